Source: an optimization exercise on an open RTL-to-GDS flow (aim: small area). Production flows keep margins and buffers that such runs may drop.
At most, simulation tests tie the RTL to the original design; equivalence was not proved.
Runs are listed by start time; runs that overlapped did not see each other's results, and the first one shown may already differ from the original design.
The series may have gaps, and a smaller design here may also do less where the tests do not look.
No functional check of the RTL was part of runs 14 to 18, 28 and 31.
Power is estimated from default activity; no workload was simulated.

### flow/design.v
module stage23_encode_module (
    clk , rst_n ,
    original_data_1 , original_data_2 , original_data_3 ,
    message_en_in ,
    message_en_out ,
    packet_head_data_out ,
    length_fast_1_out , length_fast_2_out , length_fast_3_out ,
    message_fast_1_out , message_fast_2_out , message_fast_3_out ,
    packet_ETX_data_out
    );
    input          clk , rst_n , message_en_in ;
    input  [263:0] original_data_1 , original_data_2 , original_data_3 ;
    output         message_en_out ;
    output [119:0] packet_head_data_out ;
    output [7:0]   length_fast_1_out , length_fast_2_out , length_fast_3_out ;
    output [343:0] message_fast_1_out , message_fast_2_out , message_fast_3_out ;
    output [7:0]   packet_ETX_data_out ;
    reg         en1 ;
    reg [263:0] s1_d1 , s1_d2 , s1_d3 ;
    always @( posedge clk ) begin
        en1   <= rst_n & message_en_in ;
        s1_d1 <= original_data_1 ;
        s1_d2 <= original_data_2 ;
        s1_d3 <= original_data_3 ;
    end
    reg  [7:0]  dict_pid , dict_mc , dict_mt ;
    wire [23:0] eh1 , eh2 , eh3 ;
    wire        v1 , v2 , v3 ;
    hdr_eff #( .SLOT3 ( 0 ) ) he1 ( .d ( s1_d1 ) , .d2 ( s1_d2 ) , .eh ( eh1 ) , .valid ( v1 ) );
    hdr_eff #( .SLOT3 ( 0 ) ) he2 ( .d ( s1_d2 ) , .d2 ( s1_d2 ) , .eh ( eh2 ) , .valid ( v2 ) );
    hdr_eff #( .SLOT3 ( 1 ) ) he3 ( .d ( s1_d3 ) , .d2 ( s1_d2 ) , .eh ( eh3 ) , .valid ( v3 ) );
    wire [2:0] ne1 = { eh1[23:16] != dict_pid , eh1[15:8] != dict_mc , eh1[7:0] != dict_mt } ;
    wire [2:0] ne2 = { eh2[23:16] != dict_pid , eh2[15:8] != dict_mc , eh2[7:0] != dict_mt } ;
    wire [2:0] ne3 = { eh3[23:16] != dict_pid , eh3[15:8] != dict_mc , eh3[7:0] != dict_mt } ;
    always @( posedge clk ) begin
        if ( !rst_n )
            { dict_pid , dict_mc , dict_mt } <= 24'd0 ;
        else if ( en1 ) begin
            if ( v3 )
                { dict_pid , dict_mc , dict_mt } <= eh3 ;
            else if ( v2 )
                { dict_pid , dict_mc , dict_mt } <= eh2 ;
            else if ( v1 )
                { dict_pid , dict_mc , dict_mt } <= eh1 ;
        end
    end
    reg [79:0] seq ;
    always @( posedge clk ) begin
        if ( !rst_n )
            seq <= { 80 { 1'b1 } } ;
        else if ( en1 )
            seq <= seq + 80'd1 ;
    end
    reg         en2 ;
    reg [263:0] s2_d1 , s2_d2 , s2_d3 ;
    reg [2:0]   s2_ne1 , s2_ne2 , s2_ne3 ;
    always @( posedge clk ) begin
        en2    <= rst_n & en1 ;
        s2_d1  <= s1_d1 ;
        s2_d2  <= s1_d2 ;
        s2_d3  <= s1_d3 ;
        s2_ne1 <= ne1 ;
        s2_ne2 <= ne2 ;
        s2_ne3 <= ne3 ;
    end
    fast_slot #( .QUIRK ( 1 ) ) fs1 ( .d ( s2_d1 ) , .qd ( s2_d1 ) , .ne ( s2_ne1 ) ,
                                      .msg ( message_fast_1_out ) , .len ( length_fast_1_out ) );
    fast_slot #( .QUIRK ( 0 ) ) fs2 ( .d ( s2_d2 ) , .qd ( s2_d2 ) , .ne ( s2_ne2 ) ,
                                      .msg ( message_fast_2_out ) , .len ( length_fast_2_out ) );
    fast_slot #( .QUIRK ( 0 ) ) fs3 ( .d ( s2_d3 ) , .qd ( s2_d2 ) , .ne ( s2_ne3 ) ,
                                      .msg ( message_fast_3_out ) , .len ( length_fast_3_out ) );
    wire [1:0] msg_count = { 1'b0 , s2_d1[255:248] != 8'd0 } +
                           { 1'b0 , s2_d2[255:248] != 8'd0 } +
                           { 1'b0 , s2_d3[255:248] != 8'd0 } ;
    assign message_en_out       = en2 ;
    assign packet_head_data_out = { 8'hAA , 8'h0F , seq , 16'h0000 , 6'b000000 , msg_count } ;
    assign packet_ETX_data_out  = 8'h55 ;
endmodule
module hdr_eff #( parameter SLOT3 = 0 ) ( d , d2 , eh , valid );
    input  [263:0] d , d2 ;
    output [23:0]  eh ;
    output         valid ;
    wire [7:0] c = d[255:248] ;
    wire [7:0] t = d[247:240] ;
    wire is_d = ( c == 8'h64 ) ;
    wire is_q = ( c == 8'h71 ) ;
    wire is_n = ( c == 8'h4e ) ;
    wire n_ok = ( t == 8'h4c ) | ( t == 8'h4d ) | ( t == 8'h4e ) | ( t == 8'h52 ) | ( t == 8'h53 ) ;
    assign valid = ( c == 8'h61 ) | is_d | ( c == 8'h6b ) | is_q | is_n ;
    wire zero = is_d | ( is_n & !n_ok ) ;
    wire [23:0] h = ( SLOT3 && is_q ) ? d2[263:240] : d[263:240] ;
    assign eh = zero ? 24'd0 : h ;
endmodule
module fast_slot #( parameter QUIRK = 0 ) ( d , qd , ne , msg , len );
    input  [263:0] d , qd ;
    input  [2:0]   ne ;
    output [343:0] msg ;
    output [7:0]   len ;
    wire [7:0] P = d[263:256] ;
    wire [7:0] C = d[255:248] ;
    wire [7:0] T = d[247:240] ;
    wire is_a = ( C == 8'h61 ) ;
    wire is_d = ( C == 8'h64 ) ;
    wire is_k = ( C == 8'h6b ) ;
    wire is_q = ( C == 8'h71 ) ;
    wire is_n = ( C == 8'h4e ) ;
    wire n_lr = is_n & ( ( T == 8'h4c ) | ( T == 8'h52 ) ) ;
    wire n_m  = is_n & ( T == 8'h4d ) ;
    wire n_ns = is_n & ( ( T == 8'h4e ) | ( T == 8'h53 ) ) ;
    wire fam  = is_a | is_k | n_lr | n_m | n_ns ;    
    wire nonq = fam | is_d ;
    wire [1:0] k = { 1'b0 , ne[2] } + { 1'b0 , ne[1] } + { 1'b0 , ne[0] } ;
    wire [5:0] base = is_a ? 6'd28 : is_k ? 6'd32 : ( is_d | is_q ) ? 6'd19 :
                      n_lr ? 6'd2 : n_m ? 6'd6 : n_ns ? 6'd10 : 6'd0 ;
    assign len = { 2'b00 , base } + { 6'd0 , ( nonq | is_q ) ? k : 2'd0 } ;
    wire [7:0] g2 = ne[0] ? T : ne[1] ? C : P ;
    wire [7:0] g1 = ( ne[0] & ne[1] ) ? C : P ;
    wire [7:0] g0 = P ;
    wire [135:0] dbody = { d[262:240] , 8'h00 , d[239:231] , d[222:200] , 8'h00 , d[199:135] } ;
    wire [7:0] y [0:37] ;
    genvar mi ;
    generate
        for ( mi = 0 ; mi <= 34 ; mi = mi + 1 ) begin : gy
            localparam integer m = mi - 2 ;
            wire [7:0] fv , dv , qv ;
            wire       fs , ds , qs ;
            if ( m < 0 ) begin : neg
                assign fv = 8'h00 ; assign fs = 1'b0 ;
            end else if ( m < 3 ) begin : hdr
                assign fv = ( m == 0 ) ? g0 : ( m == 1 ) ? g1 : g2 ;
                assign fs = fam ;
            end else begin : body
                assign fv = d[239 - 8 * ( m - 3 ) -: 8] ;
                assign fs = fam & ( base >= m ) ;
            end
            if ( m >= 3 && m <= 19 ) begin : dd
                assign dv = dbody[135 - 8 * ( m - 3 ) -: 8] ;
                assign ds = is_d ;
            end else begin : nd
                assign dv = 8'h00 ; assign ds = 1'b0 ;
            end
            if ( m <= 8 ) begin : qq
                assign qv = qd[239 - 8 * ( m + 8 ) -: 8] ;
                assign qs = ( m < 0 ) ? 1'b1 : is_q ;
            end else begin : nq
                assign qv = 8'h00 ; assign qs = 1'b0 ;
            end
            assign y[mi] = ( { 8 { fs } } & fv ) | ( { 8 { ds } } & dv ) | ( { 8 { qs } } & qv ) ;
        end
    endgenerate
    assign y[35] = 8'h00 ;
    assign y[36] = 8'h00 ;
    assign y[37] = 8'h00 ;
    wire [7:0] z [0:37] ;    
    genvar j ;
    generate
        for ( j = 0 ; j <= 37 ; j = j + 1 ) begin : gz
            if ( j == 0 ) begin : z0
                assign z[j] = k[0] ? 8'h00 : y[j] ;
            end else begin : zn
                assign z[j] = k[0] ? y[j - 1] : y[j] ;
            end
        end
    endgenerate
    wire [7:0] o [0:34] ;
    generate
        for ( j = 0 ; j <= 34 ; j = j + 1 ) begin : go
            wire [7:0] sh = k[1] ? z[j + 1] : z[j + 3] ;
            if ( j == 0 ) begin : pm0
                assign o[j] = is_q ? sh : { nonq , ~ne[2] & nonq , ~ne[1] & nonq , ~ne[0] & nonq , 4'b0000 } ;
            end else if ( j == 1 ) begin : pm1
                assign o[j] = is_q ? sh : 8'h00 ;
            end else begin : rest
                assign o[j] = sh ;
            end
        end
    endgenerate
    wire [343:0] norm ;
    generate
        for ( j = 0 ; j <= 34 ; j = j + 1 ) begin : gm
            assign norm[343 - 8 * j -: 8] = o[j] ;
        end
    endgenerate
    assign norm[63:0] = 64'd0 ;
    wire quirk = ( QUIRK != 0 ) & n_lr & ( ne == 3'b011 ) ;
    assign msg = quirk ? { 7'b0 , C , T , 321'b0 } : norm ;
endmodule
### flow/constraint.sdc
create_clock -name core_clock -period 7.0 [get_ports {clk}]
set_input_delay 1.4000 -clock core_clock [delete_from_list [all_inputs] [get_ports {clk}]]
set_output_delay 1.4000 -clock core_clock [all_outputs]
set_load 0.01 [all_outputs]
### flow/config.mk
export PLATFORM = sky130hd
export DESIGN_NAME = stage23_encode_module
export DESIGN_NICKNAME = stage23_encode_module
export VERILOG_FILES = /design/flow/design.v
export SDC_FILE = /design/flow/constraint.sdc
export NUM_CORES = 8
export LEC_CHECK = 0
export CAP_MARGIN = 20
export CORE_AREA = 5 5 715 715
export DIE_AREA = 0 0 720 720
export SLEW_MARGIN = 20
### flow/run.sh
#!/bin/bash
# synth_recipe.tcl (not shown) runs the flow's synth.tcl, then flattens the netlist and writes it again
# the make line also repeats each setting of config.mk as NAME=value (left out here)
make -C /OpenROAD-flow-scripts/flow DESIGN_CONFIG=/design/flow/config.mk WORK_HOME=/design/flow/orfs CLKGATE_MAP_FILE= SYNTH_SCRIPT=/design/flow/synth_recipe.tcl finish
==> impl_metrics.yaml, run 1 <==
synthesis:
  ys_ff_latch: 1699
  ys_seq_area_share_pct: 49.9
  synth_flop_cell: "dfxtp_1"
  async_flop_share_pct: 0
  netlist_area_mm2: 0.0682
  ys_types: 88
  syn_inst: 6442
  syn_avg_cell_area_um2: 10.6
  synth_edf_count: 0
  yosysWarnings: 3
power_and_ir_drop:
  powerDensity_mw_per_mm2: 244
  irDropWorstVdd_mv: 0.235
  seq_power_share_pct: 45.6
  p_clk_share_pct: 46.7
  p_comb_share_pct: 7.8
  intPower_mw: 17.8
  switchingPower_mw: 6.59
  swShare_pct: 27.1
  p_leak_nw: 37.6
global_route:
  grt_pass1_vias: 60157
  grt.total_usage_pct: 19.0
  antenna_found_initial: 229
  grt_max_degree: 110
  overflow: 0
  grt_pass1_wl_um: 654000
worst_setup_path:
  rrSetupSlack_ns: 3.24
  crit_required_ns: 5.60
  cp-end-kind: "output pin"
  path_class: "flop to output pin"
  critPathArrivalTime_ns: 5.40
  rr_endpoint: "seq[79]"
  path_buf_inv: 3
  worstSetupStartpointType: "flop"
  slowest_delay_ns: 1.18
  crit_path_top_delay_cell: "fa_4"
  r2r_start: "en1"
  path_cells: "fa_4, buf_12, buf_4, a221o_1, nand2_1, o21ai_0, clkdlybuf4s50_1"
  critPathTopFamily: "buffers and inverters"
  crit_fanout: 107
  ff2ff_path_depth: 8
die:
  initial_core_util_pct: 13.6
  die_area_mm2: 0.518
  chipHeight_um: 720
  row_count: 260
  ios: 1980
  coreArea_mm2: 0.502
  dieWidth_um: 720
routing:
  vias_per_cell: 4.32
  drt_first_pass_iters: 9
  drt_iter0_drc: 8656
  wl_per_cell_um: 34.9
  wl_um: 522000
  ant_nets: 0
  drcViolationCount: 0
  dr_total_vias: 64696
status:
  status: "no timing/DRC/antenna violations"
place:
  place.detailed.hpwl_um: 435000
  portBuffers: 1735
  place_congestion: 1.03
layout:
  drive_gt1_share_pct: 11.2
  nNetsFinal: 8813
  fill_cells: 54942
  layout_commonest_cell: "clkdlybuf4s50_1"
  final_util_pct: 19.9
  multi_input_area_mm2: 0.0312
  syn_to_final_growth_pct: 46.3
  ff_latch_area_mm2: 0.0340
  final_cell_mix: "1706 x clkdlybuf4s50_1, 1699 x dfxtp_1, 568 x mux2i_1, 402 x nand2_1, 331 x o21ai_0"
clock_network:
  clk_path_buf_depth: 4
  cts-resized-gates: 0
  clock_sinks: 1699
  cts_buffers: 198
  cts_tree: "built"
  holdBufCountCts: 0
  cts-root-buf: "clkbuf_16"
  path_clk_slew_ns: 0.07
  worst_skew_pair.late_latency_ns: 0.98
  post_cts_buffers: 0
  cts-htree-levels: 4
worst_hold_path:
  min_to: "s2_d3[136]"
  hp-class: "flop to flop"
  hold_depth: 0
  min-delay-start: "s1_d3[136]"
timing:
  finClkSkew_ns: 0.128
  slew_viol_final: 0
  worstMarginPinSlew_ns: 1.09
  fin_crit_ns: 6.80
  finalHoldViolCount: 0
  tns_ns: 0
  timing.fmax_mhz: 147
  whs_ns: 0.257
  rsz0062_at_grt: "no"
  slew_headroom_pct: 26.7
  period_share_pct: 97.1
  finalSetupViolations: 0
job:
  maxCapViolations: 0
[state kept, by name, indices dropped and copies added (netlist names)]
register	cells
dict_mc	8
dict_mt	8
dict_pid	8
en1	1
en2	1
s1_d1	264
s1_d2	264
s1_d3	264
s2_d1	264
s2_d2	264
s2_d3	264
s2_ne1	3
s2_ne2	3
s2_ne3	3
seq	80
[how the worst max path moves through the flow]
| stage | slack (ns) | cells after the start | from | to |
|---|---|---|---|---|
| finish | 0.20 | 7 | s2_ne3[1] | message_fast_3_out[237] |
| floorplan | 2.55 | 11 | s2_ne3[0] | length_fast_3_out[4] |
| global route | 0.0005 | 7 | s2_ne3[0] | message_fast_3_out[237] |
| detailed placement | 1.10 | 7 | s2_ne3[1] | message_fast_3_out[237] |
| CTS | 0.07 | 7 | s2_ne3[0] | message_fast_3_out[237] |
| global placement | 0.86 | 6 | s2_ne2[0] | message_fast_2_out[342] |
[metal layers]
| layer | GRT usage, % | part of all wire [%] |
|---|---|---|
| met1 | 23.4 | 40 |
| met3 | 6.49 | 11 |
| met2 | 29.2 | 44 |
| met4 | 9.81 | 5.4 |
| met5 | 0 | 0.12 |
[metrics by stage]
| stage | instances | cell area (um^2) | setup slack [ns] | power [mW] |
|---|---|---|---|---|
| 2_1_floorplan | 6684 | 69100 | 2.55 | 11.6 |
| 3_3_place_gp | 14482 | 92300 | 0.863 | 13.1 |
| 3_5_place_dp | 14485 | 92300 | 1.10 | 13.1 |
| 4_1_cts | 14850 | 99400 | 0.0745 | 24.7 |
| 5_1_grt | 14950 | 99700 | 0.000468 | 25.1 |
| 6_report | 14983 | 99700 | 0.205 | 24.4 |
[logic make-up after synthesis]
family | Yosys count | share of synthesized area (%)
flip-flops | 1699 | 49.9
multiplexers | 917 | 16.5
AND/OR/NAND/NOR | 1302 | 9.71
buffers and inverters | 801 | 5.85
adder cells (fa/ha/maj) | 14 | 0.334
XOR/XNOR | 106 | 1.36
AO/OA/AOI/OAI | 1601 | 16.4
other | 2 | 0.0110
[cell usage after synthesis, drive strengths merged, types with 39 or more instances]
cell    count  share of area [%]
dfxtp    1699                 50
mux2i     568                8.3
nand2     402                2.2
buf       374                3.5
clkbuf    372                2.0
o21ai     339                2.5
nor2      259                1.4
mux2      206                3.4
a21oi     205                1.5
a22oi     199                2.2
and2      186                1.7
a22o      172                2.2
mux4      143                4.7
nand3      99               0.73
a221oi     88                1.1
and3       88               0.81
o22ai      88               0.81
a211oi     83               0.91
a31oi      82               0.76
a21o       81               0.89
xnor2      67               0.86
a221o      57               0.84
inv        52               0.29
nor3       39               0.30
xor2       39               0.50
[power groups by stage]
stage,sequential (mW),combinational (mW),clock [mW]
2_1_floorplan,10.7,0.944,0
3_3_place_gp,11.3,1.87,0
3_5_place_dp,11.3,1.87,0
4_1_cts,11.1,1.88,11.7
5_1_grt,11.1,2.00,12.0
6_report,11.1,1.89,11.4
[cell type report]
| type | count | area share (%) |
|---|---|---|
| flip-flops and latches | 1699 | 34.1 |
| multi-input cells | 4184 | 31.3 |
| clock buffers | 249 | 5.45 |
| repair buffers | 1866 | 18.5 |
| inverters | 55 | 0.237 |
| clock inverters | 116 | 1.68 |
| diodes | 133 | 0.334 |
| well taps | 6681 | 8.38 |
==> run 2: changes to the inputs <==
==> flow/flow/run.sh (new file) <==
#!/bin/bash
# Own layout flow: the standard flow, except that
#  - synthesis maps with an area-oriented ABC script (same Yosys passes and registers otherwise),
#  - the port buffers are the smallest buffer cell.
set -euo pipefail
W=$(pwd)
F=$W/flow

# ORFS's synth.tcl with the ABC call replaced
sed -e 's|log_cmd abc {\*}\$abc_args|log_cmd abc -script $::env(OWN_ABC_SCRIPT) {*}$lib_args {*}$lib_dont_use_args|' \
    "$FLOW_HOME/scripts/synth.tcl" > "$W/own_synth.tcl"
grep -q 'OWN_ABC_SCRIPT' "$W/own_synth.tcl"
export OWN_SYNTH_TCL=$W/own_synth.tcl
export OWN_ABC_SCRIPT=$F/abc_area.script

bash standard.sh SYNTH_SCRIPT="$F/synth_wrap.tcl" synth > "$W/own_synth.log" 2>&1
bash standard.sh BUFFER_PORTS_ARGS="-buffer_cell sky130_fd_sc_hd__buf_1" finish > "$W/own_layout.log" 2>&1
test -s out/final.def
==> flow/flow/abc_area.script (new file) <==
strash
dc2
dch -f
amap
==> flow/flow/synth_wrap.tcl (new file) <==
proc synth {args} { yosys synth -nofsm -noshare {*}$args }
source $::env(OWN_SYNTH_TCL)
# left out here: clear keep_hierarchy, flatten, clean up, hide names made inside functions, write 1_2_yosys.v
==> flow/standard.sh (new file) <==
#!/bin/bash
# synth_recipe.tcl (not shown) runs the flow's synth.tcl, then flattens the netlist and writes it again
# the make line also repeats each setting of config.mk as NAME=value (left out here)
make -C /OpenROAD-flow-scripts/flow DESIGN_CONFIG=/design/flow/config.mk WORK_HOME=/design/flow/orfs CLKGATE_MAP_FILE= SYNTH_SCRIPT=/design/flow/synth_recipe.tcl "${@:-finish}"
removed: flow/run.sh
==> impl_metrics.yaml, run 2 <==
routing:
  drt_first_pass_iters: 7
  wl_per_cell_um: 35.1
  dr_total_vias: 63231
  vias_per_cell: 4.19
  drt_iter0_drc: 7003
  drcViolationCount: 0
  wl_um: 530000
  ant_nets: 0
worst_setup_path:
  worstSetupStartpointType: "flop"
  path_cells: "nand2b_1, or3_1, nor3_2, clkinv_1, nand2_4, or2_4, a222oi_1, buf_2, buf_6, o22a_1, o22ai_1, buf_1"
  crit_path_top_delay_cell: "o22a_1"
  cp-end-kind: "output pin"
  crit_required_ns: 5.60
  path_class: "flop to output pin"
  crit_fanout: 15
  slowest_delay_ns: 0.84
  critPathArrivalTime_ns: 5.33
global_route:
  grt_busiest_layer: "met2"
  overflow: 0
  antenna_found_initial: 262
  grt.total_usage_pct: 19.3
  grt_util_met1_pct: 19.9
  grt_max_degree: 203
  use_met3_pct: 3.52
  grt_pass1_wl_um: 656000
  grtUsageMet2_pct: 36.5
  grt_pass1_vias: 59123
worst_hold_path:
  hp-class: "flop to flop"
synthesis:
  syn_avg_cell_area_um2: 10.0
  yosysWarnings: 3
  ys_ff_latch: 1699
  yosys-top-cells-count: "1699 x dfxtp_1, 1174 x o22ai_1, 446 x o22a_1"
  async_flop_share_pct: 0
  synth_top_area_share_pct: 56.7
  ys_seq_area_share_pct: 56.7
  synth_edf_count: 0
  synth_area_leader_cell: "dfxtp_1"
  yosys.cell_count.top_type: "dfxtp_1"
  synth.area.top_cells: "dfxtp_1 57%, o22ai_1 12%, o22a_1 6.5%, buf_4 3.1%, a22oi_1 3.0%"
  ys_types: 52
  netlist_area_mm2: 0.0600
  synth_flop_cell: "dfxtp_1"
  syn_inst: 5974
layout:
  nNetsFinal: 8882
  drive_gt1_share_pct: 7.71
  syn_to_final_growth_pct: 39.7
  layout_commonest_cell: "buf_1"
  fill_cells: 56735
  final_cell_mix: "1708 x buf_1, 1692 x dfxtp_1, 1171 x o22ai_1, 446 x o22a_1, 399 x nand2_1"
  fin_area_mm2: 0.0838
  final_util_pct: 16.7
clock_network:
  cts_tree: "built"
  cts-resized-gates: 3
  cts_buffers: 208
  clk_path_buf_depth: 4
  cts-root-buf: "clkbuf_16"
  worst_skew_pair.late_latency_ns: 0.93
  clock_sinks: 1699
  holdBufCountCts: 0
  post_cts_buffers: 0
  cts-htree-levels: 4
  path_clk_slew_ns: 0.07
status:
  status: "no timing/DRC/antenna violations"
timing:
  fin_crit_ns: 6.73
  worstMarginPinSlew_ns: 1.36
  finalSetupViolations: 0
  slew_viol_final: 0
  fin_ws_ns: 0.265
  whs_ns: 0.286
  finalHoldViolCount: 0
  slew_headroom_pct: 9.10
  rsz0062_at_grt: "no"
  finClkSkew_ns: 0.0445
  timing.fmax_mhz: 148
  period_share_pct: 96.2
power_and_ir_drop:
  p_total_mw: 23.9
  irDropWorstVdd_mv: 0.228
  p_leak_nw: 27.6
  powerDensity_mw_per_mm2: 285
die:
  die_area_mm2: 0.518
  initial_core_util_pct: 11.9
  dieWidth_um: 720
  chipHeight_um: 720
  row_count: 260
  ios: 1980
  coreArea_mm2: 0.502
place:
  place_area_mm2: 0.0760
  place.detailed.hpwl_um: 449000
  portBuffers: 1735
  place_congestion: 0.959
  place_ws_ns: 0.733
job:
  maxCapViolations: 0
## run 2: area by class of cell
type	count	area (um^2)	share of cell area [%]
sequential	1699	34000	40.6
clock buffer	255	5660	6.75
antenna	152	380	0.454
timing repair buffer	1891	8200	9.78
inverter	337	1320	1.57
clock inverter	133	1780	2.12
tap	6681	8360	9.97
multi-input combinational	3936	24100	28.7
## run 2: worst paths after layout
path | start | to | slack (ns) | depth (start not counted)
setup reg to reg | en1 | seq[58] | 2.59 | 12
hold reg to reg | s1_d1[150] | s2_d1[150] | 0.29 | 0
setup / recovery | s2_d3[255] | message_fast_3_out[269] | 0.27 | 12
hold / removal | s1_d1[150] | s2_d1[150] | 0.29 | 0
## run 2: through the flow
stage	std cells	setup TNS (ns)
after CTS	14930	0
after global routing	15050	0
after floorplan	6216	-2445.62
after global placement	14529	0
after detailed placement	14542	0
final	15084	0
## run 2: where the power goes
part / total, mW / internal [mW] / switching, mW
Combinational: 1.42 / 0.434 / 0.988
Sequential: 10.7 / 10.2 / 0.538
Clock: 11.7 / 6.83 / 4.91
## run 2: cells by family (layout without fill, tap and decap cells)
group,Yosys count,after routing,share of synthesized area (%)
XOR/XNOR,1,1,0.0146
adder cells (fa/ha/maj),14,14,0.380
flip-flops,1699,1699,56.7
buffers and inverters,581,2616,5.16
other,2,396,0.0125
AND/OR/NAND/NOR,1223,1223,9.49
AO/OA/AOI/OAI,2454,2454,28.2
## run 2: critical path, delay by kind of cell, from the launching register on
family | cells | cell delay (ns)
AOI/OAI and AO/OA | 3 | 2.00
buffers and inverters | 4 | 0.98
DFF | 1 | 0.40
and+or+nand+nor | 5 | 1.01
## run 2: metal layers
metal | share of wire, % | up-vias
li1 | - | 27242
met1 | 34 | 30998
met2 | 53 | 4004
met3 | 6.3 | 979
met4 | 6.3 | 8
met5 | 0.012 | -
==> run 3: changes to the inputs <==
--- a/flow/design.v
+++ b/flow/design.v
@@ -56,2 +56,3 @@
     reg [2:0]   s2_ne1 , s2_ne2 , s2_ne3 ;
+    reg [1:0]   s2_k1 , s2_k2 , s2_k3 ;       
     always @( posedge clk ) begin
@@ -64,8 +65,11 @@
         s2_ne3 <= ne3 ;
+        s2_k1  <= { 1'b0 , ne1[2] } + { 1'b0 , ne1[1] } + { 1'b0 , ne1[0] } ;
+        s2_k2  <= { 1'b0 , ne2[2] } + { 1'b0 , ne2[1] } + { 1'b0 , ne2[0] } ;
+        s2_k3  <= { 1'b0 , ne3[2] } + { 1'b0 , ne3[1] } + { 1'b0 , ne3[0] } ;
     end
-    fast_slot #( .QUIRK ( 1 ) ) fs1 ( .d ( s2_d1 ) , .qd ( s2_d1 ) , .ne ( s2_ne1 ) ,
+    fast_slot #( .QUIRK ( 1 ) ) fs1 ( .d ( s2_d1 ) , .qd ( s2_d1 ) , .ne ( s2_ne1 ) , .k ( s2_k1 ) ,
                                       .msg ( message_fast_1_out ) , .len ( length_fast_1_out ) );
-    fast_slot #( .QUIRK ( 0 ) ) fs2 ( .d ( s2_d2 ) , .qd ( s2_d2 ) , .ne ( s2_ne2 ) ,
+    fast_slot #( .QUIRK ( 0 ) ) fs2 ( .d ( s2_d2 ) , .qd ( s2_d2 ) , .ne ( s2_ne2 ) , .k ( s2_k2 ) ,
                                       .msg ( message_fast_2_out ) , .len ( length_fast_2_out ) );
-    fast_slot #( .QUIRK ( 0 ) ) fs3 ( .d ( s2_d3 ) , .qd ( s2_d2 ) , .ne ( s2_ne3 ) ,
+    fast_slot #( .QUIRK ( 0 ) ) fs3 ( .d ( s2_d3 ) , .qd ( s2_d2 ) , .ne ( s2_ne3 ) , .k ( s2_k3 ) ,
                                       .msg ( message_fast_3_out ) , .len ( length_fast_3_out ) );
@@ -93,5 +97,6 @@
 endmodule
-module fast_slot #( parameter QUIRK = 0 ) ( d , qd , ne , msg , len );
+module fast_slot #( parameter QUIRK = 0 ) ( d , qd , ne , k , msg , len );
     input  [263:0] d , qd ;
     input  [2:0]   ne ;
+    input  [1:0]   k ;
     output [343:0] msg ;
@@ -111,3 +116,2 @@
     wire nonq = fam | is_d ;
-    wire [1:0] k = { 1'b0 , ne[2] } + { 1'b0 , ne[1] } + { 1'b0 , ne[0] } ;
     wire [5:0] base = is_a ? 6'd28 : is_k ? 6'd32 : ( is_d | is_q ) ? 6'd19 :
==> flow/run.sh (new file) <==
#!/bin/bash
# synth_recipe.tcl (not shown) runs the flow's synth.tcl, then flattens the netlist and writes it again
# the make line also repeats each setting of config.mk as NAME=value (left out here)
make -C /OpenROAD-flow-scripts/flow DESIGN_CONFIG=/design/flow/config.mk WORK_HOME=/design/flow/orfs CLKGATE_MAP_FILE= SYNTH_SCRIPT=/design/flow/synth_recipe.tcl finish
--- a/flow/config.mk
+++ b/flow/config.mk
@@ -9,2 +9,3 @@
 export CORE_AREA = 5 5 715 715
+export CTS_BUF_LIST = sky130_fd_sc_hd__clkbuf_4 sky130_fd_sc_hd__clkbuf_8
 export DIE_AREA = 0 0 720 720
removed: flow/flow/run.sh
removed: flow/flow/abc_area.script
removed: flow/flow/synth_wrap.tcl
removed: flow/standard.sh
==> impl_metrics.yaml, run 3 <==
routing:
  drcViolationCount: 0
  wl_um: 596000
  highest_layer: "met5"
  dr_wl_met3_um: 77100
  drt_first_pass_iters: 8
  wl_per_cell_um: 38.7
  drt_iter0_drc: 9319
  vias_per_cell: 4.49
  wl_met1_um: 236000
  met2WireLength_um: 253000
  dr_total_vias: 69146
  ant_nets: 0
clock_network:
  cts-htree-levels: 5
  path_clk_slew_ns: 0.06
  holdBufCountCts: 0
  cts_buffers: 331
  cts-root-buf: "clkbuf_8"
  clock_sinks: 1705
  worst_skew_pair.late_latency_ns: 1.23
  clk_path_buf_depth: 4
  cts_tree: "built"
power_and_ir_drop:
  powerDensity_mw_per_mm2: 249
  p_leak_nw: 38.4
  irDropWorstVdd_mv: 0.190
die:
  die_area_mm2: 0.518
  ios: 1980
  coreArea_mm2: 0.502
  initial_core_util_pct: 13.7
  chipHeight_um: 720
  row_count: 260
  dieWidth_um: 720
synthesis:
  synth.area.top_cells: "dfxtp_1 50%, mux2i_1 7.5%, a211oi_1 3.0%, a22o_1 3.0%, buf_4 2.9%"
  syn_inst: 6648
  ys_types: 105
  synth_flop_cell: "dfxtp_1"
  ys_seq_area_share_pct: 49.5
  async_flop_share_pct: 0
  ys_ff_latch: 1705
  syn_avg_cell_area_um2: 10.4
  yosys.cell_count.top_type: "dfxtp_1"
  synth_area_leader_cell: "dfxtp_1"
  netlist_area_mm2: 0.0690
  yosysWarnings: 3
  synth_edf_count: 0
  synth_top_area_share_pct: 49.5
  yosys-top-cells-count: "1705 x dfxtp_1, 518 x mux2i_1, 369 x clkbuf_1"
layout:
  fin_area_mm2: 0.101
  drive_gt1_share_pct: 13.0
  multi_input_area_mm2: 0.0315
  final_cell_mix: "1725 x clkdlybuf4s50_1, 1690 x dfxtp_1, 514 x mux2i_1, 414 x clkbuf_8, 357 x nand2_1"
  syn_to_final_growth_pct: 47.1
  layout_commonest_cell: "clkdlybuf4s50_1"
  ff_latch_area_mm2: 0.0342
  fill_cells: 54868
  final_util_pct: 20.2
  nNetsFinal: 9163
job:
  maxCapViolations: 0
timing:
  fin_crit_ns: 6.79
  worstMarginPinSlew_ns: 1.37
  slew_headroom_pct: 8.41
  period_share_pct: 97.0
  finalHoldViolCount: 0
  rsz0062_at_grt: "no"
  tns_ns: 0
  finClkSkew_ns: 0.188
  timing.fmax_mhz: 147
  whs_ns: 0.179
  fin_ws_ns: 0.210
  finalSetupViolations: 0
  slew_viol_final: 0
worst_hold_path:
  hp-class: "flop to flop"
global_route:
  antenna_found_initial: 402
  grt.total_usage_pct: 21.7
  grt_max_degree: 137
  grt_pass1_vias: 64418
  grt_pass1_wl_um: 739000
  overflow: 0
worst_setup_path:
  crit_path_top_delay_cell: "o22ai_1"
  rrSetupSlack_ns: 3.34
  path_cells: "nor3b_1, and3_4, buf_12, nand2_1, o22ai_1, clkdlybuf4s50_1"
  critPathTopFamily: "simple AND/OR/NAND/NOR gates"
  critPathArrivalTime_ns: 5.39
  crit_fanout: 51
  cp-end-kind: "output pin"
  crit_required_ns: 5.60
  slowest_delay_ns: 0.85
  path_class: "flop to output pin"
  worstSetupStartpointType: "flop"
  path_buf_inv: 2
place:
  place_area_mm2: 0.0932
  place_congestion: 1.02
  portBuffers: 1735
  place_ws_ns: 1.16
  place.detailed.hpwl_um: 502000
status:
  status: "no timing/DRC/antenna violations"
## run 3: cell types whose count changed after synthesis, moves of 149 or more
cell / before / now
o22ai_1: 1174 / 127
mux2i_1: 0 / 518
o22a_1: 446 / 7
clkbuf_1: 0 / 369
clkinv_1: 337 / 0
a211oi_1: 8 / 280
a22o_1: 7 / 240
nor2_1: 349 / 200
## run 3: stage by stage
step                      cells  total power, mW
final                     15393             25.2
after global routing      15322             26.1
after CTS                 15300             25.6
after floorplan            6890             11.7
after global placement    14701             13.3
after detailed placement  14702             13.3
## run 3: final timing paths
kind | from | to | cells past startpoint
max | s2_d3[248] | message_fast_3_out[106] | 6
min reg2reg | s1_d2[171] | s2_d2[171] | 0
min | s1_d2[171] | s2_d2[171] | 0
max reg2reg | s1_d3[246] | s2_k3[0] | 7
## run 3: logic make-up (layout without fill, tap and decap cells)
logic type | after synthesis | in the layout | synth area share, %
AO/OA/AOI/OAI | 1961 | 1961 | 20.8
XOR/XNOR | 100 | 100 | 1.27
AND/OR/NAND/NOR | 1294 | 1294 | 9.98
other | 2 | 337 | 0.0109
flip-flops | 1705 | 1705 | 49.5
adder cells (fa/ha/maj) | 14 | 14 | 0.330
multiplexers | 715 | 715 | 11.8
buffers and inverters | 857 | 2586 | 6.36
## run 3: what timing repair did
item	in CTS	in global routing
pin swaps	0	1
hold endpoints to repair	0	0
setup buffers	0	0
endpoints found under the setup margin	1	4
gates resized for setup	1	4
## run 3: power breakdown
group	leakage (nW)	switching (mW)	internal (mW)	total, mW
Sequential	14.3	0.824	10.3	11.1
Clock	4.14	5.09	7.01	12.1
Combinational	19.9	1.09	0.942	2.03
## run 3: layout make-up
class / count / area share (%)
diodes: 93 / 0.229
flip-flops and latches: 1705 / 33.7
repair buffers: 1931 / 18.7
multi-input cells: 4328 / 31.1
well taps: 6681 / 8.24
clock inverters: 117 / 1.71
clock buffers: 481 / 6.11
inverters: 57 / 0.241
## run 3: per-layer routing
| metal | vias up | GRT usage [%] |
|---|---|---|
| li1 | 27952 | - |
| met1 | 34116 | 26.8 |
| met2 | 5368 | 32.8 |
| met3 | 1460 | 10.0 |
| met4 | 250 | 8.47 |
| met5 | - | 0 |
==> run 4: changes to the inputs <==
==> flow/flow/run.sh (new file) <==
#!/bin/bash
# Own layout flow: the standard flow, except that
#  - synthesis maps with an area-oriented ABC script (same Yosys passes and registers otherwise),
#  - the port buffers are the smallest buffer cell.
set -euo pipefail
W=$(pwd)
F=$W/flow

# ORFS's synth.tcl with the ABC call replaced
sed -e 's|log_cmd abc {\*}\$abc_args|log_cmd abc -script $::env(OWN_ABC_SCRIPT) {*}$lib_args {*}$lib_dont_use_args|' \
    "$FLOW_HOME/scripts/synth.tcl" > "$W/own_synth.tcl"
grep -q 'OWN_ABC_SCRIPT' "$W/own_synth.tcl"
export OWN_SYNTH_TCL=$W/own_synth.tcl
export OWN_ABC_SCRIPT=$F/abc_area.script

bash standard.sh SYNTH_SCRIPT="$F/synth_wrap.tcl" synth > "$W/own_synth.log" 2>&1
bash standard.sh BUFFER_PORTS_ARGS="-buffer_cell sky130_fd_sc_hd__buf_1" finish > "$W/own_layout.log" 2>&1
test -s out/final.def
==> flow/flow/abc_area.script (new file) <==
strash
dc2
dch -f
amap
==> flow/flow/synth_wrap.tcl (new file) <==
proc synth {args} { yosys synth -nofsm -noshare {*}$args }
source $::env(OWN_SYNTH_TCL)
# left out here: clear keep_hierarchy, flatten, clean up, hide names made inside functions, write 1_2_yosys.v
==> flow/standard.sh (new file) <==
#!/bin/bash
# synth_recipe.tcl (not shown) runs the flow's synth.tcl, then flattens the netlist and writes it again
# the make line also repeats each setting of config.mk as NAME=value (left out here)
make -C /OpenROAD-flow-scripts/flow DESIGN_CONFIG=/design/flow/config.mk WORK_HOME=/design/flow/orfs CLKGATE_MAP_FILE= SYNTH_SCRIPT=/design/flow/synth_recipe.tcl "${@:-finish}"
--- a/flow/config.mk
+++ b/flow/config.mk
@@ -9,4 +9,7 @@
 export CORE_AREA = 5 5 715 715
-export CTS_BUF_LIST = sky130_fd_sc_hd__clkbuf_4 sky130_fd_sc_hd__clkbuf_8
+export CTS_BUF_LIST = sky130_fd_sc_hd__clkbuf_16
+export CTS_CLUSTER_DIAMETER = 100
+export CTS_CLUSTER_SIZE = 20
 export DIE_AREA = 0 0 720 720
+export PLACE_DENSITY = 0.85
 export SLEW_MARGIN = 20
removed: flow/run.sh
==> impl_metrics.yaml, run 4 <==
synthesis:
  syn_avg_cell_area_um2: 10.0
  ys_types: 54
  yosysWarnings: 3
  synth_compound_area_share_pct: 28.1
  synth_top_family_by_area: "compound AO/OA/AOI/OAI gates"
  yosys-top-cells-count: "1705 x dfxtp_1, 1180 x o22ai_1, 420 x nand2_1"
  synth_mux_area_share_pct: 0
  netlist_area_mm2: 0.0602
  synthAdderAreaFrac_pct: 0.378
  ys_ff_latch: 1705
  yosys.cell_count.top_type: "dfxtp_1"
  synth_top_area_share_pct: 56.7
  syn_inst: 6008
  synth_edf_count: 0
  synth_flop_cell: "dfxtp_1"
  ys_seq_area_share_pct: 56.7
  yosys.area_share.simple_pct: 9.66
  synth_area_leader_cell: "dfxtp_1"
  synth_xor_area_share_pct: 0.0146
  synth.area.top_cells: "dfxtp_1 57%, o22ai_1 12%, o22a_1 5.7%, buf_4 3.0%, a22oi_1 2.9%"
  async_flop_share_pct: 0
die:
  coreArea_mm2: 0.502
  chipHeight_um: 720
  die_area_mm2: 0.518
  row_count: 260
  ios: 1980
  dieWidth_um: 720
  initial_core_util_pct: 12.0
place:
  place_congestion: 1.01
  place.detailed.hpwl_um: 431000
  portBuffers: 1735
worst_setup_path:
  crit_cells: 18
  cp-end-kind: "output pin"
  path_buf_inv: 6
  crit_path_top_delay_cell: "dfxtp_1"
  rrSetupSlack_ns: 2.14
  worstSetupStartpointType: "flop"
  path_common_cell: "nor2_1"
  slowest_delay_ns: 0.44
  crit_required_ns: 5.60
  path_cells: "clkinv_1, nand2_1, or3_1, nor2_4, nor2_2, buf_4, inv_6, nor2_1, buf_4, clkinv_2, nor2_1, nor2_1, ha_1, a21oi_2, o21bai_4, nor2_1, a21oi_4, buf_12"
  path_class: "flop to output pin"
  critPathArrivalTime_ns: 5.35
  rr_endpoint: "s2_k3[0]"
  r2r_start: "s1_d3[241]"
  critPathTopFamily: "simple AND/OR/NAND/NOR gates"
  ff2ff_path_depth: 13
  crit_fanout: 21
layout:
  syn_to_final_growth_pct: 33.4
  ff_latch_area_mm2: 0.0342
  drive_gt1_share_pct: 5.23
  nNetsFinal: 8792
  multi_input_area_mm2: 0.0242
  fill_cells: 56879
  layout_commonest_cell: "dfxtp_1"
  final_util_pct: 16.0
  final_cell_mix: "1698 x dfxtp_1, 1672 x buf_1, 1174 x o22ai_1, 418 x nand2_1, 393 x o22a_1"
power_and_ir_drop:
  irDropWorstVdd_mv: 0.218
  powerDensity_mw_per_mm2: 243
  p_total_mw: 19.5
  p_leak_nw: 26.0
clock_network:
  path_clk_slew_ns: 0.09
  cts_buffers: 119
  cts_tree: "built"
  cts-htree-levels: 3
  clk_path_buf_depth: 4
  clock_sinks: 1705
  worst_skew_pair.late_latency_ns: 0.91
  cts-root-buf: "clkbuf_16"
job:
  maxCapViolations: 0
timing:
  slew_viol_final: 0
  slew_headroom_pct: 13.0
  timing.fmax_mhz: 148
  rsz0062_at_grt: "no"
  worstMarginPinSlew_ns: 1.31
  fin_crit_ns: 6.75
  finalHoldViolCount: 0
  finalSetupViolations: 0
  period_share_pct: 96.4
  finClkSkew_ns: 0.0826
routing:
  drt_iter0_drc: 9935
  drt_first_pass_iters: 10
  wl_um: 507000
  drcViolationCount: 0
  dr_total_vias: 65021
  ant_nets: 0
  wl_per_cell_um: 34.1
  vias_per_cell: 4.37
worst_hold_path:
  hold_depth: 0
  min_to: "s2_d1[38]"
  min-delay-start: "s1_d1[38]"
  hp-class: "flop to flop"
global_route:
  antenna_found_initial: 246
  grt.total_usage_pct: 18.3
  grt_pass1_wl_um: 629000
  grt_max_degree: 173
  overflow: 0
  grt_pass1_vias: 59095
status:
  status: "no timing/DRC/antenna violations"
[run 4: worst max path at each step]
stage	start	endpoint	slack [ns]
after floorplan	s2_k3[1]	length_fast_3_out[2]	-2.49
after global placement	s2_d3[249]	length_fast_3_out[2]	0.11
after detailed placement	s2_d3[249]	length_fast_3_out[2]	0.22
after CTS	s2_d3[249]	length_fast_3_out[2]	0.03
after global routing	s2_d3[250]	message_fast_3_out[340]	0.006
final	s2_d3[250]	length_fast_3_out[3]	0.25
[run 4: cell type report]
class	instances	share of cell area, %
flip-flops and latches	1705	42.5
multi-input cells	3976	30.2
well taps	6681	10.4
repair buffers	1856	10.2
clock buffers	120	3.74
inverters	325	1.60
clock inverters	50	0.870
diodes	151	0.471
[run 4: through the flow]
stage	cells	hold WS [ns]	setup TNS [ns]	setup slack, ns	cell area [um^2]
after global placement	14541	0.310	0	0.112	76100
final	14864	0.319	0	0.253	80300
after global routing	14793	0.305	0	0.00598	80100
after floorplan	6250	0.310	-1729.43	-2.49	61200
after detailed placement	14543	0.312	0	0.217	76200
after CTS	14713	0.314	0	0.0299	79900
[run 4: what timing repair did]
action	in CTS	in global routing
setup buffers	0	0
gates resized for setup	8	3
hold buffers	0	0
endpoints found under the setup margin	21	80
[run 4: cell families (layout without fill, tap and decap cells)]
group / Yosys count / in the layout
flops: 1705 / 1705
simple gates: 1256 / 1256
fa+ha+maj: 14 / 14
compound gates: 2461 / 2461
other cells: 2 / 395
buf+inv: 569 / 2351
xor+xnor: 1 / 1
[run 4: worst register-to-register path, stage by stage (launching register included)]
cell,delay (ns)
dfxtp_1,0.86
clkinv_1,0.18
o31a_1,0.33
or3_1,0.38
a21oi_1,0.23
clkinv_1,0.56
nor2_1,0.39
a21oi_1,0.10
a2111oi_0,0.53
o2111ai_1,0.40
buf_4,0.29
clkinv_1,0.07
fa_1,0.42
clkinv_1,0.08
[run 4: power breakdown]
part           internal (mW)  switching (mW)  total (mW)
logic                  0.458           0.971        1.43
registers               10.2           0.583        10.8
clock network           3.36            3.91        7.26
[run 4: routing by layer]
metal	track usage (%)	routed length, um	vias up
li1	-	-	26920
met5	0	799	-
met3	8.84	68500	978
met1	22.3	198000	32131
met4	7.43	25700	109
met2	27.4	214000	4883
==> run 5: changes to the inputs <==
--- a/flow/config.mk
+++ b/flow/config.mk
@@ -13,3 +13,2 @@
 export DIE_AREA = 0 0 720 720
-export PLACE_DENSITY = 0.85
 export SLEW_MARGIN = 20
==> impl_metrics.yaml, run 5 <==
worst_setup_path:
  slowest_delay_ns: 0.76
  critPathArrivalTime_ns: 5.40
  rr_endpoint: "s2_k3[0]"
  r2r_start: "s1_d3[241]"
  cp-endpoint: "message_fast_3_out[324]"
  worstSetupStartpointType: "flop"
  crit_fanout: 22
  crit_required_ns: 5.60
  path_class: "flop to output pin"
  ff2ff_path_depth: 13
  path_cells: "nand2b_1, nand2b_1, or2_0, nor2_1, clkinv_1, o21ai_0, or3_2, buf_4, a222oi_1, nor2_1, a21oi_1, o22ai_2, buf_1"
  crit_path_top_delay_cell: "or3_2"
  path_buf_inv: 3
  rrSetupSlack_ns: 2.15
  critPathTopFamily: "simple AND/OR/NAND/NOR gates"
  crit_cells: 13
  cp-end-kind: "output pin"
  crit_start: "s2_d3[255]"
synthesis:
  synth_area_leader_cell: "dfxtp_1"
  syn_inst: 6008
  synth_top_area_share_pct: 56.7
  ys_seq_area_share_pct: 56.7
  async_flop_share_pct: 0
  yosys.cell_count.top_type: "dfxtp_1"
  synth.area.top_cells: "dfxtp_1 57%, o22ai_1 12%, o22a_1 5.7%, buf_4 3.0%, a22oi_1 2.9%"
  synth_edf_count: 0
  yosys-top-cells-count: "1705 x dfxtp_1, 1180 x o22ai_1, 420 x nand2_1"
  ys_types: 54
  yosysWarnings: 3
  ys_ff_latch: 1705
  synth_flop_cell: "dfxtp_1"
  syn_avg_cell_area_um2: 10.0
  netlist_area_mm2: 0.0602
die:
  dieWidth_um: 720
  coreArea_mm2: 0.502
  initial_core_util_pct: 12.0
  chipHeight_um: 720
  die_area_mm2: 0.518
  row_count: 260
  ios: 1980
timing:
  period_share_pct: 97.1
  rsz0062_at_grt: "no"
  slew_headroom_pct: 20.6
  finalHoldViolCount: 0
  timing.fmax_mhz: 147
  fin_ws_ns: 0.204
  fin_crit_ns: 6.80
  slew_viol_final: 0
  tns_ns: 0
  finalSetupViolations: 0
  worstMarginPinSlew_ns: 1.19
  finClkSkew_ns: 0.169
global_route:
  grt_pass1_vias: 59026
  grt.total_usage_pct: 18.1
  grt_max_degree: 186
  overflow: 0
  antenna_found_initial: 268
  grt_pass1_wl_um: 625000
place:
  place_area_mm2: 0.0758
  place_ws_ns: 0.848
  place.detailed.hpwl_um: 420000
  portBuffers: 1735
  place_congestion: 1.05
power_and_ir_drop:
  p_leak_nw: 25.9
  irDropWorstVdd_mv: 0.211
  p_total_mw: 19.8
  powerDensity_mw_per_mm2: 247
layout:
  final_cell_mix: "1697 x dfxtp_1, 1695 x buf_1, 1175 x o22ai_1, 417 x nand2_1, 393 x o22a_1"
  syn_to_final_growth_pct: 32.8
  drive_gt1_share_pct: 4.79
  fin_area_mm2: 0.0799
  layout_commonest_cell: "dfxtp_1"
  nNetsFinal: 8777
clock_network:
  path_clk_slew_ns: 0.10
  cts-htree-levels: 3
  clk_path_buf_depth: 4
  cts_buffers: 122
  cts_tree: "built"
  clock_sinks: 1705
  cts-root-buf: "clkbuf_16"
  worst_skew_pair.late_latency_ns: 0.95
routing:
  dr_total_vias: 64621
  wl_um: 499000
  drcViolationCount: 0
  ant_nets: 0
  drt_first_pass_iters: 14
  drt_iter0_drc: 9303
  wl_per_cell_um: 33.7
  vias_per_cell: 4.36
status:
  status: "no timing/DRC/antenna violations"
job:
  maxCapViolations: 0
worst_hold_path:
  hp-class: "flop to flop"
## run 5: worst min path at each step
stage,cells past startpoint,to,slack [ns],start
final,0,s2_d2[186],0.29,s1_d2[186]
after global routing,0,s2_d2[186],0.29,s1_d2[186]
after CTS,0,s2_d3[105],0.30,s1_d3[105]
after detailed placement,0,s2_d1[100],0.31,s1_d1[100]
after global placement,0,s2_d1[80],0.31,s1_d1[80]
after floorplan,0,s2_d1[0],0.31,s1_d1[0]
## run 5: logic make-up (layout without fill, tap and decap cells)
logic type	after synthesis	count (layout)	synth area share, %
AOI/OAI and AO/OA	2461	2461	28.1
xor gates and xnor gates	1	1	0.0146
adders and majority gates	14	14	0.378
buffers and inverters	569	2341	5.07
DFF	1705	1705	56.7
other	2	354	0.0125
and+or+nand+nor	1256	1256	9.66
## run 5: what timing repair did
| action | in CTS | in global routing |
|---|---|---|
| gates cloned | 0 | 0 |
| hold buffers | 0 | 0 |
| endpoints found under the setup margin | 4 | 8 |
| resized for setup | 3 | 3 |
| buffers inserted | 0 | 0 |
## run 5: worst reg2reg max path, cell delays in order, from the launching register on
cell       delay (ns)
dfxtp_1          0.77
clkinv_1         0.16
o31a_1           0.31
or3_1            0.37
a21oi_1          0.25
clkinv_1         0.63
nor2_1           0.40
a21oi_1          0.12
a2111oi_0        0.56
o2111ai_1        0.46
buf_4            0.31
clkinv_1         0.07
fa_1             0.41
clkinv_1         0.05
## run 5: area by class of cell
class                           instances  area [um^2]
Clock inverter                         56          769
Fill cell                           57236       422000
Clock buffer                          122         3050
Inverter                              325         1290
Multi-Input combinational cell       3976        24200
Tap cell                             6681         8360
Antenna cell                          110          275
Sequential cell                      1705        34200
Timing Repair Buffer                 1838         7820
## run 5: per-layer routing
metal  up-vias  track usage (%)  share of wire [%]
met5         -                0               0.14
met4       114             7.01                4.4
met3       962             7.84                 12
met2      4660             27.5                 43
met1     31977             22.4                 40
li1      26908                -                  -
## run 5: power breakdown
group          switching, mW  internal (mW)
logic                   1.00          0.456
registers              0.599           10.2
clock network           4.08           3.41
total                   5.67           14.1
## run 5: per-stage QoR
step	utilization, %	hold slack (ns)	instances
final	15.9	0.289	14813
after detailed placement	15.1	0.312	14525
after global routing	15.9	0.290	14751
after global placement	15.1	0.310	14522
after CTS	15.9	0.300	14703
after floorplan	-	0.310	6250
==> run 6: changes to the inputs <==
--- a/flow/config.mk
+++ b/flow/config.mk
@@ -8,3 +8,3 @@
 export CAP_MARGIN = 20
-export CORE_AREA = 5 5 715 715
+export CORE_AREA = 5 5 445 445
 export CTS_BUF_LIST = sky130_fd_sc_hd__clkbuf_16
@@ -12,3 +12,3 @@
 export CTS_CLUSTER_SIZE = 20
-export DIE_AREA = 0 0 720 720
+export DIE_AREA = 0 0 450 450
 export SLEW_MARGIN = 20
==> impl_metrics.yaml, run 6 <==
status:
  status: "stopped before the end"
  failed_stage: "I/O pin placement (3_2_place_iop)"
  firstError: "[ERROR PPL-0024] Number of IO pins (1980) exceeds maximum number of available positions (1628). Increase the die perimeter from 1800.00um to 2692.80um."
synthesis:
  syn_inst: 6008
  synth_edf_count: 0
  ys_ff_latch: 1705
  synth_area_leader_cell: "dfxtp_1"
  netlist_area_mm2: 0.0602
  synth.area.top_cells: "dfxtp_1 57%, o22ai_1 12%, o22a_1 5.7%, buf_4 3.0%, a22oi_1 2.9%"
  synth_flop_cell: "dfxtp_1"
  syn_avg_cell_area_um2: 10.0
  ys_types: 54
  async_flop_share_pct: 0
  yosysWarnings: 3
  synth_top_area_share_pct: 56.7
  yosys-top-cells-count: "1705 x dfxtp_1, 1180 x o22ai_1, 420 x nand2_1"
  ys_seq_area_share_pct: 56.7
  yosys.cell_count.top_type: "dfxtp_1"
die:
  initial_core_util_pct: 31.3
  dieWidth_um: 450
  chipHeight_um: 450
  row_count: 161
[run 6: cell counts after synthesis]
No cell type changed its count.
[run 6: cells by family after synthesis]
logic type	share of synthesized area [%]
flops	56.7
compound gates	28.1
fa+ha+maj	0.378
simple gates	9.66
other cells	0.0125
xor+xnor	0.0146
buf+inv	5.07
==> run 7: changes to the inputs <==
--- a/flow/design.v
+++ b/flow/design.v
@@ -46,3 +46,18 @@
     end
-    reg [79:0] seq ;
+    reg  [79:0] seq ;
+    wire [9:0]  seq_all ;
+    wire [10:0] seq_tg ;
+    wire [79:0] seq_t ;
+    assign seq_tg[0] = en1 ;
+    genvar sg , si ;
+    generate
+        for ( sg = 0 ; sg < 10 ; sg = sg + 1 ) begin : gsq
+            assign seq_all[sg]    = &seq[8 * sg + 7 : 8 * sg] ;
+            assign seq_tg[sg + 1] = seq_tg[sg] & seq_all[sg] ;
+            assign seq_t[8 * sg]  = seq_tg[sg] ;
+            for ( si = 1 ; si < 8 ; si = si + 1 ) begin : gsb
+                assign seq_t[8 * sg + si] = seq_t[8 * sg + si - 1] & seq[8 * sg + si - 1] ;
+            end
+        end
+    endgenerate
     always @( posedge clk ) begin
@@ -50,4 +65,4 @@
             seq <= { 80 { 1'b1 } } ;
-        else if ( en1 )
-            seq <= seq + 80'd1 ;
+        else
+            seq <= seq ^ seq_t ;
     end
--- a/flow/config.mk
+++ b/flow/config.mk
@@ -8,3 +8,3 @@
 export CAP_MARGIN = 20
-export CORE_AREA = 5 5 445 445
+export CORE_AREA = 5 5 715 715
 export CTS_BUF_LIST = sky130_fd_sc_hd__clkbuf_16
@@ -12,3 +12,3 @@
 export CTS_CLUSTER_SIZE = 20
-export DIE_AREA = 0 0 450 450
+export DIE_AREA = 0 0 720 720
 export SLEW_MARGIN = 20
==> impl_metrics.yaml, run 7 <==
status:
  status: "no timing/DRC/antenna violations"
global_route:
  grt_pass1_vias: 56810
  grt.total_usage_pct: 19.9
  grt_pass1_wl_um: 667000
  grt_max_degree: 233
  overflow: 0
  antenna_found_initial: 398
place:
  place_congestion: 1.05
  place.detailed.hpwl_um: 464000
  place_ws_ns: 0.921
  placed_cells: 14284
  portBuffers: 1735
  place_area_mm2: 0.0782
worst_setup_path:
  rrSetupSlack_ns: 2.38
  path_class: "flop to output pin"
  crit_fanout: 147
  worstSetupStartpointType: "flop"
  crit_required_ns: 5.60
  cp-end-kind: "output pin"
  critPathArrivalTime_ns: 5.25
power_and_ir_drop:
  irDropWorstVdd_mv: 0.210
  p_leak_nw: 27.2
  powerDensity_mw_per_mm2: 245
  p_total_mw: 20.3
routing:
  wl_um: 546000
  drcViolationCount: 0
  ant_nets: 0
  drt_iter0_drc: 7578
  dr_total_vias: 61476
  drt_first_pass_iters: 8
  vias_per_cell: 4.20
  wl_per_cell_um: 37.3
die:
  ios: 1980
  chipHeight_um: 720
  coreArea_mm2: 0.502
  die_area_mm2: 0.518
  initial_core_util_pct: 11.8
  dieWidth_um: 720
  row_count: 260
synthesis:
  ys_ff_latch: 1705
  yosysWarnings: 3
  synth.area.top_cells: "dfxtp_1 57%, o22ai_1 13%, o22a_1 5.7%, buf_4 3.1%, a22oi_1 2.8%"
  syn_avg_cell_area_um2: 10.4
  synth_edf_count: 0
  netlist_area_mm2: 0.0594
  synth_area_leader_cell: "dfxtp_1"
  synth_top_area_share_pct: 57.5
  yosys-top-cells-count: "1705 x dfxtp_1, 1250 x o22ai_1, 385 x o22a_1"
  async_flop_share_pct: 0
  ys_seq_area_share_pct: 57.5
  syn_inst: 5723
  synth_flop_cell: "dfxtp_1"
  yosys.cell_count.top_type: "dfxtp_1"
  ys_types: 50
layout:
  layout_commonest_cell: "dfxtp_1"
  fin_area_mm2: 0.0829
  fill_cells: 56713
  stdcell_count: 14630
  syn_to_final_growth_pct: 39.7
  drive_gt1_share_pct: 8.63
  final_cell_mix: "1689 x dfxtp_1, 1485 x buf_1, 1241 x o22ai_1, 384 x o22a_1, 322 x nand2_1"
  final_util_pct: 16.5
  nNetsFinal: 8620
timing:
  timing.fmax_mhz: 150
  finalSetupViolations: 0
  slew_headroom_pct: 20.4
  finClkSkew_ns: 0.0966
  period_share_pct: 95.0
  fin_crit_ns: 6.65
  whs_ns: 0.299
  finalHoldViolCount: 0
  fin_ws_ns: 0.353
  tns_ns: 0
  rsz0062_at_grt: "no"
  worstMarginPinSlew_ns: 1.19
  slew_viol_final: 0
clock_network:
  clk_path_buf_depth: 4
  worst_skew_pair.late_latency_ns: 0.86
  cts-resized-gates: 1
  holdBufCountCts: 0
  cts-root-buf: "clkbuf_16"
  cts_tree: "built"
  clock_sinks: 1705
  post_cts_buffers: 0
  cts_buffers: 136
  path_clk_slew_ns: 0.08
  cts-htree-levels: 4
job:
  maxCapViolations: 0
worst_hold_path:
  hp-class: "flop to flop"
run 7: cell count changes after synthesis, moves of 41 or more:
cell | previous run | this run
or3_1 | 50 | 9
nor2_1 | 380 | 270
or2_0 | 39 | 88
o22ai_1 | 1180 | 1250
ha_1 | 7 | 76
nand2_1 | 420 | 324
a21oi_1 | 223 | 134
run 7: critical path: stages, from the launching register on:
cell and delay [ns]:
dfxtp_1 0.48, nand3_1 0.16, or2_0 0.39, nor4_4 0.31
clkinv_1 0.17, o21ai_4 0.11, buf_12 0.42, a22oi_1 0.50
o22a_1 0.49, o22ai_1 0.63, buf_4 0.24
run 7: worst paths after layout:
kind         startpoint                 endpoint  cells past startpoint
max          s2_d3[253]  message_fast_3_out[195]                     10
min          s1_d2[166]               s2_d2[166]                      0
max reg2reg         en1                  seq[78]                     19
min reg2reg  s1_d2[166]               s2_d2[166]                      0
run 7: cell families after synthesis:
kind of cell | after synthesis | share of synthesized area [%]
AOI/OAI and AO/OA | 2374 | 27.8
DFF | 1705 | 57.5
and+or+nand+nor | 979 | 7.70
buffers and inverters | 580 | 5.21
adders and majority gates | 83 | 1.84
other | 2 | 0.0126
run 7: where the power goes:
| part | internal [mW] | switching, mW |
|---|---|---|
| Clock | 3.93 | 4.39 |
| Combinational | 0.395 | 0.780 |
| Sequential | 10.2 | 0.573 |
| Total | 14.6 | 5.74 |
run 7: layer usage:
layer | vias to the layer above | part of all wire, % | track usage (%)
li1 | 25991 | - | -
met5 | - | 0.12 | 0
met1 | 30020 | 35 | 21.1
met4 | 96 | 6.3 | 9.37
met3 | 1149 | 8.8 | 5.79
met2 | 4220 | 50 | 36.0
run 7: cell type report:
cell class                      instances  area, um^2  share of cell area (%)
Tap cell                             6681        8360                    10.1
Antenna cell                          137         343                   0.413
Sequential cell                      1705       34200                    41.2
Multi-Input combinational cell       3680       23300                    28.1
Clock inverter                         69         946                    1.14
Timing Repair Buffer                 1883       11000                    13.3
Inverter                              336        1310                    1.58
Clock buffer                          139        3480                    4.19
==> run 8: changes to the inputs <==
--- a/flow/config.mk
+++ b/flow/config.mk
@@ -13,2 +13,3 @@
 export DIE_AREA = 0 0 720 720
+export GPL_TIMING_DRIVEN = 0
 export SLEW_MARGIN = 20
==> impl_metrics.yaml, run 8 <==
worst_setup_path:
  critPathArrivalTime_ns: 5.42
  ff2ff_path_depth: 11
  crit_required_ns: 5.60
  cp-end-kind: "output pin"
  crit_fanout: 19
  worstSetupStartpointType: "flop"
  path_class: "flop to output pin"
timing:
  tns_ns: 0
  fin_crit_ns: 6.82
  whs_ns: 0.303
  timing.fmax_mhz: 147
  slew_headroom_pct: 14.6
  rsz0062_at_grt: "no"
  finalHoldViolCount: 0
  finalSetupViolations: 0
  worstMarginPinSlew_ns: 1.27
  slew_viol_final: 0
  finClkSkew_ns: 0.103
  period_share_pct: 97.5
global_route:
  grt.total_usage_pct: 19.5
  antenna_found_initial: 405
  overflow: 0
  grt_pass1_vias: 56053
  grt_pass1_wl_um: 650000
  grt_max_degree: 126
layout:
  layout_commonest_cell: "buf_1"
  fill_cells: 56727
  nNetsFinal: 8872
  final_util_pct: 16.5
  syn_to_final_growth_pct: 39.1
  fin_area_mm2: 0.0826
  drive_gt1_share_pct: 8.93
  final_cell_mix: "1718 x buf_1, 1686 x dfxtp_1, 1241 x o22ai_1, 380 x o22a_1, 320 x nand2_1"
synthesis:
  synth_area_leader_cell: "dfxtp_1"
  syn_inst: 5723
  yosys.cell_count.top_type: "dfxtp_1"
  async_flop_share_pct: 0
  synth_top_area_share_pct: 57.5
  synth.area.top_cells: "dfxtp_1 57%, o22ai_1 13%, o22a_1 5.7%, buf_4 3.1%, a22oi_1 2.8%"
  yosysWarnings: 3
  ys_ff_latch: 1705
  syn_avg_cell_area_um2: 10.4
  ys_seq_area_share_pct: 57.5
  synth_flop_cell: "dfxtp_1"
  ys_types: 50
  netlist_area_mm2: 0.0594
  yosys-top-cells-count: "1705 x dfxtp_1, 1250 x o22ai_1, 385 x o22a_1"
  synth_edf_count: 0
power_and_ir_drop:
  p_total_mw: 19.2
  p_leak_nw: 27.3
  irDropWorstVdd_mv: 0.214
  powerDensity_mw_per_mm2: 232
routing:
  drt_iter0_drc: 7518
  drt_first_pass_iters: 10
  wl_um: 533000
  drcViolationCount: 0
  dr_total_vias: 62344
  wl_per_cell_um: 35.8
  ant_nets: 0
  vias_per_cell: 4.19
die:
  dieWidth_um: 720
  ios: 1980
  die_area_mm2: 0.518
  chipHeight_um: 720
  row_count: 260
  initial_core_util_pct: 11.8
  coreArea_mm2: 0.502
clock_network:
  clock_sinks: 1705
  cts-root-buf: "clkbuf_16"
  cts_buffers: 119
  clk_path_buf_depth: 4
  cts_tree: "built"
  holdBufCountCts: 0
  worst_skew_pair.late_latency_ns: 0.94
  cts-htree-levels: 3
  path_clk_slew_ns: 0.08
job:
  maxCapViolations: 0
place:
  place_area_mm2: 0.0781
  portBuffers: 1735
  place_congestion: 1.08
  place.detailed.hpwl_um: 459000
worst_hold_path:
  hp-class: "flop to flop"
  hold_depth: 0
status:
  status: "no timing/DRC/antenna violations"
==> run 8: cell counts after synthesis <==
No cell type changed its count.
==> run 8: cells by family (layout without fill, tap and decap cells) <==
group	after synthesis	after routing	share of synthesized area, %
AOI/OAI and AO/OA	2374	2374	27.8
DFF	1705	1705	57.5
and+or+nand+nor	979	979	7.70
buffers and inverters	580	2657	5.21
adders and majority gates	83	83	1.84
other	2	391	0.0126
==> run 8: final timing paths <==
check	from	end	slack, ns
setup / recovery	s2_d3[248]	message_fast_3_out[324]	0.18
hold / removal	s1_d1[23]	s2_d1[23]	0.30
setup reg to reg	s1_d3[250]	dict_mc[7]	1.37
hold reg to reg	s1_d1[23]	s2_d1[23]	0.30
==> run 8: critical path, cell delays in order, from the launching register on <==
cell and delay [ns]:
dfxtp_1 0.44, clkinv_1 0.24, or3_1 0.52, nor2_2 0.76, nor2_4 0.20, clkinv_1 0.14, or3_4 0.43, buf_12 0.27
a222oi_1 0.17, nor2_1 0.16, a21oi_1 0.10, o22ai_1 0.21, buf_1 0.76
==> run 8: cell type report <==
cell class	instances	area, um^2	share of cell area (%)
sequential	1705	34200	41.4
multi-input combinational	3680	23500	28.5
timing repair buffer	1907	9330	11.3
tap	6681	8360	10.1
clock buffer	119	2980	3.60
buffer	244	1830	2.22
inverter	336	1400	1.69
clock inverter	50	659	0.798
antenna	147	368	0.445
timing repair inverter	1	8.76	0.0106
==> run 8: routing by layer <==
metal	GRT usage [%]	share of wire [%]	vias to the layer above
met5	0	0.15	-
met4	11.5	7.5	120
met3	6.91	10	1206
met2	33.8	49	4556
met1	20.1	34	29943
li1	-	-	26519
==> run 8: timing repair <==
action	CTS	global route
buffers inserted	12	7
gates resized for setup	72	12
hold endpoints to repair	0	0
pin swaps	10	4
gates cloned	0	1
setup endpoints to repair	432	28
==> run 8: where the power goes <==
group / switching [mW] / internal (mW) / total, mW
combinational: 0.702 / 0.446 / 1.15
clock: 3.96 / 3.30 / 7.25
sequential: 0.561 / 10.2 / 10.8
==> run 8: stage by stage <==
stage	setup WS (ns)	std cells
after floorplan	-2.60	5965
after global placement	-16.00	14381
after detailed placement	-2.20	14533
after CTS	-0.0178	14714
after global routing	0.0291	14788
final	0.178	14870
==> run 9: changes to the inputs <==
--- a/flow/config.mk
+++ b/flow/config.mk
@@ -13,3 +13,3 @@
 export DIE_AREA = 0 0 720 720
-export GPL_TIMING_DRIVEN = 0
+export PLACE_DENSITY = 0.3
 export SLEW_MARGIN = 20
==> impl_metrics.yaml, run 9 <==
layout:
  layout_commonest_cell: "dfxtp_1"
  final_cell_mix: "1700 x dfxtp_1, 1632 x buf_1, 1243 x o22ai_1, 385 x o22a_1, 329 x clkinv_1"
  syn_to_final_growth_pct: 35.6
  fin_area_mm2: 0.0805
  nNetsFinal: 8616
  drive_gt1_share_pct: 6.53
  final_util_pct: 16.0
  stdcell_count: 14578
routing:
  ant_nets: 0
  drcViolationCount: 0
  vias_per_cell: 4.11
  wl_um: 494000
  drt_iter0_drc: 5670
  drt_first_pass_iters: 7
  wl_per_cell_um: 33.9
  dr_total_vias: 59946
place:
  portBuffers: 1735
  placed_cells: 14272
  place_area_mm2: 0.0757
  place_congestion: 0.928
  place_ws_ns: 0.885
  place.detailed.hpwl_um: 412000
synthesis:
  synth_area_leader_cell: "dfxtp_1"
  syn_inst: 5723
  synth_top_area_share_pct: 57.5
  yosys.cell_count.top_type: "dfxtp_1"
  synth_flop_cell: "dfxtp_1"
  yosysWarnings: 3
  synth.area.top_cells: "dfxtp_1 57%, o22ai_1 13%, o22a_1 5.7%, buf_4 3.1%, a22oi_1 2.8%"
  yosys-top-cells-count: "1705 x dfxtp_1, 1250 x o22ai_1, 385 x o22a_1"
  async_flop_share_pct: 0
  netlist_area_mm2: 0.0594
  syn_avg_cell_area_um2: 10.4
  synth_edf_count: 0
  ys_ff_latch: 1705
  ys_seq_area_share_pct: 57.5
  ys_types: 50
power_and_ir_drop:
  p_total_mw: 20.5
  p_clk_share_pct: 42.0
  swShare_pct: 27.9
  p_leak_nw: 26.2
  switchingPower_mw: 5.71
  seq_power_share_pct: 52.8
  intPower_mw: 14.8
  p_comb_share_pct: 5.2
  powerDensity_mw_per_mm2: 254
  irDropWorstVdd_mv: 0.155
global_route:
  grt_max_degree: 149
  grt_pass1_wl_um: 624000
  antenna_found_initial: 278
  overflow: 0
  grt_pass1_vias: 59364
  grt.total_usage_pct: 18.0
clock_network:
  clock_sinks: 1705
  cts-root-buf: "clkbuf_16"
  cts-htree-levels: 4
  cts_tree: "built"
  clk_path_buf_depth: 4
  path_clk_slew_ns: 0.08
  worst_skew_pair.late_latency_ns: 0.89
  holdBufCountCts: 0
  cts_buffers: 144
timing:
  period_share_pct: 97.8
  rsz0062_at_grt: "no"
  slew_viol_final: 0
  finalHoldViolCount: 0
  fin_ws_ns: 0.154
  finalSetupViolations: 0
  finClkSkew_ns: 0.0749
  whs_ns: 0.285
  timing.fmax_mhz: 146
  slew_headroom_pct: 20.5
  fin_crit_ns: 6.85
  worstMarginPinSlew_ns: 1.18
  tns_ns: 0
worst_setup_path:
  slowest_delay_ns: 1.18
  critPathTopFamily: "compound AO/OA/AOI/OAI gates"
  crit_cells: 13
  worstSetupStartpointType: "flop"
  crit_path_top_delay_cell: "a222oi_1"
  crit_required_ns: 5.60
  rrSetupSlack_ns: 2.34
  crit_start: "s2_d2[247]"
  cp-endpoint: "message_fast_2_out[312]"
  rr_endpoint: "seq[78]"
  crit_fanout: 22
  r2r_start: "en1"
  critPathArrivalTime_ns: 5.45
  path_cells: "nand2b_1, or3_1, nor3_1, a31oi_1, a31oi_1, nor2_2, clkinv_1, a21oi_1, nand2_2, a222oi_1, o22a_1, o22ai_1, buf_1"
  path_common_cell: "a31oi_1"
  path_buf_inv: 2
  cp-end-kind: "output pin"
  path_class: "flop to output pin"
  ff2ff_path_depth: 19
worst_hold_path:
  min-delay-start: "s1_d2[182]"
  hp-class: "flop to flop"
job:
  maxCapViolations: 0
status:
  status: "no timing/DRC/antenna violations"
die:
  row_count: 260
  die_area_mm2: 0.518
  coreArea_mm2: 0.502
  chipHeight_um: 720
  dieWidth_um: 720
  ios: 1980
  initial_core_util_pct: 11.8
==> run 9: cell counts after synthesis <==
No cell type changed its count.
==> run 9: how the worst min path moves through the flow <==
stage	end	slack, ns	cells after the start
final	s2_d2[182]	0.29	0
after global routing	s2_d2[182]	0.29	0
after CTS	s2_d3[113]	0.29	0
after detailed placement	s2_d2[217]	0.31	0
after global placement	s2_d3[19]	0.31	0
after floorplan	s2_d1[0]	0.31	0
==> run 9: kinds of logic (layout without fill, tap and decap cells) <==
kind of cell / count (synthesis) / after routing / synth area share (%)
flops: 1705 / 1705 / 57.5
other cells: 2 / 328 / 0.0126
buf+inv: 580 / 2428 / 5.21
simple gates: 979 / 979 / 7.70
compound gates: 2374 / 2374 / 27.8
fa+ha+maj: 83 / 83 / 1.84
==> run 9: final cells by class <==
class	instances	area [um^2]
fill	57073	421000
sequential	1705	34200
multi-input combinational	3680	23300
timing repair buffer	1871	8600
tap	6681	8360
clock buffer	147	3680
inverter	336	1310
clock inverter	74	913
antenna	84	210
==> run 9: worst register-to-register path, stage by stage, from the launching register on <==
cell      delay (ns)
dfxtp_1         0.49
clkinv_1        0.15
nor3_1          0.22
nand3_1         0.15
nor3_1          0.35
nand2_1         0.15
nor3_1          0.48
nand4_1         0.34
nor3_1          0.31
nand2_1         0.14
nor3_1          0.26
nor3b_1         0.23
ha_1            0.18
ha_1            0.14
ha_1            0.14
ha_1            0.18
ha_1            0.16
ha_1            0.13
ha_1            0.21
or2_0           0.19
==> run 9: power by group through the flow <==
stage          clock network, mW  registers, mW  logic (mW)
5_1_grt                     9.26           10.9        1.16
2_1_floorplan                  0           10.7       0.560
4_1_cts                     9.01           10.8        1.08
6_report                    8.59           10.8        1.07
3_5_place_dp                   0           11.0        1.07
3_3_place_gp                   0           11.1        1.07
==> run 9: what timing repair did <==
action                                  CTS  global route
setup buffers                             0             1
gates resized for setup                   3             2
cloned                                    0             0
pin swaps                                 0             1
endpoints found under the setup margin    3             6
==> run 9: layer usage <==
metal | global-route usage [%] | routed length (um) | vias up | share of wire [%]
li1 | - | - | 25890 | -
met1 | 18.8 | 175000 | 29907 | 35
met2 | 35.2 | 267000 | 3237 | 54
met3 | 3.05 | 27100 | 882 | 5.5
met4 | 7.22 | 24900 | 30 | 5.0
met5 | 0 | 191 | - | 0.039
==> run 10: changes to the inputs <==
--- a/flow/config.mk
+++ b/flow/config.mk
@@ -8,3 +8,3 @@
 export CAP_MARGIN = 20
-export CORE_AREA = 5 5 715 715
+export CORE_AREA = 5 5 1095 255
 export CTS_BUF_LIST = sky130_fd_sc_hd__clkbuf_16
@@ -12,4 +12,3 @@
 export CTS_CLUSTER_SIZE = 20
-export DIE_AREA = 0 0 720 720
-export PLACE_DENSITY = 0.3
+export DIE_AREA = 0 0 1100 260
 export SLEW_MARGIN = 20
==> impl_metrics.yaml, run 10 <==
clock_network:
  cts-htree-levels: 3
  clk_path_buf_depth: 3
  worst_skew_pair.late_latency_ns: 0.80
  path_clk_slew_ns: 0.10
  holdBufCountCts: 0
  cts-root-buf: "clkbuf_16"
  post_cts_buffers: 0
  clock_sinks: 1705
  cts-resized-gates: 0
  cts_buffers: 95
  cts_tree: "built"
die:
  chipHeight_um: 260
  ios: 1980
  die_area_mm2: 0.286
  dieWidth_um: 1100
  row_count: 91
  coreArea_mm2: 0.270
  initial_core_util_pct: 22.0
power_and_ir_drop:
  p_comb_share_pct: 5.5
  irDropWorstVdd_mv: 0.194
  swShare_pct: 26.6
  switchingPower_mw: 4.76
  p_leak_nw: 24.4
  seq_power_share_pct: 60.5
  intPower_mw: 13.1
  powerDensity_mw_per_mm2: 244
  p_clk_share_pct: 34.0
global_route:
  grt.total_usage_pct: 26.1
  antenna_found_initial: 184
  overflow: 0
  grt_pass1_wl_um: 509000
  grt_pass1_vias: 53820
  grt_max_degree: 240
timing:
  finClkSkew_ns: 0.0533
  rsz0062_at_grt: "no"
  worstMarginPinSlew_ns: 1.17
  slew_viol_final: 0
  period_share_pct: 95.9
  slew_headroom_pct: 21.9
  fin_ws_ns: 0.288
  finalHoldViolCount: 0
  fin_crit_ns: 6.71
  timing.fmax_mhz: 149
  finalSetupViolations: 0
synthesis:
  ys_ff_latch: 1705
  yosys.cell_count.top_type: "dfxtp_1"
  netlist_area_mm2: 0.0594
  synth_edf_count: 0
  synth_top_area_share_pct: 57.5
  ys_types: 50
  synth.area.top_cells: "dfxtp_1 57%, o22ai_1 13%, o22a_1 5.7%, buf_4 3.1%, a22oi_1 2.8%"
  synth_flop_cell: "dfxtp_1"
  ys_seq_area_share_pct: 57.5
  synth_top_family_by_area: "compound AO/OA/AOI/OAI gates"
  async_flop_share_pct: 0
  syn_inst: 5723
  yosys-top-cells-count: "1705 x dfxtp_1, 1250 x o22ai_1, 385 x o22a_1"
  syn_avg_cell_area_um2: 10.4
  synthAdderAreaFrac_pct: 1.84
  synth_mux_area_share_pct: 0
  synth_xor_area_share_pct: 0
  yosysWarnings: 3
  synth_compound_area_share_pct: 27.8
  synth_area_leader_cell: "dfxtp_1"
  yosys.area_share.simple_pct: 7.70
routing:
  ant_nets: 0
  drt_iter0_drc: 10847
  drcViolationCount: 0
  vias_per_cell: 5.38
  dr_total_vias: 61201
  wl_per_cell_um: 35.4
  wl_um: 402000
  drt_first_pass_iters: 10
worst_setup_path:
  path_class: "flop to output pin"
  cp-end-kind: "output pin"
  path_cells: "clkinv_1, nand3_1, or2_0, nor4_4, clkinv_1, o21ai_4, buf_12, nand2_1, o22a_1, o22ai_1, buf_1"
  worstSetupStartpointType: "flop"
  crit_path_top_delay_cell: "clkinv_1"
  critPathArrivalTime_ns: 5.31
  crit_required_ns: 5.60
  crit_fanout: 145
  slowest_delay_ns: 0.75
  path_common_cell: "clkinv_1"
job:
  maxCapViolations: 0
layout:
  drive_gt1_share_pct: 2.99
  nNetsFinal: 8505
  syn_to_final_growth_pct: 23.4
  layout_commonest_cell: "buf_1"
  final_cell_mix: "1733 x buf_1, 1700 x dfxtp_1, 1250 x o22ai_1, 385 x o22a_1, 322 x nand2_1"
  fin_area_mm2: 0.0733
  fill_cells: 29251
place:
  place_congestion: 1.10
  place_area_mm2: 0.0704
  place.detailed.hpwl_um: 330000
  place_ws_ns: 1.32
  portBuffers: 1735
status:
  status: "no timing/DRC/antenna violations"
worst_hold_path:
  hp-class: "flop to flop"
==> run 10: routing by layer <==
metal  track usage [%]  routed length [um]
met2              37.1              164000
met3              12.2               51900
met1              34.9              169000
met4              8.37               16400
met5             0.700                 833
==> run 10: cells by family after synthesis <==
family          Yosys count
compound gates         2374
fa+ha+maj                83
buf+inv                 580
flops                  1705
other cells               2
simple gates            979
==> run 10: path summary, 6_finish.rpt <==
kind / cells past startpoint / to / slack [ns] / start
setup / recovery: 11 / message_fast_3_out[116] / 0.29 / s2_d3[255]
hold / removal: 0 / s2_d2[168] / 0.29 / s1_d2[168]
setup reg to reg: 19 / seq[78] / 1.72 / en1
hold reg to reg: 0 / s2_d2[168] / 0.29 / s1_d2[168]
==> run 10: worst max-delay path, delay by kind of cell (launching register included) <==
family	cells	cell delay, ns
flip-flops	1	0.36
AO/OA/AOI/OAI	3	0.91
AND/OR/NAND/NOR	4	1.16
buffers and inverters	4	1.78
==> run 10: layout make-up <==
| class | instances | area (um^2) | share of cell area (%) |
|---|---|---|---|
| Antenna cell | 102 | 255 | 0.348 |
| Clock buffer | 95 | 2380 | 3.24 |
| Clock inverter | 12 | 248 | 0.338 |
| Inverter | 336 | 1310 | 1.79 |
| Multi-Input combinational cell | 3680 | 23200 | 31.7 |
| Sequential cell | 1705 | 34200 | 46.6 |
| Tap cell | 3627 | 4540 | 6.19 |
| Timing Repair Buffer | 1809 | 7200 | 9.82 |
==> run 10: power groups by stage <==
stage	clock network (mW)	logic [mW]	registers [mW]
after floorplan	0	0.560	10.7
after global placement	0	0.951	11.0
after detailed placement	0	0.956	11.0
after CTS	6.18	0.963	10.8
after global routing	6.53	1.07	10.8
final	6.07	0.985	10.8
==> run 10: per-stage QoR <==
step,std cells,power (mW),hold WS (ns),TNS (ns),utilization [%]
floorplan,5965,11.2,0.310,-1699.64,-
global placement,11157,11.9,0.310,0,26.1
detailed placement,11157,11.9,0.312,0,26.1
CTS,11264,17.9,0.295,0,27.1
global route,11293,18.4,0.300,0,27.1
finish,11366,17.9,0.291,0,27.2
==> run 11: changes to the inputs <==
--- a/flow/config.mk
+++ b/flow/config.mk
@@ -8,3 +8,3 @@
 export CAP_MARGIN = 20
-export CORE_AREA = 5 5 1095 255
+export CORE_AREA = 5 5 1395 195
 export CTS_BUF_LIST = sky130_fd_sc_hd__clkbuf_16
@@ -12,3 +12,3 @@
 export CTS_CLUSTER_SIZE = 20
-export DIE_AREA = 0 0 1100 260
+export DIE_AREA = 0 0 1400 200
 export SLEW_MARGIN = 20
==> impl_metrics.yaml, run 11 <==
status:
  status: "no timing/DRC/antenna violations"
global_route:
  antenna_found_initial: 85
  overflow: 0
  grt_max_degree: 215
  grt.total_usage_pct: 22.8
  grt_pass1_wl_um: 448000
  grt_pass1_vias: 52307
synthesis:
  synth_flop_cell: "dfxtp_1"
  yosys.cell_count.top_type: "dfxtp_1"
  synth.area.top_cells: "dfxtp_1 57%, o22ai_1 13%, o22a_1 5.7%, buf_4 3.1%, a22oi_1 2.8%"
  synth_edf_count: 0
  yosys-top-cells-count: "1705 x dfxtp_1, 1250 x o22ai_1, 385 x o22a_1"
  syn_avg_cell_area_um2: 10.4
  yosysWarnings: 3
  synth_area_leader_cell: "dfxtp_1"
  syn_inst: 5723
  netlist_area_mm2: 0.0594
  ys_seq_area_share_pct: 57.5
  ys_ff_latch: 1705
  async_flop_share_pct: 0
  ys_types: 50
  synth_top_area_share_pct: 57.5
worst_setup_path:
  slowest_delay_ns: 0.60
  crit_path_top_delay_cell: "clkinvlp_4"
  crit_required_ns: 5.60
  path_cells: "clkinv_1, nor2_2, clkinv_1, nor3_1, clkinvlp_4, nand2_4, buf_12, o22ai_1, buf_1"
  worstSetupStartpointType: "flop"
  critPathArrivalTime_ns: 5.42
  cp-end-kind: "output pin"
  crit_fanout: 130
  path_buf_inv: 5
  r2r_start: "en1"
  critPathTopFamily: "buffers and inverters"
  crit_start: "s2_ne1[0]"
  path_common_cell: "clkinv_1"
  path_class: "flop to output pin"
die:
  initial_core_util_pct: 22.8
  die_area_mm2: 0.280
  row_count: 69
  ios: 1980
  chipHeight_um: 200
  dieWidth_um: 1400
  coreArea_mm2: 0.261
timing:
  period_share_pct: 97.4
  timing.fmax_mhz: 147
  finalHoldViolCount: 0
  tns_ns: 0
  finalSetupViolations: 0
  slew_headroom_pct: 18.1
  finClkSkew_ns: 0.111
  slew_viol_final: 0
  fin_ws_ns: 0.182
  rsz0062_at_grt: "no"
  fin_crit_ns: 6.82
  worstMarginPinSlew_ns: 1.23
layout:
  ff_latch_area_mm2: 0.0342
  final_util_pct: 28.1
  syn_to_final_growth_pct: 23.5
  layout_commonest_cell: "buf_1"
  fill_cells: 28066
  nNetsFinal: 8519
  drive_gt1_share_pct: 3.33
  final_cell_mix: "1722 x buf_1, 1700 x dfxtp_1, 1250 x o22ai_1, 385 x o22a_1, 322 x nand2_1"
  multi_input_area_mm2: 0.0233
routing:
  drcViolationCount: 0
  drt_first_pass_iters: 10
  ant_nets: 0
  vias_per_cell: 5.29
  dr_total_vias: 59689
  drt_iter0_drc: 9519
  wl_per_cell_um: 30.6
  wl_um: 345000
power_and_ir_drop:
  irDropWorstVdd_mv: 0.227
  p_leak_nw: 24.5
  powerDensity_mw_per_mm2: 243
  p_total_mw: 17.8
clock_network:
  cts-root-buf: "clkbuf_16"
  cts_tree: "built"
  cts-htree-levels: 3
  clock_sinks: 1705
  post_cts_buffers: 0
  cts_buffers: 99
  clk_path_buf_depth: 4
  path_clk_slew_ns: 0.10
  worst_skew_pair.late_latency_ns: 0.90
  holdBufCountCts: 0
place:
  place.detailed.hpwl_um: 276000
  portBuffers: 1735
  place_congestion: 1.04
  place_ws_ns: 0.805
job:
  maxCapViolations: 0
worst_hold_path:
  hp-class: "flop to flop"
  min-delay-start: "s1_d1[135]"
[run 11: cell counts after synthesis]
No cell type changed its count.
[run 11: path summary, 6_finish.rpt]
| kind | slack, ns | cells past startpoint | end |
|---|---|---|---|
| setup / recovery | 0.18 | 9 | message_fast_1_out[242] |
| hold / removal | 0.25 | 0 | s2_d1[135] |
| setup reg to reg | 1.61 | 19 | seq[78] |
| hold reg to reg | 0.25 | 0 | s2_d1[135] |
[run 11: metal layers]
metal | vias up | wire (um) | GRT usage, % | part of all wire, %
met2 | 4109 | 140000 | 32.0 | 40
met1 | 29195 | 146000 | 31.0 | 42
met3 | 690 | 46600 | 10.4 | 13
li1 | 25661 | - | - | -
met5 | - | 535 | 1.44 | 0.15
met4 | 34 | 12900 | 6.94 | 3.7
[run 11: cell families after synthesis]
family	synth area share (%)
compound gates	27.8
other cells	0.0126
buf+inv	5.21
fa+ha+maj	1.84
flops	57.5
simple gates	7.70
[run 11: layout make-up]
cell class              instances  share of cell area, %
inverters                     336                   1.80
well taps                    3550                   6.06
multi-input cells            3681                   31.7
repair buffers               1818                   10.1
clock buffers                 100                   3.41
clock inverters                 7                  0.118
flip-flops and latches       1705                   46.6
diodes                         85                  0.290
[run 11: through the flow]
step	instance area (um^2)	instances	hold slack (ns)
after global placement	70500	11089	0.309
after floorplan	60400	5965	0.310
final	73300	11282	0.252
after detailed placement	70500	11089	0.312
after global routing	73200	11241	0.274
after CTS	73100	11196	0.272
[run 11: repair_timing]
item / 4_1_cts / 5_1_grt
pin swaps: 0 / 1
gates resized for setup: 1 / 3
endpoints found under the setup margin: 163 / 232
gates cloned: 0 / 1
[run 11: power breakdown]
| group | switching [mW] | internal, mW |
|---|---|---|
| combinational | 0.643 | 0.345 |
| clock | 3.54 | 2.57 |
| sequential | 0.497 | 10.2 |
==> run 12: changes to the inputs <==
--- a/flow/config.mk
+++ b/flow/config.mk
@@ -8,3 +8,3 @@
 export CAP_MARGIN = 20
-export CORE_AREA = 5 5 1395 195
+export CORE_AREA = 5 5 1095 255
 export CTS_BUF_LIST = sky130_fd_sc_hd__clkbuf_16
@@ -12,3 +12,4 @@
 export CTS_CLUSTER_SIZE = 20
-export DIE_AREA = 0 0 1400 200
+export DIE_AREA = 0 0 1100 260
+export PLACE_DENSITY = 0.35
 export SLEW_MARGIN = 20
==> impl_metrics.yaml, run 12 <==
routing:
  wl_per_cell_um: 30.7
  vias_per_cell: 5.06
  dr_total_vias: 57280
  drcViolationCount: 0
  drt_first_pass_iters: 8
  drt_iter0_drc: 6320
  ant_nets: 0
  wl_um: 348000
job:
  maxCapViolations: 0
worst_hold_path:
  hp-class: "flop to flop"
  min-delay-start: "s1_d3[163]"
  min_to: "s2_d3[163]"
  hold_depth: 0
layout:
  syn_to_final_growth_pct: 23.4
  nNetsFinal: 8517
  fin_area_mm2: 0.0733
  final_cell_mix: "1733 x buf_1, 1700 x dfxtp_1, 1250 x o22ai_1, 385 x o22a_1, 321 x nand2_1"
  layout_commonest_cell: "buf_1"
  fill_cells: 29360
  drive_gt1_share_pct: 3.23
global_route:
  grt_pass1_wl_um: 461000
  overflow: 0
  use_met3_pct: 3.44
  grt_max_degree: 230
  grtUsageMet2_pct: 39.9
  grt.total_usage_pct: 22.6
  grt_pass1_vias: 54292
  grt_busiest_layer: "met2"
  antenna_found_initial: 99
  grt_util_met1_pct: 29.0
worst_setup_path:
  ff2ff_path_depth: 12
  critPathTopFamily: "buffers and inverters"
  path_cells: "nand2b_1, nand2b_1, or2_0, nor3_2, buf_4, nor2_4, buf_4, buf_4, nor2b_1, o22ai_1, o22ai_1, buf_1"
  path_common_cell: "buf_4"
  worstSetupStartpointType: "flop"
  critPathArrivalTime_ns: 5.36
  crit_path_top_delay_cell: "buf_4"
  slowest_delay_ns: 0.78
  path_buf_inv: 4
  cp-end-kind: "output pin"
  rrSetupSlack_ns: 1.87
  path_class: "flop to output pin"
  r2r_start: "s1_d3[248]"
  crit_fanout: 77
  crit_required_ns: 5.60
  rr_endpoint: "dict_mc[6]"
synthesis:
  synth.area.top_cells: "dfxtp_1 57%, o22ai_1 13%, o22a_1 5.7%, buf_4 3.1%, a22oi_1 2.8%"
  synth_edf_count: 0
  yosys.cell_count.top_type: "dfxtp_1"
  netlist_area_mm2: 0.0594
  synth_top_area_share_pct: 57.5
  synth_flop_cell: "dfxtp_1"
  yosysWarnings: 3
  async_flop_share_pct: 0
  ys_seq_area_share_pct: 57.5
  synth_area_leader_cell: "dfxtp_1"
  ys_ff_latch: 1705
  syn_inst: 5723
  yosys-top-cells-count: "1705 x dfxtp_1, 1250 x o22ai_1, 385 x o22a_1"
  syn_avg_cell_area_um2: 10.4
  ys_types: 50
timing:
  fin_crit_ns: 6.76
  period_share_pct: 96.5
  rsz0062_at_grt: "no"
  finalHoldViolCount: 0
  timing.fmax_mhz: 148
  finalSetupViolations: 0
  finClkSkew_ns: 0.0449
  slew_headroom_pct: 18.6
  slew_viol_final: 0
  worstMarginPinSlew_ns: 1.22
  tns_ns: 0
status:
  status: "no timing/DRC/antenna violations"
die:
  initial_core_util_pct: 22.0
  coreArea_mm2: 0.270
  die_area_mm2: 0.286
  chipHeight_um: 260
  dieWidth_um: 1100
  row_count: 91
  ios: 1980
clock_network:
  cts_buffers: 95
  post_cts_buffers: 0
  clk_path_buf_depth: 3
  clock_sinks: 1705
  cts-htree-levels: 3
  worst_skew_pair.late_latency_ns: 0.79
  holdBufCountCts: 0
  path_clk_slew_ns: 0.10
  cts-root-buf: "clkbuf_16"
  cts_tree: "built"
power_and_ir_drop:
  p_leak_nw: 24.4
  powerDensity_mw_per_mm2: 242
  irDropWorstVdd_mv: 0.164
place:
  place_area_mm2: 0.0706
  portBuffers: 1735
  place.detailed.hpwl_um: 272000
  place_congestion: 0.920
run 12: changes by cell type in the layout (fill, tap and decap cells not counted), sizes merged, moves of 2 or more:
cell and change:
buf +3, clkbuf -3, diode -43, inv +2
run 12: worst reg2reg max path: stages (launching register included):
cell      delay [ns]
dfxtp_1         0.45
clkinv_1        0.15
or2_0           0.15
nor2_1          0.08
nand3_1         0.62
clkinv_1        0.79
nor3_2          0.32
buf_4           0.47
nand2_1         0.43
o21ai_1         0.28
clkinv_1        0.72
o21ai_0         0.44
a31oi_1         0.08
run 12: what timing repair did:
item,4_1_cts,5_1_grt
setup endpoints to repair,0,1
resized for setup,0,1
endpoints found under the hold margin,0,0
run 12: power breakdown:
group	switching (mW)	total, mW	internal (mW)
Sequential	0.383	10.6	10.2
Clock	3.63	6.17	2.54
Combinational	0.615	0.957	0.342
run 12: how the worst max path moves through the flow:
stage	from	endpoint	slack, ns	depth (start not counted)
CTS	s2_d2[255]	message_fast_2_out[266]	0.27	16
floorplan	s2_k2[0]	length_fast_2_out[4]	-2.60	6
global route	s2_d1[255]	message_fast_1_out[136]	0.07	11
detailed placement	s2_d2[255]	message_fast_2_out[266]	1.15	16
global placement	s2_d2[255]	message_fast_2_out[266]	1.21	16
finish	s2_d1[255]	message_fast_1_out[136]	0.24	12
run 12: cells by family after synthesis:
logic type               Yosys count  synth area share, %
other                              2               0.0126
flip-flops                      1705                 57.5
AO/OA/AOI/OAI                   2374                 27.8
buffers and inverters            580                 5.21
AND/OR/NAND/NOR                  979                 7.70
adder cells (fa/ha/maj)           83                 1.84
run 12: cell type report:
class,instances,area [um^2],share of cell area (%)
Multi-Input combinational cell,3680,23200,31.7
Antenna cell,42,105,0.143
Tap cell,3627,4540,6.19
Inverter,336,1310,1.79
Clock buffer,97,2430,3.31
Clock inverter,10,139,0.190
Timing Repair Buffer,1821,7360,10.1
Sequential cell,1705,34200,46.6
run 12: layer usage:
layer | wire, um | part of all wire [%] | vias up
met5 | 77 | 0.022 | -
met2 | 173000 | 50 | 2487
li1 | - | - | 25608
met1 | 144000 | 42 | 28713
met4 | 9590 | 2.8 | 12
met3 | 20300 | 5.8 | 460
run 12: per-stage QoR:
stage	utilization [%]	total power [mW]	hold WS [ns]	worst slack, ns	std cells
floorplan	-	11.2	0.310	-2.60	5965
global placement	26.2	11.8	0.310	1.21	11168
detailed placement	26.2	11.8	0.312	1.15	11169
CTS	27.1	17.9	0.288	0.271	11276
global route	27.1	18.5	0.311	0.0728	11305
finish	27.2	17.7	0.296	0.244	11318
==> run 13: changes to the inputs <==
--- a/flow/config.mk
+++ b/flow/config.mk
@@ -10,6 +10,5 @@
 export CTS_BUF_LIST = sky130_fd_sc_hd__clkbuf_16
-export CTS_CLUSTER_DIAMETER = 100
+export CTS_CLUSTER_DIAMETER = 60
 export CTS_CLUSTER_SIZE = 20
 export DIE_AREA = 0 0 1100 260
-export PLACE_DENSITY = 0.35
 export SLEW_MARGIN = 20
==> impl_metrics.yaml, run 13 <==
synthesis:
  synth.area.top_cells: "dfxtp_1 57%, o22ai_1 13%, o22a_1 5.7%, buf_4 3.1%, a22oi_1 2.8%"
  synthAdderAreaFrac_pct: 1.84
  netlist_area_mm2: 0.0594
  synth_area_leader_cell: "dfxtp_1"
  ys_ff_latch: 1705
  yosys.area_share.simple_pct: 7.70
  syn_inst: 5723
  synth_compound_area_share_pct: 27.8
  ys_seq_area_share_pct: 57.5
  yosysWarnings: 3
  syn_avg_cell_area_um2: 10.4
  synth_top_family_by_area: "compound AO/OA/AOI/OAI gates"
  ys_types: 50
  synth_mux_area_share_pct: 0
  yosys.cell_count.top_type: "dfxtp_1"
  yosys-top-cells-count: "1705 x dfxtp_1, 1250 x o22ai_1, 385 x o22a_1"
  synth_xor_area_share_pct: 0
  synth_top_area_share_pct: 57.5
  synth_flop_cell: "dfxtp_1"
  synth_edf_count: 0
  async_flop_share_pct: 0
worst_setup_path:
  r2r_start: "en1"
  critPathArrivalTime_ns: 5.34
  rrSetupSlack_ns: 1.76
  slowest_delay_ns: 0.75
  path_class: "flop to output pin"
  crit_required_ns: 5.60
  ff2ff_path_depth: 19
  rr_endpoint: "seq[78]"
  path_buf_inv: 4
  path_common_cell: "clkinv_1"
  crit_path_top_delay_cell: "clkinv_1"
  path_cells: "clkinv_1, nand3_1, or2_0, nor4_4, clkinv_1, o21ai_4, buf_12, nand2_1, o22a_1, o22ai_1, buf_1"
  cp-end-kind: "output pin"
  worstSetupStartpointType: "flop"
  crit_fanout: 145
  critPathTopFamily: "buffers and inverters"
routing:
  wl_per_cell_um: 35.3
  dr_total_vias: 61050
  drcViolationCount: 0
  vias_per_cell: 5.36
  drt_first_pass_iters: 13
  wl_um: 402000
  ant_nets: 0
  drt_iter0_drc: 10626
clock_network:
  cts_buffers: 98
  path_clk_slew_ns: 0.10
  cts-resized-gates: 0
  post_cts_buffers: 0
  worst_skew_pair.late_latency_ns: 0.79
  cts_tree: "built"
  cts-root-buf: "clkbuf_16"
  cts-htree-levels: 3
  clk_path_buf_depth: 3
  holdBufCountCts: 0
  clock_sinks: 1705
timing:
  tns_ns: 0
  timing.fmax_mhz: 148
  period_share_pct: 96.2
  rsz0062_at_grt: "no"
  slew_headroom_pct: 23.8
  whs_ns: 0.292
  slew_viol_final: 0
  finalSetupViolations: 0
  finalHoldViolCount: 0
  worstMarginPinSlew_ns: 1.14
  finClkSkew_ns: 0.0507
  fin_crit_ns: 6.74
global_route:
  grt.total_usage_pct: 26.1
  grt_pass1_vias: 53846
  grt_pass1_wl_um: 509000
  grt_max_degree: 240
  overflow: 0
  antenna_found_initial: 182
layout:
  final_cell_mix: "1733 x buf_1, 1700 x dfxtp_1, 1250 x o22ai_1, 385 x o22a_1"
  final_util_pct: 27.2
  layout_commonest_cell: "buf_1"
  nNetsFinal: 8508
  drive_gt1_share_pct: 3.09
  stdcell_count: 11382
  fin_area_mm2: 0.0734
  syn_to_final_growth_pct: 23.7
place:
  portBuffers: 1735
  place.detailed.hpwl_um: 330000
  placed_cells: 11157
  place_area_mm2: 0.0704
  place_congestion: 1.10
job:
  maxCapViolations: 0
die:
  chipHeight_um: 260
  coreArea_mm2: 0.270
  initial_core_util_pct: 22.0
  ios: 1980
  die_area_mm2: 0.286
  dieWidth_um: 1100
  row_count: 91
power_and_ir_drop:
  irDropWorstVdd_mv: 0.223
  p_leak_nw: 24.4
  powerDensity_mw_per_mm2: 245
worst_hold_path:
  hold_depth: 0
  min_to: "s2_d2[134]"
  hp-class: "flop to flop"
  min-delay-start: "s1_d2[134]"
status:
  status: "no timing/DRC/antenna violations"
[run 13: cell families after synthesis]
kind of cell,after synthesis
AO/OA/AOI/OAI,2374
flip-flops,1705
AND/OR/NAND/NOR,979
buffers and inverters,580
adder cells (fa/ha/maj),83
other,2
[run 13: how the worst max path moves through the flow]
| stage | cells past startpoint | slack (ns) | from | to |
|---|---|---|---|---|
| 2_1_floorplan | 6 | -2.60 | s2_k2[0] | length_fast_2_out[4] |
| 3_3_place_gp | 14 | 1.42 | s2_d3[255] | length_fast_3_out[2] |
| 3_5_place_dp | 18 | 1.32 | s2_d1[255] | message_fast_1_out[324] |
| 4_1_cts | 18 | 0.43 | s2_d1[255] | message_fast_1_out[324] |
| 5_1_grt | 14 | 0.19 | s2_d3[255] | message_fast_3_out[337] |
| 6_report | 11 | 0.26 | s2_d3[255] | message_fast_3_out[116] |
[run 13: final cells by class]
type	count	area, um^2
diodes	107	268
clock buffers	98	2450
clock inverters	20	312
fillers	29240	196000
inverters	336	1310
multi-input cells	3680	23200
flip-flops and latches	1705	34200
well taps	3627	4540
repair buffers	1809	7200
[run 13: layer usage]
| metal | GRT usage (%) | share of wire, % |
|---|---|---|
| met1 | 34.5 | 42 |
| met2 | 37.2 | 41 |
| met3 | 12.6 | 13 |
| met4 | 8.16 | 4.0 |
| met5 | 1.42 | 0.17 |
[run 13: report_power, final]
group / internal [mW] / switching [mW] / total [mW]
Combinational: 0.340 / 0.647 / 0.987
Sequential: 10.2 / 0.556 / 10.8
Clock: 2.61 / 3.60 / 6.20
Total: 13.2 / 4.80 / 18.0
[run 13: stage by stage]
stage | setup WS [ns] | power (mW)
floorplan | -2.60 | 11.2
global placement | 1.42 | 11.9
detailed placement | 1.32 | 11.9
CTS | 0.430 | 18.0
global route | 0.189 | 18.5
finish | 0.263 | 18.0
==> run 14: changes to the inputs <==
--- a/flow/design.v
+++ b/flow/design.v
@@ -143,26 +143,16 @@
             localparam integer m = mi - 2 ;
-            wire [7:0] fv , dv , qv ;
-            wire       fs , ds , qs ;
-            if ( m < 0 ) begin : neg
-                assign fv = 8'h00 ; assign fs = 1'b0 ;
-            end else if ( m < 3 ) begin : hdr
-                assign fv = ( m == 0 ) ? g0 : ( m == 1 ) ? g1 : g2 ;
-                assign fs = fam ;
-            end else begin : body
-                assign fv = d[239 - 8 * ( m - 3 ) -: 8] ;
-                assign fs = fam & ( base >= m ) ;
-            end
-            if ( m >= 3 && m <= 19 ) begin : dd
-                assign dv = dbody[135 - 8 * ( m - 3 ) -: 8] ;
-                assign ds = is_d ;
-            end else begin : nd
-                assign dv = 8'h00 ; assign ds = 1'b0 ;
-            end
-            if ( m <= 8 ) begin : qq
-                assign qv = qd[239 - 8 * ( m + 8 ) -: 8] ;
-                assign qs = ( m < 0 ) ? 1'b1 : is_q ;
-            end else begin : nq
-                assign qv = 8'h00 ; assign qs = 1'b0 ;
-            end
-            assign y[mi] = ( { 8 { fs } } & fv ) | ( { 8 { ds } } & dv ) | ( { 8 { qs } } & qv ) ;
+            wire [7:0] fv = ( m == 0 ) ? g0 : ( m == 1 ) ? g1 : ( m == 2 ) ? g2 :
+                            ( m >= 3 ) ? d[239 - 8 * ( m - 3 ) -: 8] : 8'h00 ;
+            wire [7:0] dv = ( m >= 3 && m <= 19 ) ? dbody[135 - 8 * ( m - 3 ) -: 8] : 8'h00 ;
+            wire [7:0] qv = ( m <= 8 ) ? qd[239 - 8 * ( m + 8 ) -: 8] : 8'h00 ;
+            if ( m < 0 ) begin : yq
+                assign y[mi] = qv ;
+            end else if ( m <= 8 ) begin : yqdf
+                wire fsel = ~is_q & ~is_d ;
+                assign y[mi] = ( { 8 { is_q } } & qv ) | ( { 8 { is_d } } & dv ) | ( { 8 { fsel } } & fv ) ;
+            end else if ( m <= 19 ) begin : ydf
+                assign y[mi] = is_d ? dv : fv ;
+            end else begin : yf
+                assign y[mi] = fv ;
+            end
         end
@@ -172,3 +162,3 @@
     assign y[37] = 8'h00 ;
-    wire [7:0] z [0:37] ;    
+    wire [7:0] z [0:37] ;
     genvar j ;
@@ -183,2 +173,5 @@
     endgenerate
+    wire quirk = ( QUIRK != 0 ) & n_lr & ( ne == 3'b011 ) ;
+    wire pm    = nonq & ~quirk ;
+    wire [5:0] lim = quirk ? 6'd0 : is_q ? { 4'd0 , k } + 6'd8 : len[5:0] ;
     wire [7:0] o [0:34] ;
@@ -186,5 +179,7 @@
         for ( j = 0 ; j <= 34 ; j = j + 1 ) begin : go
-            wire [7:0] sh = k[1] ? z[j + 1] : z[j + 3] ;
+            wire       gj = ( lim > j ) ;
+            wire       sa = gj & k[1] , sb = gj & ~k[1] ;
+            wire [7:0] sh = ( { 8 { sa } } & z[j + 1] ) | ( { 8 { sb } } & z[j + 3] ) ;
             if ( j == 0 ) begin : pm0
-                assign o[j] = is_q ? sh : { nonq , ~ne[2] & nonq , ~ne[1] & nonq , ~ne[0] & nonq , 4'b0000 } ;
+                assign o[j] = is_q ? sh : { pm , ~ne[2] & pm , ~ne[1] & pm , ~ne[0] & pm , 4'b0000 } ;
             end else if ( j == 1 ) begin : pm1
@@ -203,4 +198,3 @@
     assign norm[63:0] = 64'd0 ;
-    wire quirk = ( QUIRK != 0 ) & n_lr & ( ne == 3'b011 ) ;
-    assign msg = quirk ? { 7'b0 , C , T , 321'b0 } : norm ;
+    assign msg = norm | { 7'b0 , { 16 { quirk } } & { C , T } , 321'b0 } ;
 endmodule
==> flow/flow/run.sh (replaced) <==
#!/bin/bash
# Own layout flow: the standard flow (standard.sh), except that
#  - synthesis maps with an area-oriented ABC script and without ORFS's adder
#    extraction (same Yosys passes, registers and names otherwise),
#  - the port buffers are the smallest buffer cell,
#  - clock tree synthesis uses no dummy loads.
set -euo pipefail
W=$(pwd)
F=$W/flow

# ORFS's synth.tcl with the ABC call replaced
sed -e 's|log_cmd abc {\*}\$abc_args|log_cmd abc -script $::env(OWN_ABC_SCRIPT) {*}$lib_args {*}$lib_dont_use_args|' \
    "$FLOW_HOME/scripts/synth.tcl" > "$W/own_synth.tcl"
grep -q 'OWN_ABC_SCRIPT' "$W/own_synth.tcl"
export OWN_SYNTH_TCL=$W/own_synth.tcl
export OWN_ABC_SCRIPT=$F/abc_area.script

bash standard.sh SYNTH_SCRIPT="$F/synth_wrap.tcl" ADDER_MAP_FILE= SYNTH_INSBUF=0 synth > "$W/own_synth.log" 2>&1

CTS="-sink_clustering_enable -repair_clock_nets -sink_clustering_size 20 -sink_clustering_max_diameter 60"
CTS="$CTS -buf_list sky130_fd_sc_hd__clkbuf_16 -dont_use_dummy_load"
bash standard.sh BUFFER_PORTS_ARGS="-buffer_cell sky130_fd_sc_hd__buf_1" CTS_ARGS="$CTS" finish > "$W/own_layout.log" 2>&1
test -s out/final.def
--- a/flow/config.mk
+++ b/flow/config.mk
@@ -7,8 +7,5 @@
 export LEC_CHECK = 0
-export CAP_MARGIN = 20
+export CAP_MARGIN = 30
 export CORE_AREA = 5 5 1095 255
-export CTS_BUF_LIST = sky130_fd_sc_hd__clkbuf_16
-export CTS_CLUSTER_DIAMETER = 60
-export CTS_CLUSTER_SIZE = 20
 export DIE_AREA = 0 0 1100 260
-export SLEW_MARGIN = 20
+export SLEW_MARGIN = 30
==> impl_metrics.yaml, run 14 <==
status:
  status: "failed layout checks"
  so_faults: "setup timing"
layout:
  ff_latch_area_mm2: 0.0341
  layout_commonest_cell: "buf_1"
  nNetsFinal: 8638
  syn_to_final_growth_pct: 32.4
  multi_input_area_mm2: 0.0229
  drive_gt1_share_pct: 7.46
  stdcell_count: 11551
  final_util_pct: 27.4
  final_cell_mix: "1728 x buf_1, 1701 x dfxtp_1, 1613 x o22ai_1, 389 x clkinv_1, 381 x nor2_1"
  fin_area_mm2: 0.0740
  fill_cells: 29261
die:
  chipHeight_um: 260
  row_count: 91
  coreArea_mm2: 0.270
  dieWidth_um: 1100
  initial_core_util_pct: 20.7
  ios: 1980
  die_area_mm2: 0.286
clock_network:
  cts_tree: "built"
  holdBufCountCts: 0
  cts-root-buf: "clkbuf_16"
  cts-htree-levels: 3
  clk_path_buf_depth: 3
  worst_skew_pair.late_latency_ns: 0.78
  clock_sinks: 1705
  path_clk_slew_ns: 0.09
  cts_buffers: 101
global_route:
  overflow: 0
  grt_pass1_vias: 55193
  grt.total_usage_pct: 26.2
  grt_max_degree: 177
  antenna_found_initial: 155
  grt_pass1_wl_um: 513000
worst_setup_path:
  slowest_delay_ns: 0.36
  rr_endpoint: "seq[79]"
  cp-end-kind: "flop"
  ff2ff_path_depth: 38
  cp-endpoint: "seq[79]"
  crit_required_ns: 7.66
  path_common_cell: "and3_4"
  crit_path_top_delay_cell: "dfxtp_2"
  crit_fanout: 4
  r2r_start: "en1"
  worstSetupStartpointType: "flop"
  crit_start: "en1"
  path_class: "flop to flop"
  critPathArrivalTime_ns: 7.69
  rrSetupSlack_ns: -0.03
routing:
  drt_iter0_drc: 10208
  wl_um: 402000
  wl_per_cell_um: 34.8
  drcViolationCount: 0
  drt_first_pass_iters: 14
  vias_per_cell: 5.36
  dr_total_vias: 61947
  ant_nets: 0
synthesis:
  ys_ff_latch: 1705
  synth.area.top_cells: "dfxtp_1 61%, o22ai_1 19%, clkinv_1 2.7%, nor2_1 2.7%, o21ai_0 2.5%"
  synth_area_leader_cell: "dfxtp_1"
  synth_top_area_share_pct: 61.1
  netlist_area_mm2: 0.0559
  synth_flop_cell: "dfxtp_1"
  yosys.cell_count.top_type: "o22ai_1"
  ys_seq_area_share_pct: 61.1
  yosysWarnings: 3
  syn_avg_cell_area_um2: 10.0
  syn_inst: 5564
  ys_types: 50
  async_flop_share_pct: 0
  synth_edf_count: 0
  yosys-top-cells-count: "1725 x o22ai_1, 1705 x dfxtp_1, 407 x clkinv_1"
timing:
  slew_viol_final: 0
  finClkSkew_ns: 0.0707
  fin_ws_ns: -0.0346
  timing.fmax_mhz: 142
  tns_ns: -0.0717
  finalHoldViolCount: 0
  worstMarginPinSlew_ns: 1.12
  fin_crit_ns: 7.03
  period_share_pct: 100
  finalSetupViolations: 3
  rsz0062_at_grt: "yes"
  slew_headroom_pct: 25.1
power_and_ir_drop:
  powerDensity_mw_per_mm2: 248
  irDropWorstVdd_mv: 0.222
  p_leak_nw: 26.3
  p_total_mw: 18.3
place:
  portBuffers: 1735
  placed_cells: 11341
  place_area_mm2: 0.0709
  place.detailed.hpwl_um: 331000
  place_congestion: 1.04
worst_hold_path:
  hp-class: "flop to flop"
job:
  maxCapViolations: 0
## run 14: cell count changes after synthesis, moves of 71 or more
cell	previous run	this run
o22ai_1	1250	1725
o22a_1	385	99
buf_4	244	0
a22oi_1	225	58
o21ai_0	115	277
nor2_1	270	406
nor2b_1	159	31
nand2_1	324	220
ha_1	76	0
clkinv_1	336	407
## run 14: kinds of logic (layout without fill, tap and decap cells)
logic type / count (synthesis) / in the layout / share of synthesized area (%)
compound gates: 2515 / 2515 / 28.6
flops: 1705 / 1705 / 61.1
simple gates: 932 / 933 / 7.50
buf+inv: 407 / 2441 / 2.73
xor+xnor: 3 / 3 / 0.0470
other cells: 2 / 327 / 0.0134
## run 14: layer usage
layer  track usage (%)  routed length, um  vias to the layer above
met4              10.5              19500                       54
met3              8.64              44300                      922
met5                 0                364                        -
li1                  -                  -                    26082
met1              34.5             165000                    30605
met2              39.4             173000                     4284
## run 14: area by class of cell
class	instances	area share, %
multi-input combinational	3695	30.9
tap	3627	6.13
sequential	1705	46.1
inverter	407	2.14
antenna	83	0.281
clock buffer	101	3.41
timing repair buffer	1933	11.0
## run 14: worst min path at each step
stage | start | to | slack (ns) | depth (start not counted)
6_report | s1_d1[166] | s2_d1[166] | 0.30 | 0
2_1_floorplan | s1_d1[0] | s2_d1[0] | 0.31 | 0
5_1_grt | s1_d1[166] | s2_d1[166] | 0.28 | 0
4_1_cts | s1_d1[166] | s2_d1[166] | 0.28 | 0
3_3_place_gp | s1_d1[87] | s2_d1[87] | 0.31 | 0
3_5_place_dp | s1_d2[31] | s2_d2[31] | 0.31 | 0
## run 14: worst max-delay path, delay by kind of cell (launching register included)
kind	cells	cell delay, ns
buffers and inverters	2	0.24
flip-flops	1	0.36
AND/OR/NAND/NOR	35	6.28
AO/OA/AOI/OAI	1	0.07
## run 14: timing repair
item,4_1_cts,5_1_grt
setup endpoints to repair,11,51
gates cloned,0,1
resized for setup,33,22
buffers inserted,10,14
pin swaps,5,5
## run 14: stage by stage
stage,setup slack [ns],hold slack (ns)
floorplan,-5.04,0.310
CTS,-0.00247,0.279
global route,-0.354,0.281
detailed placement,-0.425,0.312
finish,-0.0346,0.299
global placement,-0.334,0.310
## run 14: power breakdown
group | switching (mW) | internal (mW)
Sequential | 0.535 | 10.2
Combinational | 1.11 | 0.506
Clock | 3.40 | 2.56
Total | 5.04 | 13.3
==> run 15: changes to the inputs <==
--- a/flow/config.mk
+++ b/flow/config.mk
@@ -7,5 +7,5 @@
 export LEC_CHECK = 0
-export CAP_MARGIN = 30
-export CORE_AREA = 5 5 1095 255
-export DIE_AREA = 0 0 1100 260
-export SLEW_MARGIN = 30
+export CAP_MARGIN = 20
+export CORE_AREA = 5 5 945 415
+export DIE_AREA = 0 0 950 420
+export SLEW_MARGIN = 20
==> impl_metrics.yaml, run 15 <==
worst_setup_path:
  crit_required_ns: 7.71
  crit_fanout: 4
  worstSetupStartpointType: "flop"
  cp-end-kind: "flop"
  path_common_cell: "and3_4"
  path_class: "flop to flop"
  slowest_delay_ns: 0.36
  crit_path_top_delay_cell: "dfxtp_2"
  critPathArrivalTime_ns: 7.78
global_route:
  grt_pass1_vias: 59070
  overflow: 0
  antenna_found_initial: 215
  grt.total_usage_pct: 25.6
  grt_pass1_wl_um: 664000
  grt_max_degree: 168
status:
  status: "failed layout checks"
  so_faults: "setup timing"
die:
  ios: 1980
  initial_core_util_pct: 14.6
  die_area_mm2: 0.399
  chipHeight_um: 420
  row_count: 150
  dieWidth_um: 950
  coreArea_mm2: 0.383
timing:
  slew_headroom_pct: 10.2
  rsz0062_at_grt: "yes"
  finClkSkew_ns: 0.109
  finalHoldViolCount: 0
  slew_viol_final: 0
  fin_ws_ns: -0.0713
  timing.fmax_mhz: 141
  finalSetupViolations: 4
  fin_crit_ns: 7.07
  period_share_pct: 101
  worstMarginPinSlew_ns: 1.35
  tns_ns: -0.213
clock_network:
  cts-root-buf: "clkbuf_16"
  cts_buffers: 144
  path_clk_slew_ns: 0.09
  clock_sinks: 1705
  clk_path_buf_depth: 4
  cts-htree-levels: 4
  holdBufCountCts: 0
  cts_tree: "built"
  worst_skew_pair.late_latency_ns: 0.92
routing:
  ant_nets: 0
  vias_per_cell: 4.92
  drt_iter0_drc: 9915
  drcViolationCount: 0
  highest_layer: "met5"
  met2WireLength_um: 229000
  drt_first_pass_iters: 9
  dr_wl_met3_um: 53200
  wl_per_cell_um: 41.3
  dr_total_vias: 64597
  wl_um: 542000
  wl_met1_um: 228000
synthesis:
  syn_avg_cell_area_um2: 10.0
  synth_flop_cell: "dfxtp_1"
  syn_inst: 5564
  ys_types: 50
  synth_area_leader_cell: "dfxtp_1"
  yosys.cell_count.top_type: "o22ai_1"
  synth.area.top_cells: "dfxtp_1 61%, o22ai_1 19%, clkinv_1 2.7%, nor2_1 2.7%, o21ai_0 2.5%"
  synth_top_area_share_pct: 61.1
  async_flop_share_pct: 0
  synth_edf_count: 0
  ys_seq_area_share_pct: 61.1
  ys_ff_latch: 1705
  yosysWarnings: 3
  netlist_area_mm2: 0.0559
  yosys-top-cells-count: "1725 x o22ai_1, 1705 x dfxtp_1, 407 x clkinv_1"
place:
  portBuffers: 1735
  place.detailed.hpwl_um: 458000
  place_congestion: 1.05
power_and_ir_drop:
  irDropWorstVdd_mv: 0.181
  powerDensity_mw_per_mm2: 261
  p_leak_nw: 27.1
  p_total_mw: 20.2
layout:
  final_cell_mix: "1705 x buf_1, 1699 x dfxtp_1, 1606 x o22ai_1, 384 x clkinv_1, 380 x nor2_1"
  syn_to_final_growth_pct: 38.9
  nNetsFinal: 8699
  drive_gt1_share_pct: 8.83
  layout_commonest_cell: "buf_1"
  fill_cells: 42807
worst_hold_path:
  hp-class: "flop to flop"
job:
  maxCapViolations: 0
-- run 15: cell counts after synthesis --
Identical to the previous run, type by type.
-- run 15: worst paths after layout --
check / startpoint / to / slack (ns) / depth (start not counted)
min reg2reg: s1_d2[113] / s2_d2[113] / 0.26 / 0
min: s1_d2[113] / s2_d2[113] / 0.26 / 0
max: en1 / seq[79] / -0.07 / 38
max reg2reg: en1 / seq[79] / -0.07 / 38
-- run 15: worst max-delay path, delay by kind of cell, from the launching register on --
kind | cells | cell delay (ns)
AOI/OAI and AO/OA | 1 | 0.07
DFF | 1 | 0.36
and+or+nand+nor | 35 | 6.23
buffers and inverters | 2 | 0.23
-- run 15: metal layers --
metal / GRT usage, % / vias up
li1: - / 26169
met1: 33.8 / 32758
met2: 37.7 / 4415
met3: 8.00 / 1207
met4: 12.2 / 48
met5: 0 / -
-- run 15: repair_timing --
item / 4_1_cts / 5_1_grt
pin swaps: 11 / 6
buffers inserted: 14 / 11
resized for setup: 59 / 35
endpoints found under the setup margin: 80 / 131
-- run 15: final cells by class --
| type | count | area, um^2 | share of cell area, % |
|---|---|---|---|
| flip-flops and latches | 1705 | 34100 | 44.0 |
| repair buffers | 1952 | 8630 | 11.1 |
| diodes | 65 | 163 | 0.209 |
| clock buffers | 144 | 3600 | 4.64 |
| multi-input cells | 3694 | 23000 | 29.7 |
| well taps | 5168 | 6470 | 8.33 |
| inverters | 407 | 1610 | 2.07 |
-- run 15: report_power, final --
| group | switching [mW] | internal, mW |
|---|---|---|
| logic | 1.36 | 0.511 |
| registers | 0.680 | 10.2 |
| clock network | 3.82 | 3.63 |
| total | 5.87 | 14.4 |
-- run 15: per-stage QoR --
step	setup WS (ns)	cell area [um^2]	hold slack [ns]	cells	utilization [%]
global route	-0.324	77500	0.284	13093	20.2
finish	-0.0713	77600	0.261	13135	20.2
CTS	0.00220	77300	0.288	13059	20.2
floorplan	-5.04	58200	0.310	5806	-
detailed placement	-0.652	73300	0.312	12901	19.1
global placement	-0.766	73300	0.310	12900	19.1
-- run 15: cell families (layout without fill, tap and decap cells) --
logic type | count (synthesis) | after routing | synth area share [%]
AO/OA/AOI/OAI | 2515 | 2515 | 28.6
buffers and inverters | 407 | 2503 | 2.73
other | 2 | 309 | 0.0134
flip-flops | 1705 | 1705 | 61.1
AND/OR/NAND/NOR | 932 | 932 | 7.50
XOR/XNOR | 3 | 3 | 0.0470
==> run 16: changes to the inputs <==
--- a/flow/design.v
+++ b/flow/design.v
@@ -47,5 +47,6 @@
     reg  [79:0] seq ;
-    wire [9:0]  seq_all ;
-    wire [10:0] seq_tg ;
+    reg  [4:0]  seq_all ;
+    wire [5:0]  seq_tg ;
     wire [79:0] seq_t ;
+    wire [79:0] seq_n = seq ^ seq_t ;
     assign seq_tg[0] = en1 ;
@@ -53,16 +54,18 @@
     generate
-        for ( sg = 0 ; sg < 10 ; sg = sg + 1 ) begin : gsq
-            assign seq_all[sg]    = &seq[8 * sg + 7 : 8 * sg] ;
+        for ( sg = 0 ; sg < 5 ; sg = sg + 1 ) begin : gsq
             assign seq_tg[sg + 1] = seq_tg[sg] & seq_all[sg] ;
-            assign seq_t[8 * sg]  = seq_tg[sg] ;
-            for ( si = 1 ; si < 8 ; si = si + 1 ) begin : gsb
-                assign seq_t[8 * sg + si] = seq_t[8 * sg + si - 1] & seq[8 * sg + si - 1] ;
-            end
-        end
-    endgenerate
-    always @( posedge clk ) begin
-        if ( !rst_n )
-            seq <= { 80 { 1'b1 } } ;
-        else
-            seq <= seq ^ seq_t ;
+            assign seq_t[16 * sg]  = seq_tg[sg] ;
+            for ( si = 1 ; si < 16 ; si = si + 1 ) begin : gsb
+                assign seq_t[16 * sg + si] = seq_t[16 * sg + si - 1] & seq[16 * sg + si - 1] ;
+            end
+        end
+    endgenerate
+    always @( posedge clk ) begin
+        if ( !rst_n ) begin
+            seq     <= { 80 { 1'b1 } } ;
+            seq_all <= 5'b11111 ;
+        end else begin
+            seq     <= seq_n ;
+            seq_all <= { &seq_n[79:64] , &seq_n[63:48] , &seq_n[47:32] , &seq_n[31:16] , &seq_n[15:0] } ;
+        end
     end
--- a/flow/config.mk
+++ b/flow/config.mk
@@ -7,5 +7,5 @@
 export LEC_CHECK = 0
-export CAP_MARGIN = 20
-export CORE_AREA = 5 5 945 415
-export DIE_AREA = 0 0 950 420
-export SLEW_MARGIN = 20
+export CAP_MARGIN = 30
+export CORE_AREA = 5 5 1095 255
+export DIE_AREA = 0 0 1100 260
+export SLEW_MARGIN = 30
==> impl_metrics.yaml, run 16 <==
clock_network:
  worst_skew_pair.late_latency_ns: 0.85
  clk_path_buf_depth: 4
  clock_sinks: 1709
  cts-root-buf: "clkbuf_16"
  cts-htree-levels: 3
  path_clk_slew_ns: 0.10
  cts_buffers: 103
  cts_tree: "built"
routing:
  drcViolationCount: 0
  ant_nets: 0
  dr_total_vias: 63856
  vias_per_cell: 5.52
  drt_first_pass_iters: 10
  wl_um: 448000
  wl_per_cell_um: 38.7
  drt_iter0_drc: 11697
worst_setup_path:
  cp-end-kind: "output pin"
  path_class: "flop to output pin"
  crit_path_top_delay_cell: "or4_1"
  crit_fanout: 8
  rrSetupSlack_ns: 1.72
  critPathArrivalTime_ns: 5.37
  worstSetupStartpointType: "flop"
  path_cells: "nand4_1, or4_1, a2111oi_4, or3_1, or3_1, nor2_1, a21oi_1, a32oi_1, nor2_1, a21oi_1, nand2_1, clkinv_2, o31ai_2, o31ai_2, or2_0, buf_4, o22ai_1, buf_1"
  critPathTopFamily: "compound AO/OA/AOI/OAI gates"
  crit_required_ns: 5.60
  path_buf_inv: 3
  slowest_delay_ns: 0.56
place:
  place_congestion: 1.12
  place_ws_ns: 0.864
  place.detailed.hpwl_um: 374000
  portBuffers: 1735
job:
  maxCapViolations: 0
synthesis:
  ys_seq_area_share_pct: 61.0
  synth_mux_area_share_pct: 0
  ys_ff_latch: 1709
  synth_xor_area_share_pct: 0.0312
  syn_avg_cell_area_um2: 10.0
  syn_inst: 5598
  ys_types: 52
  yosysWarnings: 3
  yosys-top-cells-count: "1755 x o22ai_1, 1709 x dfxtp_1, 456 x clkinv_1"
  netlist_area_mm2: 0.0561
  yosys.cell_count.top_type: "o22ai_1"
  synthAdderAreaFrac_pct: 0
  async_flop_share_pct: 0
  synth.area.top_cells: "dfxtp_1 61%, o22ai_1 20%, clkinv_1 3.1%, nor2_1 2.5%, o21ai_0 2.2%"
  yosys.area_share.simple_pct: 7.19
  synth_top_family_by_area: "compound AO/OA/AOI/OAI gates"
  synth_flop_cell: "dfxtp_1"
  synth_edf_count: 0
  synth_top_area_share_pct: 61.0
  synth_compound_area_share_pct: 28.7
  synth_area_leader_cell: "dfxtp_1"
layout:
  ff_latch_area_mm2: 0.0342
  layout_commonest_cell: "buf_1"
  final_cell_mix: "1732 x buf_1, 1703 x dfxtp_1, 1682 x o22ai_1, 437 x clkinv_1, 368 x nor2_1"
  syn_to_final_growth_pct: 30.5
  fill_cells: 29345
  nNetsFinal: 8618
  multi_input_area_mm2: 0.0221
  drive_gt1_share_pct: 5.34
global_route:
  use_met3_pct: 16.6
  grt_pass1_wl_um: 557000
  grt.total_usage_pct: 29.1
  antenna_found_initial: 203
  overflow: 0
  grt_util_met1_pct: 39.6
  grtUsageMet2_pct: 38.3
  grt_max_degree: 180
  grt_pass1_vias: 54781
  grt_busiest_layer: "met1"
power_and_ir_drop:
  p_total_mw: 18.8
  seq_power_share_pct: 57.7
  switchingPower_mw: 5.47
  irDropWorstVdd_mv: 0.226
  swShare_pct: 29.0
  p_clk_share_pct: 33.0
  intPower_mw: 13.4
  p_comb_share_pct: 9.4
  p_leak_nw: 25.9
  powerDensity_mw_per_mm2: 257
timing:
  fin_crit_ns: 6.77
  slew_headroom_pct: 20.9
  finalHoldViolCount: 0
  period_share_pct: 96.8
  rsz0062_at_grt: "no"
  slew_viol_final: 0
  worstMarginPinSlew_ns: 1.17
  fin_ws_ns: 0.226
  timing.fmax_mhz: 148
  finClkSkew_ns: 0.0956
  finalSetupViolations: 0
die:
  die_area_mm2: 0.286
  dieWidth_um: 1100
  initial_core_util_pct: 20.8
  row_count: 91
  coreArea_mm2: 0.270
  chipHeight_um: 260
  ios: 1980
status:
  status: "no timing/DRC/antenna violations"
worst_hold_path:
  hp-class: "flop to flop"
[run 16: power by group through the flow]
stage               clock network (mW)  logic (mW)  registers [mW]
finish                            6.21        1.77            10.9
global route                      6.64        1.82            10.9
CTS                               6.28        1.66            10.8
detailed placement                   0        1.65            11.0
global placement                     0        1.67            11.0
floorplan                            0       0.824            10.7
[run 16: worst paths after layout]
path,start,endpoint,cells past startpoint
max,s2_d1[250],message_fast_1_out[263],18
min,s1_d1[40],s2_d1[40],0
max reg2reg,en1,seq_all[3],23
min reg2reg,s1_d1[40],s2_d1[40],0
[run 16: logic make-up after synthesis]
| kind of cell | count (synthesis) |
|---|---|
| AO/OA/AOI/OAI | 2515 |
| buffers and inverters | 456 |
| AND/OR/NAND/NOR | 914 |
| XOR/XNOR | 2 |
| flip-flops | 1709 |
| other | 2 |
[run 16: per-stage QoR]
step	util [%]	instance area (um^2)	TNS (ns)	cells	hold WS, ns
floorplan	-	57800	-2782.55	5840	0.310
global placement	26.0	70100	0	11336	0.310
detailed placement	26.0	70100	0	11337	0.312
CTS	27.0	72700	0	11442	0.251
global route	27.1	73000	0	11493	0.260
finish	27.1	73200	0	11573	0.229
[run 16: repair_timing]
action / CTS / global route
pin swaps: 1 / 1
endpoints found under the setup margin: 6 / 233
hold buffers: 0 / 0
endpoints found under the hold margin: 0 / 0
buffers inserted: 2 / 1
gates cloned: 0 / 1
gates resized for setup: 1 / 27
[run 16: layout make-up]
class | instances | area share, %
antenna | 125 | 0.427
clock buffer | 103 | 3.52
inverter | 456 | 2.39
multi-input combinational | 3676 | 30.2
sequential | 1709 | 46.7
tap | 3627 | 6.20
timing repair buffer | 1877 | 10.5
[run 16: layer usage]
metal	vias to the layer above	routed length (um)
li1	26074	-
met1	31802	190000
met2	4934	171000
met3	982	70100
met4	64	16100
met5	-	513
==> run 17: changes to the inputs <==
--- a/flow/config.mk
+++ b/flow/config.mk
@@ -7,5 +7,5 @@
 export LEC_CHECK = 0
-export CAP_MARGIN = 30
+export CAP_MARGIN = 20
 export CORE_AREA = 5 5 1095 255
 export DIE_AREA = 0 0 1100 260
-export SLEW_MARGIN = 30
+export SLEW_MARGIN = 20
==> impl_metrics.yaml, run 17 <==
status:
  status: "no timing/DRC/antenna violations"
clock_network:
  clk_path_buf_depth: 3
  cts-root-buf: "clkbuf_16"
  holdBufCountCts: 0
  worst_skew_pair.late_latency_ns: 0.79
  clock_sinks: 1709
  cts-htree-levels: 3
  cts_buffers: 97
  cts_tree: "built"
  path_clk_slew_ns: 0.10
timing:
  fin_crit_ns: 6.76
  worstMarginPinSlew_ns: 1.36
  finClkSkew_ns: 0.0949
  finalSetupViolations: 0
  tns_ns: 0
  slew_viol_final: 0
  period_share_pct: 96.6
  slew_headroom_pct: 8.53
  fin_ws_ns: 0.241
  timing.fmax_mhz: 148
  finalHoldViolCount: 0
synthesis:
  syn_inst: 5598
  ys_seq_area_share_pct: 61.0
  syn_avg_cell_area_um2: 10.0
  synth_flop_cell: "dfxtp_1"
  synth_area_leader_cell: "dfxtp_1"
  ys_ff_latch: 1709
  synth.area.top_cells: "dfxtp_1 61%, o22ai_1 20%, clkinv_1 3.1%, nor2_1 2.5%, o21ai_0 2.2%"
  yosys-top-cells-count: "1755 x o22ai_1, 1709 x dfxtp_1, 456 x clkinv_1"
  async_flop_share_pct: 0
  synth_top_area_share_pct: 61.0
  yosysWarnings: 3
  synth_edf_count: 0
  netlist_area_mm2: 0.0561
  ys_types: 52
  yosys.cell_count.top_type: "o22ai_1"
layout:
  syn_to_final_growth_pct: 30.1
  drive_gt1_share_pct: 5.07
  layout_commonest_cell: "buf_1"
  nNetsFinal: 8607
  final_cell_mix: "1732 x buf_1, 1705 x dfxtp_1, 1685 x o22ai_1, 438 x clkinv_1, 370 x nor2_1"
die:
  ios: 1980
  initial_core_util_pct: 20.8
  die_area_mm2: 0.286
  row_count: 91
  chipHeight_um: 260
  coreArea_mm2: 0.270
  dieWidth_um: 1100
worst_setup_path:
  critPathTopFamily: "compound AO/OA/AOI/OAI gates"
  path_class: "flop to output pin"
  path_buf_inv: 3
  cp-end-kind: "output pin"
  crit_required_ns: 5.60
  critPathArrivalTime_ns: 5.36
  crit_path_top_delay_cell: "o31ai_2"
  crit_fanout: 8
  rrSetupSlack_ns: 1.72
  path_cells: "nand4_1, or4_1, a2111oi_2, or3_1, or3_1, nor2_1, a21oi_1, a32oi_1, nor2_1, a21oi_1, nand2_1, clkinv_2, o31ai_2, o31ai_2, or2_0, buf_4, o22ai_1, buf_1"
  worstSetupStartpointType: "flop"
  slowest_delay_ns: 0.58
global_route:
  grt_pass1_wl_um: 556000
  overflow: 0
  grt_max_degree: 180
  grt_pass1_vias: 54817
  antenna_found_initial: 201
  grt.total_usage_pct: 29.0
power_and_ir_drop:
  powerDensity_mw_per_mm2: 255
  irDropWorstVdd_mv: 0.183
  p_leak_nw: 25.7
routing:
  drcViolationCount: 0
  wl_per_cell_um: 38.6
  wl_um: 447000
  vias_per_cell: 5.49
  drt_first_pass_iters: 13
  drt_iter0_drc: 11996
  ant_nets: 0
  dr_total_vias: 63614
job:
  maxCapViolations: 0
worst_hold_path:
  hp-class: "flop to flop"
place:
  place.detailed.hpwl_um: 373000
  place_ws_ns: 0.831
  place_congestion: 1.12
  portBuffers: 1735
run 17: cell count changes in the layout (fill, tap and decap cells not counted), sizes merged:
cell | previous run | this run
buf | 1876 | 1871
clkbuf | 104 | 98
diode | 125 | 148
run 17: cell type report:
class	instances	area (um^2)
Fill cell	29356	197000
Sequential cell	1709	34200
Multi-Input combinational cell	3676	22100
Timing Repair Buffer	1872	7580
Tap cell	3627	4540
Clock buffer	97	2430
Inverter	456	1750
Antenna cell	148	370
run 17: path summary, 6_finish.rpt:
| kind | start | end | cells past startpoint |
|---|---|---|---|
| setup / recovery | s2_d1[251] | message_fast_1_out[263] | 18 |
| hold reg to reg | s1_d1[40] | s2_d1[40] | 0 |
| hold / removal | s1_d1[40] | s2_d1[40] | 0 |
| setup reg to reg | en1 | seq_all[3] | 23 |
run 17: worst reg2reg max path, cell delays in order (launching register included):
cell,delay (ns)
dfxtp_1,0.61
clkinv_1,0.81
nor2b_1,0.51
and2_1,0.19
buf_4,0.39
and2_0,0.34
nand2_1,0.15
nor2_1,0.20
nand2_1,0.11
nor2_1,0.18
nand2_1,0.11
nor2_1,0.17
nand2_1,0.11
nor2_1,0.17
nand2_1,0.10
nor2_1,0.15
nand2_1,0.10
nor2_1,0.17
nand2_1,0.11
nor2_1,0.16
nor2_1,0.06
a21oi_1,0.11
nor2_1,0.07
nor3_1,0.20
run 17: per-layer routing:
layer	wire (um)	vias to the layer above	global-route usage, %
li1	-	26062	-
met1	190000	31665	39.6
met2	171000	4893	38.2
met3	70200	940	16.6
met4	16300	54	8.54
met5	336	-	0
run 17: cells by family (layout without fill, tap and decap cells):
logic type | after synthesis | in the layout | synth area share, %
XOR/XNOR | 2 | 2 | 0.0312
other | 2 | 392 | 0.0134
AND/OR/NAND/NOR | 914 | 915 | 7.19
AO/OA/AOI/OAI | 2515 | 2515 | 28.7
buffers and inverters | 456 | 2425 | 3.05
flip-flops | 1709 | 1709 | 61.0
run 17: power breakdown:
part / total (mW) / internal, mW / switching (mW)
Combinational: 1.76 / 0.501 / 1.26
Clock: 5.97 / 2.46 / 3.51
Sequential: 10.9 / 10.3 / 0.602
Total: 18.6 / 13.2 / 5.37
run 17: timing repair:
item,in CTS,in global routing
endpoints found under the setup margin,0,162
resized for setup,0,16
buffers inserted,0,3
run 17: stage by stage:
step / instances / cell area (um^2) / utilization (%) / total power, mW / hold slack [ns]
floorplan: 5840 / 57800 / - / 11.5 / 0.310
global placement: 11336 / 70100 / 26.0 / 12.7 / 0.310
detailed placement: 11336 / 70100 / 26.0 / 12.7 / 0.312
CTS: 11433 / 72500 / 26.9 / 18.5 / 0.275
global route: 11484 / 72700 / 27.0 / 19.1 / 0.294
finish: 11585 / 73000 / 27.1 / 18.6 / 0.277
==> run 18: changes to the inputs <==
--- a/flow/config.mk
+++ b/flow/config.mk
@@ -8,4 +8,4 @@
 export CAP_MARGIN = 20
-export CORE_AREA = 5 5 1095 255
-export DIE_AREA = 0 0 1100 260
+export CORE_AREA = 5 5 1245 225
+export DIE_AREA = 0 0 1250 230
 export SLEW_MARGIN = 20
==> impl_metrics.yaml, run 18 <==
synthesis:
  synth_area_leader_cell: "dfxtp_1"
  synth_flop_cell: "dfxtp_1"
  ys_ff_latch: 1709
  yosys.cell_count.top_type: "o22ai_1"
  synth_top_area_share_pct: 61.0
  async_flop_share_pct: 0
  yosys-top-cells-count: "1755 x o22ai_1, 1709 x dfxtp_1, 456 x clkinv_1"
  synth.area.top_cells: "dfxtp_1 61%, o22ai_1 20%, clkinv_1 3.1%, nor2_1 2.5%, o21ai_0 2.2%"
  syn_inst: 5598
  ys_seq_area_share_pct: 61.0
  netlist_area_mm2: 0.0561
  yosysWarnings: 3
  ys_types: 52
  syn_avg_cell_area_um2: 10.0
  synth_edf_count: 0
worst_setup_path:
  cp-end-kind: "output pin"
  critPathArrivalTime_ns: 5.43
  crit_required_ns: 5.60
  worstSetupStartpointType: "flop"
  path_class: "flop to output pin"
  crit_fanout: 8
status:
  status: "failed layout checks"
  so_faults: "antenna rules"
routing:
  drcViolationCount: 0
  drt_first_pass_iters: 12
  drt_iter0_drc: 10342
  wl_um: 355000
  vias_per_cell: 5.29
  ant_nets: 3
  dr_total_vias: 60961
  wl_per_cell_um: 30.8
die:
  dieWidth_um: 1250
  row_count: 80
  coreArea_mm2: 0.270
  chipHeight_um: 230
  ios: 1980
  initial_core_util_pct: 20.8
  die_area_mm2: 0.288
power_and_ir_drop:
  powerDensity_mw_per_mm2: 252
  irDropWorstVdd_mv: 0.212
  p_total_mw: 18.3
  p_leak_nw: 25.7
layout:
  fin_area_mm2: 0.0727
  fill_cells: 29526
  nNetsFinal: 8583
  drive_gt1_share_pct: 4.71
  final_cell_mix: "1734 x buf_1, 1703 x dfxtp_1, 1684 x o22ai_1, 440 x clkinv_1, 369 x nor2_1"
  syn_to_final_growth_pct: 29.6
  layout_commonest_cell: "buf_1"
timing:
  slew_viol_final: 0
  period_share_pct: 97.6
  rsz0062_at_grt: "yes"
  fin_crit_ns: 6.83
  finalSetupViolations: 0
  slew_headroom_pct: 13.7
  worstMarginPinSlew_ns: 1.29
  fin_ws_ns: 0.171
  finalHoldViolCount: 0
  finClkSkew_ns: 0.146
  timing.fmax_mhz: 146
global_route:
  overflow: 0
  grt.total_usage_pct: 22.8
  use_met3_pct: 8.04
  grt_util_met1_pct: 30.7
  grt_busiest_layer: "met2"
  grt_max_degree: 222
  grt_pass1_vias: 52509
  antenna_found_initial: 159
  grtUsageMet2_pct: 33.5
  grt_pass1_wl_um: 460000
clock_network:
  clk_path_buf_depth: 4
  worst_skew_pair.late_latency_ns: 0.93
  holdBufCountCts: 0
  cts-htree-levels: 3
  cts_tree: "built"
  cts_buffers: 101
  clock_sinks: 1709
  path_clk_slew_ns: 0.10
  cts-root-buf: "clkbuf_16"
place:
  place_congestion: 1.08
  place_ws_ns: 0.652
  place.detailed.hpwl_um: 288000
  portBuffers: 1735
  place_area_mm2: 0.0699
worst_hold_path:
  hp-class: "flop to flop"
job:
  maxCapViolations: 0
==> run 18: cells by family after synthesis <==
kind of cell / Yosys count / share of synthesized area, %
xor+xnor: 2 / 0.0312
flops: 1709 / 61.0
simple gates: 914 / 7.19
other cells: 2 / 0.0134
buf+inv: 456 / 3.05
compound gates: 2515 / 28.7
==> run 18: timing repair <==
| item | CTS | global route |
|---|---|---|
| pin swaps | 0 | 2 |
| endpoints found under the hold margin | 0 | 0 |
| resized for setup | 3 | 27 |
| setup buffers | 0 | 3 |
| setup endpoints to repair | 8 | 191 |
==> run 18: through the flow <==
stage / setup TNS, ns / hold WS [ns] / instances / util [%]
2_1_floorplan: -2782.55 / 0.310 / 5840 / -
3_3_place_gp: 0 / 0.310 / 11331 / 25.9
3_5_place_dp: 0 / 0.312 / 11331 / 25.9
4_1_cts: 0 / 0.237 / 11432 / 26.8
5_1_grt: -0.165 / 0.242 / 11483 / 26.9
6_report: 0 / 0.217 / 11531 / 27.0
==> run 18: final cells by class <==
class	instances	area, um^2	area share [%]
Multi-Input combinational cell	3675	22000	30.3
Antenna cell	96	240	0.330
Clock buffer	101	2530	3.48
Sequential cell	1709	34200	47.1
Tap cell	3649	4570	6.28
Timing Repair Buffer	1845	7380	10.1
Inverter	456	1750	2.41
==> run 18: worst paths after layout <==
| kind | to | depth (start not counted) | start | slack [ns] |
|---|---|---|---|---|
| worst max-delay path | message_fast_2_out[324] | 14 | s2_d2[247] | 0.17 |
| worst min-delay path | s2_d2[218] | 0 | s1_d2[218] | 0.22 |
| worst max register to register | seq[79] | 17 | en1 | 1.48 |
| worst min register to register | s2_d2[218] | 0 | s1_d2[218] | 0.22 |
==> run 18: critical path: stages (launching register included) <==
cell,delay [ns]
dfxtp_1,0.34
nand2b_1,0.16
or4b_1,0.65
o22a_1,0.24
or3_1,0.35
nor4b_2,0.19
a22oi_1,0.24
o21a_1,0.19
nand2_1,0.07
o21ai_0,0.21
clkinv_1,0.22
or3_1,0.42
o21bai_1,0.72
o22ai_1,0.30
buf_1,0.19
==> run 18: where the power goes <==
group / internal [mW] / switching, mW
registers: 10.3 / 0.441
logic: 0.495 / 1.12
clock network: 2.57 / 3.45
total: 13.3 / 5.01
==> run 18: metal layers <==
layer | up-vias | routed length, um
met2 | 4416 | 148000
met3 | 899 | 45800
met5 | - | 271
met4 | 30 | 16200
li1 | 25987 | -
met1 | 29629 | 144000
==> run 19: changes to the inputs <==
--- a/flow/design.v
+++ b/flow/design.v
@@ -137,2 +137,16 @@
     assign len = { 2'b00 , base } + { 6'd0 , ( nonq | is_q ) ? k : 2'd0 } ;
+    wire k_ge1 = k[0] | k[1] ;
+    wire k_ge2 = k[1] ;
+    wire k_eq3 = k[0] & k[1] ;
+    function lt ;
+        input integer jj , b ;
+        input         c ;
+        begin
+            if ( jj < b )          lt = c ;
+            else if ( jj == b )     lt = c & k_ge1 ;
+            else if ( jj == b + 1 ) lt = c & k_ge2 ;
+            else if ( jj == b + 2 ) lt = c & k_eq3 ;
+            else                    lt = 1'b0 ;
+        end
+    endfunction
     wire [7:0] g2 = ne[0] ? T : ne[1] ? C : P ;
@@ -178,3 +192,3 @@
     wire pm    = nonq & ~quirk ;
-    wire [5:0] lim = quirk ? 6'd0 : is_q ? { 4'd0 , k } + 6'd8 : len[5:0] ;
+    wire c_lr = n_lr & ~quirk ;
     wire [7:0] o [0:34] ;
@@ -182,3 +196,5 @@
         for ( j = 0 ; j <= 34 ; j = j + 1 ) begin : go
-            wire       gj = ( lim > j ) ;
+            wire gj = lt ( j , 28 , is_a ) | lt ( j , 32 , is_k ) | lt ( j , 19 , is_d ) |
+                      lt ( j , 8 , is_q ) | lt ( j , 2 , c_lr ) | lt ( j , 6 , n_m ) |
+                      lt ( j , 10 , n_ns ) ;
             wire       sa = gj & k[1] , sb = gj & ~k[1] ;
--- a/flow/config.mk
+++ b/flow/config.mk
@@ -8,4 +8,4 @@
 export CAP_MARGIN = 20
-export CORE_AREA = 5 5 1245 225
-export DIE_AREA = 0 0 1250 230
+export CORE_AREA = 5 5 1095 255
+export DIE_AREA = 0 0 1100 260
 export SLEW_MARGIN = 20
==> impl_metrics.yaml, run 19 <==
worst_setup_path:
  crit_fanout: 22
  rrSetupSlack_ns: 2.00
  crit_required_ns: 5.60
  path_class: "flop to output pin"
  worstSetupStartpointType: "flop"
  cp-end-kind: "output pin"
  critPathArrivalTime_ns: 5.23
routing:
  highest_layer: "met5"
  ant_nets: 0
  wl_um: 420000
  wl_met1_um: 173000
  dr_total_vias: 62718
  drt_iter0_drc: 11518
  dr_wl_met3_um: 61800
  drcViolationCount: 0
  wl_per_cell_um: 36.3
  met2WireLength_um: 163000
  vias_per_cell: 5.42
  drt_first_pass_iters: 10
layout:
  final_cell_mix: "1734 x buf_1, 1706 x dfxtp_1, 1697 x o22ai_1, 465 x nor2_1, 383 x clkinv_1"
  drive_gt1_share_pct: 3.72
  fin_area_mm2: 0.0722
  syn_to_final_growth_pct: 29.2
  nNetsFinal: 8556
  layout_commonest_cell: "buf_1"
  final_util_pct: 26.8
timing:
  period_share_pct: 94.7
  slew_headroom_pct: 17.3
  fin_crit_ns: 6.63
  worstMarginPinSlew_ns: 1.24
  finalHoldViolCount: 0
  finalSetupViolations: 0
  rsz0062_at_grt: "no"
  fin_ws_ns: 0.372
  finClkSkew_ns: 0.0991
  slew_viol_final: 0
  timing.fmax_mhz: 151
place:
  place_area_mm2: 0.0692
  place.detailed.hpwl_um: 346000
  portBuffers: 1735
  place_ws_ns: 1.35
  place_congestion: 1.14
clock_network:
  clock_sinks: 1709
  cts_tree: "built"
  worst_skew_pair.late_latency_ns: 0.79
  post_cts_buffers: 0
  clk_path_buf_depth: 3
  cts-resized-gates: 0
  cts-htree-levels: 3
  cts-root-buf: "clkbuf_16"
  path_clk_slew_ns: 0.09
  holdBufCountCts: 0
  cts_buffers: 99
power_and_ir_drop:
  intPower_mw: 13.2
  p_total_mw: 18.2
  swShare_pct: 27.2
  p_leak_nw: 25.5
  p_clk_share_pct: 32.2
  irDropWorstVdd_mv: 0.214
  switchingPower_mw: 4.96
  powerDensity_mw_per_mm2: 252
  seq_power_share_pct: 59.5
  p_comb_share_pct: 8.3
synthesis:
  synth_area_leader_cell: "dfxtp_1"
  yosys.cell_count.top_type: "o22ai_1"
  synth_flop_cell: "dfxtp_1"
  syn_inst: 5587
  synth_edf_count: 0
  async_flop_share_pct: 0
  yosys-top-cells-count: "1732 x o22ai_1, 1709 x dfxtp_1, 469 x nor2_1"
  syn_avg_cell_area_um2: 10.0
  ys_seq_area_share_pct: 61.3
  ys_types: 48
  ys_ff_latch: 1709
  synth_top_area_share_pct: 61.3
  netlist_area_mm2: 0.0559
  yosysWarnings: 3
  synth.area.top_cells: "dfxtp_1 61%, o22ai_1 19%, nor2_1 3.2%, clkinv_1 2.7%, o21ai_0 2.5%"
status:
  status: "no timing/DRC/antenna violations"
global_route:
  grt_pass1_wl_um: 526000
  overflow: 0
  antenna_found_initial: 311
  grt.total_usage_pct: 27.3
  grt_pass1_vias: 54093
  grt_max_degree: 150
job:
  maxCapViolations: 0
die:
  coreArea_mm2: 0.270
  initial_core_util_pct: 20.7
  ios: 1980
  row_count: 91
  chipHeight_um: 260
  dieWidth_um: 1100
  die_area_mm2: 0.286
worst_hold_path:
  hp-class: "flop to flop"
run 19: cell type report:
type / count / area, um^2
multi-input combinational: 3723 / 21700
inverter: 397 / 1520
antenna: 181 / 453
timing repair buffer: 1831 / 7240
fill: 29472 / 198000
clock buffer: 99 / 2480
tap: 3627 / 4540
sequential: 1709 / 34200
run 19: power groups by stage:
stage / logic [mW] / registers, mW / clock network, mW
2_1_floorplan: 0.790 / 10.7 / 0
3_3_place_gp: 1.45 / 11.0 / 0
3_5_place_dp: 1.44 / 11.0 / 0
4_1_cts: 1.45 / 10.8 / 5.92
5_1_grt: 1.59 / 10.8 / 6.30
6_report: 1.52 / 10.8 / 5.86
run 19: stage by stage:
| step | TNS [ns] | hold WS [ns] | cells |
|---|---|---|---|
| global route | 0 | 0.288 | 11504 |
| finish | 0 | 0.277 | 11567 |
| global placement | 0 | 0.310 | 11286 |
| detailed placement | 0 | 0.312 | 11287 |
| floorplan | -1729.71 | 0.310 | 5829 |
| CTS | 0 | 0.288 | 11386 |
run 19: kinds of logic (layout without fill, tap and decap cells):
logic type      Yosys count  in the layout  share of synthesized area [%]
flops                  1709           1709                           61.3
xor+xnor                  2              2                         0.0314
simple gates            969            969                           7.53
compound gates         2508           2508                           28.5
other cells               2            425                         0.0134
buf+inv                 397           2327                           2.67
run 19: path summary, 6_finish.rpt:
kind | startpoint | cells past startpoint | endpoint
max | s2_d3[250] | 13 | message_fast_3_out[341]
max reg2reg | s1_d3[255] | 15 | s2_k3[1]
min | s1_d2[221] | 0 | s2_d2[221]
min reg2reg | s1_d2[221] | 0 | s2_d2[221]
run 19: worst max-delay path, stage by stage, from the launching register on:
cell and delay [ns]:
dfxtp_1 0.48, nand2_1 0.15, or4_1 0.60, or2_0 0.25
nor4_1 0.55, clkinv_1 0.26, nand3_1 0.19, nor2_1 0.09
nor2_1 0.25, clkinv_1 0.42, buf_4 0.36, o32a_1 0.31
o22ai_1 0.25, buf_1 0.27
run 19: layer usage:
| layer | global-route usage [%] | up-vias |
|---|---|---|
| li1 | - | 25940 |
| met1 | 35.4 | 30466 |
| met2 | 36.7 | 5048 |
| met3 | 14.9 | 1162 |
| met4 | 11.3 | 102 |
| met5 | 3.53 | - |
==> run 20: changes to the inputs <==
--- a/flow/config.mk
+++ b/flow/config.mk
@@ -10,2 +10,3 @@
 export DIE_AREA = 0 0 1100 260
+export PLACE_DENSITY = 0.5
 export SLEW_MARGIN = 20
==> impl_metrics.yaml, run 20 <==
synthesis:
  syn_inst: 5587
  syn_avg_cell_area_um2: 10.0
  yosys.cell_count.top_type: "o22ai_1"
  netlist_area_mm2: 0.0559
  ys_ff_latch: 1709
  synth_edf_count: 0
  async_flop_share_pct: 0
  synth_area_leader_cell: "dfxtp_1"
  yosysWarnings: 3
  ys_types: 48
  synth.area.top_cells: "dfxtp_1 61%, o22ai_1 19%, nor2_1 3.2%, clkinv_1 2.7%, o21ai_0 2.5%"
  ys_seq_area_share_pct: 61.3
  synth_flop_cell: "dfxtp_1"
  synth_top_area_share_pct: 61.3
  yosys-top-cells-count: "1732 x o22ai_1, 1709 x dfxtp_1, 469 x nor2_1"
power_and_ir_drop:
  p_total_mw: 18.3
  powerDensity_mw_per_mm2: 255
  irDropWorstVdd_mv: 0.179
  p_leak_nw: 25.5
global_route:
  grt_pass1_vias: 56699
  grt.total_usage_pct: 27.2
  overflow: 0
  grt_pass1_wl_um: 533000
  grt_max_degree: 206
  antenna_found_initial: 124
timing:
  period_share_pct: 93.4
  whs_ns: 0.293
  finalHoldViolCount: 0
  rsz0062_at_grt: "no"
  timing.fmax_mhz: 153
  finClkSkew_ns: 0.0503
  slew_headroom_pct: 18.2
  fin_crit_ns: 6.54
  tns_ns: 0
  slew_viol_final: 0
  finalSetupViolations: 0
  fin_ws_ns: 0.460
  worstMarginPinSlew_ns: 1.23
worst_setup_path:
  rr_endpoint: "s2_k3[1]"
  crit_fanout: 26
  worstSetupStartpointType: "flop"
  crit_required_ns: 5.60
  rrSetupSlack_ns: 1.68
  crit_start: "s2_d3[250]"
  cp-end-kind: "output pin"
  path_class: "flop to output pin"
  critPathArrivalTime_ns: 5.14
  cp-endpoint: "message_fast_3_out[334]"
  r2r_start: "s1_d3[255]"
  ff2ff_path_depth: 16
die:
  dieWidth_um: 1100
  die_area_mm2: 0.286
  ios: 1980
  chipHeight_um: 260
  initial_core_util_pct: 20.7
  coreArea_mm2: 0.270
  row_count: 91
clock_network:
  worst_skew_pair.late_latency_ns: 0.78
  path_clk_slew_ns: 0.09
  cts-htree-levels: 3
  cts_tree: "built"
  clk_path_buf_depth: 3
  holdBufCountCts: 0
  cts_buffers: 96
  cts-root-buf: "clkbuf_16"
  clock_sinks: 1709
  post_cts_buffers: 0
  cts-resized-gates: 0
layout:
  multi_input_area_mm2: 0.0217
  final_util_pct: 26.6
  drive_gt1_share_pct: 3.64
  nNetsFinal: 8545
  fill_cells: 29472
  ff_latch_area_mm2: 0.0342
  layout_commonest_cell: "buf_1"
  syn_to_final_growth_pct: 28.5
  final_cell_mix: "1733 x buf_1, 1706 x dfxtp_1, 1697 x o22ai_1, 465 x nor2_1, 382 x clkinv_1"
routing:
  drt_first_pass_iters: 9
  vias_per_cell: 5.35
  wl_per_cell_um: 36.4
  wl_um: 416000
  drt_iter0_drc: 8865
  dr_total_vias: 61163
  drcViolationCount: 0
  ant_nets: 0
status:
  status: "no timing/DRC/antenna violations"
place:
  place.detailed.hpwl_um: 341000
  place_ws_ns: 1.35
  place_congestion: 1.06
  portBuffers: 1735
worst_hold_path:
  hp-class: "flop to flop"
job:
  maxCapViolations: 0
-- run 20: cell counts after synthesis --
Identical to the previous run, type by type.
-- run 20: power by group --
part | leakage, nW | switching [mW] | total [mW] | internal, mW
Combinational | 9.89 | 1.15 | 1.63 | 0.477
Sequential | 14.4 | 0.539 | 10.8 | 10.3
Clock | 1.18 | 3.43 | 5.87 | 2.44
Total | 25.5 | 5.12 | 18.3 | 13.2
-- run 20: worst min-delay path by stage --
stage / startpoint / cells after the start / endpoint
2_1_floorplan: s1_d1[0] / 0 / s2_d1[0]
3_3_place_gp: s1_d2[41] / 0 / s2_d2[41]
3_5_place_dp: s1_d2[179] / 0 / s2_d2[179]
4_1_cts: s1_d3[32] / 0 / s2_d3[32]
5_1_grt: s1_d3[32] / 0 / s2_d3[32]
6_report: s1_d3[32] / 0 / s2_d3[32]
-- run 20: final cells by class --
type / count / share of cell area (%)
Antenna cell: 49 / 0.171
Timing Repair Buffer: 1823 / 10.1
Multi-Input combinational cell: 3723 / 30.3
Sequential cell: 1709 / 47.7
Inverter: 397 / 2.12
Tap cell: 3627 / 6.32
Clock buffer: 96 / 3.35
-- run 20: critical path: stages (launching register included) --
cell and delay [ns]:
dfxtp_1 0.45, nand2_1 0.14, or4_1 0.60, or2_0 0.25
nor4_1 0.70, clkinv_1 0.32, nand3_1 0.24, nor2_1 0.11
nor2_1 0.26, clkinv_1 0.27, buf_4 0.30, o32a_1 0.33
nor2_1 0.20, buf_1 0.20
-- run 20: cell families (layout without fill, tap and decap cells) --
family          count (synthesis)  after routing  share of synthesized area (%)
compound gates               2508           2508                           28.5
simple gates                  969            969                           7.53
other cells                     2            293                         0.0134
buf+inv                       397           2316                           2.67
xor+xnor                        2              2                         0.0314
flops                        1709           1709                           61.3
-- run 20: stage by stage --
stage / cells / area (um^2)
2_1_floorplan: 5829 / 57300
3_3_place_gp: 11276 / 69200
3_5_place_dp: 11277 / 69200
4_1_cts: 11373 / 71600
5_1_grt: 11400 / 71700
6_report: 11424 / 71800
-- run 20: per-layer routing --
layer | GRT usage (%) | part of all wire [%] | vias up
li1 | - | - | 25683
met1 | 34.9 | 41 | 30617
met2 | 42.7 | 44 | 3882
met3 | 8.11 | 9.4 | 935
met4 | 11.2 | 5.1 | 46
met5 | 0 | 0.094 | -
==> run 21: changes to the inputs <==
--- a/flow/config.mk
+++ b/flow/config.mk
@@ -8,5 +8,4 @@
 export CAP_MARGIN = 20
-export CORE_AREA = 5 5 1095 255
-export DIE_AREA = 0 0 1100 260
-export PLACE_DENSITY = 0.5
+export CORE_AREA = 5 5 1195 235
+export DIE_AREA = 0 0 1200 240
 export SLEW_MARGIN = 20
==> impl_metrics.yaml, run 21 <==
worst_setup_path:
  rr_endpoint: "s2_k3[1]"
  worstSetupStartpointType: "flop"
  crit_required_ns: 5.60
  rrSetupSlack_ns: 1.60
  critPathArrivalTime_ns: 5.32
  cp-end-kind: "output pin"
  ff2ff_path_depth: 16
  r2r_start: "s1_d3[248]"
  crit_fanout: 23
  path_class: "flop to output pin"
timing:
  tns_ns: 0
  finClkSkew_ns: 0.0566
  whs_ns: 0.272
  worstMarginPinSlew_ns: 1.22
  timing.fmax_mhz: 149
  slew_headroom_pct: 18.3
  fin_crit_ns: 6.72
  rsz0062_at_grt: "no"
  period_share_pct: 96.1
  finalHoldViolCount: 0
  finalSetupViolations: 0
  slew_viol_final: 0
  fin_ws_ns: 0.276
die:
  coreArea_mm2: 0.272
  initial_core_util_pct: 20.5
  chipHeight_um: 240
  ios: 1980
  dieWidth_um: 1200
  row_count: 84
  die_area_mm2: 0.288
global_route:
  grt_pass1_vias: 54750
  grt.total_usage_pct: 27.6
  overflow: 0
  antenna_found_initial: 176
  grt_max_degree: 243
  grt_pass1_wl_um: 534000
clock_network:
  worst_skew_pair.late_latency_ns: 0.79
  clk_path_buf_depth: 3
  holdBufCountCts: 0
  cts-root-buf: "clkbuf_16"
  path_clk_slew_ns: 0.09
  cts-htree-levels: 3
  cts-resized-gates: 0
  cts_buffers: 100
  clock_sinks: 1709
  cts_tree: "built"
  post_cts_buffers: 0
routing:
  vias_per_cell: 5.33
  drcViolationCount: 0
  drt_first_pass_iters: 10
  ant_nets: 0
  wl_per_cell_um: 36.5
  wl_um: 425000
  drt_iter0_drc: 9797
  dr_total_vias: 61936
synthesis:
  yosys.cell_count.top_type: "o22ai_1"
  syn_avg_cell_area_um2: 10.0
  syn_inst: 5587
  synth_edf_count: 0
  yosys.area_share.simple_pct: 7.53
  synth_xor_area_share_pct: 0.0314
  synth.area.top_cells: "dfxtp_1 61%, o22ai_1 19%, nor2_1 3.2%, clkinv_1 2.7%, o21ai_0 2.5%"
  synth_top_family_by_area: "compound AO/OA/AOI/OAI gates"
  synth_compound_area_share_pct: 28.5
  ys_seq_area_share_pct: 61.3
  yosys-top-cells-count: "1732 x o22ai_1, 1709 x dfxtp_1, 469 x nor2_1"
  synth_area_leader_cell: "dfxtp_1"
  ys_types: 48
  ys_ff_latch: 1709
  synth_top_area_share_pct: 61.3
  async_flop_share_pct: 0
  synth_mux_area_share_pct: 0
  synthAdderAreaFrac_pct: 0
  netlist_area_mm2: 0.0559
  synth_flop_cell: "dfxtp_1"
  yosysWarnings: 3
worst_hold_path:
  min_to: "s2_d1[146]"
  hp-class: "flop to flop"
  min-delay-start: "s1_d1[146]"
  hold_depth: 0
power_and_ir_drop:
  irDropWorstVdd_mv: 0.186
  p_leak_nw: 25.5
  powerDensity_mw_per_mm2: 253
  p_total_mw: 18.3
place:
  place.detailed.hpwl_um: 350000
  place_congestion: 1.18
  portBuffers: 1735
  place_ws_ns: 1.37
layout:
  layout_commonest_cell: "buf_1"
  syn_to_final_growth_pct: 29.4
  drive_gt1_share_pct: 3.69
  nNetsFinal: 8558
  final_cell_mix: "1734 x buf_1, 1706 x dfxtp_1, 1697 x o22ai_1, 465 x nor2_1, 385 x clkinv_1"
job:
  maxCapViolations: 0
status:
  status: "no timing/DRC/antenna violations"
## run 21: cell counts after synthesis
Identical to the previous run, type by type.
## run 21: through the flow
step           utilization (%)  area [um^2]  instances
2_1_floorplan                -        57300       5829
3_3_place_gp              25.5        69400      11359
3_5_place_dp              25.5        69400      11359
4_1_cts                   26.4        71900      11459
5_1_grt                   26.5        72000      11526
6_report                  26.6        72300      11618
## run 21: worst max-delay path: stages (launching register included)
cell	delay [ns]
dfxtp_1	0.50
nand2_1	0.16
or4_1	0.62
or2_0	0.26
nor4_1	0.56
clkinv_1	0.29
nand3_1	0.22
nor2_1	0.11
nor2_1	0.28
clkinv_1	0.35
buf_4	0.34
o32a_1	0.32
o22ai_1	0.33
buf_1	0.20
## run 21: logic make-up (layout without fill, tap and decap cells)
group,after synthesis,in the layout
other,2,403
and+or+nand+nor,969,969
xor gates and xnor gates,2,2
AOI/OAI and AO/OA,2508,2508
DFF,1709,1709
buffers and inverters,397,2329
## run 21: worst max-delay path by stage
stage | slack [ns] | cells past startpoint | start | endpoint
2_1_floorplan | -2.75 | 6 | s2_k3[0] | message_fast_3_out[119]
3_3_place_gp | 1.45 | 13 | s2_d3[250] | message_fast_3_out[343]
3_5_place_dp | 1.37 | 14 | s2_d3[250] | length_fast_3_out[2]
4_1_cts | 0.52 | 14 | s2_d3[250] | length_fast_3_out[2]
5_1_grt | 0.02 | 14 | s2_d3[250] | length_fast_3_out[2]
6_report | 0.28 | 13 | s2_d3[250] | message_fast_3_out[340]
## run 21: where the power goes
| group | internal (mW) | leakage (nW) | switching [mW] |
|---|---|---|---|
| Sequential | 10.3 | 14.4 | 0.565 |
| Combinational | 0.478 | 9.93 | 1.10 |
| Clock | 2.53 | 1.23 | 3.38 |
| Total | 13.3 | 25.5 | 5.04 |
## run 21: routing by layer
metal,global-route usage [%],vias to the layer above,wire length (um),share of wire (%)
li1,-,25881,-,-
met1,36.0,30654,179000,42
met2,40.0,4376,175000,41
met3,11.8,959,49200,12
met4,11.0,66,20700,4.9
met5,1.99,-,1010,0.24
## run 21: area by class of cell
cell class              instances  area (um^2)
fillers                     29751       200000
flip-flops and latches       1709        34200
multi-input cells            3723        21700
repair buffers               1832         7280
well taps                    3698         4630
clock buffers                 100         2500
inverters                     397         1520
diodes                        159          398
==> run 22: changes to the inputs <==
--- a/flow/flow/run.sh
+++ b/flow/flow/run.sh
@@ -5,3 +5,4 @@
 #  - the port buffers are the smallest buffer cell,
-#  - clock tree synthesis uses no dummy loads.
+#  - clock tree synthesis uses no dummy loads (its sink clustering and buffer
+#    come from config.mk's CTS_* settings, with defaults below).
 set -euo pipefail
@@ -19,4 +20,8 @@
 
-CTS="-sink_clustering_enable -repair_clock_nets -sink_clustering_size 20 -sink_clustering_max_diameter 60"
-CTS="$CTS -buf_list sky130_fd_sc_hd__clkbuf_16 -dont_use_dummy_load"
+setting() { sed -n "s/^export $1 = //p" config.mk | tail -1; }
+CSIZE=$(setting CTS_CLUSTER_SIZE); CSIZE=${CSIZE:-20}
+CDIAM=$(setting CTS_CLUSTER_DIAMETER); CDIAM=${CDIAM:-60}
+CBUF=$(setting CTS_BUF_LIST); CBUF=${CBUF:-sky130_fd_sc_hd__clkbuf_16}
+CTS="-sink_clustering_enable -repair_clock_nets -sink_clustering_size $CSIZE"
+CTS="$CTS -sink_clustering_max_diameter $CDIAM -buf_list {$CBUF} -dont_use_dummy_load"
 bash standard.sh BUFFER_PORTS_ARGS="-buffer_cell sky130_fd_sc_hd__buf_1" CTS_ARGS="$CTS" finish > "$W/own_layout.log" 2>&1
--- a/flow/config.mk
+++ b/flow/config.mk
@@ -8,4 +8,6 @@
 export CAP_MARGIN = 20
-export CORE_AREA = 5 5 1195 235
-export DIE_AREA = 0 0 1200 240
+export CORE_AREA = 5 5 1095 255
+export CTS_CLUSTER_DIAMETER = 70
+export CTS_CLUSTER_SIZE = 24
+export DIE_AREA = 0 0 1100 260
 export SLEW_MARGIN = 20
==> impl_metrics.yaml, run 22 <==
place:
  portBuffers: 1735
  place_congestion: 1.14
  place.detailed.hpwl_um: 346000
  place_ws_ns: 1.35
global_route:
  grt.total_usage_pct: 27.2
  antenna_found_initial: 309
  grt_max_degree: 150
  grt_pass1_wl_um: 525000
  overflow: 0
  grt_pass1_vias: 54103
clock_network:
  worst_skew_pair.late_latency_ns: 0.77
  path_clk_slew_ns: 0.10
  cts_buffers: 83
  post_cts_buffers: 0
  cts-resized-gates: 0
  holdBufCountCts: 0
  cts_tree: "built"
  cts-root-buf: "clkbuf_16"
  cts-htree-levels: 3
  clk_path_buf_depth: 3
  clock_sinks: 1709
die:
  ios: 1980
  die_area_mm2: 0.286
  row_count: 91
  chipHeight_um: 260
  coreArea_mm2: 0.270
  dieWidth_um: 1100
  initial_core_util_pct: 20.7
routing:
  ant_nets: 0
  wl_um: 420000
  drt_iter0_drc: 11672
  vias_per_cell: 5.45
  wl_per_cell_um: 36.4
  drcViolationCount: 0
  drt_first_pass_iters: 8
  dr_total_vias: 62884
synthesis:
  ys_ff_latch: 1709
  syn_inst: 5587
  yosysWarnings: 3
  ys_types: 48
  async_flop_share_pct: 0
  synth_flop_cell: "dfxtp_1"
  syn_avg_cell_area_um2: 10.0
  ys_seq_area_share_pct: 61.3
  netlist_area_mm2: 0.0559
  synth_top_area_share_pct: 61.3
  yosys.cell_count.top_type: "o22ai_1"
  yosys-top-cells-count: "1732 x o22ai_1, 1709 x dfxtp_1, 469 x nor2_1"
  synth.area.top_cells: "dfxtp_1 61%, o22ai_1 19%, nor2_1 3.2%, clkinv_1 2.7%, o21ai_0 2.5%"
  synth_edf_count: 0
  synth_area_leader_cell: "dfxtp_1"
layout:
  final_cell_mix: "1734 x buf_1, 1706 x dfxtp_1, 1697 x o22ai_1, 465 x nor2_1, 383 x clkinv_1"
  nNetsFinal: 8540
  final_util_pct: 26.6
  fill_cells: 29523
  layout_commonest_cell: "buf_1"
  syn_to_final_growth_pct: 28.5
  drive_gt1_share_pct: 3.53
status:
  status: "no timing/DRC/antenna violations"
timing:
  timing.fmax_mhz: 151
  whs_ns: 0.280
  fin_crit_ns: 6.64
  fin_ws_ns: 0.363
  slew_viol_final: 0
  rsz0062_at_grt: "no"
  worstMarginPinSlew_ns: 1.21
  finalSetupViolations: 0
  finalHoldViolCount: 0
  finClkSkew_ns: 0.0852
  tns_ns: 0
  period_share_pct: 94.8
  slew_headroom_pct: 19.2
worst_setup_path:
  cp-end-kind: "output pin"
  critPathArrivalTime_ns: 5.24
  path_class: "flop to output pin"
  crit_fanout: 22
  worstSetupStartpointType: "flop"
  crit_required_ns: 5.60
worst_hold_path:
  hp-class: "flop to flop"
power_and_ir_drop:
  p_leak_nw: 25.3
  irDropWorstVdd_mv: 0.170
  powerDensity_mw_per_mm2: 247
  p_total_mw: 17.7
job:
  maxCapViolations: 0
run 22: cell counts after synthesis:
No cell type changed its count.
run 22: area by class of cell:
| type | instances | area, um^2 | area share [%] |
|---|---|---|---|
| multi-input combinational | 3723 | 21700 | 30.3 |
| sequential | 1709 | 34200 | 47.7 |
| antenna | 177 | 443 | 0.617 |
| tap | 3627 | 4540 | 6.32 |
| timing repair buffer | 1831 | 7240 | 10.1 |
| clock buffer | 83 | 2080 | 2.89 |
| inverter | 397 | 1520 | 2.12 |
run 22: power by group:
group,switching (mW),internal (mW)
logic,1.05,0.475
clock network,3.26,2.13
registers,0.562,10.3
run 22: per-layer routing:
metal	share of wire, %	track usage [%]	up-vias
met2	39	36.7	5207
met5	0.45	3.33	-
met3	15	15.2	1176
li1	-	-	25861
met1	41	35.2	30544
met4	4.8	11.1	96
run 22: cell families after synthesis:
group	count (synthesis)	share of synthesized area (%)
other	2	0.0134
flip-flops	1709	61.3
XOR/XNOR	2	0.0314
AO/OA/AOI/OAI	2508	28.5
AND/OR/NAND/NOR	969	7.53
buffers and inverters	397	2.67
run 22: worst max-delay path, cell delays in order (launching register included):
cell and delay [ns]:
dfxtp_1 0.47, nand2_1 0.15, or4_1 0.60, or2_0 0.25, nor4_1 0.55, clkinv_1 0.26
nand3_1 0.19, nor2_1 0.09, nor2_1 0.26, clkinv_1 0.44, buf_4 0.37, o32a_1 0.31
o22ai_1 0.26, buf_1 0.28
run 22: worst paths after layout:
check             start                       to  cells past startpoint  slack, ns
max          s2_d3[250]  message_fast_3_out[341]                     13       0.36
min           s1_d1[62]                s2_d1[62]                      0       0.28
max reg2reg  s1_d3[255]                 s2_k3[1]                     16       1.97
min reg2reg   s1_d1[62]                s2_d1[62]                      0       0.28
run 22: through the flow:
step,instances,instance area (um^2)
2_1_floorplan,5829,57300
3_3_place_gp,11286,69200
3_5_place_dp,11287,69200
4_1_cts,11370,71300
5_1_grt,11465,71600
6_report,11547,71800
==> run 23: changes to the inputs <==
--- a/flow/config.mk
+++ b/flow/config.mk
@@ -9,4 +9,4 @@
 export CORE_AREA = 5 5 1095 255
-export CTS_CLUSTER_DIAMETER = 70
-export CTS_CLUSTER_SIZE = 24
+export CTS_CLUSTER_DIAMETER = 60
+export CTS_CLUSTER_SIZE = 20
 export DIE_AREA = 0 0 1100 260
==> impl_metrics.yaml, run 23 <==
clock_network:
  cts-htree-levels: 3
  cts-resized-gates: 0
  clock_sinks: 1709
  post_cts_buffers: 0
  holdBufCountCts: 0
  worst_skew_pair.late_latency_ns: 0.79
  cts-root-buf: "clkbuf_16"
  cts_buffers: 99
  path_clk_slew_ns: 0.09
  cts_tree: "built"
  clk_path_buf_depth: 3
synthesis:
  synth_edf_count: 0
  synth.area.top_cells: "dfxtp_1 61%, o22ai_1 19%, nor2_1 3.2%, clkinv_1 2.7%, o21ai_0 2.5%"
  ys_ff_latch: 1709
  syn_avg_cell_area_um2: 10.0
  syn_inst: 5587
  yosysWarnings: 3
  ys_types: 48
  netlist_area_mm2: 0.0559
  synth_flop_cell: "dfxtp_1"
  yosys-top-cells-count: "1732 x o22ai_1, 1709 x dfxtp_1, 469 x nor2_1"
  synth_area_leader_cell: "dfxtp_1"
  async_flop_share_pct: 0
  yosys.cell_count.top_type: "o22ai_1"
  synth_top_area_share_pct: 61.3
  ys_seq_area_share_pct: 61.3
power_and_ir_drop:
  irDropWorstVdd_mv: 0.214
  powerDensity_mw_per_mm2: 252
  p_leak_nw: 25.5
worst_setup_path:
  rr_endpoint: "s2_k3[1]"
  worstSetupStartpointType: "flop"
  ff2ff_path_depth: 15
  rrSetupSlack_ns: 2.00
  path_class: "flop to output pin"
  r2r_start: "s1_d3[255]"
  crit_required_ns: 5.60
  crit_fanout: 22
  critPathArrivalTime_ns: 5.23
  cp-end-kind: "output pin"
timing:
  fin_crit_ns: 6.63
  slew_viol_final: 0
  finalSetupViolations: 0
  worstMarginPinSlew_ns: 1.24
  period_share_pct: 94.7
  timing.fmax_mhz: 151
  tns_ns: 0
  finClkSkew_ns: 0.0991
  finalHoldViolCount: 0
  rsz0062_at_grt: "no"
  slew_headroom_pct: 17.3
  fin_ws_ns: 0.372
layout:
  fill_cells: 29472
  nNetsFinal: 8556
  multi_input_area_mm2: 0.0217
  final_cell_mix: "1734 x buf_1, 1706 x dfxtp_1, 1697 x o22ai_1, 465 x nor2_1, 383 x clkinv_1"
  syn_to_final_growth_pct: 29.2
  drive_gt1_share_pct: 3.72
  ff_latch_area_mm2: 0.0342
  final_util_pct: 26.8
  layout_commonest_cell: "buf_1"
routing:
  dr_wl_met3_um: 61800
  met2WireLength_um: 163000
  ant_nets: 0
  dr_total_vias: 62718
  wl_met1_um: 173000
  drt_first_pass_iters: 10
  wl_um: 420000
  drcViolationCount: 0
  highest_layer: "met5"
  wl_per_cell_um: 36.3
  drt_iter0_drc: 11518
  vias_per_cell: 5.42
worst_hold_path:
  min-delay-start: "s1_d2[221]"
  hp-class: "flop to flop"
  hold_depth: 0
  min_to: "s2_d2[221]"
die:
  initial_core_util_pct: 20.7
  ios: 1980
  die_area_mm2: 0.286
  row_count: 91
  dieWidth_um: 1100
  coreArea_mm2: 0.270
  chipHeight_um: 260
place:
  place_ws_ns: 1.35
  portBuffers: 1735
  place.detailed.hpwl_um: 346000
  place_congestion: 1.14
global_route:
  overflow: 0
  grt.total_usage_pct: 27.3
  antenna_found_initial: 311
  grt_max_degree: 150
  grt_pass1_wl_um: 526000
  grt_pass1_vias: 54093
status:
  status: "no timing/DRC/antenna violations"
job:
  maxCapViolations: 0
[run 23: changes by cell type in the layout (fill, tap and decap cells not counted), sizes merged]
cell,previous run,this run
clkbuf,84,100
diode,177,181
[run 23: through the flow]
stage	power (mW)	hold slack, ns	instance area (um^2)	instances
2_1_floorplan	11.5	0.310	57300	5829
3_3_place_gp	12.4	0.310	69200	11286
3_5_place_dp	12.4	0.312	69200	11287
4_1_cts	18.1	0.288	71700	11386
5_1_grt	18.7	0.288	72000	11504
6_report	18.2	0.277	72200	11567
[run 23: per-layer routing]
| metal | vias to the layer above | global-route usage, % |
|---|---|---|
| met5 | - | 3.53 |
| met4 | 102 | 11.3 |
| met3 | 1162 | 14.9 |
| met2 | 5048 | 36.7 |
| met1 | 30466 | 35.4 |
| li1 | 25940 | - |
[run 23: worst max-delay path by stage]
| stage | startpoint | endpoint | slack (ns) |
|---|---|---|---|
| after floorplan | s2_k3[0] | message_fast_3_out[119] | -2.75 |
| after global placement | s2_d1[252] | message_fast_1_out[330] | 1.42 |
| after detailed placement | s2_d3[250] | message_fast_3_out[341] | 1.35 |
| after CTS | s2_d3[250] | message_fast_3_out[341] | 0.45 |
| after global routing | s2_d3[250] | message_fast_3_out[341] | 0.06 |
| final | s2_d3[250] | message_fast_3_out[341] | 0.37 |
[run 23: final cells by class]
type	instances	area share, %
diodes	181	0.628
clock buffers	99	3.43
inverters	397	2.11
multi-input cells	3723	30.1
flip-flops and latches	1709	47.4
well taps	3627	6.29
repair buffers	1831	10.0
[run 23: cells by family (layout without fill, tap and decap cells)]
logic type	Yosys count	after routing	synth area share, %
AOI/OAI and AO/OA	2508	2508	28.5
DFF	1709	1709	61.3
and+or+nand+nor	969	969	7.53
buffers and inverters	397	2327	2.67
other	2	425	0.0134
xor gates and xnor gates	2	2	0.0314
[run 23: critical path, stage by stage, from the launching register on]
cell and delay (ns):
dfxtp_1 0.48, nand2_1 0.15, or4_1 0.60, or2_0 0.25, nor4_1 0.55, clkinv_1 0.26
nand3_1 0.19, nor2_1 0.09, nor2_1 0.25, clkinv_1 0.42, buf_4 0.36, o32a_1 0.31
o22ai_1 0.25, buf_1 0.27
[run 23: report_power, final]
part | internal, mW | leakage (nW) | total (mW) | switching (mW)
combinational | 0.475 | 9.90 | 1.52 | 1.04
clock | 2.51 | 1.22 | 5.86 | 3.35
sequential | 10.3 | 14.4 | 10.8 | 0.562
total | 13.2 | 25.5 | 18.2 | 4.96
==> run 24: changes to the inputs <==
--- a/flow/config.mk
+++ b/flow/config.mk
@@ -9,3 +9,3 @@
 export CORE_AREA = 5 5 1095 255
-export CTS_CLUSTER_DIAMETER = 60
+export CTS_CLUSTER_DIAMETER = 50
 export CTS_CLUSTER_SIZE = 20
==> impl_metrics.yaml, run 24 <==
status:
  status: "no timing/DRC/antenna violations"
worst_setup_path:
  cp-endpoint: "message_fast_3_out[341]"
  rrSetupSlack_ns: 1.94
  crit_fanout: 22
  ff2ff_path_depth: 15
  critPathArrivalTime_ns: 5.19
  r2r_start: "s1_d3[255]"
  crit_start: "s2_d3[250]"
  path_class: "flop to output pin"
  cp-end-kind: "output pin"
  crit_required_ns: 5.60
  worstSetupStartpointType: "flop"
  rr_endpoint: "s2_k3[1]"
synthesis:
  async_flop_share_pct: 0
  syn_avg_cell_area_um2: 10.0
  synth_area_leader_cell: "dfxtp_1"
  ys_types: 48
  yosys-top-cells-count: "1732 x o22ai_1, 1709 x dfxtp_1, 469 x nor2_1"
  synth_top_area_share_pct: 61.3
  ys_ff_latch: 1709
  synthAdderAreaFrac_pct: 0
  yosysWarnings: 3
  synth_edf_count: 0
  yosys.cell_count.top_type: "o22ai_1"
  netlist_area_mm2: 0.0559
  synth.area.top_cells: "dfxtp_1 61%, o22ai_1 19%, nor2_1 3.2%, clkinv_1 2.7%, o21ai_0 2.5%"
  syn_inst: 5587
  yosys.area_share.simple_pct: 7.53
  ys_seq_area_share_pct: 61.3
  synth_flop_cell: "dfxtp_1"
  synth_mux_area_share_pct: 0
  synth_top_family_by_area: "compound AO/OA/AOI/OAI gates"
  synth_xor_area_share_pct: 0.0314
  synth_compound_area_share_pct: 28.5
layout:
  ff_latch_area_mm2: 0.0342
  fin_area_mm2: 0.0723
  drive_gt1_share_pct: 3.77
  final_util_pct: 26.8
  layout_commonest_cell: "buf_1"
  nNetsFinal: 8560
  multi_input_area_mm2: 0.0217
  stdcell_count: 11575
  final_cell_mix: "1734 x buf_1, 1706 x dfxtp_1, 1697 x o22ai_1, 465 x nor2_1, 383 x clkinv_1"
  fill_cells: 29468
  syn_to_final_growth_pct: 29.4
die:
  chipHeight_um: 260
  coreArea_mm2: 0.270
  ios: 1980
  dieWidth_um: 1100
  initial_core_util_pct: 20.7
  row_count: 91
  die_area_mm2: 0.286
routing:
  dr_total_vias: 62675
  wl_per_cell_um: 36.3
  vias_per_cell: 5.41
  drt_first_pass_iters: 9
  drcViolationCount: 0
  drt_iter0_drc: 11140
  ant_nets: 0
  wl_um: 420000
clock_network:
  cts_buffers: 103
  clk_path_buf_depth: 3
  holdBufCountCts: 0
  clock_sinks: 1709
  cts-htree-levels: 3
  path_clk_slew_ns: 0.08
  cts_tree: "built"
  post_cts_buffers: 0
  worst_skew_pair.late_latency_ns: 0.79
  cts-resized-gates: 0
  cts-root-buf: "clkbuf_16"
global_route:
  grt_max_degree: 150
  antenna_found_initial: 300
  grt.total_usage_pct: 27.3
  grt_pass1_wl_um: 526000
  grt_pass1_vias: 54184
  overflow: 0
timing:
  rsz0062_at_grt: "no"
  finalSetupViolations: 0
  slew_viol_final: 0
  finClkSkew_ns: 0.102
  slew_headroom_pct: 17.9
  period_share_pct: 94.2
  fin_ws_ns: 0.407
  whs_ns: 0.283
  finalHoldViolCount: 0
  tns_ns: 0
  fin_crit_ns: 6.59
  worstMarginPinSlew_ns: 1.23
  timing.fmax_mhz: 152
worst_hold_path:
  hp-class: "flop to flop"
  hold_depth: 0
power_and_ir_drop:
  powerDensity_mw_per_mm2: 253
  irDropWorstVdd_mv: 0.218
  p_total_mw: 18.3
  p_leak_nw: 25.6
place:
  place_area_mm2: 0.0692
  portBuffers: 1735
  place.detailed.hpwl_um: 346000
  placed_cells: 11287
  place_ws_ns: 1.35
  place_congestion: 1.14
job:
  maxCapViolations: 0
## run 24: cell counts after synthesis
No cell type changed its count.
## run 24: critical path, cell delays in order, from the launching register on
cell      delay (ns)
dfxtp_1         0.47
nand2_1         0.15
or4_1           0.61
or2_0           0.25
nor4_1          0.55
clkinv_1        0.26
nand3_1         0.19
nor2_1          0.09
nor2_1          0.26
clkinv_1        0.42
buf_4           0.36
o32a_1          0.31
o22ai_1         0.23
buf_1           0.28
## run 24: cells by family after synthesis
| family | after synthesis |
|---|---|
| other | 2 |
| xor gates and xnor gates | 2 |
| AOI/OAI and AO/OA | 2508 |
| DFF | 1709 |
| and+or+nand+nor | 969 |
| buffers and inverters | 397 |
## run 24: per-layer routing
layer | GRT usage, % | up-vias | share of wire, %
li1 | - | 25922 | -
met2 | 36.6 | 5062 | 39
met3 | 15.5 | 1099 | 14
met1 | 35.1 | 30514 | 42
met4 | 11.3 | 78 | 4.8
met5 | 3.33 | - | 0.26
## run 24: how the worst min path moves through the flow
stage / to / from
finish: s2_d1[134] / s1_d1[134]
CTS: s2_d3[100] / s1_d3[100]
global placement: s2_d2[4] / s1_d2[4]
detailed placement: s2_d2[28] / s1_d2[28]
global route: s2_d3[100] / s1_d3[100]
floorplan: s2_d1[0] / s1_d1[0]
## run 24: cell type report
| class | count | area share [%] |
|---|---|---|
| inverter | 397 | 2.11 |
| sequential | 1709 | 47.3 |
| clock buffer | 103 | 3.57 |
| timing repair buffer | 1831 | 10.0 |
| tap | 3627 | 6.28 |
| multi-input combinational | 3723 | 30.0 |
| antenna | 185 | 0.640 |
## run 24: power by group
part	internal [mW]	switching [mW]	total, mW
Sequential	10.3	0.561	10.8
Combinational	0.475	1.04	1.52
Clock	2.60	3.38	5.98
==> run 25: changes to the inputs <==
--- a/flow/flow/run.sh
+++ b/flow/flow/run.sh
@@ -5,2 +5,3 @@
 #  - the port buffers are the smallest buffer cell,
+#  - after global routing, gates off the critical paths are downsized (RECOVER_POWER),
 #  - clock tree synthesis uses no dummy loads (its sink clustering and buffer
@@ -26,3 +27,3 @@
 CTS="$CTS -sink_clustering_max_diameter $CDIAM -buf_list {$CBUF} -dont_use_dummy_load"
-bash standard.sh BUFFER_PORTS_ARGS="-buffer_cell sky130_fd_sc_hd__buf_1" CTS_ARGS="$CTS" finish > "$W/own_layout.log" 2>&1
+bash standard.sh BUFFER_PORTS_ARGS="-buffer_cell sky130_fd_sc_hd__buf_1" CTS_ARGS="$CTS" RECOVER_POWER=100 finish > "$W/own_layout.log" 2>&1
 test -s out/final.def
--- a/flow/config.mk
+++ b/flow/config.mk
@@ -9,4 +9,4 @@
 export CORE_AREA = 5 5 1095 255
-export CTS_CLUSTER_DIAMETER = 50
-export CTS_CLUSTER_SIZE = 20
+export CTS_CLUSTER_DIAMETER = 60
+export CTS_CLUSTER_SIZE = 22
 export DIE_AREA = 0 0 1100 260
==> impl_metrics.yaml, run 25 <==
clock_network:
  cts-root-buf: "clkbuf_16"
  clock_sinks: 1709
  worst_skew_pair.late_latency_ns: 0.79
  path_clk_slew_ns: 0.11
  cts_buffers: 91
  cts_tree: "built"
  clk_path_buf_depth: 3
  cts-htree-levels: 3
  post_cts_buffers: 0
  holdBufCountCts: 0
  cts-resized-gates: 0
synthesis:
  syn_avg_cell_area_um2: 10.0
  async_flop_share_pct: 0
  netlist_area_mm2: 0.0559
  ys_seq_area_share_pct: 61.3
  yosysWarnings: 3
  synth.area.top_cells: "dfxtp_1 61%, o22ai_1 19%, nor2_1 3.2%, clkinv_1 2.7%, o21ai_0 2.5%"
  synth_top_area_share_pct: 61.3
  yosys-top-cells-count: "1732 x o22ai_1, 1709 x dfxtp_1, 469 x nor2_1"
  synth_flop_cell: "dfxtp_1"
  ys_ff_latch: 1709
  synth_area_leader_cell: "dfxtp_1"
  syn_inst: 5587
  ys_types: 48
  yosys.cell_count.top_type: "o22ai_1"
  synth_edf_count: 0
timing:
  period_share_pct: 97.6
  tns_ns: 0
  slew_viol_final: 643
  slew_headroom_pct: -139
  rsz0062_at_grt: "no"
  worstMarginPinSlew_ns: 3.59
  fin_crit_ns: 6.83
  finalHoldViolCount: 0
  timing.fmax_mhz: 146
  finalSetupViolations: 0
  finClkSkew_ns: 0.101
global_route:
  grt_util_met1_pct: 35.5
  grt_pass1_wl_um: 525000
  overflow: 0
  antenna_found_initial: 304
  grt.total_usage_pct: 27.2
  use_met3_pct: 14.8
  grt_busiest_layer: "met2"
  grt_pass1_vias: 54124
  grt_max_degree: 150
  grtUsageMet2_pct: 36.7
routing:
  drt_first_pass_iters: 10
  drt_iter0_drc: 11102
  drcViolationCount: 0
  ant_nets: 0
  wl_um: 420000
  wl_per_cell_um: 36.3
  vias_per_cell: 5.44
  dr_total_vias: 62867
die:
  initial_core_util_pct: 20.7
  dieWidth_um: 1100
  die_area_mm2: 0.286
  coreArea_mm2: 0.270
  chipHeight_um: 260
  ios: 1980
  row_count: 91
worst_setup_path:
  worstSetupStartpointType: "flop"
  ff2ff_path_depth: 12
  crit_start: "s2_k2[0]"
  path_class: "flop to output pin"
  crit_path_top_delay_cell: "dfxtp_2"
  r2r_start: "s1_d2[249]"
  rrSetupSlack_ns: 0.86
  path_cells: "inv_4, nor2_1, a221oi_1, or2_1, o22ai_1, buf_1"
  critPathTopFamily: "flip-flops"
  crit_required_ns: 5.60
  cp-endpoint: "message_fast_2_out[262]"
  path_buf_inv: 2
  rr_endpoint: "dict_mc[0]"
  crit_cells: 6
  slowest_delay_ns: 1.39
  critPathArrivalTime_ns: 5.43
  cp-end-kind: "output pin"
  crit_fanout: 114
worst_hold_path:
  hp-class: "flop to flop"
  min-delay-start: "s1_d3[185]"
layout:
  drive_gt1_share_pct: 3.04
  final_util_pct: 26.6
  final_cell_mix: "1707 x dfxtp_1, 1706 x o22ai_1, 1700 x buf_1, 468 x nor2_1, 383 x clkinv_1"
  syn_to_final_growth_pct: 28.3
  nNetsFinal: 8548
  layout_commonest_cell: "dfxtp_1"
power_and_ir_drop:
  powerDensity_mw_per_mm2: 251
  irDropWorstVdd_mv: 0.190
  p_leak_nw: 25.3
status:
  status: "failed layout checks"
  so_faults: "capacitance limit, slew limit"
place:
  portBuffers: 1735
  place.detailed.hpwl_um: 346000
  place_congestion: 1.14
job:
  maxCapViolations: 13
-- run 25: cell counts after synthesis --
Identical to the previous run, type by type.
-- run 25: stage by stage --
| step | hold WS (ns) | instances | setup WS [ns] | total power [mW] | instance area, um^2 |
|---|---|---|---|---|---|
| floorplan | 0.310 | 5829 | -2.75 | 11.5 | 57300 |
| global placement | 0.310 | 11286 | 1.42 | 12.4 | 69200 |
| detailed placement | 0.312 | 11287 | 1.35 | 12.4 | 69200 |
| CTS | 0.274 | 11378 | 0.445 | 17.9 | 71500 |
| global route | 0.285 | 11459 | 0.0533 | 18.5 | 71400 |
| finish | 0.274 | 11555 | 0.169 | 18.0 | 71700 |
-- run 25: logic make-up after synthesis --
group,after synthesis,synth area share (%)
xor gates and xnor gates,2,0.0314
other,2,0.0134
DFF,1709,61.3
AOI/OAI and AO/OA,2508,28.5
buffers and inverters,397,2.67
and+or+nand+nor,969,7.53
-- run 25: worst reg2reg max path: stages, from the launching register on --
cell and delay (ns):
dfxtp_1 0.57, nor2_1 0.28, nand2_1 0.07, nor3_1 0.56, a31oi_1 0.17, o41ai_1 0.13, clkbuf_1 1.12, clkinv_1 1.25
a31oi_1 0.52, clkinv_1 0.11, clkbuf_1 0.70, a22oi_1 0.43, nor2_1 0.06
-- run 25: layout make-up --
cell class | instances | area [um^2]
Timing Repair Buffer | 1831 | 7150
Tap cell | 3627 | 4540
Sequential cell | 1709 | 34200
Multi-Input combinational cell | 3723 | 21500
Antenna cell | 177 | 443
Fill cell | 29559 | 198000
Inverter | 397 | 1510
Clock buffer | 91 | 2280
-- run 25: worst min path at each step --
stage / end / depth (start not counted)
3_5_place_dp: s2_d2[28] / 0
2_1_floorplan: s2_d1[0] / 0
3_3_place_gp: s2_d2[4] / 0
6_report: s2_d3[185] / 0
4_1_cts: s2_d3[185] / 0
5_1_grt: s2_d3[202] / 0
-- run 25: power by group --
part	internal, mW	leakage [nW]	switching (mW)
Sequential	10.3	14.4	0.563
Clock	2.32	1.12	3.29
Combinational	0.474	9.80	1.04
-- run 25: metal layers --
metal,wire (um),up-vias
met1,175000,30580
li1,-,25876
met5,1130,-
met2,163000,5153
met4,20500,92
met3,60500,1166
==> run 26: changes to the inputs <==
--- a/flow/config.mk
+++ b/flow/config.mk
@@ -10,3 +10,3 @@
 export CTS_CLUSTER_DIAMETER = 60
-export CTS_CLUSTER_SIZE = 22
+export CTS_CLUSTER_SIZE = 20
 export DIE_AREA = 0 0 1100 260
==> impl_metrics.yaml, run 26 <==
status:
  status: "failed layout checks"
  so_faults: "capacitance limit, slew limit"
worst_setup_path:
  critPathArrivalTime_ns: 5.40
  ff2ff_path_depth: 12
  crit_start: "s2_k2[0]"
  r2r_start: "s1_d2[249]"
  path_class: "flop to output pin"
  rr_endpoint: "dict_mc[0]"
  rrSetupSlack_ns: 0.83
  worstSetupStartpointType: "flop"
  crit_required_ns: 5.60
  cp-end-kind: "output pin"
  crit_fanout: 114
synthesis:
  synth_flop_cell: "dfxtp_1"
  yosys-top-cells-count: "1732 x o22ai_1, 1709 x dfxtp_1, 469 x nor2_1"
  async_flop_share_pct: 0
  yosysWarnings: 3
  yosys.cell_count.top_type: "o22ai_1"
  synth.area.top_cells: "dfxtp_1 61%, o22ai_1 19%, nor2_1 3.2%, clkinv_1 2.7%, o21ai_0 2.5%"
  syn_avg_cell_area_um2: 10.0
  ys_seq_area_share_pct: 61.3
  synth_area_leader_cell: "dfxtp_1"
  syn_inst: 5587
  ys_ff_latch: 1709
  netlist_area_mm2: 0.0559
  synth_top_area_share_pct: 61.3
  ys_types: 48
  synth_edf_count: 0
clock_network:
  post_cts_buffers: 0
  cts_buffers: 99
  cts_tree: "built"
  clock_sinks: 1709
  cts-root-buf: "clkbuf_16"
  holdBufCountCts: 0
  worst_skew_pair.late_latency_ns: 0.79
  clk_path_buf_depth: 3
  cts-resized-gates: 0
  path_clk_slew_ns: 0.09
  cts-htree-levels: 3
timing:
  fin_crit_ns: 6.80
  rsz0062_at_grt: "no"
  slew_headroom_pct: -142
  slew_viol_final: 768
  finalHoldViolCount: 0
  finalSetupViolations: 0
  finClkSkew_ns: 0.0945
  worstMarginPinSlew_ns: 3.63
  period_share_pct: 97.2
  whs_ns: 0.279
  fin_ws_ns: 0.197
  timing.fmax_mhz: 147
layout:
  final_cell_mix: "1707 x dfxtp_1, 1702 x o22ai_1, 1701 x buf_1, 468 x nor2_1, 383 x clkinv_1"
  ff_latch_area_mm2: 0.0342
  multi_input_area_mm2: 0.0216
  fill_cells: 29514
  nNetsFinal: 8556
  syn_to_final_growth_pct: 28.8
  drive_gt1_share_pct: 3.20
  layout_commonest_cell: "dfxtp_1"
global_route:
  overflow: 0
  use_met3_pct: 14.9
  grt.total_usage_pct: 27.3
  grt_pass1_vias: 54093
  grt_pass1_wl_um: 526000
  grt_util_met1_pct: 35.4
  grt_max_degree: 150
  antenna_found_initial: 310
  grt_busiest_layer: "met2"
  grtUsageMet2_pct: 36.7
die:
  coreArea_mm2: 0.270
  row_count: 91
  initial_core_util_pct: 20.7
  die_area_mm2: 0.286
  dieWidth_um: 1100
  ios: 1980
  chipHeight_um: 260
place:
  place.detailed.hpwl_um: 346000
  portBuffers: 1735
  place_ws_ns: 1.35
  place_congestion: 1.14
power_and_ir_drop:
  powerDensity_mw_per_mm2: 253
  irDropWorstVdd_mv: 0.212
  p_total_mw: 18.2
  p_leak_nw: 25.4
job:
  maxCapViolations: 16
routing:
  dr_total_vias: 62639
  wl_um: 420000
  vias_per_cell: 5.41
  drt_first_pass_iters: 10
  drt_iter0_drc: 10999
  wl_per_cell_um: 36.3
  drcViolationCount: 0
  ant_nets: 0
worst_hold_path:
  hp-class: "flop to flop"
  min_to: "s2_d1[62]"
  hold_depth: 0
  min-delay-start: "s1_d1[62]"
[run 26: changes by cell type in the layout (fill, tap and decap cells not counted), sizes merged]
cell | previous run | this run
clkbuf | 155 | 166
diode | 177 | 182
clkinv | 383 | 384
buf | 1767 | 1764
inv | 14 | 13
[run 26: routing by layer]
metal | wire length (um) | vias up
met5 | 1960 | -
met4 | 20800 | 106
met3 | 60800 | 1146
met2 | 163000 | 5003
met1 | 174000 | 30459
li1 | - | 25925
[run 26: through the flow]
step                std cells  TNS [ns]  cell area (um^2)  utilization, %
floorplan                5829  -1729.71             57300               -
global placement        11286         0             69200            25.7
detailed placement      11287         0             69200            25.7
CTS                     11386         0             71700            26.6
global route            11499         0             71800            26.6
finish                  11568         0             71900            26.7
[run 26: how the worst max path moves through the flow]
stage / end / slack [ns] / cells after the start
global placement: message_fast_1_out[330] / 1.42 / 14
floorplan: message_fast_3_out[119] / -2.75 / 6
finish: message_fast_2_out[278] / 0.20 / 6
global route: message_fast_1_out[307] / 0.03 / 17
CTS: message_fast_3_out[341] / 0.45 / 13
detailed placement: message_fast_3_out[341] / 1.35 / 13
[run 26: layout make-up]
class | instances | share of cell area [%]
flip-flops and latches | 1709 | 47.6
multi-input cells | 3723 | 30.0
repair buffers | 1831 | 9.93
well taps | 3627 | 6.31
clock buffers | 99 | 3.44
inverters | 397 | 2.11
diodes | 182 | 0.633
[run 26: power breakdown]
group / internal (mW) / switching [mW] / total (mW)
clock: 2.51 / 3.36 / 5.86
sequential: 10.3 / 0.560 / 10.8
combinational: 0.474 / 1.04 / 1.52
total: 13.2 / 4.96 / 18.2
[run 26: critical path, stage by stage, from the launching register on]
cell and delay, ns:
dfxtp_2 1.41, inv_8 0.52, nor2_1 0.57, a21oi_1 0.14
or2_0 0.81, o22ai_1 0.75, buf_1 0.34
[run 26: cells by family after synthesis]
| family | after synthesis | share of synthesized area, % |
|---|---|---|
| compound gates | 2508 | 28.5 |
| other cells | 2 | 0.0134 |
| flops | 1709 | 61.3 |
| buf+inv | 397 | 2.67 |
| simple gates | 969 | 7.53 |
| xor+xnor | 2 | 0.0314 |
==> run 27: changes to the inputs <==
--- a/flow/flow/run.sh
+++ b/flow/flow/run.sh
@@ -5,3 +5,2 @@
 #  - the port buffers are the smallest buffer cell,
-#  - after global routing, gates off the critical paths are downsized (RECOVER_POWER),
 #  - clock tree synthesis uses no dummy loads (its sink clustering and buffer
@@ -27,3 +26,3 @@
 CTS="$CTS -sink_clustering_max_diameter $CDIAM -buf_list {$CBUF} -dont_use_dummy_load"
-bash standard.sh BUFFER_PORTS_ARGS="-buffer_cell sky130_fd_sc_hd__buf_1" CTS_ARGS="$CTS" RECOVER_POWER=100 finish > "$W/own_layout.log" 2>&1
+bash standard.sh BUFFER_PORTS_ARGS="-buffer_cell sky130_fd_sc_hd__buf_1" CTS_ARGS="$CTS" finish > "$W/own_layout.log" 2>&1
 test -s out/final.def
--- a/flow/config.mk
+++ b/flow/config.mk
@@ -10,3 +10,3 @@
 export CTS_CLUSTER_DIAMETER = 60
-export CTS_CLUSTER_SIZE = 20
+export CTS_CLUSTER_SIZE = 22
 export DIE_AREA = 0 0 1100 260
==> impl_metrics.yaml, run 27 <==
status:
  status: "no timing/DRC/antenna violations"
routing:
  ant_nets: 0
  vias_per_cell: 5.43
  drcViolationCount: 0
  wl_per_cell_um: 36.4
  drt_first_pass_iters: 10
  wl_um: 420000
  dr_total_vias: 62641
  drt_iter0_drc: 11038
worst_setup_path:
  path_class: "flop to output pin"
  r2r_start: "s1_d3[255]"
  rrSetupSlack_ns: 2.04
  crit_fanout: 22
  ff2ff_path_depth: 15
  worstSetupStartpointType: "flop"
  rr_endpoint: "s2_k3[1]"
  critPathArrivalTime_ns: 5.21
  crit_required_ns: 5.60
  cp-end-kind: "output pin"
  crit_start: "s2_d3[250]"
timing:
  rsz0062_at_grt: "no"
  fin_crit_ns: 6.61
  worstMarginPinSlew_ns: 1.21
  timing.fmax_mhz: 151
  period_share_pct: 94.5
  fin_ws_ns: 0.386
  finalHoldViolCount: 0
  tns_ns: 0
  slew_headroom_pct: 19.1
  slew_viol_final: 0
  finClkSkew_ns: 0.0986
  finalSetupViolations: 0
  whs_ns: 0.279
clock_network:
  post_cts_buffers: 0
  cts_buffers: 91
  cts-htree-levels: 3
  clock_sinks: 1709
  holdBufCountCts: 0
  cts-resized-gates: 0
  path_clk_slew_ns: 0.10
  cts_tree: "built"
  clk_path_buf_depth: 3
  cts-root-buf: "clkbuf_16"
  worst_skew_pair.late_latency_ns: 0.79
layout:
  fill_cells: 29502
  layout_commonest_cell: "buf_1"
  fin_area_mm2: 0.0719
  nNetsFinal: 8548
  final_util_pct: 26.7
  drive_gt1_share_pct: 3.63
  syn_to_final_growth_pct: 28.8
  final_cell_mix: "1734 x buf_1, 1706 x dfxtp_1, 1697 x o22ai_1, 465 x nor2_1, 383 x clkinv_1"
power_and_ir_drop:
  powerDensity_mw_per_mm2: 250
  p_leak_nw: 25.4
  irDropWorstVdd_mv: 0.189
die:
  die_area_mm2: 0.286
  ios: 1980
  initial_core_util_pct: 20.7
  coreArea_mm2: 0.270
  chipHeight_um: 260
  dieWidth_um: 1100
  row_count: 91
synthesis:
  ys_ff_latch: 1709
  ys_seq_area_share_pct: 61.3
  syn_inst: 5587
  synth_edf_count: 0
  yosys-top-cells-count: "1732 x o22ai_1, 1709 x dfxtp_1, 469 x nor2_1"
  synth_flop_cell: "dfxtp_1"
  syn_avg_cell_area_um2: 10.0
  ys_types: 48
  yosys.cell_count.top_type: "o22ai_1"
  synth_top_area_share_pct: 61.3
  async_flop_share_pct: 0
  synth.area.top_cells: "dfxtp_1 61%, o22ai_1 19%, nor2_1 3.2%, clkinv_1 2.7%, o21ai_0 2.5%"
  netlist_area_mm2: 0.0559
  yosysWarnings: 3
  synth_area_leader_cell: "dfxtp_1"
worst_hold_path:
  hp-class: "flop to flop"
  hold_depth: 0
  min-delay-start: "s1_d3[185]"
  min_to: "s2_d3[185]"
global_route:
  grt_pass1_wl_um: 525000
  grt.total_usage_pct: 27.2
  overflow: 0
  grt_max_degree: 150
  antenna_found_initial: 304
  grt_pass1_vias: 54124
place:
  place_congestion: 1.14
  place_area_mm2: 0.0692
  place_ws_ns: 1.35
  portBuffers: 1735
  place.detailed.hpwl_um: 346000
job:
  maxCapViolations: 0
==> run 27: cell types whose count changed in the layout (fill, tap and decap cells not counted), sizes merged <==
| cell | before | now |
|---|---|---|
| buf | 1764 | 1830 |
| clkbuf | 166 | 92 |
| diode | 182 | 166 |
==> run 27: final cells by class <==
| cell class | instances | area (um^2) | area share, % |
|---|---|---|---|
| repair buffers | 1831 | 7240 | 10.1 |
| multi-input cells | 3723 | 21700 | 30.2 |
| diodes | 166 | 415 | 0.578 |
| well taps | 3627 | 4540 | 6.31 |
| clock buffers | 91 | 2280 | 3.17 |
| flip-flops and latches | 1709 | 34200 | 47.6 |
| inverters | 397 | 1520 | 2.12 |
==> run 27: worst max path at each step <==
| stage | cells past startpoint | slack [ns] | endpoint |
|---|---|---|---|
| detailed placement | 13 | 1.35 | message_fast_3_out[341] |
| finish | 13 | 0.39 | message_fast_3_out[341] |
| CTS | 13 | 0.44 | message_fast_3_out[341] |
| floorplan | 6 | -2.75 | message_fast_3_out[119] |
| global placement | 14 | 1.42 | message_fast_1_out[330] |
| global route | 13 | 0.06 | message_fast_3_out[341] |
==> run 27: report_power, final <==
group	switching, mW	total, mW	internal [mW]
Combinational	1.04	1.52	0.475
Sequential	0.561	10.8	10.3
Clock	3.30	5.61	2.32
==> run 27: cells by family after synthesis <==
family	count (synthesis)	synth area share [%]
AO/OA/AOI/OAI	2508	28.5
XOR/XNOR	2	0.0314
buffers and inverters	397	2.67
flip-flops	1709	61.3
other	2	0.0134
AND/OR/NAND/NOR	969	7.53
==> run 27: per-layer routing <==
metal	routed length [um]	global-route usage, %	vias to the layer above
li1	-	-	25872
met1	174000	35.5	30415
met2	163000	36.7	5096
met3	60700	14.8	1160
met4	20200	11.3	98
met5	1890	2.38	-
==> run 27: critical path: stages, from the launching register on <==
cell and delay, ns:
dfxtp_1 0.49, nand2_1 0.15, or4_1 0.60, or2_0 0.25
nor4_1 0.55, clkinv_1 0.27, nand3_1 0.19, nor2_1 0.09
nor2_1 0.24, clkinv_1 0.42, buf_4 0.36, o32a_1 0.31
o22ai_1 0.23, buf_1 0.26
==> run 27: per-stage QoR <==
step	std cells	power [mW]
after floorplan	5829	11.5
after global placement	11286	12.4
after detailed placement	11287	12.4
after CTS	11378	17.9
after global routing	11467	18.5
final	11544	18.0
==> run 28: changes to the inputs <==
--- a/flow/design.v
+++ b/flow/design.v
@@ -154,3 +154,3 @@
     wire [7:0] g0 = P ;
-    wire [135:0] dbody = { d[262:240] , 8'h00 , d[239:231] , d[222:200] , 8'h00 , d[199:135] } ;
+    wire [135:0] dbody = { d[262:256] , 8'h64 , d[247:240] , 8'h00 , d[239:231] , d[222:200] , 8'h00 , d[199:135] } ;
     wire [7:0] y [0:37] ;
--- a/flow/config.mk
+++ b/flow/config.mk
@@ -8,6 +8,6 @@
 export CAP_MARGIN = 20
-export CORE_AREA = 5 5 1095 255
+export CORE_AREA = 5 5 1395 195
 export CTS_CLUSTER_DIAMETER = 60
 export CTS_CLUSTER_SIZE = 22
-export DIE_AREA = 0 0 1100 260
+export DIE_AREA = 0 0 1400 200
 export SLEW_MARGIN = 20
==> impl_metrics.yaml, run 28 <==
die:
  coreArea_mm2: 0.261
  chipHeight_um: 200
  ios: 1980
  die_area_mm2: 0.280
  dieWidth_um: 1400
  initial_core_util_pct: 21.4
  row_count: 69
synthesis:
  yosysWarnings: 3
  synth_area_leader_cell: "dfxtp_1"
  synth_top_area_share_pct: 61.3
  synth_flop_cell: "dfxtp_1"
  async_flop_share_pct: 0
  synth.area.top_cells: "dfxtp_1 61%, o22ai_1 19%, nor2_1 3.0%, clkinv_1 2.8%, o21ai_0 2.4%"
  yosys.cell_count.top_type: "o22ai_1"
  ys_ff_latch: 1709
  syn_avg_cell_area_um2: 10.0
  syn_inst: 5581
  ys_seq_area_share_pct: 61.3
  yosys-top-cells-count: "1721 x o22ai_1, 1709 x dfxtp_1, 449 x nor2_1"
  synth_edf_count: 0
  netlist_area_mm2: 0.0558
  ys_types: 49
layout:
  ff_latch_area_mm2: 0.0342
  final_cell_mix: "1730 x buf_1, 1704 x dfxtp_1, 1645 x o22ai_1, 445 x nor2_1, 403 x clkinv_1"
  multi_input_area_mm2: 0.0220
  nNetsFinal: 8554
  drive_gt1_share_pct: 4.37
  fill_cells: 28264
  syn_to_final_growth_pct: 29.2
  fin_area_mm2: 0.0721
  layout_commonest_cell: "buf_1"
timing:
  tns_ns: 0
  worstMarginPinSlew_ns: 1.32
  period_share_pct: 92.7
  finClkSkew_ns: 0.0872
  timing.fmax_mhz: 154
  slew_headroom_pct: 12.3
  finalHoldViolCount: 0
  fin_crit_ns: 6.49
  fin_ws_ns: 0.513
  slew_viol_final: 0
  rsz0062_at_grt: "no"
  finalSetupViolations: 0
place:
  portBuffers: 1735
  place_congestion: 1.11
  place_area_mm2: 0.0696
  place.detailed.hpwl_um: 319000
  place_ws_ns: 1.43
global_route:
  grt_pass1_wl_um: 491000
  overflow: 0
  grt_pass1_vias: 52740
  antenna_found_initial: 139
  grt.total_usage_pct: 25.7
  grt_max_degree: 182
clock_network:
  worst_skew_pair.late_latency_ns: 0.77
  cts-resized-gates: 0
  clk_path_buf_depth: 3
  cts-htree-levels: 3
  cts_tree: "built"
  post_cts_buffers: 0
  holdBufCountCts: 0
  cts-root-buf: "clkbuf_16"
  path_clk_slew_ns: 0.12
  clock_sinks: 1709
  cts_buffers: 88
worst_setup_path:
  path_class: "flop to output pin"
  cp-endpoint: "message_fast_3_out[327]"
  ff2ff_path_depth: 16
  r2r_start: "s1_d3[248]"
  crit_start: "s2_d3[250]"
  cp-end-kind: "output pin"
  crit_fanout: 49
  worstSetupStartpointType: "flop"
  critPathArrivalTime_ns: 5.09
  crit_required_ns: 5.60
  rrSetupSlack_ns: 1.77
  rr_endpoint: "s2_k3[1]"
routing:
  wl_um: 388000
  vias_per_cell: 5.43
  drcViolationCount: 0
  ant_nets: 0
  drt_iter0_drc: 11320
  drt_first_pass_iters: 11
  wl_per_cell_um: 34.0
  dr_total_vias: 61869
job:
  maxCapViolations: 0
status:
  status: "no timing/DRC/antenna violations"
power_and_ir_drop:
  irDropWorstVdd_mv: 0.193
  powerDensity_mw_per_mm2: 250
  p_leak_nw: 25.4
worst_hold_path:
  hp-class: "flop to flop"
==> run 28: worst min-delay path by stage <==
stage                          from   endpoint  slack, ns  cells after the start
final                     s1_d2[91]  s2_d2[91]       0.28                      0
after global routing      s1_d2[91]  s2_d2[91]       0.30                      0
after CTS                 s1_d3[67]  s2_d3[67]       0.28                      0
after detailed placement   s1_d3[9]   s2_d3[9]       0.31                      0
after global placement    s1_d1[24]  s2_d1[24]       0.31                      0
after floorplan            s1_d1[0]   s2_d1[0]       0.31                      0
==> run 28: final cells by class <==
class	instances	area share, %
inverters	415	2.20
diodes	94	0.326
well taps	3550	6.16
multi-input cells	3699	30.5
flip-flops and latches	1709	47.5
clock buffers	88	3.05
repair buffers	1846	10.3
==> run 28: report_power, final <==
group	internal, mW	total [mW]	switching (mW)
Sequential	10.3	10.8	0.572
Clock	2.25	5.64	3.39
Combinational	0.477	1.58	1.10
Total	13.0	18.1	5.06
==> run 28: through the flow <==
stage / power, mW / instances / hold WS, ns / util [%]
4_1_cts: 17.9 / 11306 / 0.283 / 27.5
3_3_place_gp: 12.5 / 11218 / 0.310 / 26.7
6_report: 18.1 / 11401 / 0.277 / 27.6
2_1_floorplan: 11.5 / 5823 / 0.310 / -
3_5_place_dp: 12.5 / 11218 / 0.312 / 26.7
5_1_grt: 18.5 / 11335 / 0.297 / 27.6
==> run 28: routing by layer <==
layer | track usage (%) | routed length, um | vias up | part of all wire, %
li1 | - | - | 25816 | -
met1 | 35.0 | 163000 | 30393 | 42
met3 | 14.2 | 59700 | 864 | 15
met4 | 7.70 | 14000 | 76 | 3.6
met5 | 0.225 | 1130 | - | 0.29
met2 | 34.2 | 150000 | 4720 | 39
==> run 28: logic make-up (layout without fill, tap and decap cells) <==
group           after synthesis  in the layout  share of synthesized area [%]
compound gates             2492           2492                           28.4
flops                      1709           1709                           61.3
simple gates                961            961                           7.50
buf+inv                     415           2349                           2.79
other cells                   2            338                         0.0135
xor+xnor                      2              2                         0.0314
==> run 28: worst max-delay path: stages (launching register included) <==
cell	delay, ns
dfxtp_1	0.54
or4_1	0.26
nor4b_2	0.07
buf_4	0.24
inv_2	0.75
nand2_1	0.35
o21ai_2	0.20
buf_4	0.32
clkinv_1	0.14
nor2_1	0.80
o22ai_1	0.38
buf_1	0.21
==> run 29: changes to the inputs <==
--- a/flow/design.v
+++ b/flow/design.v
@@ -154,3 +154,3 @@
     wire [7:0] g0 = P ;
-    wire [135:0] dbody = { d[262:256] , 8'h64 , d[247:240] , 8'h00 , d[239:231] , d[222:200] , 8'h00 , d[199:135] } ;
+    wire [135:0] dbody = { d[262:240] , 8'h00 , d[239:231] , d[222:200] , 8'h00 , d[199:135] } ;
     wire [7:0] y [0:37] ;
--- a/flow/flow/run.sh
+++ b/flow/flow/run.sh
@@ -4,2 +4,3 @@
 #    extraction (same Yosys passes, registers and names otherwise),
+#  - a tie cell drives up to 2 constant outputs instead of one (ties.tcl),
 #  - the port buffers are the smallest buffer cell,
@@ -10,2 +11,3 @@
 F=$W/flow
+R=$W/orfs/results/$FLOW_PLATFORM/stage23_encode_module/base
 
@@ -20,2 +22,6 @@
 
+bash standard.sh floorplan > "$W/own_floorplan.log" 2>&1
+ODB=$R/2_floorplan.odb LIB=$FLOW_HOME/platforms/sky130hd/lib/sky130_fd_sc_hd__tt_025C_1v80.lib TIE_FANOUT=2 \
+    openroad -no_init -exit "$F/ties.tcl" > "$W/own_ties.log" 2>&1
+
 setting() { sed -n "s/^export $1 = //p" config.mk | tail -1; }
==> flow/flow/ties.tcl (new file) <==
# Tie cells for the constant outputs: the standard flow gives each output its
# own tie cell; here one tie cell drives up to TIE_FANOUT outputs of the same
# value (in port order).
read_db $::env(ODB)
set block [ord::get_db_block]
set n $::env(TIE_FANOUT)
foreach pin {LO HI} {
  # tie cells whose only load is one output port
  set ties {}
  foreach inst [$block getInsts] {
    if {[[$inst getMaster] getName] ne "sky130_fd_sc_hd__conb_1"} continue
    set it [$inst findITerm $pin]
    set net [$it getNet]
    if {$net eq "NULL"} continue
    if {[llength [$net getITerms]] != 1 || [llength [$net getBTerms]] != 1} continue
    lappend ties [list [[lindex [$net getBTerms] 0] getName] $inst $net]
  }
  set ties [lsort -dictionary -index 0 $ties]
  set keep ""
  set used 0
  foreach t $ties {
    lassign $t name inst net
    if {$keep eq "" || $used >= $n} {
      set keep $net
      set used 1
      continue
    }
    # move the port to the kept tie's net, remove this tie cell and its net
    set bt [lindex [$net getBTerms] 0]
    $bt disconnect
    $bt connect $keep
    odb::dbInst_destroy $inst
    odb::dbNet_destroy $net
    incr used
  }
  puts "ties on $pin: [llength $ties] outputs"
}
write_db $::env(ODB)
--- a/flow/config.mk
+++ b/flow/config.mk
@@ -8,6 +8,6 @@
 export CAP_MARGIN = 20
-export CORE_AREA = 5 5 1395 195
+export CORE_AREA = 5 5 1095 255
 export CTS_CLUSTER_DIAMETER = 60
 export CTS_CLUSTER_SIZE = 22
-export DIE_AREA = 0 0 1400 200
+export DIE_AREA = 0 0 1100 260
 export SLEW_MARGIN = 20
==> impl_metrics.yaml, run 29 <==
place:
  place_congestion: 1.14
  place.detailed.hpwl_um: 330000
  portBuffers: 1735
  place_ws_ns: 1.42
worst_setup_path:
  crit_path_top_delay_cell: "o21ai_0"
  path_buf_inv: 3
  r2r_start: "s1_d3[255]"
  rrSetupSlack_ns: 2.09
  ff2ff_path_depth: 15
  path_common_cell: "o22ai_1"
  critPathArrivalTime_ns: 5.18
  crit_cells: 8
  worstSetupStartpointType: "flop"
  slowest_delay_ns: 0.91
  crit_fanout: 81
  path_class: "flop to output pin"
  crit_required_ns: 5.60
  crit_start: "s2_d1[254]"
  rr_endpoint: "s2_k3[1]"
  cp-end-kind: "output pin"
  critPathTopFamily: "compound AO/OA/AOI/OAI gates"
  path_cells: "nand4_1, nor4_4, buf_4, inv_4, o21ai_0, o22ai_1, o22ai_1, buf_1"
  cp-endpoint: "message_fast_1_out[197]"
synthesis:
  netlist_area_mm2: 0.0559
  async_flop_share_pct: 0
  syn_inst: 5587
  yosysWarnings: 3
  ys_seq_area_share_pct: 61.3
  ys_ff_latch: 1709
  synth_flop_cell: "dfxtp_1"
  yosys-top-cells-count: "1732 x o22ai_1, 1709 x dfxtp_1, 469 x nor2_1"
  synth_area_leader_cell: "dfxtp_1"
  ys_types: 48
  synth_edf_count: 0
  yosys.cell_count.top_type: "o22ai_1"
  synth_top_area_share_pct: 61.3
  synth.area.top_cells: "dfxtp_1 61%, o22ai_1 19%, nor2_1 3.2%, clkinv_1 2.7%, o21ai_0 2.5%"
  syn_avg_cell_area_um2: 10.0
global_route:
  grt_pass1_vias: 54375
  antenna_found_initial: 261
  grt_pass1_wl_um: 510000
  grt.total_usage_pct: 26.2
  overflow: 0
  grt_max_degree: 206
layout:
  syn_to_final_growth_pct: 27.8
  drive_gt1_share_pct: 3.58
  fill_cells: 29453
  multi_input_area_mm2: 0.0213
  nNetsFinal: 8417
  final_util_pct: 26.5
  layout_commonest_cell: "buf_1"
  final_cell_mix: "1734 x buf_1, 1706 x dfxtp_1, 1697 x o22ai_1, 465 x nor2_1, 383 x clkinv_1"
  ff_latch_area_mm2: 0.0342
clock_network:
  cts_buffers: 89
  worst_skew_pair.late_latency_ns: 0.76
  cts-htree-levels: 3
  cts-resized-gates: 0
  cts-root-buf: "clkbuf_16"
  cts_tree: "built"
  holdBufCountCts: 0
  clk_path_buf_depth: 3
  post_cts_buffers: 0
  path_clk_slew_ns: 0.10
  clock_sinks: 1709
routing:
  vias_per_cell: 5.47
  drcViolationCount: 0
  drt_iter0_drc: 10697
  wl_per_cell_um: 35.4
  wl_um: 403000
  ant_nets: 2
  dr_total_vias: 62243
  drt_first_pass_iters: 10
timing:
  slew_viol_final: 0
  fin_ws_ns: 0.419
  timing.fmax_mhz: 152
  rsz0062_at_grt: "no"
  slew_headroom_pct: 14.9
  finalHoldViolCount: 0
  finalSetupViolations: 0
  period_share_pct: 94.0
  worstMarginPinSlew_ns: 1.26
  fin_crit_ns: 6.58
  finClkSkew_ns: 0.0522
die:
  initial_core_util_pct: 20.7
  coreArea_mm2: 0.270
  row_count: 91
  ios: 1980
  die_area_mm2: 0.286
  chipHeight_um: 260
  dieWidth_um: 1100
power_and_ir_drop:
  p_leak_nw: 25.0
  powerDensity_mw_per_mm2: 251
  irDropWorstVdd_mv: 0.228
  p_total_mw: 17.9
status:
  so_faults: "antenna rules"
  status: "failed layout checks"
worst_hold_path:
  hp-class: "flop to flop"
job:
  maxCapViolations: 0
==> run 29: logic make-up after synthesis <==
| group | Yosys count | synth area share, % |
|---|---|---|
| AO/OA/AOI/OAI | 2508 | 28.5 |
| XOR/XNOR | 2 | 0.0314 |
| buffers and inverters | 397 | 2.67 |
| flip-flops | 1709 | 61.3 |
| other | 2 | 0.0134 |
| AND/OR/NAND/NOR | 969 | 7.53 |
==> run 29: how the worst min path moves through the flow <==
| stage | start | endpoint | cells after the start |
|---|---|---|---|
| 6_report | s1_d1[163] | s2_d1[163] | 0 |
| 5_1_grt | s1_d1[163] | s2_d1[163] | 0 |
| 4_1_cts | s1_d1[163] | s2_d1[163] | 0 |
| 3_5_place_dp | s1_d2[16] | s2_d2[16] | 0 |
| 3_3_place_gp | s1_d1[100] | s2_d1[100] | 0 |
| 2_1_floorplan | s1_d1[0] | s2_d1[0] | 0 |
==> run 29: layer usage <==
| layer | vias up | track usage, % | part of all wire (%) |
|---|---|---|---|
| met5 | - | 0.316 | 0.31 |
| met2 | 4853 | 37.5 | 41 |
| met1 | 30423 | 33.6 | 40 |
| li1 | 25688 | - | - |
| met4 | 80 | 12.6 | 5.8 |
| met3 | 1199 | 11.5 | 13 |
==> run 29: final cells by class <==
cell class | count | area share [%]
Multi-Input combinational cell | 3601 | 29.8
Inverter | 397 | 2.14
Sequential cell | 1709 | 48.0
Clock buffer | 89 | 3.12
Tap cell | 3627 | 6.36
Timing Repair Buffer | 1824 | 10.1
Antenna cell | 136 | 0.477
==> run 29: report_power, final <==
group	switching, mW	leakage [nW]	internal (mW)
logic	1.04	9.50	0.476
clock network	3.34	1.10	2.27
registers	0.508	14.4	10.3
total	4.89	25.0	13.0
==> run 29: through the flow <==
step | instances | instance area, um^2 | TNS (ns) | hold slack, ns
floorplan | 5829 | 57300 | -1729.71 | 0.310
global placement | 11156 | 68700 | 0 | 0.310
detailed placement | 11157 | 68800 | 0 | 0.312
CTS | 11246 | 71000 | 0 | 0.272
global route | 11304 | 71200 | 0 | 0.267
finish | 11383 | 71400 | 0 | 0.266
==> run 29: worst reg2reg max path: cells and delay by family, from the launching register on <==
family / cells / cell delay, ns
compound gates: 5 / 1.71
flops: 1 / 0.73
simple gates: 8 / 1.46
buf+inv: 2 / 0.96
==> run 30: changes to the inputs <==
--- a/flow/flow/run.sh
+++ b/flow/flow/run.sh
@@ -4,3 +4,3 @@
 #    extraction (same Yosys passes, registers and names otherwise),
-#  - a tie cell drives up to 2 constant outputs instead of one (ties.tcl),
+#  - a tie cell drives up to 4 constant outputs instead of one (ties.tcl),
 #  - the port buffers are the smallest buffer cell,
@@ -23,3 +23,3 @@
 bash standard.sh floorplan > "$W/own_floorplan.log" 2>&1
-ODB=$R/2_floorplan.odb LIB=$FLOW_HOME/platforms/sky130hd/lib/sky130_fd_sc_hd__tt_025C_1v80.lib TIE_FANOUT=2 \
+ODB=$R/2_floorplan.odb LIB=$FLOW_HOME/platforms/sky130hd/lib/sky130_fd_sc_hd__tt_025C_1v80.lib TIE_FANOUT=4 \
     openroad -no_init -exit "$F/ties.tcl" > "$W/own_ties.log" 2>&1
==> impl_metrics.yaml, run 30 <==
status:
  status: "no timing/DRC/antenna violations"
synthesis:
  ys_seq_area_share_pct: 61.3
  synth_edf_count: 0
  ys_ff_latch: 1709
  netlist_area_mm2: 0.0559
  syn_avg_cell_area_um2: 10.0
  syn_inst: 5587
  synth_top_area_share_pct: 61.3
  synth_flop_cell: "dfxtp_1"
  synth.area.top_cells: "dfxtp_1 61%, o22ai_1 19%, nor2_1 3.2%, clkinv_1 2.7%, o21ai_0 2.5%"
  yosysWarnings: 3
  async_flop_share_pct: 0
  synth_area_leader_cell: "dfxtp_1"
  ys_types: 48
  yosys.cell_count.top_type: "o22ai_1"
  yosys-top-cells-count: "1732 x o22ai_1, 1709 x dfxtp_1, 469 x nor2_1"
timing:
  rsz0062_at_grt: "no"
  whs_ns: 0.256
  finClkSkew_ns: 0.105
  timing.fmax_mhz: 149
  period_share_pct: 95.9
  slew_headroom_pct: 9.91
  fin_ws_ns: 0.284
  worstMarginPinSlew_ns: 1.35
  tns_ns: 0
  slew_viol_final: 0
  fin_crit_ns: 6.72
  finalHoldViolCount: 0
  finalSetupViolations: 0
routing:
  drt_first_pass_iters: 9
  drt_iter0_drc: 10086
  drcViolationCount: 0
  ant_nets: 0
  wl_per_cell_um: 35.2
  vias_per_cell: 5.40
  dr_total_vias: 61093
  wl_um: 398000
worst_setup_path:
  cp-end-kind: "output pin"
  critPathArrivalTime_ns: 5.32
  crit_fanout: 24
  path_class: "flop to output pin"
  crit_required_ns: 5.60
  worstSetupStartpointType: "flop"
clock_network:
  clk_path_buf_depth: 3
  cts_buffers: 91
  cts-root-buf: "clkbuf_16"
  worst_skew_pair.late_latency_ns: 0.78
  clock_sinks: 1709
  path_clk_slew_ns: 0.11
  cts-htree-levels: 3
  holdBufCountCts: 0
  cts-resized-gates: 0
  cts_tree: "built"
  post_cts_buffers: 0
global_route:
  antenna_found_initial: 254
  grt_util_met1_pct: 33.4
  overflow: 0
  grt_pass1_vias: 54620
  grt_max_degree: 158
  use_met3_pct: 9.26
  grt_pass1_wl_um: 507000
  grtUsageMet2_pct: 38.8
  grt_busiest_layer: "met2"
  grt.total_usage_pct: 25.9
layout:
  fin_area_mm2: 0.0711
  fill_cells: 29403
  drive_gt1_share_pct: 3.65
  layout_commonest_cell: "buf_1"
  stdcell_count: 11320
  nNetsFinal: 8356
  multi_input_area_mm2: 0.0211
  ff_latch_area_mm2: 0.0342
  final_cell_mix: "1734 x buf_1, 1706 x dfxtp_1, 1697 x o22ai_1, 465 x nor2_1, 383 x clkinv_1"
  final_util_pct: 26.4
  syn_to_final_growth_pct: 27.4
job:
  maxCapViolations: 0
power_and_ir_drop:
  powerDensity_mw_per_mm2: 251
  p_leak_nw: 24.8
  irDropWorstVdd_mv: 0.182
  p_total_mw: 17.9
die:
  die_area_mm2: 0.286
  dieWidth_um: 1100
  initial_core_util_pct: 20.7
  coreArea_mm2: 0.270
  row_count: 91
  chipHeight_um: 260
  ios: 1980
place:
  place_area_mm2: 0.0685
  place_ws_ns: 1.05
  portBuffers: 1735
  placed_cells: 11094
  place_congestion: 1.10
  place.detailed.hpwl_um: 325000
worst_hold_path:
  hp-class: "flop to flop"
==> run 30: power by group <==
part | leakage [nW] | switching (mW) | internal, mW
Clock | 1.12 | 3.30 | 2.32
Sequential | 14.4 | 0.499 | 10.3
Combinational | 9.28 | 1.03 | 0.476
Total | 24.8 | 4.83 | 13.1
==> run 30: per-layer routing <==
| metal | share of wire (%) | wire length (um) |
|---|---|---|
| met1 | 40 | 161000 |
| met2 | 43 | 170000 |
| met3 | 12 | 46300 |
| met4 | 5.3 | 21000 |
| met5 | 0.10 | 397 |
==> run 30: worst max-delay path, cell delays in order, from the launching register on <==
cell	delay [ns]
dfxtp_1	0.46
clkinv_1	0.14
nand4_1	0.21
nor3_1	0.19
or2_0	0.36
nor2_1	0.19
clkinv_1	0.20
nor2_1	0.22
nand2_1	0.13
nor2_1	0.15
clkinv_1	0.19
o21ai_2	0.15
buf_4	0.36
clkinv_1	0.58
o21ai_1	0.35
buf_4	0.23
o22ai_1	0.20
buf_1	0.21
==> run 30: final cells by class <==
class                           instances  share of cell area, %
Timing Repair Buffer                 1822                   10.1
Inverter                              397                   2.14
Multi-Input combinational cell       3540                   29.6
Antenna cell                          134                  0.471
Clock buffer                           91                   3.20
Tap cell                             3627                   6.38
Sequential cell                      1709                   48.1
==> run 30: cells by family (layout without fill, tap and decap cells) <==
kind of cell	count (synthesis)	in the layout	synth area share, %
other	2	195	0.0134
AO/OA/AOI/OAI	2508	2508	28.5
buffers and inverters	397	2310	2.67
AND/OR/NAND/NOR	969	969	7.53
flip-flops	1709	1709	61.3
XOR/XNOR	2	2	0.0314
==> run 30: worst paths after layout <==
kind | cells after the start | from | slack [ns] | to
setup reg to reg | 14 | s1_d3[252] | 2.19 | s2_k3[1]
hold / removal | 0 | s1_d2[27] | 0.26 | s2_d2[27]
setup / recovery | 17 | s2_d1[255] | 0.28 | message_fast_1_out[306]
hold reg to reg | 0 | s1_d2[27] | 0.26 | s2_d2[27]
==> run 31: changes to the inputs <==
--- a/flow/design.v
+++ b/flow/design.v
@@ -28,8 +28,13 @@
     wire        v1 , v2 , v3 ;
-    hdr_eff #( .SLOT3 ( 0 ) ) he1 ( .d ( s1_d1 ) , .d2 ( s1_d2 ) , .eh ( eh1 ) , .valid ( v1 ) );
-    hdr_eff #( .SLOT3 ( 0 ) ) he2 ( .d ( s1_d2 ) , .d2 ( s1_d2 ) , .eh ( eh2 ) , .valid ( v2 ) );
-    hdr_eff #( .SLOT3 ( 1 ) ) he3 ( .d ( s1_d3 ) , .d2 ( s1_d2 ) , .eh ( eh3 ) , .valid ( v3 ) );
-    wire [2:0] ne1 = { eh1[23:16] != dict_pid , eh1[15:8] != dict_mc , eh1[7:0] != dict_mt } ;
-    wire [2:0] ne2 = { eh2[23:16] != dict_pid , eh2[15:8] != dict_mc , eh2[7:0] != dict_mt } ;
-    wire [2:0] ne3 = { eh3[23:16] != dict_pid , eh3[15:8] != dict_mc , eh3[7:0] != dict_mt } ;
+    wire        z1 , z2 , z3 , q3 ;
+    hdr_eff #( .SLOT3 ( 0 ) ) he1 ( .d ( s1_d1 ) , .d2 ( s1_d2 ) , .eh ( eh1 ) , .valid ( v1 ) , .zero ( z1 ) , .is_q ( ) );
+    hdr_eff #( .SLOT3 ( 0 ) ) he2 ( .d ( s1_d2 ) , .d2 ( s1_d2 ) , .eh ( eh2 ) , .valid ( v2 ) , .zero ( z2 ) , .is_q ( ) );
+    hdr_eff #( .SLOT3 ( 1 ) ) he3 ( .d ( s1_d3 ) , .d2 ( s1_d2 ) , .eh ( eh3 ) , .valid ( v3 ) , .zero ( z3 ) , .is_q ( q3 ) );
+    wire [2:0]  dnz  = { dict_pid != 8'd0 , dict_mc != 8'd0 , dict_mt != 8'd0 } ;
+    wire [2:0]  c1 = { s1_d1[263:256] != dict_pid , s1_d1[255:248] != dict_mc , s1_d1[247:240] != dict_mt } ;
+    wire [2:0]  c2 = { s1_d2[263:256] != dict_pid , s1_d2[255:248] != dict_mc , s1_d2[247:240] != dict_mt } ;
+    wire [2:0]  c3 = { s1_d3[263:256] != dict_pid , s1_d3[255:248] != dict_mc , s1_d3[247:240] != dict_mt } ;
+    wire [2:0]  ne1 = z1 ? dnz : c1 ;
+    wire [2:0]  ne2 = z2 ? dnz : c2 ;
+    wire [2:0]  ne3 = q3 ? c2 : z3 ? dnz : c3 ;
     always @( posedge clk ) begin
@@ -100,3 +105,3 @@
 endmodule
-module hdr_eff #( parameter SLOT3 = 0 ) ( d , d2 , eh , valid );
+module hdr_eff #( parameter SLOT3 = 0 ) ( d , d2 , eh , valid , zero , is_q );
     input  [263:0] d , d2 ;
@@ -104,2 +109,4 @@
     output         valid ;
+    output         zero ;      
+    output         is_q ;
     wire [7:0] c = d[255:248] ;
@@ -107,3 +114,3 @@
     wire is_d = ( c == 8'h64 ) ;
-    wire is_q = ( c == 8'h71 ) ;
+    assign is_q = ( c == 8'h71 ) ;
     wire is_n = ( c == 8'h4e ) ;
@@ -111,3 +118,3 @@
     assign valid = ( c == 8'h61 ) | is_d | ( c == 8'h6b ) | is_q | is_n ;
-    wire zero = is_d | ( is_n & !n_ok ) ;
+    assign zero = is_d | ( is_n & !n_ok ) ;
     wire [23:0] h = ( SLOT3 && is_q ) ? d2[263:240] : d[263:240] ;
@@ -154,3 +161,3 @@
     wire [7:0] g0 = P ;
-    wire [135:0] dbody = { d[262:240] , 8'h00 , d[239:231] , d[222:200] , 8'h00 , d[199:135] } ;
+    wire [135:0] dbody = { d[262:256] , 8'h64 , d[247:240] , 8'h00 , d[239:231] , d[222:200] , 8'h00 , d[199:135] } ;
     wire [7:0] y [0:37] ;
==> impl_metrics.yaml, run 31 <==
timing:
  timing.fmax_mhz: 154
  slew_headroom_pct: 17.0
  fin_crit_ns: 6.51
  whs_ns: 0.259
  finalSetupViolations: 0
  worstMarginPinSlew_ns: 1.24
  finalHoldViolCount: 0
  slew_viol_final: 0
  period_share_pct: 93.0
  rsz0062_at_grt: "no"
  finClkSkew_ns: 0.0649
clock_network:
  clock_sinks: 1709
  clk_path_buf_depth: 3
  cts_tree: "built"
  worst_skew_pair.late_latency_ns: 0.73
  cts_buffers: 92
  post_cts_buffers: 0
  holdBufCountCts: 0
  cts-resized-gates: 0
  path_clk_slew_ns: 0.11
  cts-root-buf: "clkbuf_16"
  cts-htree-levels: 3
routing:
  wl_per_cell_um: 37.1
  ant_nets: 0
  drt_iter0_drc: 11555
  drcViolationCount: 0
  dr_total_vias: 62265
  wl_um: 417000
  drt_first_pass_iters: 11
  vias_per_cell: 5.55
global_route:
  antenna_found_initial: 216
  grt_pass1_wl_um: 528000
  grt.total_usage_pct: 27.1
  grt_max_degree: 170
  grt_pass1_vias: 54937
  overflow: 0
layout:
  syn_to_final_growth_pct: 27.6
  drive_gt1_share_pct: 4.04
  nNetsFinal: 8290
  fill_cells: 29487
  final_cell_mix: "1724 x buf_1, 1706 x dfxtp_1, 1677 x o22ai_1, 430 x clkinv_1, 420 x nor2_1"
  final_util_pct: 26.4
  layout_commonest_cell: "buf_1"
synthesis:
  synth_edf_count: 0
  async_flop_share_pct: 0
  yosys-top-cells-count: "1722 x o22ai_1, 1709 x dfxtp_1, 441 x clkinv_1"
  syn_inst: 5514
  synth_flop_cell: "dfxtp_1"
  ys_types: 45
  synth.area.top_cells: "dfxtp_1 61%, o22ai_1 19%, clkinv_1 3.0%, nor2_1 2.9%, o21ai_0 2.0%"
  synth_area_leader_cell: "dfxtp_1"
  netlist_area_mm2: 0.0557
  synth_top_area_share_pct: 61.4
  yosys.cell_count.top_type: "o22ai_1"
  yosysWarnings: 3
  ys_ff_latch: 1709
  ys_seq_area_share_pct: 61.4
  syn_avg_cell_area_um2: 10.1
worst_setup_path:
  cp-end-kind: "output pin"
  critPathArrivalTime_ns: 5.11
  slowest_delay_ns: 0.58
  path_class: "flop to output pin"
  crit_required_ns: 5.60
  crit_fanout: 23
  path_cells: "nand2_1, nor4_1, nand4_1, nor3_1, clkinv_1, o21ai_0, nor3_1, nor2_1, clkinv_1, buf_4, o22ai_1, buf_1"
  crit_path_top_delay_cell: "nor4_1"
  worstSetupStartpointType: "flop"
power_and_ir_drop:
  p_leak_nw: 24.6
  powerDensity_mw_per_mm2: 257
  switchingPower_mw: 5.14
  irDropWorstVdd_mv: 0.185
  p_comb_share_pct: 9.4
  intPower_mw: 13.1
  swShare_pct: 28.1
  seq_power_share_pct: 59.5
  p_clk_share_pct: 31.2
die:
  dieWidth_um: 1100
  chipHeight_um: 260
  ios: 1980
  die_area_mm2: 0.286
  coreArea_mm2: 0.270
  row_count: 91
  initial_core_util_pct: 20.7
status:
  status: "no timing/DRC/antenna violations"
place:
  portBuffers: 1735
  place_congestion: 1.10
  place.detailed.hpwl_um: 342000
job:
  maxCapViolations: 0
worst_hold_path:
  hp-class: "flop to flop"
[run 31: cell types whose count changed after synthesis, moves of 15 or more]
cell      before  now
a222oi_1      40   73
a22oi_1       73   40
clkinv_1     397  441
nand2_1      259  210
nor2_1       469  424
nor2b_1       38   13
o21ai_0      277  225
o221ai_1      25   10
o32a_1        27   44
[run 31: area by class of cell]
cell class | count | area (um^2) | share of cell area (%)
diodes | 102 | 255 | 0.359
clock buffers | 92 | 2300 | 3.24
multi-input cells | 3423 | 20800 | 29.2
well taps | 3627 | 4540 | 6.38
repair buffers | 1828 | 7350 | 10.3
inverters | 441 | 1680 | 2.36
flip-flops and latches | 1709 | 34200 | 48.1
[run 31: logic make-up (layout without fill, tap and decap cells)]
logic type / after synthesis / after routing / synth area share [%]
compound gates: 2504 / 2504 / 28.9
buf+inv: 441 / 2361 / 2.97
flops: 1709 / 1709 / 61.4
other cells: 2 / 163 / 0.0135
simple gates: 858 / 858 / 6.70
[run 31: final timing paths]
check	slack, ns	cells past startpoint	endpoint	start
hold reg to reg	0.26	0	s2_d3[230]	s1_d3[230]
hold / removal	0.26	0	s2_d3[230]	s1_d3[230]
setup reg to reg	2.45	10	dict_mt[0]	s1_d1[254]
setup / recovery	0.49	12	message_fast_2_out[319]	s2_d2[251]
[run 31: per-layer routing]
metal	up-vias	share of wire, %	track usage, %	routed length [um]
li1	25517	-	-	-
met1	30415	41	35.9	171000
met2	5121	40	38.5	169000
met3	1152	14	12.2	57300
met4	60	4.7	9.86	19400
met5	-	0.16	1.55	667
[run 31: through the flow]
| step | instances | total power, mW | cell area [um^2] | setup slack [ns] | setup TNS [ns] |
|---|---|---|---|---|---|
| 6_report | 11222 | 18.3 | 71200 | 0.490 | 0 |
| 4_1_cts | 11120 | 18.2 | 70900 | 0.594 | 0 |
| 2_1_floorplan | 5756 | 11.6 | 57200 | -2.68 | -1705.93 |
| 5_1_grt | 11171 | 18.8 | 71000 | 0.131 | 0 |
| 3_5_place_dp | 11028 | 12.6 | 68600 | 1.47 | 0 |
| 3_3_place_gp | 11028 | 12.6 | 68600 | 1.45 | 0 |
[run 31: critical path, delay by kind of cell (launching register included)]
kind | cells | cell delay, ns
DFF | 1 | 0.49
and+or+nand+nor | 6 | 1.79
AOI/OAI and AO/OA | 2 | 0.68
buffers and inverters | 4 | 1.35
[run 31: power groups by stage]
stage	clock, mW	combinational (mW)	sequential, mW
6_report	5.69	1.71	10.9
3_5_place_dp	0	1.61	11.0
2_1_floorplan	0	0.876	10.7
3_3_place_gp	0	1.62	11.0
4_1_cts	5.77	1.62	10.8
5_1_grt	6.15	1.78	10.9

==> afterwards: timing with drivers on the ports <==
No port has a modelled driver above. Below, the same layouts with a new extraction and two added sets of constraints. Step 1, drivers: a clkbuf_16 drives clk and a buf_2 each remaining input, both assumed. Step 2 adds t to the input delays and takes it off the output delays; t is the mean of the earliest and latest rising clock arrival at the registers after step 1. Input paths then give back, and output paths get back, about the clock's delay inside the block. Slacks: no drivers / after step 1 / after step 2; pairs: no drivers / after step 1.
| run | shift t [ns] | slack for setup (ns) | worst hold slack (ns) |
|---|---|---|---|
| run 1 | 0.977 | 0.205 / 0.111 / 1.088 | 0.257 / 0.257 / 0.257 |
| run 2 | 1.000 | 0.265 / 0.170 / 1.169 | 0.286 / 0.286 / 0.286 |
| run 3 | 1.192 | 0.210 / 0.115 / 1.308 | 0.179 / 0.179 / 0.179 |
| run 4 | 0.957 | 0.253 / 0.144 / 1.101 | 0.319 / 0.319 / 0.319 |
| run 5 | 0.990 | 0.204 / 0.090 / 1.080 | 0.289 / 0.289 / 0.289 |
| run 7 | 0.918 | 0.353 / 0.259 / 1.178 | 0.299 / 0.299 / 0.299 |
| run 8 | 0.983 | 0.178 / 0.083 / 1.066 | 0.303 / 0.303 / 0.303 |
| run 9 | 0.932 | 0.154 / 0.058 / 0.990 | 0.285 / 0.285 / 0.285 |
| run 10 | 0.873 | 0.288 / 0.180 / 1.054 | 0.291 / 0.291 / 0.291 |
| run 11 | 0.946 | 0.182 / 0.072 / 1.019 | 0.252 / 0.252 / 0.252 |
| run 12 | 0.863 | 0.244 / 0.153 / 1.016 | 0.296 / 0.296 / 0.296 |
| run 13 | 0.868 | 0.263 / 0.155 / 1.023 | 0.292 / 0.292 / 0.292 |
| run 14 | 0.834 | -0.035 / -0.035 / -0.035 | 0.299 / 0.299 / 0.299 |
| run 15 | 0.939 | -0.071 / -0.071 / -0.071 | 0.261 / 0.261 / 0.261 |
| run 16 | 0.939 | 0.226 / 0.119 / 1.058 | 0.229 / 0.229 / 0.229 |
| run 17 | 0.856 | 0.241 / 0.133 / 0.989 | 0.277 / 0.277 / 0.277 |
| run 18 | 0.903 | 0.171 / 0.108 / 1.012 | 0.217 / 0.217 / 0.217 |
| run 19 | 0.781 | 0.372 / 0.308 / 1.089 | 0.277 / 0.277 / 0.277 |
| run 20 | 0.851 | 0.460 / 0.347 / 1.198 | 0.293 / 0.293 / 0.293 |
| run 21 | 0.826 | 0.276 / 0.187 / 1.013 | 0.272 / 0.272 / 0.272 |
| run 22 | 0.780 | 0.363 / 0.300 / 1.080 | 0.280 / 0.280 / 0.280 |
| run 23 | 0.781 | 0.372 / 0.308 / 1.089 | 0.277 / 0.277 / 0.277 |
| run 24 | 0.793 | 0.407 / 0.343 / 1.136 | 0.283 / 0.283 / 0.283 |
| run 25 | 0.774 | 0.169 / 0.105 / -0.165 | 0.274 / 0.274 / 0.274 |
| run 26 | 0.783 | 0.197 / 0.133 / -0.170 | 0.279 / 0.279 / 0.279 |
| run 27 | 0.775 | 0.386 / 0.323 / 1.098 | 0.279 / 0.279 / 0.279 |
| run 28 | 0.825 | 0.513 / 0.419 / 1.244 | 0.277 / 0.277 / 0.277 |
| run 29 | 0.792 | 0.419 / 0.350 / 1.142 | 0.266 / 0.266 / 0.266 |
| run 30 | 0.783 | 0.284 / 0.224 / 1.008 | 0.256 / 0.256 / 0.256 |
| run 31 | 0.786 | 0.490 / 0.422 / 1.209 | 0.259 / 0.259 / 0.259 |
For run 26, which loses most, drivers alone change the setup slack by -0.064 ns; drivers and shift together by -0.367 ns.
